Context: an optimization exercise on an open-source flow, tuned for small area, a short achievable clock period and few clock cycles per item. The choices shown serve that exercise and are no tape-out recipe. Where RTL was checked, it was by simulation tests only, not by an equivalence proof against the original. The runs stand in the order in which they began. Some may have run side by side, so a run need not build on the results above it, and the first need not be the original design. Some runs may be left out. An edit can pass the tests and still lose a function that they never use. For runs 3 to 5, 8 and 9, only the layout was checked, not whether the RTL still works. Power is estimated from default activity; no workload was simulated.

File: design/flow/design.v
`timescale 1ns / 1ps
module fixed2float_32 (
    input aclk,
    input aclken,
    input aresetn,
    input s_axis_a_tvalid,
    input [31:0] s_axis_a_tdata,
    output reg m_axis_result_tvalid,
    output reg [31:0] m_axis_result_tdata
);
reg [31:0] mag;
reg [31:0] norm;
reg [5:0] lz;
reg [23:0] mant;
reg [7:0] expo;
reg rnd;
integer i;
always @(*) begin
    mag = s_axis_a_tdata[31] ? (~s_axis_a_tdata + 32'd1) : s_axis_a_tdata;
    lz = 6'd32;
    for (i = 0; i < 32; i = i + 1)
        if (mag[i]) lz = 6'd31 - i[5:0];
    norm = mag << lz[4:0];
    rnd = norm[7] & ((|norm[6:0]) | norm[8]);
    mant = {1'b0, norm[30:8]} + {23'd0, rnd};
    expo = 8'd158 - {2'b00, lz} + {7'd0, mant[23]};
end
always @(posedge aclk or negedge aresetn) begin
    if (~aresetn) begin
        m_axis_result_tvalid <= 0;
        m_axis_result_tdata <= 0;
    end else if (aclken) begin
        m_axis_result_tvalid <= s_axis_a_tvalid;
        if (mag == 32'd0)
            m_axis_result_tdata <= 32'd0;
        else
            m_axis_result_tdata <= {s_axis_a_tdata[31], expo, mant[22:0]};
    end
end
endmodule
module fixed2float_64 (
    input aclk,
    input aclken,
    input aresetn,
    input s_axis_a_tvalid,
    input [63:0] s_axis_a_tdata,
    output reg m_axis_result_tvalid,
    output reg [31:0] m_axis_result_tdata
);
reg [63:0] mag;
reg [63:0] norm;
reg [6:0] lz;
reg [23:0] mant;
reg [7:0] expo;
reg rnd;
integer i;
always @(*) begin
    mag = s_axis_a_tdata[63] ? (~s_axis_a_tdata + 64'd1) : s_axis_a_tdata;
    lz = 7'd64;
    for (i = 0; i < 64; i = i + 1)
        if (mag[i]) lz = 7'd63 - i[6:0];
    norm = mag << lz[5:0];
    rnd = norm[39] & ((|norm[38:0]) | norm[40]);
    mant = {1'b0, norm[62:40]} + {23'd0, rnd};
    expo = 8'd190 - {1'b0, lz} + {7'd0, mant[23]};
end
always @(posedge aclk or negedge aresetn) begin
    if (~aresetn) begin
        m_axis_result_tvalid <= 0;
        m_axis_result_tdata <= 0;
    end else if (aclken) begin
        m_axis_result_tvalid <= s_axis_a_tvalid;
        if (mag == 64'd0)
            m_axis_result_tdata <= 32'd0;
        else
            m_axis_result_tdata <= {s_axis_a_tdata[63], expo, mant[22:0]};
    end
end
endmodule
module sqrt (
    input aclk,
    input aclken,
    input aresetn,
    input s_axis_a_tvalid,
    input [31:0] s_axis_a_tdata,
    output reg m_axis_result_tvalid,
    output reg [31:0] m_axis_result_tdata
);
localparam NS = 7;
wire sgn = s_axis_a_tdata[31];
wire [7:0] ea = s_axis_a_tdata[30:23];
wire [22:0] fa = s_axis_a_tdata[22:0];
reg [49:0] x_r [0:NS-1];
reg [24:0] r_r [0:NS-1];
reg [27:0] rem_r [0:NS-1];
reg [7:0] e_r [0:NS-1];
reg [1:0] spc_r [0:NS-1];
reg v_r [0:NS-1];
reg [49:0] x;
reg [24:0] r;
reg [27:0] rem;
reg [27:0] trial;
reg [24:0] mant;
reg [7:0] expo;
reg [1:0] spc;
reg [31:0] res;
integer i, j;
always @(posedge aclk or negedge aresetn) begin
    if (~aresetn) begin
        for (j = 0; j < NS; j = j + 1) v_r[j] <= 0;
        m_axis_result_tvalid <= 0;
        m_axis_result_tdata <= 0;
    end else if (aclken) begin
        for (j = 0; j < NS; j = j + 1) begin
            if (j == 0) begin
                if (ea[0]) x = {1'b0, 1'b1, fa, 25'd0};
                else       x = {1'b1, fa, 26'd0};
                r = 25'd0;
                rem = 28'd0;
                expo = {1'b0, ea[7:1]} + 8'd63 + {7'd0, ea[0]};
                if (ea == 8'hff && fa != 0) spc = 2'd1;        
                else if (ea == 8'd0) spc = sgn ? 2'd3 : 2'd2;  
                else if (sgn) spc = 2'd1;                      
                else if (ea == 8'hff) spc = 2'd0;              
                else spc = 2'd0;
                if (ea == 8'hff && fa == 0 && !sgn) expo = 8'hff;
                v_r[0] <= s_axis_a_tvalid;
            end else begin
                x = x_r[j-1];
                r = r_r[j-1];
                rem = rem_r[j-1];
                expo = e_r[j-1];
                spc = spc_r[j-1];
                v_r[j] <= v_r[j-1];
            end
            for (i = 0; i < 4; i = i + 1) begin
                if (j * 4 + i < 25) begin
                    rem = {rem[25:0], x[49:48]};
                    x = {x[47:0], 2'b00};
                    trial = {1'b0, r, 2'b01};
                    if (rem >= trial) begin
                        rem = rem - trial;
                        r = {r[23:0], 1'b1};
                    end else begin
                        r = {r[23:0], 1'b0};
                    end
                end
            end
            x_r[j] <= x;
            r_r[j] <= r;
            rem_r[j] <= rem;
            e_r[j] <= expo;
            spc_r[j] <= spc;
        end
        mant = {1'b0, r_r[NS-1][24:1]} + {24'd0, r_r[NS-1][0] & ((rem_r[NS-1] != 28'd0) | r_r[NS-1][1])};
        if (spc_r[NS-1] == 2'd1)
            res = 32'h7fc00000;
        else if (spc_r[NS-1] == 2'd2)
            res = 32'd0;
        else if (spc_r[NS-1] == 2'd3)
            res = 32'h80000000;
        else if (e_r[NS-1] == 8'hff)
            res = 32'h7f800000;
        else
            res = {1'b0, e_r[NS-1] + {7'd0, mant[24]}, mant[22:0]};
        m_axis_result_tvalid <= v_r[NS-1];
        m_axis_result_tdata <= res;
    end
end
endmodule
module divide_float (
    input aclk,
    input aclken,
    input aresetn,
    input s_axis_a_tvalid,
    input [31:0] s_axis_a_tdata,
    input s_axis_b_tvalid,
    input [31:0] s_axis_b_tdata,
    output reg m_axis_result_tvalid,
    output reg [31:0] m_axis_result_tdata
);
localparam NS = 7;
wire sa = s_axis_a_tdata[31];
wire sb = s_axis_b_tdata[31];
wire [7:0] ea = s_axis_a_tdata[30:23];
wire [7:0] eb = s_axis_b_tdata[30:23];
wire [22:0] fa = s_axis_a_tdata[22:0];
wire [22:0] fb = s_axis_b_tdata[22:0];
wire a_zero = (ea == 8'd0);
wire b_zero = (eb == 8'd0);
wire a_inf = (ea == 8'hff) && (fa == 0);
wire b_inf = (eb == 8'hff) && (fb == 0);
wire a_nan = (ea == 8'hff) && (fa != 0);
wire b_nan = (eb == 8'hff) && (fb != 0);
reg [24:0] rem_r [0:NS-1];
reg [26:0] q_r [0:NS-1];
reg [23:0] mb_r [0:NS-1];
reg [9:0] e_r [0:NS-1];
reg sr_r [0:NS-1];
reg [1:0] spc_r [0:NS-1];
reg v_r [0:NS-1];
reg [24:0] rem;
reg [26:0] q;
reg [23:0] mb;
reg [9:0] e;
reg sr;
reg [1:0] spc;
reg [23:0] m;
reg g, st;
reg [24:0] mant;
reg [31:0] res;
integer i, j;
always @(posedge aclk or negedge aresetn) begin
    if (~aresetn) begin
        for (j = 0; j < NS; j = j + 1) v_r[j] <= 0;
        m_axis_result_tvalid <= 0;
        m_axis_result_tdata <= 0;
    end else if (aclken) begin
        for (j = 0; j < NS; j = j + 1) begin
            if (j == 0) begin
                rem = {2'b01, fa};
                q = 27'd0;
                mb = {1'b1, fb};
                e = {2'b00, ea} - {2'b00, eb} + 10'd127;
                sr = sa ^ sb;
                if (a_nan || b_nan || (a_zero && b_zero) || (a_inf && b_inf))
                    spc = 2'd1;                        
                else if (a_inf || b_zero)
                    spc = 2'd2;                        
                else if (a_zero || b_inf)
                    spc = 2'd3;                        
                else
                    spc = 2'd0;
                v_r[0] <= s_axis_a_tvalid & s_axis_b_tvalid;
            end else begin
                rem = rem_r[j-1];
                q = q_r[j-1];
                mb = mb_r[j-1];
                e = e_r[j-1];
                sr = sr_r[j-1];
                spc = spc_r[j-1];
                v_r[j] <= v_r[j-1];
            end
            for (i = 0; i < 4; i = i + 1) begin
                if (j * 4 + i < 27) begin
                    if (rem >= {1'b0, mb}) begin
                        rem = rem - {1'b0, mb};
                        q = {q[25:0], 1'b1};
                    end else begin
                        q = {q[25:0], 1'b0};
                    end
                    rem = {rem[23:0], 1'b0};
                end
            end
            rem_r[j] <= rem;
            q_r[j] <= q;
            mb_r[j] <= mb;
            e_r[j] <= e;
            sr_r[j] <= sr;
            spc_r[j] <= spc;
        end
        q = q_r[NS-1];
        e = e_r[NS-1];
        if (q[26]) begin
            m = q[26:3];
            g = q[2];
            st = (|q[1:0]) | (rem_r[NS-1] != 25'd0);
        end else begin
            m = q[25:2];
            g = q[1];
            st = q[0] | (rem_r[NS-1] != 25'd0);
            e = e - 10'd1;
        end
        mant = {1'b0, m} + {24'd0, g & (st | m[0])};
        if (mant[24]) e = e + 10'd1;
        sr = sr_r[NS-1];
        if (spc_r[NS-1] == 2'd1)
            res = 32'h7fc00000;
        else if (spc_r[NS-1] == 2'd2)
            res = {sr, 8'hff, 23'd0};
        else if (spc_r[NS-1] == 2'd3)
            res = {sr, 31'd0};
        else if (e[9] || e == 10'd0)
            res = {sr, 31'd0};
        else if (e >= 10'd255)
            res = {sr, 8'hff, 23'd0};
        else
            res = {sr, e[7:0], mant[22:0]};
        m_axis_result_tvalid <= v_r[NS-1];
        m_axis_result_tdata <= res;
    end
end
endmodule
`timescale 1ns / 1ps
module sub #(
    parameter BIT = 32
)
(
    input clk,
    input rst_n,
    input data_in_valid,
    output reg data_out_valid,
    input [BIT-1:0] A_in,
    input [BIT-1:0] B_in,
    output reg [BIT-1:0] C_out
    );
wire  signed [BIT-1:0] A_in_signed;
wire  signed [BIT-1:0] B_in_signed;
assign A_in_signed = A_in;
assign B_in_signed = B_in;
always @(posedge clk or negedge rst_n) begin
    if(~rst_n) begin
        C_out <= 0;
        data_out_valid <= 0;
    end
    else begin
        C_out <= A_in - B_in;
        data_out_valid <= data_in_valid;
    end
end
endmodule
`timescale 1ns / 1ps
module multiplier #(
    parameter BIT = 32
)
(
    input clk,
    input rst_n,
    input data_in_valid,
    output reg data_out_valid,
    input [BIT-1:0] A_in,
    input [BIT-1:0] B_in,
    output reg [2*BIT-1:0] C_out
    );
wire signed [BIT-1:0] A_in_signed = A_in;
wire signed [BIT-1:0] B_in_signed = B_in;
always @(posedge clk or negedge rst_n) begin
    if(~rst_n) begin
        C_out <= 0;
        data_out_valid <= 0;
    end
    else begin
        C_out <= A_in_signed * B_in_signed;
        data_out_valid <= data_in_valid;
    end
end
endmodule
`timescale 1ns / 1ps
module right_shift_N #(
    parameter N = 4,
    parameter BIT = 40
)
(
    input clk,
    input rst_n,
    input data_in_valid,
    input [BIT-1:0] data_in,
    output reg [BIT-1:0] data_out,
    output reg data_out_valid
    );
wire signed [BIT-1:0] data_in_signed;
assign data_in_signed = data_in;
always @(posedge clk or negedge rst_n) begin
    if(~rst_n) begin
        data_out <= 0;
        data_out_valid <= 0;
    end
    else if(data_in_valid) begin
        data_out_valid <= data_in_valid;
        data_out <= data_in_signed >>> N;
    end
    else begin
        data_out <= 0;
        data_out_valid <= 0;
    end
end
endmodule
`timescale 1ns / 1ps
module normalizer #(
    parameter CNT = 64,
    parameter N = 6
)
(
    input clk,
    input rst_n,
    input [31:0] data_in,
    input start_en,
    input data_in_valid,
    output process_end_flag,
    output [31:0] data_out,
    output data_out_valid
);
localparam STATE_IDLE = 6'b000000;
localparam STATE_STORE = 6'b000001;
localparam STATE_CAL_MU = 6'b000010;
localparam STATE_CAL_SIGMA = 6'b000100;
localparam STATE_WAIT_SIGMA = 6'b001000;
localparam STATE_DIVIDE = 6'b010000;
reg [5:0] current_STATE;
reg [6:0] data_cnt;
reg [6:0] rd_cnt;
reg rd_en;
reg rd_last;
reg [31:0] sum;
reg [31:0] mu;
reg [63:0] sq_sum;
reg [31:0] sigma;
(* ram_style="block" *) reg [31:0] MEM [0:CNT-1];
always @(posedge clk) begin
    if(data_in_valid && current_STATE == STATE_STORE) begin
        MEM[data_cnt[5:0]] <= data_in;
    end
end
reg [31:0] read_data;
reg read_valid_sigma;
reg read_valid_divide;
reg read_last;
always @(posedge clk or negedge rst_n) begin
    if(~rst_n) begin
        read_data <= 0;
        read_valid_sigma <= 0;
        read_valid_divide <= 0;
        read_last <= 0;
    end
    else begin
        read_data <= rd_en ? MEM[rd_cnt[5:0]] : 32'd0;
        read_valid_sigma <= rd_en && (current_STATE == STATE_CAL_SIGMA);
        read_valid_divide <= rd_en && (current_STATE == STATE_DIVIDE);
        read_last <= rd_en && rd_last && (current_STATE == STATE_CAL_SIGMA);
    end
end
wire sub_data_out_valid;
wire [31:0] sub_C_out;
sub #(
    .BIT(32)
)
sub_inst_0(
    .clk(clk),
    .rst_n(rst_n),
    .data_in_valid(read_valid_sigma),
    .data_out_valid(sub_data_out_valid),
    .A_in(read_data),
    .B_in(mu),
    .C_out(sub_C_out)
);
wire [63:0] multi_out;
wire multi_out_valid;
multiplier #(
    .BIT(32)
)
multipiler_inst_0(
    .clk(clk),
    .rst_n(rst_n),
    .data_in_valid(sub_data_out_valid),
    .data_out_valid(multi_out_valid),
    .A_in(sub_C_out),
    .B_in(sub_C_out),
    .C_out(multi_out)
);
reg sub_last, multi_last, acc_last;
always @(posedge clk or negedge rst_n) begin
    if(~rst_n) begin
        sub_last <= 0;
        multi_last <= 0;
        acc_last <= 0;
    end
    else begin
        sub_last <= read_last;
        multi_last <= sub_last;
        acc_last <= multi_last;
    end
end
always @(posedge clk or negedge rst_n) begin
    if(~rst_n) begin
        sq_sum <= 0;
    end
    else if (current_STATE == STATE_CAL_MU) begin
        sq_sum <= 0;
    end
    else if (multi_out_valid) begin
        sq_sum <= sq_sum + multi_out;
    end
end
wire [63:0] sigma2_data_out;
wire sigma2_data_out_valid;
right_shift_N #(
    .N(N),
    .BIT(64)
)
right_shift_N_inst_1(
    .clk(clk),
    .rst_n(rst_n),
    .data_in_valid(acc_last),
    .data_in(sq_sum),
    .data_out(sigma2_data_out),
    .data_out_valid(sigma2_data_out_valid)
);
wire [31:0] fixed2float_data_out;
wire fixed2float_data_out_valid;
fixed2float_64 fixed2float_64_inst (
  .aclk(clk),
  .aclken(1'b1),
  .aresetn(rst_n),
  .s_axis_a_tvalid(sigma2_data_out_valid),
  .s_axis_a_tdata(sigma2_data_out),
  .m_axis_result_tvalid(fixed2float_data_out_valid),
  .m_axis_result_tdata(fixed2float_data_out)
);
wire sqrt_data_out_valid;
wire [31:0] sqrt_data_out;
sqrt sqrt_inst (
  .aclk(clk),
  .aclken(1'b1),
  .aresetn(rst_n),
  .s_axis_a_tvalid(fixed2float_data_out_valid),
  .s_axis_a_tdata(fixed2float_data_out),
  .m_axis_result_tvalid(sqrt_data_out_valid),
  .m_axis_result_tdata(sqrt_data_out)
);
always @(posedge clk or negedge rst_n) begin
    if(~rst_n) begin
        sigma <= 0;
    end
    else if (sqrt_data_out_valid) begin
        sigma <= sqrt_data_out;
    end
end
wire [31:0] sub_C_out1;
wire sub1_data_out_valid;
sub #(
    .BIT(32)
)
sub_inst_1(
    .clk(clk),
    .rst_n(rst_n),
    .data_in_valid(read_valid_divide),
    .data_out_valid(sub1_data_out_valid),
    .A_in(read_data),
    .B_in(mu),
    .C_out(sub_C_out1)
);
wire [31:0] fixed2float_32_1_data_out;
wire fixed2float_32_1_data_out_valid;
fixed2float_32 fixed2float_32_inst_1 (
  .aclk(clk),
  .aclken(1'b1),
  .aresetn(rst_n),
  .s_axis_a_tvalid(sub1_data_out_valid),
  .s_axis_a_tdata(sub_C_out1),
  .m_axis_result_tvalid(fixed2float_32_1_data_out_valid),
  .m_axis_result_tdata(fixed2float_32_1_data_out)
);
wire [31:0] norm_data_out_float;
wire norm_data_out_float_valid;
divide_float divide_float_inst(
  .aclk(clk),
  .aclken(1'b1),
  .aresetn(rst_n),
  .s_axis_a_tvalid(fixed2float_32_1_data_out_valid),
  .s_axis_a_tdata(fixed2float_32_1_data_out),
  .s_axis_b_tvalid(1'b1),
  .s_axis_b_tdata(sigma),
  .m_axis_result_tvalid(norm_data_out_float_valid),
  .m_axis_result_tdata(norm_data_out_float)
);
assign data_out = norm_data_out_float;
assign data_out_valid = norm_data_out_float_valid;
reg data_out_valid_reg;
always @(posedge clk or negedge rst_n) begin
    if(~rst_n) begin
        data_out_valid_reg <= 0;
    end
    else begin
        data_out_valid_reg  <= data_out_valid;
    end
end
assign process_end_flag = data_out_valid_reg && ~data_out_valid;
always @(posedge clk or negedge rst_n) begin
    if(~rst_n) begin
        current_STATE <= STATE_IDLE;
        data_cnt <= 0;
        rd_cnt <= 0;
        rd_en <= 0;
        rd_last <= 0;
        sum <= 0;
        mu <= 0;
    end
    else begin
        case(current_STATE)
            STATE_IDLE: begin
                rd_en <= 0;
                if(start_en) begin
                    current_STATE <= STATE_STORE;
                    data_cnt <= 0;
                    sum <= 0;
                end
            end
            STATE_STORE: begin
                if(data_in_valid) begin
                    sum <= sum + data_in;
                    data_cnt <= data_cnt + 1;
                    if(data_cnt == CNT - 1) begin
                        current_STATE <= STATE_CAL_MU;
                    end
                end
            end
            STATE_CAL_MU: begin
                mu <= $signed(sum) >>> N;
                rd_cnt <= 0;
                rd_en <= 1;
                rd_last <= 0;
                current_STATE <= STATE_CAL_SIGMA;
            end
            STATE_CAL_SIGMA: begin
                if(rd_en) begin
                    rd_cnt <= rd_cnt + 1;
                    rd_last <= (rd_cnt == CNT - 2);
                    if(rd_last) begin
                        rd_en <= 0;
                        current_STATE <= STATE_WAIT_SIGMA;
                    end
                end
            end
            STATE_WAIT_SIGMA: begin
                if(sqrt_data_out_valid) begin
                    rd_cnt <= 0;
                    rd_en <= 1;
                    rd_last <= 0;
                    current_STATE <= STATE_DIVIDE;
                end
            end
            STATE_DIVIDE: begin
                if(rd_en) begin
                    rd_cnt <= rd_cnt + 1;
                    rd_last <= (rd_cnt == CNT - 2);
                    if(rd_last) begin
                        rd_en <= 0;
                    end
                end
                else if(process_end_flag) begin
                    if(start_en) begin
                        current_STATE <= STATE_STORE;
                        data_cnt <= 0;
                        sum <= 0;
                    end
                    else begin
                        current_STATE <= STATE_IDLE;
                    end
                end
            end
            default: current_STATE <= STATE_IDLE;
        endcase
    end
end
endmodule
File: design/flow/run.sh
#!/bin/bash
# synth_recipe.tcl (not shown) runs the flow's synth.tcl, then flattens the netlist and writes it again
# the make line also repeats each setting of config.mk as NAME=value (left out here)
make -C /OpenROAD-flow-scripts/flow DESIGN_CONFIG=/design/flow/config.mk WORK_HOME=/design/flow/orfs CLKGATE_MAP_FILE= SYNTH_SCRIPT=/design/flow/synth_recipe.tcl finish
File: design/flow/config.mk
export PLATFORM = sky130hd
export DESIGN_NAME = normalizer
export DESIGN_NICKNAME = normalizer
export VERILOG_FILES = /design/flow/design.v
export SDC_FILE = /design/flow/constraint.sdc
export NUM_CORES = 4
export LEC_CHECK = 0
export CAP_MARGIN = 20
export CORE_MARGIN = 2
export CORE_UTILIZATION = 40
export SLEW_MARGIN = 20
File: design/flow/constraint.sdc
create_clock -name core_clock -period 20.0 [get_ports {clk}]
set_input_delay 4.0000 -clock core_clock [delete_from_list [all_inputs] [get_ports {clk}]]
set_output_delay 4.0000 -clock core_clock [all_outputs]
set_load 0.01 [all_outputs]
==> flow_summary.yaml, run 1 <==
sta:
  drv_slew: 0
  fin_skew_ns: 0.1732
  fmax_mhz: 55.99
  hold_viol: 0
  relSlewSlack: 0.2289
  worst_pin_slew_ns: 1.157
  hold_ws_ns: 0.3370
  rsz0062_at_grt: "no"
  min_period_ns: 17.86
  fin_tns_setup_ns: 0
  finalCritPeriodShare: 0.8931
  setup_viol: 0
setup_path:
  r2r_end: "divide_float_inst.rem_r[5][3]"
  crit_fanout: 31
  worstPathRequired_ns: 20.70
  rr_startpoint: "divide_float_inst.mb_r[4][1]"
  critPathMostFrequentCell: "o21ai_0"
  crit_type: "reg -> reg"
  reg2reg_setup_slack_ns: 2.14
  crit_arrival_ns: 18.56
  start_kind: "flop"
  cpPeakStageDelay_ns: 0.75
  cpMaxStageDelayCell: "a2111oi_0"
  end_kind: "flop"
  rr_worst_depth: 73
die:
  die-area_um2: 583500
  ioPinCount: 70
  die_x_um: 763.9
  core-area_um2: 576300
  die_y_um: 763.9
  start_util: 0.4008
  rows: 279
yosys:
  synth_top_area_frac: 0.3825
  ys.flop_type: "edfxtp_1"
  synthTopCellsByArea: "edfxtp_1 (38%), fa_1 (8.9%), ha_1 (6.9%)"
  synth_area_um2: 231000
  seq_area_frac_synth: 0.4385
  synth.ff_latch_count: 3459
  synth-edff-count: 2942
  synth_cell_type_count: 142
  synth_top_area_cell: "edfxtp_1"
  ys.warnings.count: 21
  async_flop_share: 0.1495
  syn_inst: 19880
  syn-mean-instance-area_um2: 11.62
grt:
  gr-total-overflow: 0
  grt_usage: 0.2147
  grt_max_degree: 179
  antenna_found_initial: 28
  grt_pass1_vias: 153700
  grt_pass1_wl_um: 965900
cts:
  postCtsHoldBufs: 0
  numCtsBuffers: 357
  h-tree-depth: 5
  clock_sinks: 3459
  clk_path_buf_depth: 4
  clkLatencyLatePin_ns: 1.08
  cts.root.buffer_cell: "clkbuf_16"
  cts_tree: "built"
  cts.clk_slew.worst_paths_ns: 0.07
min_path:
  holdPathEnd: "divide_float_inst.v_r[0]"
  hp-class: "reg -> reg"
  min_from: "fixed2float_32_inst_1.m_axis_result_tvalid"
  whs_path_depth: 0
cells_and_area:
  layout-area-overhead-vs-synth_pct: 9.482
  fillers: 53070
  drive_above_1_share: 0.1138
  finish.instance_area_um2: 252900
  largest_reg_flops: 2048
  finalNetCount: 22210
  fin_cells: 27920
placement:
  postPlaceCellArea_um2: 241200
  io_buffers: 69
  routabilityCongestion: 0.9254
  dp_hpwl_um: 444800
  dpl.cell_count: 27250
route:
  drtIter0Drc: 14190
  wl_um: 639200
  ant_nets: 0
  viasPerCell: 5.615
  wire_per_inst_um: 22.89
  dr.pass1.iters: 8
  drc: 0
  vias: 156800
pwr:
  power.density_nw_per_um2: 163.4
  p_leak_nw: 101.5
  ir_drop_v: 0.0003591
status:
  status: "no timing/DRC/antenna violations"
run:
  drv_cap: 0
==> logic make-up (layout without fill, tap and decap cells) <==
logic type                 count (synthesis)  count (layout)  share of synthesized area
xor gates and xnor gates                1210            1210                    0.04598
buffers and inverters                   2427            2732                    0.04051
and+or+nand+nor                         5160            5160                     0.1078
DFF                                     3459            3459                     0.4385
muxes                                   1442            1442                     0.1004
other                                      2              16                 0.00003251
AOI/OAI and AO/OA                       3880            3880                     0.1093
adders and majority gates               2295            2295                     0.1575
==> power breakdown <==
part	internal, W	switching [W]	total [W]
sequential	0.00921	0.000321	0.00953
clock	0.00374	0.00291	0.00664
combinational	0.0109	0.0142	0.0252
==> worst max-delay path: cells and delay by family (launching register included) <==
| kind | cells | cell delay (ns) |
|---|---|---|
| compound gates | 52 | 12.18 |
| fa+ha+maj | 4 | 1.25 |
| buf+inv | 6 | 1.70 |
| flops | 1 | 0.48 |
| mux | 1 | 0.39 |
| simple gates | 10 | 1.55 |
==> cell usage after synthesis, types with 31 or more instances <==
cell	instances
a21boi_0	104
inv_1	1702
o21a_1	198
o21bai_1	133
a211oi_1	131
fa_1	1022
nand4_1	187
or2_2	94
nor2_1	1478
and2_1	315
mux2_2	471
and3_1	142
nand2b_1	185
o22ai_1	40
o31a_1	42
a211o_1	50
nand2_1	1449
nand3b_1	33
clkbuf_1	463
a31oi_1	106
a21oi_1	1066
o211a_1	51
and4_1	31
xnor2_1	817
nor3_1	318
edfxtp_1	2942
buf_1	149
xor2_1	390
mux2i_1	315
buf_2	59
ha_1	1273
nand3_1	319
a41oi_1	36
o41ai_1	48
a21o_1	361
mux4_2	648
dfrtp_1	517
or3_1	125
o31ai_1	143
or4_1	43
nor4_1	128
o211ai_1	105
nor2b_1	179
o21ai_0	873
==> worst max path at each step <==
stage               slack [ns]                         start                        endpoint
floorplan                 4.26  divide_float_inst.mb_r[4][1]  divide_float_inst.rem_r[5][11]
global placement          2.56  divide_float_inst.mb_r[4][1]   divide_float_inst.rem_r[5][5]
detailed placement        2.32  divide_float_inst.mb_r[4][1]  divide_float_inst.rem_r[5][20]
CTS                       2.15  divide_float_inst.mb_r[4][1]   divide_float_inst.rem_r[5][3]
global route              0.11  divide_float_inst.mb_r[4][1]   divide_float_inst.rem_r[5][3]
finish                    2.14  divide_float_inst.mb_r[4][1]   divide_float_inst.rem_r[5][3]
==> layout by cell type (no fill, tap or decap), types with 141 or more instances in the layout <==
| cell | n |
|---|---|
| dfrtp_1 | 505 |
| clkbuf_16 | 358 |
| mux2_2 | 471 |
| xor2_1 | 390 |
| mux4_2 | 648 |
| a21o_1 | 361 |
| nor3_1 | 317 |
| nand4_1 | 187 |
| nand2b_1 | 185 |
| and3_1 | 141 |
| mux2i_1 | 315 |
| nor2_1 | 1412 |
| xnor2_1 | 817 |
| o21a_1 | 198 |
| ha_1 | 1273 |
| nor2b_1 | 179 |
| inv_1 | 1702 |
| and2_1 | 315 |
| a21oi_1 | 1065 |
| edfxtp_1 | 2942 |
| buf_4 | 268 |
| o21ai_0 | 868 |
| fa_1 | 1021 |
| nand2_1 | 1447 |
| o31ai_1 | 142 |
| nand3_1 | 319 |
==> layer usage <==
metal / share of wire / vias up / global-route usage / wire (um)
met5: 0.00018 / - / 0 / 115
met4: 0.029 / 18 / 0.05794 / 18700
met3: 0.062 / 871 / 0.02729 / 39900
met2: 0.48 / 4728 / 0.3584 / 306200
met1: 0.43 / 78710 / 0.2956 / 274200
li1: - / 72460 / - / -
==> final cells by class <==
type | count | area, um2 | share of cell area
well taps | 7727 | 9668 | 0.03823
multi-input cells | 13990 | 121000 | 0.4784
clock inverters | 184 | 1997 | 0.007897
repair buffers | 346 | 2731 | 0.01080
inverters | 1725 | 6481 | 0.02563
clock buffers | 477 | 9673 | 0.03825
diodes | 10 | 25.02 | 0.00009896
flip-flops and latches | 3459 | 101300 | 0.4006
==> timing repair <==
item | 4_1_cts | 5_1_grt
setup buffers | 0 | 0
setup endpoints to repair | 0 | 14
endpoints found under the hold margin | 0 | 0
resized for setup | 0 | 2
==> metrics by stage <==
step	power (W)	setup WS (ns)	util
5_1_grt	0.04441	0.1109	0.4387
2_1_floorplan	0.02864	4.256	-
4_1_cts	0.04124	2.146	0.4387
3_5_place_dp	0.03434	2.323	0.4184
6_report	0.04133	2.139	0.4388
3_3_place_gp	0.03430	2.564	0.4184
Testbench counts, summed over its fixed seeds: cycles 28,040, batches 128.
==> run 2: changes to the inputs <==
==> design/flow/design.v (replaced) <==
`timescale 1ns / 1ps
module normalizer #(
    parameter CNT = 64,
    parameter N = 6
)
(
    input clk,
    input rst_n,
    input [31:0] data_in,
    input start_en,
    input data_in_valid,
    output process_end_flag,
    output [31:0] data_out,
    output data_out_valid
);
localparam SK = 4;                  
localparam NI = (25 + SK - 1) / SK;  
localparam RW = NI * SK;            
localparam DK = 4;                  
localparam ND = (25 + DK - 1) / DK;  
localparam ST_IDLE  = 3'd0;
localparam ST_STORE = 3'd1;
localparam ST_FIN   = 3'd2;
localparam ST_DEC   = 3'd3;
localparam ST_WAIT  = 3'd4;    
localparam ST_SQRT  = 3'd5;
localparam ST_OUT   = 3'd6;
reg [2:0] st;
reg [6:0] cnt;           
reg rot;                 
reg sh;                  
reg v1;                  
reg fb;                  
reg [31:0] S;
reg big;
reg [31:0] SR [0:CNT-1];
wire take = (st == ST_STORE) && data_in_valid;
integer k;
always @(posedge clk) begin
    if (take) SR[0] <= data_in;
    else if (rot) SR[0] <= SR[CNT-1];
    if (sh) begin
        for (k = 1; k < CNT; k = k + 1) SR[k] <= SR[k-1];
    end
end
wire [31:0] x_out = SR[CNT-1];
wire [31:0] mu = {{N{S[31]}}, S[31:N]};
wire sel_s = (st == ST_DEC) && !big;
wire [31:0] pa = v1 ? SR[0] : (sel_s ? S : x_out);
wire [31:0] pb = rot ? mu : 32'd0;
wire [31:0] dab = pa - pb;
wire [31:0] dba = pb - pa;
reg [31:0] mag_r;
reg mag_sgn;
reg m_add, m_first, m_fin, m_corr, m_dv;
reg first_pend;
always @(posedge clk) begin
    mag_r <= dab[31] ? dba : dab;
    mag_sgn <= dab[31];
end
always @(posedge clk or negedge rst_n) begin
    if (~rst_n) begin
        m_add <= 0; m_first <= 0; m_fin <= 0; m_corr <= 0; m_dv <= 0;
    end else begin
        m_add <= v1 || (rot && fb);
        m_first <= (v1 && (cnt == 1)) || (rot && fb && (cnt == 0));
        m_fin <= (rot && fb && (cnt == CNT-1)) || sel_s;
        m_corr <= sel_s;
        m_dv <= rot && !fb;
    end
end
reg [63:0] sq_r;
reg s_add, s_first, s_fin, s_corr;
wire [31:0] a = mag_r;
reg [63:0] sqv;
integer i;
always @(*) begin
    sqv = 64'd0;
    for (i = 0; i < 32; i = i + 1)
        sqv = sqv + (a[i] ? ((({32'd0, a} >> (i + 1)) << (2 * i + 2)) | (64'd1 << (2 * i))) : 64'd0);
end
always @(posedge clk) sq_r <= sqv;
always @(posedge clk or negedge rst_n) begin
    if (~rst_n) begin
        s_add <= 0; s_first <= 0; s_fin <= 0; s_corr <= 0;
    end else begin
        s_add <= m_add; s_first <= m_first; s_fin <= m_fin | m_corr; s_corr <= m_corr;
    end
end
reg [63:0] Q;
reg qdone;
wire [5:0] r = S[5:0];
wire [11:0] rr = r * r;
wire [63:0] addA = s_corr ? ~{6'd0, sq_r[63:6]} : sq_r;
wire [63:0] addB = s_corr ? {58'd0, rr[11:6]} : 64'd0;
always @(posedge clk) begin
    if (s_add || s_corr)
        Q <= (s_first ? 64'd0 : Q) + addA + addB + {63'd0, s_corr};
end
always @(posedge clk or negedge rst_n) begin
    if (~rst_n) qdone <= 0;
    else qdone <= s_fin;
end
wire nvar = qdone;
wire [57:0] nin = nvar ? Q[63:6] : {mag_r, 26'd0};
reg [5:0] lz;
integer j;
always @(*) begin
    lz = 6'd0;
    for (j = 0; j < 58; j = j + 1)
        if (nin[j]) lz = 6'd57 - j[5:0];
end
wire [57:0] nn = nin << lz;
wire nsticky = |nn[32:0];
wire nrnd = nn[33] & (nsticky | nn[34]);
wire [24:0] nm = {1'b0, nn[57:34]} + {24'd0, nrnd};
wire [5:0] np = 6'd57 - lz + {5'd0, nm[24]};
reg [23:0] n_m;       
reg [5:0] n_p;        
reg n_zero, n_sgn;
always @(posedge clk) begin
    n_m <= nm[24] ? 24'h800000 : nm[23:0];
    n_p <= np;
    n_zero <= (nin == 58'd0);
    n_sgn <= nvar ? Q[63] : mag_sgn;
end
reg n_dv, n_var;
always @(posedge clk or negedge rst_n) begin
    if (~rst_n) begin
        n_dv <= 0; n_var <= 0;
    end else begin
        n_dv <= m_dv;
        n_var <= nvar;
    end
end
reg [25:0] qx;       
reg [RW-1:0] qr;     
reg [RW+2:0] qrem;   
reg [3:0] qi;        
reg [7:0] q_e;       
reg q_nan, q_zero;
reg [25:0] tx;
reg [RW-1:0] tr;
reg [RW+2:0] trem;
reg [RW+2:0] ttr;
integer s;
always @(*) begin
    tx = qx; tr = qr; trem = qrem;
    for (s = 0; s < SK; s = s + 1) begin
        trem = {trem[RW:0], tx[25:24]};
        tx = {tx[23:0], 2'b00};
        ttr = {1'b0, tr, 2'b01};
        if (trem >= ttr) begin
            trem = trem - ttr;
            tr = {tr[RW-2:0], 1'b1};
        end else begin
            tr = {tr[RW-2:0], 1'b0};
        end
    end
end
always @(posedge clk) begin
    if (n_var) begin
        qx <= n_p[0] ? {n_m, 2'b00} : {1'b0, n_m, 1'b0};
        qr <= 0;
        qrem <= 0;
        q_e <= 8'd127 + {3'd0, n_p[5:1]};
        q_nan <= n_sgn;
        q_zero <= n_zero;
    end else begin
        qx <= tx;
        qr <= tr;
        qrem <= trem;
    end
end
reg [23:0] sB;
reg [7:0] sE;
reg s_nan, s_zero;
wire [RW-1:0] q_lowmask = (({{(RW-1){1'b0}}, 1'b1}) << (RW - 25)) - 1;
wire q_sticky = (qrem != 0) | ((qr & q_lowmask) != 0);
wire [24:0] sm = {1'b0, qr[RW-1:RW-24]} + {24'd0, qr[RW-25] & (q_sticky | qr[RW-24])};
always @(posedge clk) begin
    if (st == ST_SQRT && qi == NI + 1) begin
        sB <= sm[24] ? 24'h800000 : sm[23:0];
        sE <= q_e + {7'd0, sm[24]};
        s_nan <= q_nan;
        s_zero <= q_zero;
    end
end
reg [24:0] d_rem [0:ND-1];
reg [24:0] d_q [0:ND-1];
reg [7:0] d_e [0:ND-1];
reg d_sgn [0:ND-1];
reg d_zero [0:ND-1];
reg d_v [0:ND-1];
reg [24:0] vrem;
reg [24:0] vq;
reg [25:0] tdiff;
reg [7:0] ve;
reg vs, vz;
reg [25:0] t1, t2;
integer st_i, stp;
always @(posedge clk) begin
    for (st_i = 0; st_i < ND; st_i = st_i + 1) begin
        if (st_i == 0) begin
            t1 = {2'b00, n_m} - {2'b00, sB};
            t2 = {1'b0, n_m, 1'b0} - {2'b00, sB};
            vrem = t1[25] ? t2[24:0] : t1[24:0];
            vrem = {vrem[23:0], 1'b0};
            vq = 25'd1;
            ve = {2'b00, n_p} + 8'd228 - sE - {7'd0, t1[25]};
            vs = n_sgn;
            vz = n_zero;
        end else begin
            vrem = d_rem[st_i-1];
            vq = d_q[st_i-1];
            ve = d_e[st_i-1];
            vs = d_sgn[st_i-1];
            vz = d_zero[st_i-1];
        end
        for (stp = 0; stp < DK; stp = stp + 1) begin
            if (st_i * DK + stp >= 1 && st_i * DK + stp < 25) begin
                tdiff = {1'b0, vrem} - {2'b00, sB};
                if (!tdiff[25]) begin
                    vrem = {tdiff[23:0], 1'b0};
                    vq = {vq[23:0], 1'b1};
                end else begin
                    vrem = {vrem[23:0], 1'b0};
                    vq = {vq[23:0], 1'b0};
                end
            end
        end
        d_rem[st_i] <= vrem;
        d_q[st_i] <= vq;
        d_e[st_i] <= ve;
        d_sgn[st_i] <= vs;
        d_zero[st_i] <= vz;
    end
end
integer vi;
always @(posedge clk or negedge rst_n) begin
    if (~rst_n) begin
        for (vi = 0; vi < ND; vi = vi + 1) d_v[vi] <= 0;
    end else begin
        d_v[0] <= n_dv;
        for (vi = 1; vi < ND; vi = vi + 1) d_v[vi] <= d_v[vi-1];
    end
end
wire [24:0] fq = d_q[ND-1];
wire fst = (d_rem[ND-1] != 25'd0);
wire [23:0] fm = {1'b0, fq[23:1]} + {23'd0, fq[0] & (fst | fq[1])};
wire [7:0] fe = d_e[ND-1] + {7'd0, fm[23]};
wire fs = d_sgn[ND-1];
wire fz = d_zero[ND-1];
reg [31:0] out_r;
reg out_v, pef_r;
always @(posedge clk) begin
    if (s_nan || (fz && s_zero))
        out_r <= 32'h7fc00000;
    else if (s_zero)
        out_r <= {fs, 8'hff, 23'd0};
    else if (fz)
        out_r <= 32'd0;
    else
        out_r <= {fs, fe, fm[22:0]};
end
wire pef_d = out_v && !d_v[ND-1];
always @(posedge clk or negedge rst_n) begin
    if (~rst_n) begin
        out_v <= 0;
        pef_r <= 0;
    end else begin
        out_v <= d_v[ND-1];
        pef_r <= pef_d;
    end
end
assign data_out = out_r;
assign data_out_valid = out_v;
assign process_end_flag = pef_r;
always @(posedge clk or negedge rst_n) begin
    if (~rst_n) begin
        st <= ST_IDLE;
        cnt <= 0;
        rot <= 0;
        sh <= 0;
        v1 <= 0;
        fb <= 0;
        S <= 0;
        big <= 0;
        qi <= 0;
    end else begin
        v1 <= take;
        sh <= take && (cnt != CNT-1);
        if (v1) begin
            S <= S + SR[0];
            big <= big | ~((SR[0][31:25] == 7'h00) | (SR[0][31:25] == 7'h7f));
        end
        if (rot) begin
            cnt <= cnt + 1;
            if (cnt == CNT-1) rot <= 0;
            else sh <= 1;
        end
        case (st)
            ST_IDLE: begin
                if (start_en) begin
                    st <= ST_STORE;
                    cnt <= 0;
                    S <= 0;
                    big <= 0;
                end
            end
            ST_STORE: begin
                if (data_in_valid) begin
                    cnt <= cnt + 1;
                    if (cnt == CNT-1) st <= ST_FIN;
                end
            end
            ST_FIN: st <= ST_DEC;
            ST_DEC: begin
                st <= ST_WAIT;
                if (big) begin
                    fb <= 1;
                    rot <= 1;
                    sh <= 1;
                    cnt <= 0;
                end
            end
            ST_WAIT: begin
                if (qdone) begin
                    st <= ST_SQRT;
                    fb <= 0;
                    qi <= 0;
                end
            end
            ST_SQRT: begin
                qi <= qi + 1;
                if (qi == NI - 1) begin
                    rot <= 1;
                    sh <= 1;
                    cnt <= 0;
                end
                if (qi == NI + 1) st <= ST_OUT;
            end
            ST_OUT: begin
                if (pef_d) begin
                    st <= ST_IDLE;
                    if (start_en) begin
                    end
                end
            end
            default: st <= ST_IDLE;
        endcase
    end
end
endmodule
==> run 2 against run 1 <==
Compared with the run above:
- synthesized cell count fell by 32%
- setup slack improved by 1.5 ns
- synthesized area shrank 33%
==> flow_summary.yaml, run 2 <==
setup_path:
  critPathMostFrequentCell: "a21oi_1"
  crit_arrival_ns: 17.20
  cpMaxStageDelayCell: "o41ai_1"
  start_kind: "flop"
  end_kind: "flop"
  reg2reg_setup_slack_ns: 3.59
  crit_fanout: 31
  cp_top_family: "compound AO/OA/AOI/OAI gates"
  cpPeakStageDelay_ns: 0.57
  worstPathRequired_ns: 20.80
  cp.buffers_inverters: 8
  crit_type: "reg -> reg"
cells_and_area:
  drive_above_1_share: 0.07917
  fin_util: 0.4459
  layout-area-overhead-vs-synth_pct: 10.87
  multiInputGateArea_um2: 72200
  fillers: 35540
  largest_reg_flops: 2048
  seqCellArea_um2: 78260
  final_cell_mix: "edfxtp_1 (2,156), ha_1 (1,178), nand2_1 (1,083)"
  final_common_cell: "edfxtp_1"
  finalNetCount: 15250
die:
  ioPinCount: 70
  rows: 228
  die_y_um: 627.0
  core-area_um2: 386000
  die_x_um: 627.0
  start_util: 0.4022
  die-area_um2: 393100
min_path:
  hp-class: "reg -> reg"
grt:
  antenna_found_initial: 7
  grt_max_degree: 196
  grt_usage: 0.1752
  gr-total-overflow: 0
  grt_pass1_wl_um: 549800
  grt_pass1_vias: 97050
sta:
  setup_ws_ns: 3.595
  drv_slew: 0
  hold_viol: 0
  worst_pin_slew_ns: 1.256
  fmax_mhz: 60.96
  relSlewSlack: 0.1630
  fin_skew_ns: 0.04646
  rsz0062_at_grt: "no"
  min_period_ns: 16.41
  fin_tns_setup_ns: 0
  setup_viol: 0
  finalCritPeriodShare: 0.8203
placement:
  dp_hpwl_um: 243800
  place_ws_ns: 3.410
  routabilityCongestion: 0.8929
  io_buffers: 69
route:
  vias: 100200
  viasPerCell: 5.264
  wl_um: 349200
  ant_nets: 0
  drc: 0
  dr.pass1.iters: 6
  drtIter0Drc: 7411
  wire_per_inst_um: 18.34
yosys:
  synth_area_um2: 155200
  synth_top_area_cell: "edfxtp_1"
  synth.ff_latch_count: 2812
  ys_top_cells_by_count: "edfxtp_1 (2,156), ha_1 (1,178), nand2_1 (1,083)"
  synth-edff-count: 2156
  ys.flop_type: "edfxtp_1"
  seq_area_frac_synth: 0.5040
  synth_cell_type_count: 115
  ys.warnings.count: 8
  syn-mean-instance-area_um2: 11.50
  async_flop_share: 0.02560
  synthTopCellsByArea: "edfxtp_1 (42%), ha_1 (9.5%), dfxtp_1 (7.5%)"
  syn_inst: 13500
  yosysMostFrequentCell: "edfxtp_1"
  synth_top_area_frac: 0.4171
cts:
  postCtsHoldBufs: 0
  cts_setup_buffers: 0
  cts_tree: "built"
  numCtsBuffers: 306
  cts.root.buffer_cell: "clkbuf_16"
  h-tree-depth: 5
  cts.clk_slew.worst_paths_ns: 0.06
  cts_resized: 0
  clkLatencyLatePin_ns: 0.93
  clock_sinks: 2812
  clk_path_buf_depth: 4
status:
  status: "no timing/DRC/antenna violations"
run:
  drv_cap: 0
==> run 2: cell types whose count changed after synthesis, sizes merged, moves of 257 or more <==
| cell | previous run | this run |
|---|---|---|
| dfrtp | 517 | 72 |
| dfxtp | 0 | 584 |
| edfxtp | 2942 | 2156 |
| fa | 1022 | 432 |
| inv | 1709 | 833 |
| mux4 | 648 | 8 |
| nand2 | 1449 | 1084 |
| nor2 | 1480 | 982 |
| o21ai | 904 | 585 |
| xnor2 | 819 | 562 |
==> run 2: per-layer routing <==
metal | global-route usage | up-vias | routed length (um)
li1 | - | 49030 | -
met1 | 0.2633 | 48610 | 174800
met2 | 0.2665 | 2062 | 150000
met3 | 0.01911 | 517 | 15380
met4 | 0.04860 | 0 | 9089
met5 | 0 | - | 0
==> run 2: cells by family (layout without fill, tap and decap cells) <==
| group | after synthesis | count (layout) | share of synthesized area |
|---|---|---|---|
| and+or+nand+nor | 3541 | 3541 | 0.1068 |
| AOI/OAI and AO/OA | 2894 | 2894 | 0.1207 |
| DFF | 2812 | 2812 | 0.5040 |
| adders and majority gates | 1610 | 1610 | 0.1507 |
| buffers and inverters | 1257 | 1612 | 0.03176 |
| xor gates and xnor gates | 837 | 837 | 0.04727 |
| muxes | 550 | 550 | 0.03885 |
| other | 0 | 8 | 0 |
==> run 2: final timing paths <==
path,endpoint,start,cells past startpoint
setup / recovery,d_rem[0][4],sB[1],70
hold reg to reg,d_e[1][2],d_e[0][2],0
min in group asynchronous,S[20],rst_n,1
max in group asynchronous,qdone,rst_n,2
setup reg to reg,d_rem[0][4],sB[1],70
hold / removal,d_e[1][2],d_e[0][2],0
==> run 2: worst reg2reg max path, delay by kind of cell, from the launching register on <==
kind	cells	cell delay, ns
adder cells (fa/ha/maj)	4	1.38
multiplexers	4	1.29
flip-flops	1	0.32
buffers and inverters	8	1.99
AND/OR/NAND/NOR	11	2.04
AO/OA/AOI/OAI	43	9.29
==> run 2: final cells by class <==
class | count | share of cell area
sequential | 2812 | 0.4547
antenna | 8 | 0.0001163
tap | 5175 | 0.03762
clock buffer | 379 | 0.04715
timing repair buffer | 221 | 0.01176
clock inverter | 177 | 0.01096
multi-input combinational | 9432 | 0.4195
inverter | 835 | 0.01823
==> run 2: metrics by stage <==
step | cells | area [um2] | hold slack [ns]
after global placement | 18470 | 162000 | 0.3096
after floorplan | 13500 | 155200 | 0.3096
final | 19040 | 172100 | 0.3087
after CTS | 19030 | 172000 | 0.3083
after detailed placement | 18470 | 162000 | 0.3121
after global routing | 19030 | 172100 | 0.3213
Testbench counts for the RTL of run 2, summed over its fixed seeds: cycles 19,336, batches 128.
Power of run 2 is not shown: default switching activity piles up to over one toggle a cycle in this logic, so the estimate is an artifact.
==> run 3: changes to the inputs <==
--- a/design/flow/design.v
+++ b/design/flow/design.v
@@ -1,2 +1,1007 @@
 `timescale 1ns / 1ps
+module squarer_cs (
+    input [31:0] a,
+    output [63:0] s,
+    output [63:0] c
+);
+wire t1 = (a[0] & a[25]) ^ (a[1] & a[24]);
+wire t2 = (a[0] & a[25]) & (a[1] & a[24]);
+wire t3 = (a[0] & a[26]) ^ (a[1] & a[25]);
+wire t4 = (a[0] & a[26]) & (a[1] & a[25]);
+wire t5 = (a[0] & a[27]) ^ (a[1] & a[26]) ^ (a[2] & a[25]);
+wire t6 = ((a[0] & a[27]) & (a[1] & a[26])) | ((a[0] & a[27]) & (a[2] & a[25])) | ((a[1] & a[26]) & (a[2] & a[25]));
+wire t7 = (a[3] & a[24]) ^ (a[4] & a[23]);
+wire t8 = (a[3] & a[24]) & (a[4] & a[23]);
+wire t9 = (a[0] & a[28]) ^ (a[1] & a[27]) ^ (a[2] & a[26]);
+wire t10 = ((a[0] & a[28]) & (a[1] & a[27])) | ((a[0] & a[28]) & (a[2] & a[26])) | ((a[1] & a[27]) & (a[2] & a[26]));
+wire t11 = (a[3] & a[25]) ^ (a[4] & a[24]);
+wire t12 = (a[3] & a[25]) & (a[4] & a[24]);
+wire t13 = (a[0] & a[29]) ^ (a[1] & a[28]) ^ (a[2] & a[27]);
+wire t14 = ((a[0] & a[29]) & (a[1] & a[28])) | ((a[0] & a[29]) & (a[2] & a[27])) | ((a[1] & a[28]) & (a[2] & a[27]));
+wire t15 = (a[3] & a[26]) ^ (a[4] & a[25]) ^ (a[5] & a[24]);
+wire t16 = ((a[3] & a[26]) & (a[4] & a[25])) | ((a[3] & a[26]) & (a[5] & a[24])) | ((a[4] & a[25]) & (a[5] & a[24]));
+wire t17 = (a[6] & a[23]) ^ (a[7] & a[22]);
+wire t18 = (a[6] & a[23]) & (a[7] & a[22]);
+wire t19 = (a[0] & a[30]) ^ (a[1] & a[29]) ^ (a[2] & a[28]);
+wire t20 = ((a[0] & a[30]) & (a[1] & a[29])) | ((a[0] & a[30]) & (a[2] & a[28])) | ((a[1] & a[29]) & (a[2] & a[28]));
+wire t21 = (a[3] & a[27]) ^ (a[4] & a[26]) ^ (a[5] & a[25]);
+wire t22 = ((a[3] & a[27]) & (a[4] & a[26])) | ((a[3] & a[27]) & (a[5] & a[25])) | ((a[4] & a[26]) & (a[5] & a[25]));
+wire t23 = (a[6] & a[24]) ^ (a[7] & a[23]);
+wire t24 = (a[6] & a[24]) & (a[7] & a[23]);
+wire t25 = (a[0] & a[31]) ^ (a[1] & a[30]) ^ (a[2] & a[29]);
+wire t26 = ((a[0] & a[31]) & (a[1] & a[30])) | ((a[0] & a[31]) & (a[2] & a[29])) | ((a[1] & a[30]) & (a[2] & a[29]));
+wire t27 = (a[3] & a[28]) ^ (a[4] & a[27]) ^ (a[5] & a[26]);
+wire t28 = ((a[3] & a[28]) & (a[4] & a[27])) | ((a[3] & a[28]) & (a[5] & a[26])) | ((a[4] & a[27]) & (a[5] & a[26]));
+wire t29 = (a[6] & a[25]) ^ (a[7] & a[24]) ^ (a[8] & a[23]);
+wire t30 = ((a[6] & a[25]) & (a[7] & a[24])) | ((a[6] & a[25]) & (a[8] & a[23])) | ((a[7] & a[24]) & (a[8] & a[23]));
+wire t31 = (a[9] & a[22]) ^ (a[10] & a[21]);
+wire t32 = (a[9] & a[22]) & (a[10] & a[21]);
+wire t33 = (a[1] & a[31]) ^ (a[2] & a[30]) ^ (a[3] & a[29]);
+wire t34 = ((a[1] & a[31]) & (a[2] & a[30])) | ((a[1] & a[31]) & (a[3] & a[29])) | ((a[2] & a[30]) & (a[3] & a[29]));
+wire t35 = (a[4] & a[28]) ^ (a[5] & a[27]) ^ (a[6] & a[26]);
+wire t36 = ((a[4] & a[28]) & (a[5] & a[27])) | ((a[4] & a[28]) & (a[6] & a[26])) | ((a[5] & a[27]) & (a[6] & a[26]));
+wire t37 = (a[7] & a[25]) ^ (a[8] & a[24]) ^ (a[9] & a[23]);
+wire t38 = ((a[7] & a[25]) & (a[8] & a[24])) | ((a[7] & a[25]) & (a[9] & a[23])) | ((a[8] & a[24]) & (a[9] & a[23]));
+wire t39 = (a[2] & a[31]) ^ (a[3] & a[30]) ^ (a[4] & a[29]);
+wire t40 = ((a[2] & a[31]) & (a[3] & a[30])) | ((a[2] & a[31]) & (a[4] & a[29])) | ((a[3] & a[30]) & (a[4] & a[29]));
+wire t41 = (a[5] & a[28]) ^ (a[6] & a[27]) ^ (a[7] & a[26]);
+wire t42 = ((a[5] & a[28]) & (a[6] & a[27])) | ((a[5] & a[28]) & (a[7] & a[26])) | ((a[6] & a[27]) & (a[7] & a[26]));
+wire t43 = (a[8] & a[25]) ^ (a[9] & a[24]) ^ (a[10] & a[23]);
+wire t44 = ((a[8] & a[25]) & (a[9] & a[24])) | ((a[8] & a[25]) & (a[10] & a[23])) | ((a[9] & a[24]) & (a[10] & a[23]));
+wire t45 = (a[3] & a[31]) ^ (a[4] & a[30]) ^ (a[5] & a[29]);
+wire t46 = ((a[3] & a[31]) & (a[4] & a[30])) | ((a[3] & a[31]) & (a[5] & a[29])) | ((a[4] & a[30]) & (a[5] & a[29]));
+wire t47 = (a[6] & a[28]) ^ (a[7] & a[27]) ^ (a[8] & a[26]);
+wire t48 = ((a[6] & a[28]) & (a[7] & a[27])) | ((a[6] & a[28]) & (a[8] & a[26])) | ((a[7] & a[27]) & (a[8] & a[26]));
+wire t49 = (a[4] & a[31]) ^ (a[5] & a[30]) ^ (a[6] & a[29]);
+wire t50 = ((a[4] & a[31]) & (a[5] & a[30])) | ((a[4] & a[31]) & (a[6] & a[29])) | ((a[5] & a[30]) & (a[6] & a[29]));
+wire t51 = (a[7] & a[28]) ^ (a[8] & a[27]) ^ (a[9] & a[26]);
+wire t52 = ((a[7] & a[28]) & (a[8] & a[27])) | ((a[7] & a[28]) & (a[9] & a[26])) | ((a[8] & a[27]) & (a[9] & a[26]));
+wire t53 = (a[5] & a[31]) ^ (a[6] & a[30]) ^ (a[7] & a[29]);
+wire t54 = ((a[5] & a[31]) & (a[6] & a[30])) | ((a[5] & a[31]) & (a[7] & a[29])) | ((a[6] & a[30]) & (a[7] & a[29]));
+wire t55 = (a[6] & a[31]) ^ (a[7] & a[30]) ^ (a[8] & a[29]);
+wire t56 = ((a[6] & a[31]) & (a[7] & a[30])) | ((a[6] & a[31]) & (a[8] & a[29])) | ((a[7] & a[30]) & (a[8] & a[29]));
+wire t57 = (a[0] & a[17]) ^ (a[1] & a[16]);
+wire t58 = (a[0] & a[17]) & (a[1] & a[16]);
+wire t59 = (a[0] & a[18]) ^ (a[1] & a[17]);
+wire t60 = (a[0] & a[18]) & (a[1] & a[17]);
+wire t61 = (a[0] & a[19]) ^ (a[1] & a[18]) ^ (a[2] & a[17]);
+wire t62 = ((a[0] & a[19]) & (a[1] & a[18])) | ((a[0] & a[19]) & (a[2] & a[17])) | ((a[1] & a[18]) & (a[2] & a[17]));
+wire t63 = (a[3] & a[16]) ^ (a[4] & a[15]);
+wire t64 = (a[3] & a[16]) & (a[4] & a[15]);
+wire t65 = (a[0] & a[20]) ^ (a[1] & a[19]) ^ (a[2] & a[18]);
+wire t66 = ((a[0] & a[20]) & (a[1] & a[19])) | ((a[0] & a[20]) & (a[2] & a[18])) | ((a[1] & a[19]) & (a[2] & a[18]));
+wire t67 = (a[3] & a[17]) ^ (a[4] & a[16]);
+wire t68 = (a[3] & a[17]) & (a[4] & a[16]);
+wire t69 = (a[0] & a[21]) ^ (a[1] & a[20]) ^ (a[2] & a[19]);
+wire t70 = ((a[0] & a[21]) & (a[1] & a[20])) | ((a[0] & a[21]) & (a[2] & a[19])) | ((a[1] & a[20]) & (a[2] & a[19]));
+wire t71 = (a[3] & a[18]) ^ (a[4] & a[17]) ^ (a[5] & a[16]);
+wire t72 = ((a[3] & a[18]) & (a[4] & a[17])) | ((a[3] & a[18]) & (a[5] & a[16])) | ((a[4] & a[17]) & (a[5] & a[16]));
+wire t73 = (a[6] & a[15]) ^ (a[7] & a[14]);
+wire t74 = (a[6] & a[15]) & (a[7] & a[14]);
+wire t75 = (a[0] & a[22]) ^ (a[1] & a[21]) ^ (a[2] & a[20]);
+wire t76 = ((a[0] & a[22]) & (a[1] & a[21])) | ((a[0] & a[22]) & (a[2] & a[20])) | ((a[1] & a[21]) & (a[2] & a[20]));
+wire t77 = (a[3] & a[19]) ^ (a[4] & a[18]) ^ (a[5] & a[17]);
+wire t78 = ((a[3] & a[19]) & (a[4] & a[18])) | ((a[3] & a[19]) & (a[5] & a[17])) | ((a[4] & a[18]) & (a[5] & a[17]));
+wire t79 = (a[6] & a[16]) ^ (a[7] & a[15]);
+wire t80 = (a[6] & a[16]) & (a[7] & a[15]);
+wire t81 = (a[0] & a[23]) ^ (a[1] & a[22]) ^ (a[2] & a[21]);
+wire t82 = ((a[0] & a[23]) & (a[1] & a[22])) | ((a[0] & a[23]) & (a[2] & a[21])) | ((a[1] & a[22]) & (a[2] & a[21]));
+wire t83 = (a[3] & a[20]) ^ (a[4] & a[19]) ^ (a[5] & a[18]);
+wire t84 = ((a[3] & a[20]) & (a[4] & a[19])) | ((a[3] & a[20]) & (a[5] & a[18])) | ((a[4] & a[19]) & (a[5] & a[18]));
+wire t85 = (a[6] & a[17]) ^ (a[7] & a[16]) ^ (a[8] & a[15]);
+wire t86 = ((a[6] & a[17]) & (a[7] & a[16])) | ((a[6] & a[17]) & (a[8] & a[15])) | ((a[7] & a[16]) & (a[8] & a[15]));
+wire t87 = (a[9] & a[14]) ^ (a[10] & a[13]);
+wire t88 = (a[9] & a[14]) & (a[10] & a[13]);
+wire t89 = (a[0] & a[24]) ^ (a[1] & a[23]) ^ (a[2] & a[22]);
+wire t90 = ((a[0] & a[24]) & (a[1] & a[23])) | ((a[0] & a[24]) & (a[2] & a[22])) | ((a[1] & a[23]) & (a[2] & a[22]));
+wire t91 = (a[3] & a[21]) ^ (a[4] & a[20]) ^ (a[5] & a[19]);
+wire t92 = ((a[3] & a[21]) & (a[4] & a[20])) | ((a[3] & a[21]) & (a[5] & a[19])) | ((a[4] & a[20]) & (a[5] & a[19]));
+wire t93 = (a[6] & a[18]) ^ (a[7] & a[17]) ^ (a[8] & a[16]);
+wire t94 = ((a[6] & a[18]) & (a[7] & a[17])) | ((a[6] & a[18]) & (a[8] & a[16])) | ((a[7] & a[17]) & (a[8] & a[16]));
+wire t95 = (a[9] & a[15]) ^ (a[10] & a[14]);
+wire t96 = (a[9] & a[15]) & (a[10] & a[14]);
+wire t97 = t1 ^ (a[2] & a[23]) ^ (a[3] & a[22]);
+wire t98 = (t1 & (a[2] & a[23])) | (t1 & (a[3] & a[22])) | ((a[2] & a[23]) & (a[3] & a[22]));
+wire t99 = (a[4] & a[21]) ^ (a[5] & a[20]) ^ (a[6] & a[19]);
+wire t100 = ((a[4] & a[21]) & (a[5] & a[20])) | ((a[4] & a[21]) & (a[6] & a[19])) | ((a[5] & a[20]) & (a[6] & a[19]));
+wire t101 = (a[7] & a[18]) ^ (a[8] & a[17]) ^ (a[9] & a[16]);
+wire t102 = ((a[7] & a[18]) & (a[8] & a[17])) | ((a[7] & a[18]) & (a[9] & a[16])) | ((a[8] & a[17]) & (a[9] & a[16]));
+wire t103 = (a[10] & a[15]) ^ (a[11] & a[14]) ^ (a[12] & a[13]);
+wire t104 = ((a[10] & a[15]) & (a[11] & a[14])) | ((a[10] & a[15]) & (a[12] & a[13])) | ((a[11] & a[14]) & (a[12] & a[13]));
+wire t105 = t2 ^ t3 ^ (a[2] & a[24]);
+wire t106 = (t2 & t3) | (t2 & (a[2] & a[24])) | (t3 & (a[2] & a[24]));
+wire t107 = (a[3] & a[23]) ^ (a[4] & a[22]) ^ (a[5] & a[21]);
+wire t108 = ((a[3] & a[23]) & (a[4] & a[22])) | ((a[3] & a[23]) & (a[5] & a[21])) | ((a[4] & a[22]) & (a[5] & a[21]));
+wire t109 = (a[6] & a[20]) ^ (a[7] & a[19]) ^ (a[8] & a[18]);
+wire t110 = ((a[6] & a[20]) & (a[7] & a[19])) | ((a[6] & a[20]) & (a[8] & a[18])) | ((a[7] & a[19]) & (a[8] & a[18]));
+wire t111 = (a[9] & a[17]) ^ (a[10] & a[16]) ^ (a[11] & a[15]);
+wire t112 = ((a[9] & a[17]) & (a[10] & a[16])) | ((a[9] & a[17]) & (a[11] & a[15])) | ((a[10] & a[16]) & (a[11] & a[15]));
+wire t113 = t4 ^ t5 ^ t7;
+wire t114 = (t4 & t5) | (t4 & t7) | (t5 & t7);
+wire t115 = (a[5] & a[22]) ^ (a[6] & a[21]) ^ (a[7] & a[20]);
+wire t116 = ((a[5] & a[22]) & (a[6] & a[21])) | ((a[5] & a[22]) & (a[7] & a[20])) | ((a[6] & a[21]) & (a[7] & a[20]));
+wire t117 = (a[8] & a[19]) ^ (a[9] & a[18]) ^ (a[10] & a[17]);
+wire t118 = ((a[8] & a[19]) & (a[9] & a[18])) | ((a[8] & a[19]) & (a[10] & a[17])) | ((a[9] & a[18]) & (a[10] & a[17]));
+wire t119 = (a[11] & a[16]) ^ (a[12] & a[15]) ^ (a[13] & a[14]);
+wire t120 = ((a[11] & a[16]) & (a[12] & a[15])) | ((a[11] & a[16]) & (a[13] & a[14])) | ((a[12] & a[15]) & (a[13] & a[14]));
+wire t121 = t6 ^ t8 ^ t9;
+wire t122 = (t6 & t8) | (t6 & t9) | (t8 & t9);
+wire t123 = t11 ^ (a[5] & a[23]) ^ (a[6] & a[22]);
+wire t124 = (t11 & (a[5] & a[23])) | (t11 & (a[6] & a[22])) | ((a[5] & a[23]) & (a[6] & a[22]));
+wire t125 = (a[7] & a[21]) ^ (a[8] & a[20]) ^ (a[9] & a[19]);
+wire t126 = ((a[7] & a[21]) & (a[8] & a[20])) | ((a[7] & a[21]) & (a[9] & a[19])) | ((a[8] & a[20]) & (a[9] & a[19]));
+wire t127 = (a[10] & a[18]) ^ (a[11] & a[17]) ^ (a[12] & a[16]);
+wire t128 = ((a[10] & a[18]) & (a[11] & a[17])) | ((a[10] & a[18]) & (a[12] & a[16])) | ((a[11] & a[17]) & (a[12] & a[16]));
+wire t129 = t10 ^ t12 ^ t13;
+wire t130 = (t10 & t12) | (t10 & t13) | (t12 & t13);
+wire t131 = t15 ^ t17 ^ (a[8] & a[21]);
+wire t132 = (t15 & t17) | (t15 & (a[8] & a[21])) | (t17 & (a[8] & a[21]));
+wire t133 = (a[9] & a[20]) ^ (a[10] & a[19]) ^ (a[11] & a[18]);
+wire t134 = ((a[9] & a[20]) & (a[10] & a[19])) | ((a[9] & a[20]) & (a[11] & a[18])) | ((a[10] & a[19]) & (a[11] & a[18]));
+wire t135 = (a[12] & a[17]) ^ (a[13] & a[16]) ^ (a[14] & a[15]);
+wire t136 = ((a[12] & a[17]) & (a[13] & a[16])) | ((a[12] & a[17]) & (a[14] & a[15])) | ((a[13] & a[16]) & (a[14] & a[15]));
+wire t137 = t14 ^ t16 ^ t18;
+wire t138 = (t14 & t16) | (t14 & t18) | (t16 & t18);
+wire t139 = t19 ^ t21 ^ t23;
+wire t140 = (t19 & t21) | (t19 & t23) | (t21 & t23);
+wire t141 = (a[8] & a[22]) ^ (a[9] & a[21]) ^ (a[10] & a[20]);
+wire t142 = ((a[8] & a[22]) & (a[9] & a[21])) | ((a[8] & a[22]) & (a[10] & a[20])) | ((a[9] & a[21]) & (a[10] & a[20]));
+wire t143 = (a[11] & a[19]) ^ (a[12] & a[18]) ^ (a[13] & a[17]);
+wire t144 = ((a[11] & a[19]) & (a[12] & a[18])) | ((a[11] & a[19]) & (a[13] & a[17])) | ((a[12] & a[18]) & (a[13] & a[17]));
+wire t145 = t20 ^ t22 ^ t24;
+wire t146 = (t20 & t22) | (t20 & t24) | (t22 & t24);
+wire t147 = t25 ^ t27 ^ t29;
+wire t148 = (t25 & t27) | (t25 & t29) | (t27 & t29);
+wire t149 = t31 ^ (a[11] & a[20]) ^ (a[12] & a[19]);
+wire t150 = (t31 & (a[11] & a[20])) | (t31 & (a[12] & a[19])) | ((a[11] & a[20]) & (a[12] & a[19]));
+wire t151 = (a[13] & a[18]) ^ (a[14] & a[17]) ^ (a[15] & a[16]);
+wire t152 = ((a[13] & a[18]) & (a[14] & a[17])) | ((a[13] & a[18]) & (a[15] & a[16])) | ((a[14] & a[17]) & (a[15] & a[16]));
+wire t153 = t26 ^ t28 ^ t30;
+wire t154 = (t26 & t28) | (t26 & t30) | (t28 & t30);
+wire t155 = t32 ^ t33 ^ t35;
+wire t156 = (t32 & t33) | (t32 & t35) | (t33 & t35);
+wire t157 = t37 ^ (a[10] & a[22]) ^ (a[11] & a[21]);
+wire t158 = (t37 & (a[10] & a[22])) | (t37 & (a[11] & a[21])) | ((a[10] & a[22]) & (a[11] & a[21]));
+wire t159 = (a[12] & a[20]) ^ (a[13] & a[19]) ^ (a[14] & a[18]);
+wire t160 = ((a[12] & a[20]) & (a[13] & a[19])) | ((a[12] & a[20]) & (a[14] & a[18])) | ((a[13] & a[19]) & (a[14] & a[18]));
+wire t161 = t34 ^ t36 ^ t38;
+wire t162 = (t34 & t36) | (t34 & t38) | (t36 & t38);
+wire t163 = t39 ^ t41 ^ t43;
+wire t164 = (t39 & t41) | (t39 & t43) | (t41 & t43);
+wire t165 = (a[11] & a[22]) ^ (a[12] & a[21]) ^ (a[13] & a[20]);
+wire t166 = ((a[11] & a[22]) & (a[12] & a[21])) | ((a[11] & a[22]) & (a[13] & a[20])) | ((a[12] & a[21]) & (a[13] & a[20]));
+wire t167 = (a[14] & a[19]) ^ (a[15] & a[18]) ^ (a[16] & a[17]);
+wire t168 = ((a[14] & a[19]) & (a[15] & a[18])) | ((a[14] & a[19]) & (a[16] & a[17])) | ((a[15] & a[18]) & (a[16] & a[17]));
+wire t169 = t40 ^ t42 ^ t44;
+wire t170 = (t40 & t42) | (t40 & t44) | (t42 & t44);
+wire t171 = t45 ^ t47 ^ (a[9] & a[25]);
+wire t172 = (t45 & t47) | (t45 & (a[9] & a[25])) | (t47 & (a[9] & a[25]));
+wire t173 = (a[10] & a[24]) ^ (a[11] & a[23]) ^ (a[12] & a[22]);
+wire t174 = ((a[10] & a[24]) & (a[11] & a[23])) | ((a[10] & a[24]) & (a[12] & a[22])) | ((a[11] & a[23]) & (a[12] & a[22]));
+wire t175 = (a[13] & a[21]) ^ (a[14] & a[20]) ^ (a[15] & a[19]);
+wire t176 = ((a[13] & a[21]) & (a[14] & a[20])) | ((a[13] & a[21]) & (a[15] & a[19])) | ((a[14] & a[20]) & (a[15] & a[19]));
+wire t177 = t46 ^ t48 ^ t49;
+wire t178 = (t46 & t48) | (t46 & t49) | (t48 & t49);
+wire t179 = t51 ^ (a[10] & a[25]) ^ (a[11] & a[24]);
+wire t180 = (t51 & (a[10] & a[25])) | (t51 & (a[11] & a[24])) | ((a[10] & a[25]) & (a[11] & a[24]));
+wire t181 = (a[12] & a[23]) ^ (a[13] & a[22]) ^ (a[14] & a[21]);
+wire t182 = ((a[12] & a[23]) & (a[13] & a[22])) | ((a[12] & a[23]) & (a[14] & a[21])) | ((a[13] & a[22]) & (a[14] & a[21]));
+wire t183 = (a[15] & a[20]) ^ (a[16] & a[19]) ^ (a[17] & a[18]);
+wire t184 = ((a[15] & a[20]) & (a[16] & a[19])) | ((a[15] & a[20]) & (a[17] & a[18])) | ((a[16] & a[19]) & (a[17] & a[18]));
+wire t185 = t50 ^ t52 ^ t53;
+wire t186 = (t50 & t52) | (t50 & t53) | (t52 & t53);
+wire t187 = (a[8] & a[28]) ^ (a[9] & a[27]) ^ (a[10] & a[26]);
+wire t188 = ((a[8] & a[28]) & (a[9] & a[27])) | ((a[8] & a[28]) & (a[10] & a[26])) | ((a[9] & a[27]) & (a[10] & a[26]));
+wire t189 = (a[11] & a[25]) ^ (a[12] & a[24]) ^ (a[13] & a[23]);
+wire t190 = ((a[11] & a[25]) & (a[12] & a[24])) | ((a[11] & a[25]) & (a[13] & a[23])) | ((a[12] & a[24]) & (a[13] & a[23]));
+wire t191 = (a[14] & a[22]) ^ (a[15] & a[21]) ^ (a[16] & a[20]);
+wire t192 = ((a[14] & a[22]) & (a[15] & a[21])) | ((a[14] & a[22]) & (a[16] & a[20])) | ((a[15] & a[21]) & (a[16] & a[20]));
+wire t193 = t54 ^ t55 ^ (a[9] & a[28]);
+wire t194 = (t54 & t55) | (t54 & (a[9] & a[28])) | (t55 & (a[9] & a[28]));
+wire t195 = (a[10] & a[27]) ^ (a[11] & a[26]) ^ (a[12] & a[25]);
+wire t196 = ((a[10] & a[27]) & (a[11] & a[26])) | ((a[10] & a[27]) & (a[12] & a[25])) | ((a[11] & a[26]) & (a[12] & a[25]));
+wire t197 = (a[13] & a[24]) ^ (a[14] & a[23]) ^ (a[15] & a[22]);
+wire t198 = ((a[13] & a[24]) & (a[14] & a[23])) | ((a[13] & a[24]) & (a[15] & a[22])) | ((a[14] & a[23]) & (a[15] & a[22]));
+wire t199 = (a[16] & a[21]) ^ (a[17] & a[20]) ^ (a[18] & a[19]);
+wire t200 = ((a[16] & a[21]) & (a[17] & a[20])) | ((a[16] & a[21]) & (a[18] & a[19])) | ((a[17] & a[20]) & (a[18] & a[19]));
+wire t201 = t56 ^ (a[7] & a[31]) ^ (a[8] & a[30]);
+wire t202 = (t56 & (a[7] & a[31])) | (t56 & (a[8] & a[30])) | ((a[7] & a[31]) & (a[8] & a[30]));
+wire t203 = (a[9] & a[29]) ^ (a[10] & a[28]) ^ (a[11] & a[27]);
+wire t204 = ((a[9] & a[29]) & (a[10] & a[28])) | ((a[9] & a[29]) & (a[11] & a[27])) | ((a[10] & a[28]) & (a[11] & a[27]));
+wire t205 = (a[12] & a[26]) ^ (a[13] & a[25]) ^ (a[14] & a[24]);
+wire t206 = ((a[12] & a[26]) & (a[13] & a[25])) | ((a[12] & a[26]) & (a[14] & a[24])) | ((a[13] & a[25]) & (a[14] & a[24]));
+wire t207 = (a[15] & a[23]) ^ (a[16] & a[22]) ^ (a[17] & a[21]);
+wire t208 = ((a[15] & a[23]) & (a[16] & a[22])) | ((a[15] & a[23]) & (a[17] & a[21])) | ((a[16] & a[22]) & (a[17] & a[21]));
+wire t209 = (a[8] & a[31]) ^ (a[9] & a[30]) ^ (a[10] & a[29]);
+wire t210 = ((a[8] & a[31]) & (a[9] & a[30])) | ((a[8] & a[31]) & (a[10] & a[29])) | ((a[9] & a[30]) & (a[10] & a[29]));
+wire t211 = (a[11] & a[28]) ^ (a[12] & a[27]) ^ (a[13] & a[26]);
+wire t212 = ((a[11] & a[28]) & (a[12] & a[27])) | ((a[11] & a[28]) & (a[13] & a[26])) | ((a[12] & a[27]) & (a[13] & a[26]));
+wire t213 = (a[14] & a[25]) ^ (a[15] & a[24]) ^ (a[16] & a[23]);
+wire t214 = ((a[14] & a[25]) & (a[15] & a[24])) | ((a[14] & a[25]) & (a[16] & a[23])) | ((a[15] & a[24]) & (a[16] & a[23]));
+wire t215 = (a[17] & a[22]) ^ (a[18] & a[21]) ^ (a[19] & a[20]);
+wire t216 = ((a[17] & a[22]) & (a[18] & a[21])) | ((a[17] & a[22]) & (a[19] & a[20])) | ((a[18] & a[21]) & (a[19] & a[20]));
+wire t217 = (a[9] & a[31]) ^ (a[10] & a[30]) ^ (a[11] & a[29]);
+wire t218 = ((a[9] & a[31]) & (a[10] & a[30])) | ((a[9] & a[31]) & (a[11] & a[29])) | ((a[10] & a[30]) & (a[11] & a[29]));
+wire t219 = (a[12] & a[28]) ^ (a[13] & a[27]) ^ (a[14] & a[26]);
+wire t220 = ((a[12] & a[28]) & (a[13] & a[27])) | ((a[12] & a[28]) & (a[14] & a[26])) | ((a[13] & a[27]) & (a[14] & a[26]));
+wire t221 = (a[15] & a[25]) ^ (a[16] & a[24]) ^ (a[17] & a[23]);
+wire t222 = ((a[15] & a[25]) & (a[16] & a[24])) | ((a[15] & a[25]) & (a[17] & a[23])) | ((a[16] & a[24]) & (a[17] & a[23]));
+wire t223 = (a[10] & a[31]) ^ (a[11] & a[30]) ^ (a[12] & a[29]);
+wire t224 = ((a[10] & a[31]) & (a[11] & a[30])) | ((a[10] & a[31]) & (a[12] & a[29])) | ((a[11] & a[30]) & (a[12] & a[29]));
+wire t225 = (a[13] & a[28]) ^ (a[14] & a[27]) ^ (a[15] & a[26]);
+wire t226 = ((a[13] & a[28]) & (a[14] & a[27])) | ((a[13] & a[28]) & (a[15] & a[26])) | ((a[14] & a[27]) & (a[15] & a[26]));
+wire t227 = (a[16] & a[25]) ^ (a[17] & a[24]) ^ (a[18] & a[23]);
+wire t228 = ((a[16] & a[25]) & (a[17] & a[24])) | ((a[16] & a[25]) & (a[18] & a[23])) | ((a[17] & a[24]) & (a[18] & a[23]));
+wire t229 = (a[11] & a[31]) ^ (a[12] & a[30]) ^ (a[13] & a[29]);
+wire t230 = ((a[11] & a[31]) & (a[12] & a[30])) | ((a[11] & a[31]) & (a[13] & a[29])) | ((a[12] & a[30]) & (a[13] & a[29]));
+wire t231 = (a[14] & a[28]) ^ (a[15] & a[27]) ^ (a[16] & a[26]);
+wire t232 = ((a[14] & a[28]) & (a[15] & a[27])) | ((a[14] & a[28]) & (a[16] & a[26])) | ((a[15] & a[27]) & (a[16] & a[26]));
+wire t233 = (a[12] & a[31]) ^ (a[13] & a[30]) ^ (a[14] & a[29]);
+wire t234 = ((a[12] & a[31]) & (a[13] & a[30])) | ((a[12] & a[31]) & (a[14] & a[29])) | ((a[13] & a[30]) & (a[14] & a[29]));
+wire t235 = (a[15] & a[28]) ^ (a[16] & a[27]) ^ (a[17] & a[26]);
+wire t236 = ((a[15] & a[28]) & (a[16] & a[27])) | ((a[15] & a[28]) & (a[17] & a[26])) | ((a[16] & a[27]) & (a[17] & a[26]));
+wire t237 = (a[13] & a[31]) ^ (a[14] & a[30]) ^ (a[15] & a[29]);
+wire t238 = ((a[13] & a[31]) & (a[14] & a[30])) | ((a[13] & a[31]) & (a[15] & a[29])) | ((a[14] & a[30]) & (a[15] & a[29]));
+wire t239 = (a[14] & a[31]) ^ (a[15] & a[30]) ^ (a[16] & a[29]);
+wire t240 = ((a[14] & a[31]) & (a[15] & a[30])) | ((a[14] & a[31]) & (a[16] & a[29])) | ((a[15] & a[30]) & (a[16] & a[29]));
+wire t241 = (a[0] & a[11]) ^ (a[1] & a[10]);
+wire t242 = (a[0] & a[11]) & (a[1] & a[10]);
+wire t243 = (a[0] & a[12]) ^ (a[1] & a[11]);
+wire t244 = (a[0] & a[12]) & (a[1] & a[11]);
+wire t245 = (a[0] & a[13]) ^ (a[1] & a[12]) ^ (a[2] & a[11]);
+wire t246 = ((a[0] & a[13]) & (a[1] & a[12])) | ((a[0] & a[13]) & (a[2] & a[11])) | ((a[1] & a[12]) & (a[2] & a[11]));
+wire t247 = (a[3] & a[10]) ^ (a[4] & a[9]);
+wire t248 = (a[3] & a[10]) & (a[4] & a[9]);
+wire t249 = (a[0] & a[14]) ^ (a[1] & a[13]) ^ (a[2] & a[12]);
+wire t250 = ((a[0] & a[14]) & (a[1] & a[13])) | ((a[0] & a[14]) & (a[2] & a[12])) | ((a[1] & a[13]) & (a[2] & a[12]));
+wire t251 = (a[3] & a[11]) ^ (a[4] & a[10]);
+wire t252 = (a[3] & a[11]) & (a[4] & a[10]);
+wire t253 = (a[0] & a[15]) ^ (a[1] & a[14]) ^ (a[2] & a[13]);
+wire t254 = ((a[0] & a[15]) & (a[1] & a[14])) | ((a[0] & a[15]) & (a[2] & a[13])) | ((a[1] & a[14]) & (a[2] & a[13]));
+wire t255 = (a[3] & a[12]) ^ (a[4] & a[11]) ^ (a[5] & a[10]);
+wire t256 = ((a[3] & a[12]) & (a[4] & a[11])) | ((a[3] & a[12]) & (a[5] & a[10])) | ((a[4] & a[11]) & (a[5] & a[10]));
+wire t257 = (a[6] & a[9]) ^ (a[7] & a[8]);
+wire t258 = (a[6] & a[9]) & (a[7] & a[8]);
+wire t259 = (a[0] & a[16]) ^ (a[1] & a[15]) ^ (a[2] & a[14]);
+wire t260 = ((a[0] & a[16]) & (a[1] & a[15])) | ((a[0] & a[16]) & (a[2] & a[14])) | ((a[1] & a[15]) & (a[2] & a[14]));
+wire t261 = (a[3] & a[13]) ^ (a[4] & a[12]) ^ (a[5] & a[11]);
+wire t262 = ((a[3] & a[13]) & (a[4] & a[12])) | ((a[3] & a[13]) & (a[5] & a[11])) | ((a[4] & a[12]) & (a[5] & a[11]));
+wire t263 = (a[6] & a[10]) ^ (a[7] & a[9]);
+wire t264 = (a[6] & a[10]) & (a[7] & a[9]);
+wire t265 = t57 ^ (a[2] & a[15]) ^ (a[3] & a[14]);
+wire t266 = (t57 & (a[2] & a[15])) | (t57 & (a[3] & a[14])) | ((a[2] & a[15]) & (a[3] & a[14]));
+wire t267 = (a[4] & a[13]) ^ (a[5] & a[12]) ^ (a[6] & a[11]);
+wire t268 = ((a[4] & a[13]) & (a[5] & a[12])) | ((a[4] & a[13]) & (a[6] & a[11])) | ((a[5] & a[12]) & (a[6] & a[11]));
+wire t269 = (a[7] & a[10]) ^ (a[8] & a[9]) ^ a[9];
+wire t270 = ((a[7] & a[10]) & (a[8] & a[9])) | ((a[7] & a[10]) & a[9]) | ((a[8] & a[9]) & a[9]);
+wire t271 = t58 ^ t59 ^ (a[2] & a[16]);
+wire t272 = (t58 & t59) | (t58 & (a[2] & a[16])) | (t59 & (a[2] & a[16]));
+wire t273 = (a[3] & a[15]) ^ (a[4] & a[14]) ^ (a[5] & a[13]);
+wire t274 = ((a[3] & a[15]) & (a[4] & a[14])) | ((a[3] & a[15]) & (a[5] & a[13])) | ((a[4] & a[14]) & (a[5] & a[13]));
+wire t275 = (a[6] & a[12]) ^ (a[7] & a[11]) ^ (a[8] & a[10]);
+wire t276 = ((a[6] & a[12]) & (a[7] & a[11])) | ((a[6] & a[12]) & (a[8] & a[10])) | ((a[7] & a[11]) & (a[8] & a[10]));
+wire t277 = t60 ^ t61 ^ t63;
+wire t278 = (t60 & t61) | (t60 & t63) | (t61 & t63);
+wire t279 = (a[5] & a[14]) ^ (a[6] & a[13]) ^ (a[7] & a[12]);
+wire t280 = ((a[5] & a[14]) & (a[6] & a[13])) | ((a[5] & a[14]) & (a[7] & a[12])) | ((a[6] & a[13]) & (a[7] & a[12]));
+wire t281 = (a[8] & a[11]) ^ (a[9] & a[10]) ^ a[10];
+wire t282 = ((a[8] & a[11]) & (a[9] & a[10])) | ((a[8] & a[11]) & a[10]) | ((a[9] & a[10]) & a[10]);
+wire t283 = t62 ^ t64 ^ t65;
+wire t284 = (t62 & t64) | (t62 & t65) | (t64 & t65);
+wire t285 = t67 ^ (a[5] & a[15]) ^ (a[6] & a[14]);
+wire t286 = (t67 & (a[5] & a[15])) | (t67 & (a[6] & a[14])) | ((a[5] & a[15]) & (a[6] & a[14]));
+wire t287 = (a[7] & a[13]) ^ (a[8] & a[12]) ^ (a[9] & a[11]);
+wire t288 = ((a[7] & a[13]) & (a[8] & a[12])) | ((a[7] & a[13]) & (a[9] & a[11])) | ((a[8] & a[12]) & (a[9] & a[11]));
+wire t289 = t66 ^ t68 ^ t69;
+wire t290 = (t66 & t68) | (t66 & t69) | (t68 & t69);
+wire t291 = t71 ^ t73 ^ (a[8] & a[13]);
+wire t292 = (t71 & t73) | (t71 & (a[8] & a[13])) | (t73 & (a[8] & a[13]));
+wire t293 = (a[9] & a[12]) ^ (a[10] & a[11]) ^ a[11];
+wire t294 = ((a[9] & a[12]) & (a[10] & a[11])) | ((a[9] & a[12]) & a[11]) | ((a[10] & a[11]) & a[11]);
+wire t295 = t70 ^ t72 ^ t74;
+wire t296 = (t70 & t72) | (t70 & t74) | (t72 & t74);
+wire t297 = t75 ^ t77 ^ t79;
+wire t298 = (t75 & t77) | (t75 & t79) | (t77 & t79);
+wire t299 = (a[8] & a[14]) ^ (a[9] & a[13]) ^ (a[10] & a[12]);
+wire t300 = ((a[8] & a[14]) & (a[9] & a[13])) | ((a[8] & a[14]) & (a[10] & a[12])) | ((a[9] & a[13]) & (a[10] & a[12]));
+wire t301 = t76 ^ t78 ^ t80;
+wire t302 = (t76 & t78) | (t76 & t80) | (t78 & t80);
+wire t303 = t81 ^ t83 ^ t85;
+wire t304 = (t81 & t83) | (t81 & t85) | (t83 & t85);
+wire t305 = t87 ^ (a[11] & a[12]) ^ a[12];
+wire t306 = (t87 & (a[11] & a[12])) | (t87 & a[12]) | ((a[11] & a[12]) & a[12]);
+wire t307 = t82 ^ t84 ^ t86;
+wire t308 = (t82 & t84) | (t82 & t86) | (t84 & t86);
+wire t309 = t88 ^ t89 ^ t91;
+wire t310 = (t88 & t89) | (t88 & t91) | (t89 & t91);
+wire t311 = t93 ^ t95 ^ (a[11] & a[13]);
+wire t312 = (t93 & t95) | (t93 & (a[11] & a[13])) | (t95 & (a[11] & a[13]));
+wire t313 = t90 ^ t92 ^ t94;
+wire t314 = (t90 & t92) | (t90 & t94) | (t92 & t94);
+wire t315 = t96 ^ t97 ^ t99;
+wire t316 = (t96 & t97) | (t96 & t99) | (t97 & t99);
+wire t317 = t101 ^ t103 ^ a[13];
+wire t318 = (t101 & t103) | (t101 & a[13]) | (t103 & a[13]);
+wire t319 = t98 ^ t100 ^ t102;
+wire t320 = (t98 & t100) | (t98 & t102) | (t100 & t102);
+wire t321 = t104 ^ t105 ^ t107;
+wire t322 = (t104 & t105) | (t104 & t107) | (t105 & t107);
+wire t323 = t109 ^ t111 ^ (a[12] & a[14]);
+wire t324 = (t109 & t111) | (t109 & (a[12] & a[14])) | (t111 & (a[12] & a[14]));
+wire t325 = t106 ^ t108 ^ t110;
+wire t326 = (t106 & t108) | (t106 & t110) | (t108 & t110);
+wire t327 = t112 ^ t113 ^ t115;
+wire t328 = (t112 & t113) | (t112 & t115) | (t113 & t115);
+wire t329 = t117 ^ t119 ^ a[14];
+wire t330 = (t117 & t119) | (t117 & a[14]) | (t119 & a[14]);
+wire t331 = t114 ^ t116 ^ t118;
+wire t332 = (t114 & t116) | (t114 & t118) | (t116 & t118);
+wire t333 = t120 ^ t121 ^ t123;
+wire t334 = (t120 & t121) | (t120 & t123) | (t121 & t123);
+wire t335 = t125 ^ t127 ^ (a[13] & a[15]);
+wire t336 = (t125 & t127) | (t125 & (a[13] & a[15])) | (t127 & (a[13] & a[15]));
+wire t337 = t122 ^ t124 ^ t126;
+wire t338 = (t122 & t124) | (t122 & t126) | (t124 & t126);
+wire t339 = t128 ^ t129 ^ t131;
+wire t340 = (t128 & t129) | (t128 & t131) | (t129 & t131);
+wire t341 = t133 ^ t135 ^ a[15];
+wire t342 = (t133 & t135) | (t133 & a[15]) | (t135 & a[15]);
+wire t343 = t130 ^ t132 ^ t134;
+wire t344 = (t130 & t132) | (t130 & t134) | (t132 & t134);
+wire t345 = t136 ^ t137 ^ t139;
+wire t346 = (t136 & t137) | (t136 & t139) | (t137 & t139);
+wire t347 = t141 ^ t143 ^ (a[14] & a[16]);
+wire t348 = (t141 & t143) | (t141 & (a[14] & a[16])) | (t143 & (a[14] & a[16]));
+wire t349 = t138 ^ t140 ^ t142;
+wire t350 = (t138 & t140) | (t138 & t142) | (t140 & t142);
+wire t351 = t144 ^ t145 ^ t147;
+wire t352 = (t144 & t145) | (t144 & t147) | (t145 & t147);
+wire t353 = t149 ^ t151 ^ a[16];
+wire t354 = (t149 & t151) | (t149 & a[16]) | (t151 & a[16]);
+wire t355 = t146 ^ t148 ^ t150;
+wire t356 = (t146 & t148) | (t146 & t150) | (t148 & t150);
+wire t357 = t152 ^ t153 ^ t155;
+wire t358 = (t152 & t153) | (t152 & t155) | (t153 & t155);
+wire t359 = t157 ^ t159 ^ (a[15] & a[17]);
+wire t360 = (t157 & t159) | (t157 & (a[15] & a[17])) | (t159 & (a[15] & a[17]));
+wire t361 = t154 ^ t156 ^ t158;
+wire t362 = (t154 & t156) | (t154 & t158) | (t156 & t158);
+wire t363 = t160 ^ t161 ^ t163;
+wire t364 = (t160 & t161) | (t160 & t163) | (t161 & t163);
+wire t365 = t165 ^ t167 ^ a[17];
+wire t366 = (t165 & t167) | (t165 & a[17]) | (t167 & a[17]);
+wire t367 = t162 ^ t164 ^ t166;
+wire t368 = (t162 & t164) | (t162 & t166) | (t164 & t166);
+wire t369 = t168 ^ t169 ^ t171;
+wire t370 = (t168 & t169) | (t168 & t171) | (t169 & t171);
+wire t371 = t173 ^ t175 ^ (a[16] & a[18]);
+wire t372 = (t173 & t175) | (t173 & (a[16] & a[18])) | (t175 & (a[16] & a[18]));
+wire t373 = t170 ^ t172 ^ t174;
+wire t374 = (t170 & t172) | (t170 & t174) | (t172 & t174);
+wire t375 = t176 ^ t177 ^ t179;
+wire t376 = (t176 & t177) | (t176 & t179) | (t177 & t179);
+wire t377 = t181 ^ t183 ^ a[18];
+wire t378 = (t181 & t183) | (t181 & a[18]) | (t183 & a[18]);
+wire t379 = t178 ^ t180 ^ t182;
+wire t380 = (t178 & t180) | (t178 & t182) | (t180 & t182);
+wire t381 = t184 ^ t185 ^ t187;
+wire t382 = (t184 & t185) | (t184 & t187) | (t185 & t187);
+wire t383 = t189 ^ t191 ^ (a[17] & a[19]);
+wire t384 = (t189 & t191) | (t189 & (a[17] & a[19])) | (t191 & (a[17] & a[19]));
+wire t385 = t186 ^ t188 ^ t190;
+wire t386 = (t186 & t188) | (t186 & t190) | (t188 & t190);
+wire t387 = t192 ^ t193 ^ t195;
+wire t388 = (t192 & t193) | (t192 & t195) | (t193 & t195);
+wire t389 = t197 ^ t199 ^ a[19];
+wire t390 = (t197 & t199) | (t197 & a[19]) | (t199 & a[19]);
+wire t391 = t194 ^ t196 ^ t198;
+wire t392 = (t194 & t196) | (t194 & t198) | (t196 & t198);
+wire t393 = t200 ^ t201 ^ t203;
+wire t394 = (t200 & t201) | (t200 & t203) | (t201 & t203);
+wire t395 = t205 ^ t207 ^ (a[18] & a[20]);
+wire t396 = (t205 & t207) | (t205 & (a[18] & a[20])) | (t207 & (a[18] & a[20]));
+wire t397 = t202 ^ t204 ^ t206;
+wire t398 = (t202 & t204) | (t202 & t206) | (t204 & t206);
+wire t399 = t208 ^ t209 ^ t211;
+wire t400 = (t208 & t209) | (t208 & t211) | (t209 & t211);
+wire t401 = t213 ^ t215 ^ a[20];
+wire t402 = (t213 & t215) | (t213 & a[20]) | (t215 & a[20]);
+wire t403 = t210 ^ t212 ^ t214;
+wire t404 = (t210 & t212) | (t210 & t214) | (t212 & t214);
+wire t405 = t216 ^ t217 ^ t219;
+wire t406 = (t216 & t217) | (t216 & t219) | (t217 & t219);
+wire t407 = t221 ^ (a[18] & a[22]) ^ (a[19] & a[21]);
+wire t408 = (t221 & (a[18] & a[22])) | (t221 & (a[19] & a[21])) | ((a[18] & a[22]) & (a[19] & a[21]));
+wire t409 = t218 ^ t220 ^ t222;
+wire t410 = (t218 & t220) | (t218 & t222) | (t220 & t222);
+wire t411 = t223 ^ t225 ^ t227;
+wire t412 = (t223 & t225) | (t223 & t227) | (t225 & t227);
+wire t413 = (a[19] & a[22]) ^ (a[20] & a[21]) ^ a[21];
+wire t414 = ((a[19] & a[22]) & (a[20] & a[21])) | ((a[19] & a[22]) & a[21]) | ((a[20] & a[21]) & a[21]);
+wire t415 = t224 ^ t226 ^ t228;
+wire t416 = (t224 & t226) | (t224 & t228) | (t226 & t228);
+wire t417 = t229 ^ t231 ^ (a[17] & a[25]);
+wire t418 = (t229 & t231) | (t229 & (a[17] & a[25])) | (t231 & (a[17] & a[25]));
+wire t419 = (a[18] & a[24]) ^ (a[19] & a[23]) ^ (a[20] & a[22]);
+wire t420 = ((a[18] & a[24]) & (a[19] & a[23])) | ((a[18] & a[24]) & (a[20] & a[22])) | ((a[19] & a[23]) & (a[20] & a[22]));
+wire t421 = t230 ^ t232 ^ t233;
+wire t422 = (t230 & t232) | (t230 & t233) | (t232 & t233);
+wire t423 = t235 ^ (a[18] & a[25]) ^ (a[19] & a[24]);
+wire t424 = (t235 & (a[18] & a[25])) | (t235 & (a[19] & a[24])) | ((a[18] & a[25]) & (a[19] & a[24]));
+wire t425 = (a[20] & a[23]) ^ (a[21] & a[22]) ^ a[22];
+wire t426 = ((a[20] & a[23]) & (a[21] & a[22])) | ((a[20] & a[23]) & a[22]) | ((a[21] & a[22]) & a[22]);
+wire t427 = t234 ^ t236 ^ t237;
+wire t428 = (t234 & t236) | (t234 & t237) | (t236 & t237);
+wire t429 = (a[16] & a[28]) ^ (a[17] & a[27]) ^ (a[18] & a[26]);
+wire t430 = ((a[16] & a[28]) & (a[17] & a[27])) | ((a[16] & a[28]) & (a[18] & a[26])) | ((a[17] & a[27]) & (a[18] & a[26]));
+wire t431 = (a[19] & a[25]) ^ (a[20] & a[24]) ^ (a[21] & a[23]);
+wire t432 = ((a[19] & a[25]) & (a[20] & a[24])) | ((a[19] & a[25]) & (a[21] & a[23])) | ((a[20] & a[24]) & (a[21] & a[23]));
+wire t433 = t238 ^ t239 ^ (a[17] & a[28]);
+wire t434 = (t238 & t239) | (t238 & (a[17] & a[28])) | (t239 & (a[17] & a[28]));
+wire t435 = (a[18] & a[27]) ^ (a[19] & a[26]) ^ (a[20] & a[25]);
+wire t436 = ((a[18] & a[27]) & (a[19] & a[26])) | ((a[18] & a[27]) & (a[20] & a[25])) | ((a[19] & a[26]) & (a[20] & a[25]));
+wire t437 = (a[21] & a[24]) ^ (a[22] & a[23]) ^ a[23];
+wire t438 = ((a[21] & a[24]) & (a[22] & a[23])) | ((a[21] & a[24]) & a[23]) | ((a[22] & a[23]) & a[23]);
+wire t439 = t240 ^ (a[15] & a[31]) ^ (a[16] & a[30]);
+wire t440 = (t240 & (a[15] & a[31])) | (t240 & (a[16] & a[30])) | ((a[15] & a[31]) & (a[16] & a[30]));
+wire t441 = (a[17] & a[29]) ^ (a[18] & a[28]) ^ (a[19] & a[27]);
+wire t442 = ((a[17] & a[29]) & (a[18] & a[28])) | ((a[17] & a[29]) & (a[19] & a[27])) | ((a[18] & a[28]) & (a[19] & a[27]));
+wire t443 = (a[20] & a[26]) ^ (a[21] & a[25]) ^ (a[22] & a[24]);
+wire t444 = ((a[20] & a[26]) & (a[21] & a[25])) | ((a[20] & a[26]) & (a[22] & a[24])) | ((a[21] & a[25]) & (a[22] & a[24]));
+wire t445 = (a[16] & a[31]) ^ (a[17] & a[30]) ^ (a[18] & a[29]);
+wire t446 = ((a[16] & a[31]) & (a[17] & a[30])) | ((a[16] & a[31]) & (a[18] & a[29])) | ((a[17] & a[30]) & (a[18] & a[29]));
+wire t447 = (a[19] & a[28]) ^ (a[20] & a[27]) ^ (a[21] & a[26]);
+wire t448 = ((a[19] & a[28]) & (a[20] & a[27])) | ((a[19] & a[28]) & (a[21] & a[26])) | ((a[20] & a[27]) & (a[21] & a[26]));
+wire t449 = (a[22] & a[25]) ^ (a[23] & a[24]) ^ a[24];
+wire t450 = ((a[22] & a[25]) & (a[23] & a[24])) | ((a[22] & a[25]) & a[24]) | ((a[23] & a[24]) & a[24]);
+wire t451 = (a[17] & a[31]) ^ (a[18] & a[30]) ^ (a[19] & a[29]);
+wire t452 = ((a[17] & a[31]) & (a[18] & a[30])) | ((a[17] & a[31]) & (a[19] & a[29])) | ((a[18] & a[30]) & (a[19] & a[29]));
+wire t453 = (a[20] & a[28]) ^ (a[21] & a[27]) ^ (a[22] & a[26]);
+wire t454 = ((a[20] & a[28]) & (a[21] & a[27])) | ((a[20] & a[28]) & (a[22] & a[26])) | ((a[21] & a[27]) & (a[22] & a[26]));
+wire t455 = (a[18] & a[31]) ^ (a[19] & a[30]) ^ (a[20] & a[29]);
+wire t456 = ((a[18] & a[31]) & (a[19] & a[30])) | ((a[18] & a[31]) & (a[20] & a[29])) | ((a[19] & a[30]) & (a[20] & a[29]));
+wire t457 = (a[21] & a[28]) ^ (a[22] & a[27]) ^ (a[23] & a[26]);
+wire t458 = ((a[21] & a[28]) & (a[22] & a[27])) | ((a[21] & a[28]) & (a[23] & a[26])) | ((a[22] & a[27]) & (a[23] & a[26]));
+wire t459 = (a[19] & a[31]) ^ (a[20] & a[30]) ^ (a[21] & a[29]);
+wire t460 = ((a[19] & a[31]) & (a[20] & a[30])) | ((a[19] & a[31]) & (a[21] & a[29])) | ((a[20] & a[30]) & (a[21] & a[29]));
+wire t461 = (a[20] & a[31]) ^ (a[21] & a[30]) ^ (a[22] & a[29]);
+wire t462 = ((a[20] & a[31]) & (a[21] & a[30])) | ((a[20] & a[31]) & (a[22] & a[29])) | ((a[21] & a[30]) & (a[22] & a[29]));
+wire t463 = (a[0] & a[7]) ^ (a[1] & a[6]);
+wire t464 = (a[0] & a[7]) & (a[1] & a[6]);
+wire t465 = (a[0] & a[8]) ^ (a[1] & a[7]);
+wire t466 = (a[0] & a[8]) & (a[1] & a[7]);
+wire t467 = (a[0] & a[9]) ^ (a[1] & a[8]) ^ (a[2] & a[7]);
+wire t468 = ((a[0] & a[9]) & (a[1] & a[8])) | ((a[0] & a[9]) & (a[2] & a[7])) | ((a[1] & a[8]) & (a[2] & a[7]));
+wire t469 = (a[3] & a[6]) ^ (a[4] & a[5]);
+wire t470 = (a[3] & a[6]) & (a[4] & a[5]);
+wire t471 = (a[0] & a[10]) ^ (a[1] & a[9]) ^ (a[2] & a[8]);
+wire t472 = ((a[0] & a[10]) & (a[1] & a[9])) | ((a[0] & a[10]) & (a[2] & a[8])) | ((a[1] & a[9]) & (a[2] & a[8]));
+wire t473 = (a[3] & a[7]) ^ (a[4] & a[6]);
+wire t474 = (a[3] & a[7]) & (a[4] & a[6]);
+wire t475 = t241 ^ (a[2] & a[9]) ^ (a[3] & a[8]);
+wire t476 = (t241 & (a[2] & a[9])) | (t241 & (a[3] & a[8])) | ((a[2] & a[9]) & (a[3] & a[8]));
+wire t477 = (a[4] & a[7]) ^ (a[5] & a[6]) ^ a[6];
+wire t478 = ((a[4] & a[7]) & (a[5] & a[6])) | ((a[4] & a[7]) & a[6]) | ((a[5] & a[6]) & a[6]);
+wire t479 = t242 ^ t243 ^ (a[2] & a[10]);
+wire t480 = (t242 & t243) | (t242 & (a[2] & a[10])) | (t243 & (a[2] & a[10]));
+wire t481 = (a[3] & a[9]) ^ (a[4] & a[8]) ^ (a[5] & a[7]);
+wire t482 = ((a[3] & a[9]) & (a[4] & a[8])) | ((a[3] & a[9]) & (a[5] & a[7])) | ((a[4] & a[8]) & (a[5] & a[7]));
+wire t483 = t244 ^ t245 ^ t247;
+wire t484 = (t244 & t245) | (t244 & t247) | (t245 & t247);
+wire t485 = (a[5] & a[8]) ^ (a[6] & a[7]) ^ a[7];
+wire t486 = ((a[5] & a[8]) & (a[6] & a[7])) | ((a[5] & a[8]) & a[7]) | ((a[6] & a[7]) & a[7]);
+wire t487 = t246 ^ t248 ^ t249;
+wire t488 = (t246 & t248) | (t246 & t249) | (t248 & t249);
+wire t489 = t251 ^ (a[5] & a[9]) ^ (a[6] & a[8]);
+wire t490 = (t251 & (a[5] & a[9])) | (t251 & (a[6] & a[8])) | ((a[5] & a[9]) & (a[6] & a[8]));
+wire t491 = t250 ^ t252 ^ t253;
+wire t492 = (t250 & t252) | (t250 & t253) | (t252 & t253);
+wire t493 = t255 ^ t257 ^ a[8];
+wire t494 = (t255 & t257) | (t255 & a[8]) | (t257 & a[8]);
+wire t495 = t254 ^ t256 ^ t258;
+wire t496 = (t254 & t256) | (t254 & t258) | (t256 & t258);
+wire t497 = t259 ^ t261 ^ t263;
+wire t498 = (t259 & t261) | (t259 & t263) | (t261 & t263);
+wire t499 = t260 ^ t262 ^ t264;
+wire t500 = (t260 & t262) | (t260 & t264) | (t262 & t264);
+wire t501 = t265 ^ t267 ^ t269;
+wire t502 = (t265 & t267) | (t265 & t269) | (t267 & t269);
+wire t503 = t266 ^ t268 ^ t270;
+wire t504 = (t266 & t268) | (t266 & t270) | (t268 & t270);
+wire t505 = t271 ^ t273 ^ t275;
+wire t506 = (t271 & t273) | (t271 & t275) | (t273 & t275);
+wire t507 = t272 ^ t274 ^ t276;
+wire t508 = (t272 & t274) | (t272 & t276) | (t274 & t276);
+wire t509 = t277 ^ t279 ^ t281;
+wire t510 = (t277 & t279) | (t277 & t281) | (t279 & t281);
+wire t511 = t278 ^ t280 ^ t282;
+wire t512 = (t278 & t280) | (t278 & t282) | (t280 & t282);
+wire t513 = t283 ^ t285 ^ t287;
+wire t514 = (t283 & t285) | (t283 & t287) | (t285 & t287);
+wire t515 = t284 ^ t286 ^ t288;
+wire t516 = (t284 & t286) | (t284 & t288) | (t286 & t288);
+wire t517 = t289 ^ t291 ^ t293;
+wire t518 = (t289 & t291) | (t289 & t293) | (t291 & t293);
+wire t519 = t290 ^ t292 ^ t294;
+wire t520 = (t290 & t292) | (t290 & t294) | (t292 & t294);
+wire t521 = t295 ^ t297 ^ t299;
+wire t522 = (t295 & t297) | (t295 & t299) | (t297 & t299);
+wire t523 = t296 ^ t298 ^ t300;
+wire t524 = (t296 & t298) | (t296 & t300) | (t298 & t300);
+wire t525 = t301 ^ t303 ^ t305;
+wire t526 = (t301 & t303) | (t301 & t305) | (t303 & t305);
+wire t527 = t302 ^ t304 ^ t306;
+wire t528 = (t302 & t304) | (t302 & t306) | (t304 & t306);
+wire t529 = t307 ^ t309 ^ t311;
+wire t530 = (t307 & t309) | (t307 & t311) | (t309 & t311);
+wire t531 = t308 ^ t310 ^ t312;
+wire t532 = (t308 & t310) | (t308 & t312) | (t310 & t312);
+wire t533 = t313 ^ t315 ^ t317;
+wire t534 = (t313 & t315) | (t313 & t317) | (t315 & t317);
+wire t535 = t314 ^ t316 ^ t318;
+wire t536 = (t314 & t316) | (t314 & t318) | (t316 & t318);
+wire t537 = t319 ^ t321 ^ t323;
+wire t538 = (t319 & t321) | (t319 & t323) | (t321 & t323);
+wire t539 = t320 ^ t322 ^ t324;
+wire t540 = (t320 & t322) | (t320 & t324) | (t322 & t324);
+wire t541 = t325 ^ t327 ^ t329;
+wire t542 = (t325 & t327) | (t325 & t329) | (t327 & t329);
+wire t543 = t326 ^ t328 ^ t330;
+wire t544 = (t326 & t328) | (t326 & t330) | (t328 & t330);
+wire t545 = t331 ^ t333 ^ t335;
+wire t546 = (t331 & t333) | (t331 & t335) | (t333 & t335);
+wire t547 = t332 ^ t334 ^ t336;
+wire t548 = (t332 & t334) | (t332 & t336) | (t334 & t336);
+wire t549 = t337 ^ t339 ^ t341;
+wire t550 = (t337 & t339) | (t337 & t341) | (t339 & t341);
+wire t551 = t338 ^ t340 ^ t342;
+wire t552 = (t338 & t340) | (t338 & t342) | (t340 & t342);
+wire t553 = t343 ^ t345 ^ t347;
+wire t554 = (t343 & t345) | (t343 & t347) | (t345 & t347);
+wire t555 = t344 ^ t346 ^ t348;
+wire t556 = (t344 & t346) | (t344 & t348) | (t346 & t348);
+wire t557 = t349 ^ t351 ^ t353;
+wire t558 = (t349 & t351) | (t349 & t353) | (t351 & t353);
+wire t559 = t350 ^ t352 ^ t354;
+wire t560 = (t350 & t352) | (t350 & t354) | (t352 & t354);
+wire t561 = t355 ^ t357 ^ t359;
+wire t562 = (t355 & t357) | (t355 & t359) | (t357 & t359);
+wire t563 = t356 ^ t358 ^ t360;
+wire t564 = (t356 & t358) | (t356 & t360) | (t358 & t360);
+wire t565 = t361 ^ t363 ^ t365;
+wire t566 = (t361 & t363) | (t361 & t365) | (t363 & t365);
+wire t567 = t362 ^ t364 ^ t366;
+wire t568 = (t362 & t364) | (t362 & t366) | (t364 & t366);
+wire t569 = t367 ^ t369 ^ t371;
+wire t570 = (t367 & t369) | (t367 & t371) | (t369 & t371);
+wire t571 = t368 ^ t370 ^ t372;
+wire t572 = (t368 & t370) | (t368 & t372) | (t370 & t372);
+wire t573 = t373 ^ t375 ^ t377;
+wire t574 = (t373 & t375) | (t373 & t377) | (t375 & t377);
+wire t575 = t374 ^ t376 ^ t378;
+wire t576 = (t374 & t376) | (t374 & t378) | (t376 & t378);
+wire t577 = t379 ^ t381 ^ t383;
+wire t578 = (t379 & t381) | (t379 & t383) | (t381 & t383);
+wire t579 = t380 ^ t382 ^ t384;
+wire t580 = (t380 & t382) | (t380 & t384) | (t382 & t384);
+wire t581 = t385 ^ t387 ^ t389;
+wire t582 = (t385 & t387) | (t385 & t389) | (t387 & t389);
+wire t583 = t386 ^ t388 ^ t390;
+wire t584 = (t386 & t388) | (t386 & t390) | (t388 & t390);
+wire t585 = t391 ^ t393 ^ t395;
+wire t586 = (t391 & t393) | (t391 & t395) | (t393 & t395);
+wire t587 = t392 ^ t394 ^ t396;
+wire t588 = (t392 & t394) | (t392 & t396) | (t394 & t396);
+wire t589 = t397 ^ t399 ^ t401;
+wire t590 = (t397 & t399) | (t397 & t401) | (t399 & t401);
+wire t591 = t398 ^ t400 ^ t402;
+wire t592 = (t398 & t400) | (t398 & t402) | (t400 & t402);
+wire t593 = t403 ^ t405 ^ t407;
+wire t594 = (t403 & t405) | (t403 & t407) | (t405 & t407);
+wire t595 = t404 ^ t406 ^ t408;
+wire t596 = (t404 & t406) | (t404 & t408) | (t406 & t408);
+wire t597 = t409 ^ t411 ^ t413;
+wire t598 = (t409 & t411) | (t409 & t413) | (t411 & t413);
+wire t599 = t410 ^ t412 ^ t414;
+wire t600 = (t410 & t412) | (t410 & t414) | (t412 & t414);
+wire t601 = t415 ^ t417 ^ t419;
+wire t602 = (t415 & t417) | (t415 & t419) | (t417 & t419);
+wire t603 = t416 ^ t418 ^ t420;
+wire t604 = (t416 & t418) | (t416 & t420) | (t418 & t420);
+wire t605 = t421 ^ t423 ^ t425;
+wire t606 = (t421 & t423) | (t421 & t425) | (t423 & t425);
+wire t607 = t422 ^ t424 ^ t426;
+wire t608 = (t422 & t424) | (t422 & t426) | (t424 & t426);
+wire t609 = t427 ^ t429 ^ t431;
+wire t610 = (t427 & t429) | (t427 & t431) | (t429 & t431);
+wire t611 = t428 ^ t430 ^ t432;
+wire t612 = (t428 & t430) | (t428 & t432) | (t430 & t432);
+wire t613 = t433 ^ t435 ^ t437;
+wire t614 = (t433 & t435) | (t433 & t437) | (t435 & t437);
+wire t615 = t434 ^ t436 ^ t438;
+wire t616 = (t434 & t436) | (t434 & t438) | (t436 & t438);
+wire t617 = t439 ^ t441 ^ t443;
+wire t618 = (t439 & t441) | (t439 & t443) | (t441 & t443);
+wire t619 = t440 ^ t442 ^ t444;
+wire t620 = (t440 & t442) | (t440 & t444) | (t442 & t444);
+wire t621 = t445 ^ t447 ^ t449;
+wire t622 = (t445 & t447) | (t445 & t449) | (t447 & t449);
+wire t623 = t446 ^ t448 ^ t450;
+wire t624 = (t446 & t448) | (t446 & t450) | (t448 & t450);
+wire t625 = t451 ^ t453 ^ (a[23] & a[25]);
+wire t626 = (t451 & t453) | (t451 & (a[23] & a[25])) | (t453 & (a[23] & a[25]));
+wire t627 = t452 ^ t454 ^ t455;
+wire t628 = (t452 & t454) | (t452 & t455) | (t454 & t455);
+wire t629 = t457 ^ (a[24] & a[25]) ^ a[25];
+wire t630 = (t457 & (a[24] & a[25])) | (t457 & a[25]) | ((a[24] & a[25]) & a[25]);
+wire t631 = t456 ^ t458 ^ t459;
+wire t632 = (t456 & t458) | (t456 & t459) | (t458 & t459);
+wire t633 = (a[22] & a[28]) ^ (a[23] & a[27]) ^ (a[24] & a[26]);
+wire t634 = ((a[22] & a[28]) & (a[23] & a[27])) | ((a[22] & a[28]) & (a[24] & a[26])) | ((a[23] & a[27]) & (a[24] & a[26]));
+wire t635 = t460 ^ t461 ^ (a[23] & a[28]);
+wire t636 = (t460 & t461) | (t460 & (a[23] & a[28])) | (t461 & (a[23] & a[28]));
+wire t637 = (a[24] & a[27]) ^ (a[25] & a[26]) ^ a[26];
+wire t638 = ((a[24] & a[27]) & (a[25] & a[26])) | ((a[24] & a[27]) & a[26]) | ((a[25] & a[26]) & a[26]);
+wire t639 = t462 ^ (a[21] & a[31]) ^ (a[22] & a[30]);
+wire t640 = (t462 & (a[21] & a[31])) | (t462 & (a[22] & a[30])) | ((a[21] & a[31]) & (a[22] & a[30]));
+wire t641 = (a[23] & a[29]) ^ (a[24] & a[28]) ^ (a[25] & a[27]);
+wire t642 = ((a[23] & a[29]) & (a[24] & a[28])) | ((a[23] & a[29]) & (a[25] & a[27])) | ((a[24] & a[28]) & (a[25] & a[27]));
+wire t643 = (a[22] & a[31]) ^ (a[23] & a[30]) ^ (a[24] & a[29]);
+wire t644 = ((a[22] & a[31]) & (a[23] & a[30])) | ((a[22] & a[31]) & (a[24] & a[29])) | ((a[23] & a[30]) & (a[24] & a[29]));
+wire t645 = (a[25] & a[28]) ^ (a[26] & a[27]) ^ a[27];
+wire t646 = ((a[25] & a[28]) & (a[26] & a[27])) | ((a[25] & a[28]) & a[27]) | ((a[26] & a[27]) & a[27]);
+wire t647 = (a[23] & a[31]) ^ (a[24] & a[30]) ^ (a[25] & a[29]);
+wire t648 = ((a[23] & a[31]) & (a[24] & a[30])) | ((a[23] & a[31]) & (a[25] & a[29])) | ((a[24] & a[30]) & (a[25] & a[29]));
+wire t649 = (a[24] & a[31]) ^ (a[25] & a[30]) ^ (a[26] & a[29]);
+wire t650 = ((a[24] & a[31]) & (a[25] & a[30])) | ((a[24] & a[31]) & (a[26] & a[29])) | ((a[25] & a[30]) & (a[26] & a[29]));
+wire t651 = (a[0] & a[5]) ^ (a[1] & a[4]);
+wire t652 = (a[0] & a[5]) & (a[1] & a[4]);
+wire t653 = (a[0] & a[6]) ^ (a[1] & a[5]);
+wire t654 = (a[0] & a[6]) & (a[1] & a[5]);
+wire t655 = t463 ^ (a[2] & a[5]) ^ (a[3] & a[4]);
+wire t656 = (t463 & (a[2] & a[5])) | (t463 & (a[3] & a[4])) | ((a[2] & a[5]) & (a[3] & a[4]));
+wire t657 = t464 ^ t465 ^ (a[2] & a[6]);
+wire t658 = (t464 & t465) | (t464 & (a[2] & a[6])) | (t465 & (a[2] & a[6]));
+wire t659 = t466 ^ t467 ^ t469;
+wire t660 = (t466 & t467) | (t466 & t469) | (t467 & t469);
+wire t661 = t468 ^ t470 ^ t471;
+wire t662 = (t468 & t470) | (t468 & t471) | (t470 & t471);
+wire t663 = t472 ^ t474 ^ t475;
+wire t664 = (t472 & t474) | (t472 & t475) | (t474 & t475);
+wire t665 = t476 ^ t478 ^ t479;
+wire t666 = (t476 & t478) | (t476 & t479) | (t478 & t479);
+wire t667 = t480 ^ t482 ^ t483;
+wire t668 = (t480 & t482) | (t480 & t483) | (t482 & t483);
+wire t669 = t484 ^ t486 ^ t487;
+wire t670 = (t484 & t486) | (t484 & t487) | (t486 & t487);
+wire t671 = t488 ^ t490 ^ t491;
+wire t672 = (t488 & t490) | (t488 & t491) | (t490 & t491);
+wire t673 = t492 ^ t494 ^ t495;
+wire t674 = (t492 & t494) | (t492 & t495) | (t494 & t495);
+wire t675 = t496 ^ t498 ^ t499;
+wire t676 = (t496 & t498) | (t496 & t499) | (t498 & t499);
+wire t677 = t500 ^ t502 ^ t503;
+wire t678 = (t500 & t502) | (t500 & t503) | (t502 & t503);
+wire t679 = t504 ^ t506 ^ t507;
+wire t680 = (t504 & t506) | (t504 & t507) | (t506 & t507);
+wire t681 = t508 ^ t510 ^ t511;
+wire t682 = (t508 & t510) | (t508 & t511) | (t510 & t511);
+wire t683 = t512 ^ t514 ^ t515;
+wire t684 = (t512 & t514) | (t512 & t515) | (t514 & t515);
+wire t685 = t516 ^ t518 ^ t519;
+wire t686 = (t516 & t518) | (t516 & t519) | (t518 & t519);
+wire t687 = t520 ^ t522 ^ t523;
+wire t688 = (t520 & t522) | (t520 & t523) | (t522 & t523);
+wire t689 = t524 ^ t526 ^ t527;
+wire t690 = (t524 & t526) | (t524 & t527) | (t526 & t527);
+wire t691 = t528 ^ t530 ^ t531;
+wire t692 = (t528 & t530) | (t528 & t531) | (t530 & t531);
+wire t693 = t532 ^ t534 ^ t535;
+wire t694 = (t532 & t534) | (t532 & t535) | (t534 & t535);
+wire t695 = t536 ^ t538 ^ t539;
+wire t696 = (t536 & t538) | (t536 & t539) | (t538 & t539);
+wire t697 = t540 ^ t542 ^ t543;
+wire t698 = (t540 & t542) | (t540 & t543) | (t542 & t543);
+wire t699 = t544 ^ t546 ^ t547;
+wire t700 = (t544 & t546) | (t544 & t547) | (t546 & t547);
+wire t701 = t548 ^ t550 ^ t551;
+wire t702 = (t548 & t550) | (t548 & t551) | (t550 & t551);
+wire t703 = t552 ^ t554 ^ t555;
+wire t704 = (t552 & t554) | (t552 & t555) | (t554 & t555);
+wire t705 = t556 ^ t558 ^ t559;
+wire t706 = (t556 & t558) | (t556 & t559) | (t558 & t559);
+wire t707 = t560 ^ t562 ^ t563;
+wire t708 = (t560 & t562) | (t560 & t563) | (t562 & t563);
+wire t709 = t564 ^ t566 ^ t567;
+wire t710 = (t564 & t566) | (t564 & t567) | (t566 & t567);
+wire t711 = t568 ^ t570 ^ t571;
+wire t712 = (t568 & t570) | (t568 & t571) | (t570 & t571);
+wire t713 = t572 ^ t574 ^ t575;
+wire t714 = (t572 & t574) | (t572 & t575) | (t574 & t575);
+wire t715 = t576 ^ t578 ^ t579;
+wire t716 = (t576 & t578) | (t576 & t579) | (t578 & t579);
+wire t717 = t580 ^ t582 ^ t583;
+wire t718 = (t580 & t582) | (t580 & t583) | (t582 & t583);
+wire t719 = t584 ^ t586 ^ t587;
+wire t720 = (t584 & t586) | (t584 & t587) | (t586 & t587);
+wire t721 = t588 ^ t590 ^ t591;
+wire t722 = (t588 & t590) | (t588 & t591) | (t590 & t591);
+wire t723 = t592 ^ t594 ^ t595;
+wire t724 = (t592 & t594) | (t592 & t595) | (t594 & t595);
+wire t725 = t596 ^ t598 ^ t599;
+wire t726 = (t596 & t598) | (t596 & t599) | (t598 & t599);
+wire t727 = t600 ^ t602 ^ t603;
+wire t728 = (t600 & t602) | (t600 & t603) | (t602 & t603);
+wire t729 = t604 ^ t606 ^ t607;
+wire t730 = (t604 & t606) | (t604 & t607) | (t606 & t607);
+wire t731 = t608 ^ t610 ^ t611;
+wire t732 = (t608 & t610) | (t608 & t611) | (t610 & t611);
+wire t733 = t612 ^ t614 ^ t615;
+wire t734 = (t612 & t614) | (t612 & t615) | (t614 & t615);
+wire t735 = t616 ^ t618 ^ t619;
+wire t736 = (t616 & t618) | (t616 & t619) | (t618 & t619);
+wire t737 = t620 ^ t622 ^ t623;
+wire t738 = (t620 & t622) | (t620 & t623) | (t622 & t623);
+wire t739 = t624 ^ t626 ^ t627;
+wire t740 = (t624 & t626) | (t624 & t627) | (t626 & t627);
+wire t741 = t628 ^ t630 ^ t631;
+wire t742 = (t628 & t630) | (t628 & t631) | (t630 & t631);
+wire t743 = t632 ^ t634 ^ t635;
+wire t744 = (t632 & t634) | (t632 & t635) | (t634 & t635);
+wire t745 = t636 ^ t638 ^ t639;
+wire t746 = (t636 & t638) | (t636 & t639) | (t638 & t639);
+wire t747 = t640 ^ t642 ^ t643;
+wire t748 = (t640 & t642) | (t640 & t643) | (t642 & t643);
+wire t749 = t644 ^ t646 ^ t647;
+wire t750 = (t644 & t646) | (t644 & t647) | (t646 & t647);
+wire t751 = t648 ^ t649 ^ (a[27] & a[28]);
+wire t752 = (t648 & t649) | (t648 & (a[27] & a[28])) | (t649 & (a[27] & a[28]));
+wire t753 = t650 ^ (a[25] & a[31]) ^ (a[26] & a[30]);
+wire t754 = (t650 & (a[25] & a[31])) | (t650 & (a[26] & a[30])) | ((a[25] & a[31]) & (a[26] & a[30]));
+wire t755 = (a[26] & a[31]) ^ (a[27] & a[30]) ^ (a[28] & a[29]);
+wire t756 = ((a[26] & a[31]) & (a[27] & a[30])) | ((a[26] & a[31]) & (a[28] & a[29])) | ((a[27] & a[30]) & (a[28] & a[29]));
+wire t757 = (a[0] & a[3]) ^ (a[1] & a[2]);
+wire t758 = (a[0] & a[3]) & (a[1] & a[2]);
+wire t759 = (a[0] & a[4]) ^ (a[1] & a[3]);
+wire t760 = (a[0] & a[4]) & (a[1] & a[3]);
+wire t761 = t651 ^ (a[2] & a[3]) ^ a[3];
+wire t762 = (t651 & (a[2] & a[3])) | (t651 & a[3]) | ((a[2] & a[3]) & a[3]);
+wire t763 = t652 ^ t653 ^ (a[2] & a[4]);
+wire t764 = (t652 & t653) | (t652 & (a[2] & a[4])) | (t653 & (a[2] & a[4]));
+wire t765 = t654 ^ t655 ^ a[4];
+wire t766 = (t654 & t655) | (t654 & a[4]) | (t655 & a[4]);
+wire t767 = t656 ^ t657 ^ (a[3] & a[5]);
+wire t768 = (t656 & t657) | (t656 & (a[3] & a[5])) | (t657 & (a[3] & a[5]));
+wire t769 = t658 ^ t659 ^ a[5];
+wire t770 = (t658 & t659) | (t658 & a[5]) | (t659 & a[5]);
+wire t771 = t660 ^ t661 ^ t473;
+wire t772 = (t660 & t661) | (t660 & t473) | (t661 & t473);
+wire t773 = t662 ^ t663 ^ t477;
+wire t774 = (t662 & t663) | (t662 & t477) | (t663 & t477);
+wire t775 = t664 ^ t665 ^ t481;
+wire t776 = (t664 & t665) | (t664 & t481) | (t665 & t481);
+wire t777 = t666 ^ t667 ^ t485;
+wire t778 = (t666 & t667) | (t666 & t485) | (t667 & t485);
+wire t779 = t668 ^ t669 ^ t489;
+wire t780 = (t668 & t669) | (t668 & t489) | (t669 & t489);
+wire t781 = t670 ^ t671 ^ t493;
+wire t782 = (t670 & t671) | (t670 & t493) | (t671 & t493);
+wire t783 = t672 ^ t673 ^ t497;
+wire t784 = (t672 & t673) | (t672 & t497) | (t673 & t497);
+wire t785 = t674 ^ t675 ^ t501;
+wire t786 = (t674 & t675) | (t674 & t501) | (t675 & t501);
+wire t787 = t676 ^ t677 ^ t505;
+wire t788 = (t676 & t677) | (t676 & t505) | (t677 & t505);
+wire t789 = t678 ^ t679 ^ t509;
+wire t790 = (t678 & t679) | (t678 & t509) | (t679 & t509);
+wire t791 = t680 ^ t681 ^ t513;
+wire t792 = (t680 & t681) | (t680 & t513) | (t681 & t513);
+wire t793 = t682 ^ t683 ^ t517;
+wire t794 = (t682 & t683) | (t682 & t517) | (t683 & t517);
+wire t795 = t684 ^ t685 ^ t521;
+wire t796 = (t684 & t685) | (t684 & t521) | (t685 & t521);
+wire t797 = t686 ^ t687 ^ t525;
+wire t798 = (t686 & t687) | (t686 & t525) | (t687 & t525);
+wire t799 = t688 ^ t689 ^ t529;
+wire t800 = (t688 & t689) | (t688 & t529) | (t689 & t529);
+wire t801 = t690 ^ t691 ^ t533;
+wire t802 = (t690 & t691) | (t690 & t533) | (t691 & t533);
+wire t803 = t692 ^ t693 ^ t537;
+wire t804 = (t692 & t693) | (t692 & t537) | (t693 & t537);
+wire t805 = t694 ^ t695 ^ t541;
+wire t806 = (t694 & t695) | (t694 & t541) | (t695 & t541);
+wire t807 = t696 ^ t697 ^ t545;
+wire t808 = (t696 & t697) | (t696 & t545) | (t697 & t545);
+wire t809 = t698 ^ t699 ^ t549;
+wire t810 = (t698 & t699) | (t698 & t549) | (t699 & t549);
+wire t811 = t700 ^ t701 ^ t553;
+wire t812 = (t700 & t701) | (t700 & t553) | (t701 & t553);
+wire t813 = t702 ^ t703 ^ t557;
+wire t814 = (t702 & t703) | (t702 & t557) | (t703 & t557);
+wire t815 = t704 ^ t705 ^ t561;
+wire t816 = (t704 & t705) | (t704 & t561) | (t705 & t561);
+wire t817 = t706 ^ t707 ^ t565;
+wire t818 = (t706 & t707) | (t706 & t565) | (t707 & t565);
+wire t819 = t708 ^ t709 ^ t569;
+wire t820 = (t708 & t709) | (t708 & t569) | (t709 & t569);
+wire t821 = t710 ^ t711 ^ t573;
+wire t822 = (t710 & t711) | (t710 & t573) | (t711 & t573);
+wire t823 = t712 ^ t713 ^ t577;
+wire t824 = (t712 & t713) | (t712 & t577) | (t713 & t577);
+wire t825 = t714 ^ t715 ^ t581;
+wire t826 = (t714 & t715) | (t714 & t581) | (t715 & t581);
+wire t827 = t716 ^ t717 ^ t585;
+wire t828 = (t716 & t717) | (t716 & t585) | (t717 & t585);
+wire t829 = t718 ^ t719 ^ t589;
+wire t830 = (t718 & t719) | (t718 & t589) | (t719 & t589);
+wire t831 = t720 ^ t721 ^ t593;
+wire t832 = (t720 & t721) | (t720 & t593) | (t721 & t593);
+wire t833 = t722 ^ t723 ^ t597;
+wire t834 = (t722 & t723) | (t722 & t597) | (t723 & t597);
+wire t835 = t724 ^ t725 ^ t601;
+wire t836 = (t724 & t725) | (t724 & t601) | (t725 & t601);
+wire t837 = t726 ^ t727 ^ t605;
+wire t838 = (t726 & t727) | (t726 & t605) | (t727 & t605);
+wire t839 = t728 ^ t729 ^ t609;
+wire t840 = (t728 & t729) | (t728 & t609) | (t729 & t609);
+wire t841 = t730 ^ t731 ^ t613;
+wire t842 = (t730 & t731) | (t730 & t613) | (t731 & t613);
+wire t843 = t732 ^ t733 ^ t617;
+wire t844 = (t732 & t733) | (t732 & t617) | (t733 & t617);
+wire t845 = t734 ^ t735 ^ t621;
+wire t846 = (t734 & t735) | (t734 & t621) | (t735 & t621);
+wire t847 = t736 ^ t737 ^ t625;
+wire t848 = (t736 & t737) | (t736 & t625) | (t737 & t625);
+wire t849 = t738 ^ t739 ^ t629;
+wire t850 = (t738 & t739) | (t738 & t629) | (t739 & t629);
+wire t851 = t740 ^ t741 ^ t633;
+wire t852 = (t740 & t741) | (t740 & t633) | (t741 & t633);
+wire t853 = t742 ^ t743 ^ t637;
+wire t854 = (t742 & t743) | (t742 & t637) | (t743 & t637);
+wire t855 = t744 ^ t745 ^ t641;
+wire t856 = (t744 & t745) | (t744 & t641) | (t745 & t641);
+wire t857 = t746 ^ t747 ^ t645;
+wire t858 = (t746 & t747) | (t746 & t645) | (t747 & t645);
+wire t859 = t748 ^ t749 ^ (a[26] & a[28]);
+wire t860 = (t748 & t749) | (t748 & (a[26] & a[28])) | (t749 & (a[26] & a[28]));
+wire t861 = t750 ^ t751 ^ a[28];
+wire t862 = (t750 & t751) | (t750 & a[28]) | (t751 & a[28]);
+wire t863 = t752 ^ t753 ^ (a[27] & a[29]);
+wire t864 = (t752 & t753) | (t752 & (a[27] & a[29])) | (t753 & (a[27] & a[29]));
+wire t865 = t754 ^ t755 ^ a[29];
+wire t866 = (t754 & t755) | (t754 & a[29]) | (t755 & a[29]);
+wire t867 = t756 ^ (a[27] & a[31]) ^ (a[28] & a[30]);
+wire t868 = (t756 & (a[27] & a[31])) | (t756 & (a[28] & a[30])) | ((a[27] & a[31]) & (a[28] & a[30]));
+wire t869 = (a[28] & a[31]) ^ (a[29] & a[30]) ^ a[30];
+wire t870 = ((a[28] & a[31]) & (a[29] & a[30])) | ((a[28] & a[31]) & a[30]) | ((a[29] & a[30]) & a[30]);
+assign s[0] = a[0];
+assign c[0] = 1'b0;
+assign s[1] = 1'b0;
+assign c[1] = 1'b0;
+assign s[2] = (a[0] & a[1]);
+assign c[2] = a[1];
+assign s[3] = (a[0] & a[2]);
+assign c[3] = 1'b0;
+assign s[4] = t757;
+assign c[4] = a[2];
+assign s[5] = t758;
+assign c[5] = t759;
+assign s[6] = t760;
+assign c[6] = t761;
+assign s[7] = t762;
+assign c[7] = t763;
+assign s[8] = t764;
+assign c[8] = t765;
+assign s[9] = t766;
+assign c[9] = t767;
+assign s[10] = t768;
+assign c[10] = t769;
+assign s[11] = t770;
+assign c[11] = t771;
+assign s[12] = t772;
+assign c[12] = t773;
+assign s[13] = t774;
+assign c[13] = t775;
+assign s[14] = t776;
+assign c[14] = t777;
+assign s[15] = t778;
+assign c[15] = t779;
+assign s[16] = t780;
+assign c[16] = t781;
+assign s[17] = t782;
+assign c[17] = t783;
+assign s[18] = t784;
+assign c[18] = t785;
+assign s[19] = t786;
+assign c[19] = t787;
+assign s[20] = t788;
+assign c[20] = t789;
+assign s[21] = t790;
+assign c[21] = t791;
+assign s[22] = t792;
+assign c[22] = t793;
+assign s[23] = t794;
+assign c[23] = t795;
+assign s[24] = t796;
+assign c[24] = t797;
+assign s[25] = t798;
+assign c[25] = t799;
+assign s[26] = t800;
+assign c[26] = t801;
+assign s[27] = t802;
+assign c[27] = t803;
+assign s[28] = t804;
+assign c[28] = t805;
+assign s[29] = t806;
+assign c[29] = t807;
+assign s[30] = t808;
+assign c[30] = t809;
+assign s[31] = t810;
+assign c[31] = t811;
+assign s[32] = t812;
+assign c[32] = t813;
+assign s[33] = t814;
+assign c[33] = t815;
+assign s[34] = t816;
+assign c[34] = t817;
+assign s[35] = t818;
+assign c[35] = t819;
+assign s[36] = t820;
+assign c[36] = t821;
+assign s[37] = t822;
+assign c[37] = t823;
+assign s[38] = t824;
+assign c[38] = t825;
+assign s[39] = t826;
+assign c[39] = t827;
+assign s[40] = t828;
+assign c[40] = t829;
+assign s[41] = t830;
+assign c[41] = t831;
+assign s[42] = t832;
+assign c[42] = t833;
+assign s[43] = t834;
+assign c[43] = t835;
+assign s[44] = t836;
+assign c[44] = t837;
+assign s[45] = t838;
+assign c[45] = t839;
+assign s[46] = t840;
+assign c[46] = t841;
+assign s[47] = t842;
+assign c[47] = t843;
+assign s[48] = t844;
+assign c[48] = t845;
+assign s[49] = t846;
+assign c[49] = t847;
+assign s[50] = t848;
+assign c[50] = t849;
+assign s[51] = t850;
+assign c[51] = t851;
+assign s[52] = t852;
+assign c[52] = t853;
+assign s[53] = t854;
+assign c[53] = t855;
+assign s[54] = t856;
+assign c[54] = t857;
+assign s[55] = t858;
+assign c[55] = t859;
+assign s[56] = t860;
+assign c[56] = t861;
+assign s[57] = t862;
+assign c[57] = t863;
+assign s[58] = t864;
+assign c[58] = t865;
+assign s[59] = t866;
+assign c[59] = t867;
+assign s[60] = t868;
+assign c[60] = t869;
+assign s[61] = t870;
+assign c[61] = (a[29] & a[31]);
+assign s[62] = (a[30] & a[31]);
+assign c[62] = a[31];
+assign s[63] = 1'b0;
+assign c[63] = 1'b0;
+endmodule
+`timescale 1ns / 1ps
 module normalizer #(
@@ -15,7 +1020,27 @@
 );
-localparam SK = 4;                  
+localparam SK = 2;                  
 localparam NI = (25 + SK - 1) / SK;  
 localparam RW = NI * SK;            
-localparam DK = 4;                  
+localparam DK = 2;                  
 localparam ND = (25 + DK - 1) / DK;  
+function automatic ge32(input [31:0] a, input [31:0] b);
+    reg [31:0] g, p, g2, p2;
+    integer k, l;
+    begin
+        g = a & ~b;
+        p = a | ~b;
+        for (l = 1; l < 32; l = l * 2) begin
+            g2 = g;
+            p2 = p;
+            for (k = 0; k < 32; k = k + 1)
+                if (k >= l) begin
+                    g2[k] = g[k] | (p[k] & g[k-l]);
+                    p2[k] = p[k] & p[k-l];
+                end
+            g = g2;
+            p = p2;
+        end
+        ge32 = g[31] | p[31];
+    end
+endfunction
 localparam ST_IDLE  = 3'd0;
@@ -47,7 +1072,17 @@
 wire [31:0] mu = {{N{S[31]}}, S[31:N]};
+reg [31:0] dreg;
+reg m1_add, m1_first, m1_fin, m1_dv;
+always @(posedge clk) dreg <= x_out - mu;
+always @(posedge clk or negedge rst_n) begin
+    if (~rst_n) begin
+        m1_add <= 0; m1_first <= 0; m1_fin <= 0; m1_dv <= 0;
+    end else begin
+        m1_add <= rot && fb;
+        m1_first <= rot && fb && (cnt == 0);
+        m1_fin <= rot && fb && (cnt == CNT-1);
+        m1_dv <= rot && !fb;
+    end
+end
 wire sel_s = (st == ST_DEC) && !big;
-wire [31:0] pa = v1 ? SR[0] : (sel_s ? S : x_out);
-wire [31:0] pb = rot ? mu : 32'd0;
-wire [31:0] dab = pa - pb;
-wire [31:0] dba = pb - pa;
+wire [31:0] op = v1 ? SR[0] : (sel_s ? S : dreg);
 reg [31:0] mag_r;
@@ -55,6 +1090,5 @@
 reg m_add, m_first, m_fin, m_corr, m_dv;
-reg first_pend;
 always @(posedge clk) begin
-    mag_r <= dab[31] ? dba : dab;
-    mag_sgn <= dab[31];
+    mag_r <= op[31] ? (~op + 32'd1) : op;
+    mag_sgn <= op[31];
 end
@@ -64,20 +1098,17 @@
     end else begin
-        m_add <= v1 || (rot && fb);
-        m_first <= (v1 && (cnt == 1)) || (rot && fb && (cnt == 0));
-        m_fin <= (rot && fb && (cnt == CNT-1)) || sel_s;
+        m_add <= v1 || m1_add;
+        m_first <= (v1 && (cnt == 1)) || m1_first;
+        m_fin <= m1_fin || sel_s;
         m_corr <= sel_s;
-        m_dv <= rot && !fb;
+        m_dv <= m1_dv;
     end
 end
-reg [63:0] sq_r;
-reg s_add, s_first, s_fin, s_corr;
-wire [31:0] a = mag_r;
-reg [63:0] sqv;
-integer i;
-always @(*) begin
-    sqv = 64'd0;
-    for (i = 0; i < 32; i = i + 1)
-        sqv = sqv + (a[i] ? ((({32'd0, a} >> (i + 1)) << (2 * i + 2)) | (64'd1 << (2 * i))) : 64'd0);
+wire [63:0] sq_s, sq_c;
+squarer_cs sq_inst (.a(mag_r), .s(sq_s), .c(sq_c));
+reg [63:0] s_r, c_r;
+always @(posedge clk) begin
+    s_r <= sq_s;
+    c_r <= sq_c;
 end
-always @(posedge clk) sq_r <= sqv;
+reg s_add, s_first, s_fin, s_corr;
 always @(posedge clk or negedge rst_n) begin
@@ -86,3 +1117,3 @@
     end else begin
-        s_add <= m_add; s_first <= m_first; s_fin <= m_fin | m_corr; s_corr <= m_corr;
+        s_add <= m_add; s_first <= m_first; s_fin <= m_fin; s_corr <= m_corr;
     end
@@ -91,9 +1122,12 @@
 reg qdone;
-wire [5:0] r = S[5:0];
-wire [11:0] rr = r * r;
-wire [63:0] addA = s_corr ? ~{6'd0, sq_r[63:6]} : sq_r;
-wire [63:0] addB = s_corr ? {58'd0, rr[11:6]} : 64'd0;
+reg [5:0] rr6;
+wire [11:0] rr = S[5:0] * S[5:0];
+always @(posedge clk) rr6 <= rr[11:6];
+wire [6:0] lo6 = {1'b0, s_r[5:0]} + {1'b0, c_r[5:0]};
+wire [63:0] T1 = s_corr ? ~{6'd0, s_r[63:6]} : s_r;
+wire [63:0] T2 = s_corr ? ~{6'd0, c_r[63:6]} : c_r;
+wire [63:0] T3 = s_corr ? {57'd0, {1'b0, rr6} + 7'd2 - {6'd0, lo6[6]}} : 64'd0;
 always @(posedge clk) begin
     if (s_add || s_corr)
-        Q <= (s_first ? 64'd0 : Q) + addA + addB + {63'd0, s_corr};
+        Q <= (s_first ? 64'd0 : Q) + T1 + T2 + T3;
 end
@@ -113,24 +1147,40 @@
 wire [57:0] nn = nin << lz;
-wire nsticky = |nn[32:0];
-wire nrnd = nn[33] & (nsticky | nn[34]);
-wire [24:0] nm = {1'b0, nn[57:34]} + {24'd0, nrnd};
-wire [5:0] np = 6'd57 - lz + {5'd0, nm[24]};
-reg [23:0] n_m;       
-reg [5:0] n_p;        
-reg n_zero, n_sgn;
+reg [24:0] n1_top;
+reg n1_st;
+reg [5:0] n1_p;
+reg n1_zero, n1_sgn;
 always @(posedge clk) begin
-    n_m <= nm[24] ? 24'h800000 : nm[23:0];
-    n_p <= np;
-    n_zero <= (nin == 58'd0);
-    n_sgn <= nvar ? Q[63] : mag_sgn;
+    n1_top <= nn[57:33];
+    n1_st <= |nn[32:0];
+    n1_p <= 6'd57 - lz;
+    n1_zero <= (nin == 58'd0);
+    n1_sgn <= nvar ? Q[63] : mag_sgn;
 end
-reg n_dv, n_var;
+reg n1_dv, n1_var;
 always @(posedge clk or negedge rst_n) begin
     if (~rst_n) begin
-        n_dv <= 0; n_var <= 0;
+        n1_dv <= 0; n1_var <= 0;
     end else begin
-        n_dv <= m_dv;
-        n_var <= nvar;
+        n1_dv <= m_dv;
+        n1_var <= nvar;
     end
 end
+wire nrnd = n1_top[0] & (n1_st | n1_top[1]);
+wire [24:0] nm = {1'b0, n1_top[24:1]} + {24'd0, nrnd};
+wire [23:0] nmv = nm[24] ? 24'h800000 : nm[23:0];
+wire [5:0] npv = n1_p + {5'd0, nm[24]};
+reg [23:0] n_m;       
+reg [5:0] n_p;        
+reg n_zero, n_sgn;
+always @(posedge clk) begin
+    n_m <= nmv;
+    n_p <= npv;
+    n_zero <= n1_zero;
+    n_sgn <= n1_sgn;
+end
+reg n_dv;
+always @(posedge clk or negedge rst_n) begin
+    if (~rst_n) n_dv <= 0;
+    else n_dv <= n1_dv;
+end
 reg [25:0] qx;       
@@ -152,3 +1202,3 @@
         ttr = {1'b0, tr, 2'b01};
-        if (trem >= ttr) begin
+        if (ge32({{(31-RW-2){1'b0}}, trem}, {{(31-RW-2){1'b0}}, ttr})) begin
             trem = trem - ttr;
@@ -161,9 +1211,9 @@
 always @(posedge clk) begin
-    if (n_var) begin
-        qx <= n_p[0] ? {n_m, 2'b00} : {1'b0, n_m, 1'b0};
+    if (n1_var) begin
+        qx <= npv[0] ? {nmv, 2'b00} : {1'b0, nmv, 1'b0};
         qr <= 0;
         qrem <= 0;
-        q_e <= 8'd127 + {3'd0, n_p[5:1]};
-        q_nan <= n_sgn;
-        q_zero <= n_zero;
+        q_e <= 8'd127 + {3'd0, npv[5:1]};
+        q_nan <= n1_sgn;
+        q_zero <= n1_zero;
     end else begin
@@ -198,3 +1248,3 @@
 reg [7:0] ve;
-reg vs, vz;
+reg vs, vz, cge;
 reg [25:0] t1, t2;
@@ -204,8 +1254,9 @@
         if (st_i == 0) begin
+            cge = ge32({8'd0, n_m}, {8'd0, sB});
             t1 = {2'b00, n_m} - {2'b00, sB};
             t2 = {1'b0, n_m, 1'b0} - {2'b00, sB};
-            vrem = t1[25] ? t2[24:0] : t1[24:0];
+            vrem = cge ? t1[24:0] : t2[24:0];
             vrem = {vrem[23:0], 1'b0};
             vq = 25'd1;
-            ve = {2'b00, n_p} + 8'd228 - sE - {7'd0, t1[25]};
+            ve = {2'b00, n_p} + 8'd228 - sE - {7'd0, ~cge};
             vs = n_sgn;
@@ -222,3 +1273,3 @@
                 tdiff = {1'b0, vrem} - {2'b00, sB};
-                if (!tdiff[25]) begin
+                if (ge32({7'd0, vrem}, {8'd0, sB})) begin
                     vrem = {tdiff[23:0], 1'b0};
@@ -335,3 +1386,3 @@
                 qi <= qi + 1;
-                if (qi == NI - 1) begin
+                if (qi == NI - 3) begin
                     rot <= 1;
--- a/design/flow/config.mk
+++ b/design/flow/config.mk
@@ -7,2 +7,3 @@
 export LEC_CHECK = 0
+export ABC_AREA = 1
 export CAP_MARGIN = 20
==> run 3 against run 2 <==
Compared with the run above:
- die area increased by 7.1%
- count of clock-buffer cells in the layout increased by 67
- setup slack improved by 8.3 ns
- synthesized cell count increased by 20%
- sequential share of layout area increased by 1.2 points
- register-to-register slack improved by 8.3 ns
- final cell count increased by 16%
- critical endpoint is now Q[61]
==> flow_summary.yaml, run 3 <==
placement:
  io_buffers: 69
  routabilityCongestion: 0.9029
  dpl.cell_count: 21530
  dp_hpwl_um: 269100
  postPlaceCellArea_um2: 173900
  place_ws_ns: 11.86
grt:
  gr-total-overflow: 0
  antenna_found_initial: 16
  grt_pass1_wl_um: 598000
  grt_usage: 0.1780
  grt_max_degree: 202
  grt_pass1_vias: 105700
cts:
  numCtsBuffers: 341
  cts.clk_slew.worst_paths_ns: 0.06
  clk_path_buf_depth: 4
  cts_resized: 0
  clock_sinks: 3220
  clkLatencyLatePin_ns: 0.96
  cts_tree: "built"
  postCtsHoldBufs: 0
  h-tree-depth: 5
  cts.root.buffer_cell: "clkbuf_16"
  cts_setup_buffers: 0
sta:
  setup_ws_ns: 11.88
  hold_viol: 0
  drv_slew: 0
  setup_viol: 0
  rsz0062_at_grt: "no"
  relSlewSlack: 0.2716
  min_period_ns: 8.117
  fin_tns_setup_ns: 0
  fmax_mhz: 123.2
  fin_skew_ns: 0.08395
  worst_pin_slew_ns: 1.089
  finalCritPeriodShare: 0.4059
yosys:
  ys_top_cells_by_count: "inv_1 (2,669), nand2_1 (2,454), edfxtp_1 (2,156)"
  ys.warnings.count: 8
  synth_top_area_frac: 0.3892
  seq_area_frac_synth: 0.5198
  synth-edff-count: 2156
  synth_area_um2: 166300
  synth_top_area_cell: "edfxtp_1"
  syn_inst: 16190
  syn-mean-instance-area_um2: 10.27
  ys.flop_type: "edfxtp_1"
  synth_cell_type_count: 68
  async_flop_share: 0.02578
  synth.ff_latch_count: 3220
  synthTopCellsByArea: "edfxtp_1 (39%), dfxtp_1 (12%), ha_1 (11%)"
  yosysMostFrequentCell: "inv_1"
min_path:
  holdPathEnd: "d_q[5][7]"
  hp-class: "reg -> reg"
  min_from: "d_q[4][5]"
  whs_path_depth: 0
setup_path:
  crit_arrival_ns: 8.78
  critPathMostFrequentCell: "nand2_1"
  crit_fanout: 3
  rr_startpoint: "s_r[5]"
  cpPeakStageDelay_ns: 0.53
  cpMaxStageDelayCell: "fa_1"
  end_kind: "flop"
  rr_worst_depth: 54
  crit_type: "reg -> reg"
  worstPathRequired_ns: 20.66
  r2r_end: "Q[61]"
  reg2reg_setup_slack_ns: 11.88
  start_kind: "flop"
route:
  vias: 108400
  wire_per_inst_um: 17.18
  drc: 0
  ant_nets: 0
  wl_um: 380800
  viasPerCell: 4.887
  dr.pass1.iters: 6
  drtIter0Drc: 8135
cells_and_area:
  final_common_cell: "inv_1"
  largest_reg_flops: 2048
  layout-area-overhead-vs-synth_pct: 11.48
  finalNetCount: 18420
  finish.instance_area_um2: 185400
  drive_above_1_share: 0.05776
  fillers: 38560
  final_cell_mix: "inv_1 (2,665), nand2_1 (2,454), edfxtp_1 (2,156)"
  fin_cells: 22170
die:
  die_x_um: 648.9
  rows: 236
  core-area_um2: 413700
  die_y_um: 648.9
  die-area_um2: 421000
  ioPinCount: 70
  start_util: 0.4021
pwr:
  power.density_nw_per_um2: 158.7
  ir_drop_v: 0.0001455
  p_leak_nw: 80.70
run:
  drv_cap: 0
status:
  status: "no timing/DRC/antenna violations"
==> run 3: worst max-delay path: cells and delay by family, from the launching register on <==
kind | cells | cell delay, ns
AOI/OAI and AO/OA | 18 | 2.73
adders and majority gates | 7 | 2.33
and+or+nand+nor | 23 | 2.16
DFF | 1 | 0.31
buffers and inverters | 5 | 0.26
xor gates and xnor gates | 1 | 0.10
==> run 3: cells by family after synthesis <==
family,count (synthesis),share of synthesized area
mux,4,0.0002407
fa+ha+maj,1980,0.1710
xor+xnor,644,0.03391
compound gates,2715,0.09004
flops,3220,0.5198
buf+inv,3072,0.06995
simple gates,4559,0.1152
==> run 3: worst max-delay path by stage <==
stage                       from   endpoint  slack [ns]  depth (start not counted)
after floorplan               sh  SR[10][0]        5.69                          0
after global placement    s_r[5]      Q[61]       11.83                         54
after detailed placement  s_r[5]      Q[61]       11.86                         54
after CTS                 s_r[5]      Q[62]       11.87                         52
after global routing      s_r[5]      Q[61]       11.07                         54
final                     s_r[5]      Q[61]       11.88                         54
==> run 3: power by group <==
group | total (W) | internal, W | leakage, nW | switching [W]
Combinational | 0.0143 | 0.00552 | 48.1 | 0.00883
Clock | 0.00641 | 0.00371 | 5.53 | 0.00270
Sequential | 0.00868 | 0.00814 | 27.1 | 0.000542
Total | 0.0294 | 0.0174 | 80.7 | 0.0121
==> run 3: layout make-up <==
class                      instances  area [um2]  share of cell area
sequential                      3220       86470              0.4663
multi-input combinational       9902       68350              0.3686
inverter                        2676       10050             0.05418
clock buffer                     446        9388             0.05062
tap                             5474        6849             0.03693
timing repair buffer             264        2262             0.01220
clock inverter                   182        2054             0.01108
antenna                            8       20.02           0.0001080
==> run 3: stage by stage <==
step | hold WS [ns] | util | total power (W)
after floorplan | 0.3096 | - | 0.01963
after global placement | 0.3095 | 0.4204 | 0.02290
after detailed placement | 0.3121 | 0.4204 | 0.02312
after CTS | 0.2909 | 0.4481 | 0.02970
after global routing | 0.2917 | 0.4482 | 0.03229
final | 0.3005 | 0.4483 | 0.02943
==> run 3: routing by layer <==
metal,global-route usage,vias up,part of all wire
li1,-,54120,-
met5,0,-,0
met4,0.05034,0,0.029
met3,0.02144,592,0.045
met1,0.2522,51540,0.47
met2,0.2872,2110,0.45
==> run 4: changes to the inputs <==
--- a/design/flow/design.v
+++ b/design/flow/design.v
@@ -1025,12 +1025,13 @@
 localparam ND = (25 + DK - 1) / DK;  
-function automatic ge32(input [31:0] a, input [31:0] b);
-    reg [31:0] g, p, g2, p2;
+function automatic [63:0] padd64(input [63:0] a, input [63:0] b, input cin);
+    reg [63:0] g, p, g2, p2, c;
     integer k, l;
     begin
-        g = a & ~b;
-        p = a | ~b;
-        for (l = 1; l < 32; l = l * 2) begin
+        g = a & b;
+        p = a | b;
+        g[0] = g[0] | (p[0] & cin);
+        for (l = 1; l < 64; l = l * 2) begin
             g2 = g;
             p2 = p;
-            for (k = 0; k < 32; k = k + 1)
+            for (k = 0; k < 64; k = k + 1)
                 if (k >= l) begin
@@ -1042,3 +1043,4 @@
         end
-        ge32 = g[31] | p[31];
+        c = {g[62:0], cin};
+        padd64 = (a ^ c) ^ b;
     end
@@ -1062,2 +1064,4 @@
 wire take = (st == ST_STORE) && data_in_valid;
+wire [63:0] sum_w = padd64({32'd0, S}, {32'd0, SR[0]}, 1'b0);
+wire [31:0] sum_next = sum_w[31:0];
 integer k;
@@ -1074,3 +1078,4 @@
 reg m1_add, m1_first, m1_fin, m1_dv;
-always @(posedge clk) dreg <= x_out - mu;
+wire [63:0] dreg_w = padd64({32'd0, x_out}, {32'd0, ~mu}, 1'b1);
+always @(posedge clk) dreg <= dreg_w[31:0];
 always @(posedge clk or negedge rst_n) begin
@@ -1087,2 +1092,3 @@
 wire [31:0] op = v1 ? SR[0] : (sel_s ? S : dreg);
+wire [63:0] neg_op = padd64({32'd0, ~op}, 64'd0, 1'b1);
 reg [31:0] mag_r;
@@ -1091,3 +1097,3 @@
 always @(posedge clk) begin
-    mag_r <= op[31] ? (~op + 32'd1) : op;
+    mag_r <= op[31] ? neg_op[31:0] : op;
     mag_sgn <= op[31];
@@ -1129,5 +1135,11 @@
 wire [63:0] T3 = s_corr ? {57'd0, {1'b0, rr6} + 7'd2 - {6'd0, lo6[6]}} : 64'd0;
+wire [63:0] T0 = s_first ? 64'd0 : Q;
+wire [63:0] u1 = T0 ^ T1 ^ T2;
+wire [63:0] v1c = {(T0[62:0] & T1[62:0]) | (T0[62:0] & T2[62:0]) | (T1[62:0] & T2[62:0]), 1'b0};
+wire [63:0] u2 = u1 ^ v1c ^ T3;
+wire [63:0] v2c = {(u1[62:0] & v1c[62:0]) | (u1[62:0] & T3[62:0]) | (v1c[62:0] & T3[62:0]), 1'b0};
+wire [63:0] q_next = padd64(u2, v2c, 1'b0);
 always @(posedge clk) begin
     if (s_add || s_corr)
-        Q <= (s_first ? 64'd0 : Q) + T1 + T2 + T3;
+        Q <= q_next;
 end
@@ -1168,3 +1180,4 @@
 wire nrnd = n1_top[0] & (n1_st | n1_top[1]);
-wire [24:0] nm = {1'b0, n1_top[24:1]} + {24'd0, nrnd};
+wire [63:0] nm_w = padd64({40'd0, n1_top[24:1]}, 64'd0, nrnd);
+wire [24:0] nm = nm_w[24:0];
 wire [23:0] nmv = nm[24] ? 24'h800000 : nm[23:0];
@@ -1195,2 +1208,3 @@
 reg [RW+2:0] ttr;
+reg [63:0] tsub;
 integer s;
@@ -1202,4 +1216,5 @@
         ttr = {1'b0, tr, 2'b01};
-        if (ge32({{(31-RW-2){1'b0}}, trem}, {{(31-RW-2){1'b0}}, ttr})) begin
-            trem = trem - ttr;
+        tsub = padd64({{(63-RW-2){1'b0}}, trem}, ~{{(63-RW-2){1'b0}}, ttr}, 1'b1);
+        if (!tsub[63]) begin
+            trem = tsub[RW+2:0];
             tr = {tr[RW-2:0], 1'b1};
@@ -1229,3 +1244,4 @@
 wire q_sticky = (qrem != 0) | ((qr & q_lowmask) != 0);
-wire [24:0] sm = {1'b0, qr[RW-1:RW-24]} + {24'd0, qr[RW-25] & (q_sticky | qr[RW-24])};
+wire [63:0] sm_w = padd64({40'd0, qr[RW-1:RW-24]}, 64'd0, qr[RW-25] & (q_sticky | qr[RW-24]));
+wire [24:0] sm = sm_w[24:0];
 always @(posedge clk) begin
@@ -1249,2 +1265,3 @@
 reg vs, vz, cge;
+reg [63:0] t1w, t2w, tdw;
 reg [25:0] t1, t2;
@@ -1254,6 +1271,6 @@
         if (st_i == 0) begin
-            cge = ge32({8'd0, n_m}, {8'd0, sB});
-            t1 = {2'b00, n_m} - {2'b00, sB};
-            t2 = {1'b0, n_m, 1'b0} - {2'b00, sB};
-            vrem = cge ? t1[24:0] : t2[24:0];
+            t1w = padd64({40'd0, n_m}, ~{40'd0, sB}, 1'b1);
+            t2w = padd64({39'd0, n_m, 1'b0}, ~{40'd0, sB}, 1'b1);
+            cge = !t1w[63];
+            vrem = cge ? t1w[24:0] : t2w[24:0];
             vrem = {vrem[23:0], 1'b0};
@@ -1272,5 +1289,5 @@
             if (st_i * DK + stp >= 1 && st_i * DK + stp < 25) begin
-                tdiff = {1'b0, vrem} - {2'b00, sB};
-                if (ge32({7'd0, vrem}, {8'd0, sB})) begin
-                    vrem = {tdiff[23:0], 1'b0};
+                tdw = padd64({39'd0, vrem}, ~{40'd0, sB}, 1'b1);
+                if (!tdw[63]) begin
+                    vrem = {tdw[23:0], 1'b0};
                     vq = {vq[23:0], 1'b1};
@@ -1300,3 +1317,4 @@
 wire fst = (d_rem[ND-1] != 25'd0);
-wire [23:0] fm = {1'b0, fq[23:1]} + {23'd0, fq[0] & (fst | fq[1])};
+wire [63:0] fm_w = padd64({41'd0, fq[23:1]}, 64'd0, fq[0] & (fst | fq[1]));
+wire [23:0] fm = fm_w[23:0];
 wire [7:0] fe = d_e[ND-1] + {7'd0, fm[23]};
@@ -1344,3 +1362,3 @@
         if (v1) begin
-            S <= S + SR[0];
+            S <= sum_next;
             big <= big | ~((SR[0][31:25] == 7'h00) | (SR[0][31:25] == 7'h7f));
==> run 4 against run 3 <==
Compared with the run above:
- sequential share of layout area rose by 3.1 points
- clock skew rose by 0.0077 ns
- final cell count fell by 0.74%
- first-iteration DRC count fell by 7.0%
- wire length fell by 9.0%
- setup slack improved by 0.49 ns
- synthesized area fell by 5.8%
- critical endpoint is now Q[63]
- sequential power fell by 3.0%
- register-to-register slack improved by 0.49 ns
- still clean on timing, DRC and antenna
- total power fell by 28%
==> flow_summary.yaml, run 4 <==
setup_path:
  start_kind: "flop"
  critPathMostFrequentCell: "inv_2"
  worstPathRequired_ns: 20.62
  crit_arrival_ns: 8.25
  end_kind: "flop"
  crit_type: "reg -> reg"
  cpPeakStageDelay_ns: 0.41
  crit_fanout: 61
  cpMaxStageDelayCell: "fa_1"
sta:
  rsz0062_at_grt: "no"
  fin_skew_ns: 0.09165
  worst_pin_slew_ns: 1.028
  finalCritPeriodShare: 0.3813
  relSlewSlack: 0.3144
  fin_tns_setup_ns: 0
  hold_viol: 0
  fmax_mhz: 131.1
  drv_slew: 0
  setup_viol: 0
  min_period_ns: 7.625
grt:
  gr-total-overflow: 0
  grt_max_degree: 214
  grt_pass1_vias: 99520
  grt_usage: 0.1717
  antenna_found_initial: 14
  grt_pass1_wl_um: 545900
route:
  drtIter0Drc: 7566
  wl_um: 346500
  ant_nets: 0
  vias: 105800
  viasPerCell: 4.806
  drc: 0
  wire_per_inst_um: 15.74
  dr.pass1.iters: 8
pwr:
  total_power_w: 0.02132
  power.density_nw_per_um2: 122.5
  p_leak_nw: 74.11
  ir_drop_v: 0.00008217
placement:
  dpl.cell_count: 21390
  routabilityCongestion: 0.8893
  dp_hpwl_um: 236100
  postPlaceCellArea_um2: 162700
  io_buffers: 69
yosys:
  syn-mean-instance-area_um2: 9.504
  seq_area_frac_synth: 0.5520
  ys_top_cells_by_count: "nand2_1 (3,369), inv_1 (2,820), edfxtp_1 (2,156)"
  synth_top_area_cell: "edfxtp_1"
  synth_area_um2: 156600
  synth.ff_latch_count: 3220
  syn_inst: 16480
  async_flop_share: 0.02578
  synth_top_area_frac: 0.4134
  synth-edff-count: 2156
  ys.flop_type: "edfxtp_1"
  synthTopCellsByArea: "edfxtp_1 (41%), dfxtp_1 (13%), nand2_1 (8.1%)"
  ys.warnings.count: 8
  yosysMostFrequentCell: "nand2_1"
  synth_cell_type_count: 91
die:
  start_util: 0.4022
  rows: 229
  die-area_um2: 396600
  ioPinCount: 70
  die_x_um: 629.7
  die_y_um: 629.7
  core-area_um2: 389400
cts:
  clock_sinks: 3220
  h-tree-depth: 5
  cts.root.buffer_cell: "clkbuf_16"
  cts_resized: 0
  postCtsHoldBufs: 0
  cts_tree: "built"
  clkLatencyLatePin_ns: 0.93
  numCtsBuffers: 337
  cts_setup_buffers: 0
  cts.clk_slew.worst_paths_ns: 0.06
  clk_path_buf_depth: 4
min_path:
  hp-class: "reg -> reg"
cells_and_area:
  fin_util: 0.4467
  drive_above_1_share: 0.06308
  fin_cells: 22010
  layout-area-overhead-vs-synth_pct: 11.06
  final_cell_mix: "nand2_1 (3,369), inv_1 (2,814), edfxtp_1 (2,156)"
  finish.instance_area_um2: 173900
  final_common_cell: "nand2_1"
  largest_reg_flops: 2048
  finalNetCount: 17210
status:
  status: "no timing/DRC/antenna violations"
run:
  drv_cap: 0
## run 4: report_power, final
group | total [W] | internal (W) | leakage, nW | switching [W]
logic | 0.00659 | 0.00230 | 41.6 | 0.00429
registers | 0.00842 | 0.00792 | 27.1 | 0.000498
clock network | 0.00631 | 0.00366 | 5.45 | 0.00265
## run 4: routing by layer
| layer | routed length [um] | GRT usage | vias to the layer above |
|---|---|---|---|
| met5 | 13 | 0 | - |
| met4 | 12510 | 0.06052 | 2 |
| met3 | 16520 | 0.02100 | 638 |
| met2 | 154300 | 0.2728 | 2243 |
| met1 | 163100 | 0.2420 | 49770 |
| li1 | - | - | 53130 |
## run 4: kinds of logic after synthesis
group | Yosys count | share of synthesized area
muxes | 20 | 0.001278
adders and majority gates | 647 | 0.07516
DFF | 3220 | 0.5520
AOI/OAI and AO/OA | 2385 | 0.08895
buffers and inverters | 3371 | 0.08346
and+or+nand+nor | 6114 | 0.1587
xor gates and xnor gates | 722 | 0.04038
## run 4: cell type report
| class | instances | area, um2 |
|---|---|---|
| timing repair buffer | 212 | 1827 |
| inverter | 2869 | 10780 |
| antenna | 6 | 15.01 |
| sequential | 3220 | 86470 |
| fill | 36690 | 215400 |
| clock buffer | 427 | 9115 |
| tap | 5197 | 6502 |
| multi-input combinational | 9888 | 57120 |
| clock inverter | 189 | 2111 |
## run 4: metrics by stage
step,hold WS [ns],setup WS (ns)
global placement,0.3096,12.23
CTS,0.3085,12.31
finish,0.3007,12.38
global route,0.3180,11.70
detailed placement,0.3121,12.39
floorplan,0.3096,5.691
## run 4: worst paths after layout
check	start	endpoint	slack, ns	cells past startpoint
max reg2reg	s_corr	Q[63]	12.38	45
max in group asynchronous	rst_n	sh	15.64	2
min reg2reg	d_q[5][10]	d_q[6][12]	0.30	0
min in group asynchronous	rst_n	S[5]	3.06	1
max	s_corr	Q[63]	12.38	45
min	d_q[5][10]	d_q[6][12]	0.30	0
## run 4: worst max-delay path: cells and delay by family, from the launching register on
kind | cells | cell delay, ns
DFF | 1 | 0.32
AOI/OAI and AO/OA | 20 | 3.37
xor gates and xnor gates | 1 | 0.13
adders and majority gates | 4 | 1.18
buffers and inverters | 13 | 1.38
and+or+nand+nor | 7 | 0.92
==> run 5: changes to the inputs <==
--- a/design/flow/design.v
+++ b/design/flow/design.v
@@ -1020,5 +1020,6 @@
 );
+localparam SI = 3;                  
 localparam SK = 2;                  
-localparam NI = (25 + SK - 1) / SK;  
-localparam RW = NI * SK;            
+localparam NI = (25 - SI + SK - 1) / SK;  
+localparam RW = SI + NI * SK;       
 localparam DK = 2;                  
@@ -1126,4 +1127,4 @@
 end
-reg [63:0] Q;
-reg qdone;
+reg [63:0] Q_s, Q_c, Qv;
+reg qfin, qdone;
 reg [5:0] rr6;
@@ -1135,18 +1136,29 @@
 wire [63:0] T3 = s_corr ? {57'd0, {1'b0, rr6} + 7'd2 - {6'd0, lo6[6]}} : 64'd0;
-wire [63:0] T0 = s_first ? 64'd0 : Q;
-wire [63:0] u1 = T0 ^ T1 ^ T2;
-wire [63:0] v1c = {(T0[62:0] & T1[62:0]) | (T0[62:0] & T2[62:0]) | (T1[62:0] & T2[62:0]), 1'b0};
-wire [63:0] u2 = u1 ^ v1c ^ T3;
-wire [63:0] v2c = {(u1[62:0] & v1c[62:0]) | (u1[62:0] & T3[62:0]) | (v1c[62:0] & T3[62:0]), 1'b0};
-wire [63:0] q_next = padd64(u2, v2c, 1'b0);
+wire [63:0] A0 = s_first ? 64'd0 : Q_s;
+wire [63:0] B0 = s_first ? 64'd0 : Q_c;
+wire [63:0] u1 = A0 ^ B0 ^ T1;
+wire [63:0] v1c = {(A0[62:0] & B0[62:0]) | (A0[62:0] & T1[62:0]) | (B0[62:0] & T1[62:0]), 1'b0};
+wire [63:0] u2 = u1 ^ v1c ^ T2;
+wire [63:0] v2c = {(u1[62:0] & v1c[62:0]) | (u1[62:0] & T2[62:0]) | (v1c[62:0] & T2[62:0]), 1'b0};
+wire [63:0] u3 = u2 ^ v2c ^ T3;
+wire [63:0] v3c = {(u2[62:0] & v2c[62:0]) | (u2[62:0] & T3[62:0]) | (v2c[62:0] & T3[62:0]), 1'b0};
 always @(posedge clk) begin
-    if (s_add || s_corr)
-        Q <= q_next;
+    if (s_add || s_corr) begin
+        Q_s <= u3;
+        Q_c <= v3c;
+    end
 end
+wire [63:0] qv_w = padd64(Q_s, Q_c, 1'b0);
+always @(posedge clk) Qv <= qv_w;
 always @(posedge clk or negedge rst_n) begin
-    if (~rst_n) qdone <= 0;
-    else qdone <= s_fin;
+    if (~rst_n) begin
+        qfin <= 0;
+        qdone <= 0;
+    end else begin
+        qfin <= s_fin;
+        qdone <= qfin;
+    end
 end
 wire nvar = qdone;
-wire [57:0] nin = nvar ? Q[63:6] : {mag_r, 26'd0};
+wire [57:0] nin = nvar ? Qv[63:6] : {mag_r, 26'd0};
 reg [5:0] lz;
@@ -1168,3 +1180,3 @@
     n1_zero <= (nin == 58'd0);
-    n1_sgn <= nvar ? Q[63] : mag_sgn;
+    n1_sgn <= nvar ? Qv[63] : mag_sgn;
 end
@@ -1209,4 +1221,22 @@
 reg [63:0] tsub;
+reg [25:0] ix;
+reg [RW-1:0] ir;
+reg [RW+2:0] irem;
 integer s;
 always @(*) begin
+    ix = npv[0] ? {nmv, 2'b00} : {1'b0, nmv, 1'b0};
+    ir = 0;
+    irem = 0;
+    for (s = 0; s < SI; s = s + 1) begin
+        irem = {irem[RW:0], ix[25:24]};
+        ix = {ix[23:0], 2'b00};
+        ttr = {1'b0, ir, 2'b01};
+        tsub = padd64({{(63-RW-2){1'b0}}, irem}, ~{{(63-RW-2){1'b0}}, ttr}, 1'b1);
+        if (!tsub[63]) begin
+            irem = tsub[RW+2:0];
+            ir = {ir[RW-2:0], 1'b1};
+        end else begin
+            ir = {ir[RW-2:0], 1'b0};
+        end
+    end
     tx = qx; tr = qr; trem = qrem;
@@ -1227,5 +1257,5 @@
     if (n1_var) begin
-        qx <= npv[0] ? {nmv, 2'b00} : {1'b0, nmv, 1'b0};
-        qr <= 0;
-        qrem <= 0;
+        qx <= ix;
+        qr <= ir;
+        qrem <= irem;
         q_e <= 8'd127 + {3'd0, npv[5:1]};
@@ -1242,4 +1272,4 @@
 reg s_nan, s_zero;
-wire [RW-1:0] q_lowmask = (({{(RW-1){1'b0}}, 1'b1}) << (RW - 25)) - 1;
-wire q_sticky = (qrem != 0) | ((qr & q_lowmask) != 0);
+wire [RW:0] q_lowmask = (({{RW{1'b0}}, 1'b1}) << (RW - 25)) - 1;
+wire q_sticky = (qrem != 0) | (({1'b0, qr} & q_lowmask) != 0);
 wire [63:0] sm_w = padd64({40'd0, qr[RW-1:RW-24]}, 64'd0, qr[RW-25] & (q_sticky | qr[RW-24]));
@@ -1254,8 +1284,18 @@
 end
-reg [24:0] d_rem [0:ND-1];
-reg [24:0] d_q [0:ND-1];
-reg [7:0] d_e [0:ND-1];
-reg d_sgn [0:ND-1];
-reg d_zero [0:ND-1];
-reg d_v [0:ND-1];
+localparam NR = ND - 1;
+localparam GS = 3;
+localparam NC = (ND + GS - 1) / GS;
+reg [23:0] sBd [1:NC-1];
+integer ci;
+always @(posedge clk) begin
+    sBd[1] <= sB;
+    for (ci = 2; ci < NC; ci = ci + 1) sBd[ci] <= sBd[ci-1];
+end
+reg [23:0] bsel;
+reg [24:0] d_rem [0:NR-1];
+reg [24:0] d_q [0:NR-1];
+reg [7:0] d_e [0:NR-1];
+reg d_sgn [0:NR-1];
+reg d_zero [0:NR-1];
+reg d_v [0:NR-1];
 reg [24:0] vrem;
@@ -1269,3 +1309,3 @@
 always @(posedge clk) begin
-    for (st_i = 0; st_i < ND; st_i = st_i + 1) begin
+    for (st_i = 0; st_i < NR; st_i = st_i + 1) begin
         if (st_i == 0) begin
@@ -1289,3 +1329,4 @@
             if (st_i * DK + stp >= 1 && st_i * DK + stp < 25) begin
-                tdw = padd64({39'd0, vrem}, ~{40'd0, sB}, 1'b1);
+                bsel = (st_i < GS) ? sB : sBd[st_i / GS];
+                tdw = padd64({39'd0, vrem}, ~{40'd0, bsel}, 1'b1);
                 if (!tdw[63]) begin
@@ -1309,15 +1350,34 @@
     if (~rst_n) begin
-        for (vi = 0; vi < ND; vi = vi + 1) d_v[vi] <= 0;
+        for (vi = 0; vi < NR; vi = vi + 1) d_v[vi] <= 0;
     end else begin
         d_v[0] <= n_dv;
-        for (vi = 1; vi < ND; vi = vi + 1) d_v[vi] <= d_v[vi-1];
+        for (vi = 1; vi < NR; vi = vi + 1) d_v[vi] <= d_v[vi-1];
+    end
+end
+reg [24:0] lrem, lq;
+reg [63:0] ldw;
+integer lstp;
+always @(*) begin
+    lrem = d_rem[NR-1];
+    lq = d_q[NR-1];
+    for (lstp = 0; lstp < DK; lstp = lstp + 1) begin
+        if (NR * DK + lstp < 25) begin
+            ldw = padd64({39'd0, lrem}, ~{40'd0, (NR < GS) ? sB : sBd[NR / GS]}, 1'b1);
+            if (!ldw[63]) begin
+                lrem = {ldw[23:0], 1'b0};
+                lq = {lq[23:0], 1'b1};
+            end else begin
+                lrem = {lrem[23:0], 1'b0};
+                lq = {lq[23:0], 1'b0};
+            end
+        end
     end
 end
-wire [24:0] fq = d_q[ND-1];
-wire fst = (d_rem[ND-1] != 25'd0);
+wire [24:0] fq = lq;
+wire fst = (lrem != 25'd0);
 wire [63:0] fm_w = padd64({41'd0, fq[23:1]}, 64'd0, fq[0] & (fst | fq[1]));
 wire [23:0] fm = fm_w[23:0];
-wire [7:0] fe = d_e[ND-1] + {7'd0, fm[23]};
-wire fs = d_sgn[ND-1];
-wire fz = d_zero[ND-1];
+wire [7:0] fe = d_e[NR-1] + {7'd0, fm[23]};
+wire fs = d_sgn[NR-1];
+wire fz = d_zero[NR-1];
 reg [31:0] out_r;
@@ -1334,3 +1394,3 @@
 end
-wire pef_d = out_v && !d_v[ND-1];
+wire pef_d = out_v && !d_v[NR-1];
 always @(posedge clk or negedge rst_n) begin
@@ -1340,3 +1400,3 @@
     end else begin
-        out_v <= d_v[ND-1];
+        out_v <= d_v[NR-1];
         pef_r <= pef_d;
==> run 5 against run 4 <==
Compared with the run above:
- still clean on timing, DRC and antenna
- register-to-register slack improved by 1.0 ns
- synthesized cell count is 2.5% higher
- flip-flop and latch count is 151 higher
- largest power group unchanged
==> flow_summary.yaml, run 5 <==
route:
  dr.pass1.iters: 6
  wire_per_inst_um: 15.13
  vias: 107700
  drtIter0Drc: 7769
  ant_nets: 0
  drc: 0
  viasPerCell: 4.744
  wl_um: 343500
die:
  rows: 233
  ioPinCount: 70
  core-area_um2: 403200
  die-area_um2: 410400
  die_x_um: 640.6
  die_y_um: 640.6
  start_util: 0.4021
setup_path:
  r2r_end: "d_rem[1][19]"
  worstPathRequired_ns: 20.79
  cpPeakStageDelay_ns: 0.73
  rr_worst_depth: 35
  reg2reg_setup_slack_ns: 13.41
  critPathMostFrequentCell: "nand2_1"
  cpMaxStageDelayCell: "nand2_1"
  crit_path_end: "d_rem[1][19]"
  crit_start: "sB[0]"
  crit_fanout: 43
  start_kind: "flop"
  crit_type: "reg -> reg"
  rr_startpoint: "sB[0]"
  end_kind: "flop"
  crit_arrival_ns: 7.39
yosys:
  yosys.area_share.simple: 0.1552
  synth_cell_type_count: 88
  synth_top_area_frac: 0.4110
  synth_area_um2: 162100
  synth-edff-count: 2219
  synth_top_area_cell: "edfxtp_1"
  syn_inst: 16890
  synth.ff_latch_count: 3371
  synthTopCellsByArea: "edfxtp_1 (41%), dfxtp_1 (13%), nand2_1 (8.1%)"
  ys.warnings.count: 9
  seq_area_frac_synth: 0.5558
  syn-mean-instance-area_um2: 9.599
  synth_compound_area_frac: 0.08552
  async_flop_share: 0.02462
  synth.mux.area_fraction: 0.001482
  ys_top_cells_by_count: "nand2_1 (3,493), inv_1 (2,995), edfxtp_1 (2,219)"
  ys.flop_type: "edfxtp_1"
  synth_top_family_by_area: "simple AND/OR/NAND/NOR gates"
  synth_fa_ha_area_frac: 0.08034
  yosysMostFrequentCell: "nand2_1"
  synth_xor_xnor_area_share: 0.03895
cts:
  numCtsBuffers: 359
  cts.root.buffer_cell: "clkbuf_16"
  clkLatencyLatePin_ns: 0.95
  cts_tree: "built"
  cts_setup_buffers: 0
  clk_path_buf_depth: 4
  cts.clk_slew.worst_paths_ns: 0.06
  cts_resized: 0
  postCtsHoldBufs: 0
  clock_sinks: 3371
  h-tree-depth: 5
grt:
  gr-total-overflow: 0
  antenna_found_initial: 16
  grt_max_degree: 197
  grt_pass1_vias: 104400
  grt_usage: 0.1664
  grt_pass1_wl_um: 553000
cells_and_area:
  fin_cells: 22700
  largest_reg_flops: 2048
  fin_util: 0.4483
  final_cell_mix: "nand2_1 (3,493), inv_1 (2,992), edfxtp_1 (2,219)"
  finalNetCount: 17730
  final_common_cell: "nand2_1"
  fillers: 37770
  layout-area-overhead-vs-synth_pct: 11.48
  drive_above_1_share: 0.06132
sta:
  finalCritPeriodShare: 0.3297
  fin_skew_ns: 0.05923
  setup_viol: 0
  rsz0062_at_grt: "no"
  drv_slew: 0
  min_period_ns: 6.593
  fmax_mhz: 151.7
  relSlewSlack: 0.2878
  hold_viol: 0
  fin_tns_setup_ns: 0
  worst_pin_slew_ns: 1.058
placement:
  dp_hpwl_um: 243900
  dpl.cell_count: 22020
  routabilityCongestion: 0.8683
  io_buffers: 69
run:
  drv_cap: 0
min_path:
  hp-class: "reg -> reg"
status:
  status: "no timing/DRC/antenna violations"
pwr:
  ir_drop_v: 0.00007242
  p_leak_nw: 78.22
  power.density_nw_per_um2: 118.0
==> run 5: cell types whose count changed after synthesis, sizes merged, moves of 10 or more <==
| cell | change |
|---|---|
| a21oi | -34 |
| buf | -65 |
| dfxtp | +88 |
| edfxtp | +63 |
| fa | +60 |
| inv | +175 |
| nand2 | +113 |
| nand3 | +25 |
| nand4 | +13 |
| nor2 | -48 |
| nor3 | -11 |
| nor4 | -10 |
| o21ai | -22 |
| o21bai | +11 |
==> run 5: worst min path at each step <==
stage                     cells after the start  slack (ns)         end        from
after floorplan                               0        0.31  d_e[10][0]   d_e[9][0]
after global routing                          0        0.32   d_zero[4]   d_zero[3]
after detailed placement                      0        0.31  d_e[10][0]   d_e[9][0]
after CTS                                     0        0.31   d_zero[4]   d_zero[3]
after global placement                        0        0.31  d_q[11][4]  d_q[10][2]
final                                         0        0.31   d_e[5][4]   d_e[4][4]
==> run 5: critical path: cells and delay by family, from the launching register on <==
kind	cells	cell delay (ns)
DFF	1	0.52
buffers and inverters	1	0.49
AOI/OAI and AO/OA	14	2.21
and+or+nand+nor	20	3.27
==> run 5: logic make-up after synthesis <==
logic type,Yosys count
buffers and inverters,3497
AO/OA/AOI/OAI,2362
adder cells (fa/ha/maj),711
multiplexers,24
XOR/XNOR,721
AND/OR/NAND/NOR,6204
flip-flops,3371
==> run 5: per-stage QoR <==
step,cell area (um2),total power [W],setup slack [ns],hold slack [ns]
2_1_floorplan,162100,0.01331,5.691,0.3096
3_5_place_dp,168500,0.01469,12.76,0.3121
6_report,180700,0.02132,13.41,0.3090
5_1_grt,180700,0.02291,12.50,0.3156
3_3_place_gp,168500,0.01455,12.81,0.3099
4_1_cts,180700,0.02157,13.23,0.3080
==> run 5: area by class of cell <==
class,count,area (um2),share of cell area
Antenna cell,6,15.01,0.00008308
Clock inverter,219,2531,0.01401
Multi-Input combinational cell,10020,58650,0.3245
Inverter,3053,11460,0.06343
Clock buffer,449,9663,0.05347
Sequential cell,3371,90130,0.4987
Timing Repair Buffer,172,1515,0.008384
Tap cell,5405,6763,0.03742
==> run 5: where the power goes <==
part	internal, W	switching, W
Sequential	0.00810	0.000403
Combinational	0.00219	0.00383
Clock	0.00397	0.00282
==> run 5: layer usage <==
| metal | vias to the layer above | track usage | wire (um) |
|---|---|---|---|
| li1 | 54410 | - | - |
| met1 | 50800 | 0.2284 | 159900 |
| met2 | 1987 | 0.2770 | 160000 |
| met3 | 486 | 0.02202 | 15230 |
| met4 | 0 | 0.04406 | 8323 |
| met5 | - | 0 | 0 |
==> run 6: changes to the inputs <==
--- a/design/flow/design.v
+++ b/design/flow/design.v
@@ -1050,3 +1050,2 @@
 localparam ST_STORE = 3'd1;
-localparam ST_FIN   = 3'd2;
 localparam ST_DEC   = 3'd3;
@@ -1058,3 +1057,2 @@
 reg rot;                 
-reg sh;                  
 reg v1;                  
@@ -1063,5 +1061,8 @@
 reg big;
-reg [31:0] SR [0:CNT-1];
-wire take = (st == ST_STORE) && data_in_valid;
-wire [63:0] sum_w = padd64({32'd0, S}, {32'd0, SR[0]}, 1'b0);
+reg [31:0] SR [0:CNT];
+wire first = v1 && (cnt == 0);
+wire last_in = v1 && (cnt == CNT-1);
+wire store_open = (st == ST_STORE) && !last_in;
+reg sh;                  
+wire [63:0] sum_w = padd64({32'd0, first ? 32'd0 : S}, {32'd0, SR[0]}, 1'b0);
 wire [31:0] sum_next = sum_w[31:0];
@@ -1069,9 +1070,9 @@
 always @(posedge clk) begin
-    if (take) SR[0] <= data_in;
-    else if (rot) SR[0] <= SR[CNT-1];
+    SR[0] <= data_in;
     if (sh) begin
-        for (k = 1; k < CNT; k = k + 1) SR[k] <= SR[k-1];
+        SR[1] <= v1 ? SR[0] : SR[CNT];
+        for (k = 2; k <= CNT; k = k + 1) SR[k] <= SR[k-1];
     end
 end
-wire [31:0] x_out = SR[CNT-1];
+wire [31:0] x_out = SR[CNT];
 wire [31:0] mu = {{N{S[31]}}, S[31:N]};
@@ -1106,3 +1107,3 @@
         m_add <= v1 || m1_add;
-        m_first <= (v1 && (cnt == 1)) || m1_first;
+        m_first <= first || m1_first;
         m_fin <= m1_fin || sel_s;
@@ -1407,2 +1408,3 @@
 assign process_end_flag = pef_r;
+wire rot_d = (rot && cnt != CNT-1) || (st == ST_DEC && big) || (st == ST_SQRT && qi == NI - 3);
 always @(posedge clk or negedge rst_n) begin
@@ -1419,29 +1421,18 @@
     end else begin
-        v1 <= take;
-        sh <= take && (cnt != CNT-1);
+        v1 <= data_in_valid && store_open;
+        sh <= (data_in_valid && store_open) || rot_d;
         if (v1) begin
             S <= sum_next;
-            big <= big | ~((SR[0][31:25] == 7'h00) | (SR[0][31:25] == 7'h7f));
-        end
-        if (rot) begin
-            cnt <= cnt + 1;
-            if (cnt == CNT-1) rot <= 0;
-            else sh <= 1;
+            big <= (big && !first) | ~((SR[0][31:25] == 7'h00) | (SR[0][31:25] == 7'h7f));
         end
+        if (rot || v1) cnt <= cnt + 1;
+        rot <= rot_d;
         case (st)
             ST_IDLE: begin
-                if (start_en) begin
-                    st <= ST_STORE;
-                    cnt <= 0;
-                    S <= 0;
-                    big <= 0;
-                end
+                cnt <= 0;
+                if (start_en) st <= ST_STORE;
             end
             ST_STORE: begin
-                if (data_in_valid) begin
-                    cnt <= cnt + 1;
-                    if (cnt == CNT-1) st <= ST_FIN;
-                end
+                if (last_in) st <= ST_DEC;
             end
-            ST_FIN: st <= ST_DEC;
             ST_DEC: begin
@@ -1450,4 +1441,2 @@
                     fb <= 1;
-                    rot <= 1;
-                    sh <= 1;
                     cnt <= 0;
@@ -1464,7 +1453,3 @@
                 qi <= qi + 1;
-                if (qi == NI - 3) begin
-                    rot <= 1;
-                    sh <= 1;
-                    cnt <= 0;
-                end
+                if (qi == NI - 3) cnt <= 0;
                 if (qi == NI + 1) st <= ST_OUT;
==> run 6 against run 5 <==
Compared with the run above:
- still clean on timing, DRC and antenna
- setup slack worse by 0.66 ns
- total power grew 19%
- sequential share of layout area increased by 0.30 points
- global-route usage increased by 0.34 points
- combinational power grew 61%
- register-to-register slack got worse by 0.66 ns
- critical endpoint is now n1_st
- highest routed layer unchanged
==> flow_summary.yaml, run 6 <==
cts:
  clock_sinks: 3403
  postCtsHoldBufs: 0
  cts_tree: "built"
  clk_path_buf_depth: 4
  h-tree-depth: 5
  cts_resized: 0
  cts.clk_slew.worst_paths_ns: 0.06
  cts.root.buffer_cell: "clkbuf_16"
  cts_setup_buffers: 0
  numCtsBuffers: 359
  clkLatencyLatePin_ns: 0.97
setup_path:
  end_kind: "flop"
  cp_top_family: "simple AND/OR/NAND/NOR gates"
  worstPathRequired_ns: 20.78
  crit_arrival_ns: 8.03
  crit_type: "reg -> reg"
  crit_start: "qdone"
  rr_startpoint: "qdone"
  cp_num_cells: 69
  critPathMostFrequentCell: "nand2_1"
  cp.buffers_inverters: 2
  crit_path_end: "n1_st"
  crit_fanout: 85
  start_kind: "flop"
  cpMaxStageDelayCell: "buf_4"
  r2r_end: "n1_st"
  rr_worst_depth: 69
  cpPeakStageDelay_ns: 0.63
  reg2reg_setup_slack_ns: 12.75
cells_and_area:
  final_common_cell: "nand2_1"
  fillers: 38030
  final_cell_mix: "nand2_1 (3,559), inv_1 (2,928), edfxtp_1 (2,219)"
  multiInputGateArea_um2: 58490
  finish.instance_area_um2: 180900
  finalNetCount: 17700
  drive_above_1_share: 0.06399
  layout-area-overhead-vs-synth_pct: 11.33
  largest_reg_flops: 2080
  seqCellArea_um2: 90760
die:
  rows: 234
  die_x_um: 641.4
  die-area_um2: 411400
  die_y_um: 641.4
  start_util: 0.4008
  core-area_um2: 405500
  ioPinCount: 70
yosys:
  ys_top_cells_by_count: "nand2_1 (3,559), inv_1 (2,931), edfxtp_1 (2,219)"
  yosysMostFrequentCell: "nand2_1"
  ys.warnings.count: 9
  seq_area_frac_synth: 0.5584
  syn_inst: 16840
  synth_top_area_cell: "edfxtp_1"
  synth_area_um2: 162500
  syn-mean-instance-area_um2: 9.652
  synth_top_area_frac: 0.4100
  ys.flop_type: "edfxtp_1"
  synth_cell_type_count: 98
  synth-edff-count: 2219
  async_flop_share: 0.02439
  synthTopCellsByArea: "edfxtp_1 (41%), dfxtp_1 (14%), nand2_1 (8.2%)"
  synth.ff_latch_count: 3403
route:
  vias: 107100
  ant_nets: 0
  dr.pass1.iters: 6
  drc: 0
  wl_um: 352500
  wire_per_inst_um: 15.54
  drtIter0Drc: 7340
  viasPerCell: 4.719
grt:
  antenna_found_initial: 9
  grt_max_degree: 193
  grt_pass1_vias: 103400
  grt_pass1_wl_um: 560400
  grt_usage: 0.1698
  gr-total-overflow: 0
sta:
  relSlewSlack: 0.2868
  finalCritPeriodShare: 0.3627
  setup_ws_ns: 12.75
  setup_viol: 0
  drv_slew: 0
  fin_tns_setup_ns: 0
  rsz0062_at_grt: "no"
  fin_skew_ns: 0.08294
  fmax_mhz: 137.9
  min_period_ns: 7.254
  hold_viol: 0
  worst_pin_slew_ns: 1.070
min_path:
  hp-class: "reg -> reg"
status:
  status: "no timing/DRC/antenna violations"
placement:
  place_ws_ns: 12.87
  routabilityCongestion: 0.8889
  io_buffers: 69
  postPlaceCellArea_um2: 168900
  dp_hpwl_um: 248800
pwr:
  p_leak_nw: 78.53
  power.density_nw_per_um2: 139.7
  ir_drop_v: 0.00008941
run:
  drv_cap: 0
-- run 6: changes by cell type after synthesis, sizes merged, moves of 26 or more --
cell / previous run / this run
a21oi: 574 / 535
dfxtp: 1069 / 1101
inv: 3032 / 2994
nand2: 3529 / 3616
nand4: 80 / 53
nor2: 1716 / 1684
o211ai: 106 / 80
xor2: 452 / 481
-- run 6: final cells by class --
cell class	instances	share of cell area
clock inverters	199	0.01235
clock buffers	465	0.05383
repair buffers	179	0.008796
multi-input cells	10000	0.3233
well taps	5428	0.03754
flip-flops and latches	3403	0.5016
inverters	3007	0.06251
diodes	5	0.00006915
-- run 6: worst min-delay path by stage --
stage                            from          end  slack, ns  cells after the start
after CTS                   d_q[2][1]    d_q[3][3]       0.26                      0
after detailed placement   d_e[10][2]   d_e[11][2]       0.31                      0
after floorplan             d_e[9][0]   d_e[10][0]       0.31                      0
after global placement    d_q[10][20]  d_q[11][22]       0.31                      0
after global routing        d_q[2][1]    d_q[3][3]       0.27                      0
final                       d_q[2][1]    d_q[3][3]       0.28                      0
-- run 6: power by group --
group | internal [W] | switching, W | total [W] | leakage (nW)
Combinational | 0.00359 | 0.00610 | 0.00968 | 42.4
Sequential | 0.00840 | 0.000477 | 0.00887 | 30.3
Clock | 0.00389 | 0.00282 | 0.00672 | 5.83
-- run 6: worst register-to-register path: cells and delay by family, from the launching register on --
family / cells / cell delay [ns]
AO/OA/AOI/OAI: 1 / 0.13
buffers and inverters: 2 / 1.13
flip-flops: 1 / 0.33
AND/OR/NAND/NOR: 66 / 5.52
-- run 6: per-stage QoR --
step / total power [W] / hold WS (ns) / utilization / std cells
floorplan: 0.01649 / 0.3096 / - / 16840
global placement: 0.01849 / 0.3098 / 0.4165 / 22020
detailed placement: 0.01873 / 0.3121 / 0.4165 / 22020
CTS: 0.02554 / 0.2624 / 0.4460 / 22680
global route: 0.02746 / 0.2715 / 0.4462 / 22680
finish: 0.02527 / 0.2796 / 0.4462 / 22690
-- run 6: per-layer routing --
| metal | share of wire | routed length (um) | global-route usage | up-vias |
|---|---|---|---|---|
| li1 | - | - | - | 54100 |
| met3 | 0.043 | 15270 | 0.02324 | 586 |
| met4 | 0.032 | 11190 | 0.05349 | 0 |
| met5 | 0 | 0 | 0 | - |
| met2 | 0.45 | 159300 | 0.2740 | 1942 |
| met1 | 0.47 | 166700 | 0.2367 | 50430 |
-- run 6: logic make-up (layout without fill, tap and decap cells) --
kind of cell / after synthesis / count (layout) / synth area share
AND/OR/NAND/NOR: 6233 / 6233 / 0.1553
buffers and inverters: 3433 / 3850 / 0.08193
flip-flops: 3403 / 3403 / 0.5584
AO/OA/AOI/OAI: 2277 / 2277 / 0.08199
XOR/XNOR: 762 / 762 / 0.04107
adder cells (fa/ha/maj): 710 / 710 / 0.08007
multiplexers: 19 / 19 / 0.001178
other: 0 / 5 / 0
Testbench counts for the RTL of run 6, summed over its fixed seeds: cycles 20,616, batches 128.
==> run 7: changes to the inputs <==
--- a/design/flow/config.mk
+++ b/design/flow/config.mk
@@ -11,2 +11,3 @@
 export CORE_UTILIZATION = 40
+export CTS_BUF_LIST = sky130_fd_sc_hd__clkbuf_8
 export SLEW_MARGIN = 20
==> run 7 against run 6 <==
Compared with the run above:
- sequential share of layout area grew 0.21 points
- critical path type unchanged
- sequential power about the same
- count of clock-buffer cells in the layout is 176 higher
- largest power group unchanged
- final area fell by 0.42%
- wire length increased by 0.82%
- still clean on timing, DRC and antenna
- non-clock buffer count unchanged
- via count increased by 1.1%
- fmax is 2.8% higher
==> flow_summary.yaml, run 7 <==
status:
  status: "no timing/DRC/antenna violations"
placement:
  routabilityCongestion: 0.8889
  io_buffers: 69
  dp_hpwl_um: 248800
setup_path:
  rr_startpoint: "qdone"
  rr_worst_depth: 69
  r2r_end: "n1_st"
  crit_arrival_ns: 8.08
  crit_start: "qdone"
  crit_path_end: "n1_st"
  end_kind: "flop"
  critPathMostFrequentCell: "nand2_1"
  start_kind: "flop"
  crit_fanout: 85
  cpPeakStageDelay_ns: 0.61
  reg2reg_setup_slack_ns: 12.95
  cp.buffers_inverters: 2
  worstPathRequired_ns: 21.03
  cp_top_family: "simple AND/OR/NAND/NOR gates"
  crit_type: "reg -> reg"
  cp_num_cells: 69
  cpMaxStageDelayCell: "buf_4"
cts:
  cts_tree: "built"
  clkLatencyLatePin_ns: 1.16
  h-tree-depth: 6
  cts_setup_buffers: 0
  numCtsBuffers: 575
  cts_resized: 0
  postCtsHoldBufs: 0
  clock_sinks: 3403
  clk_path_buf_depth: 4
  cts.root.buffer_cell: "clkbuf_8"
  cts.clk_slew.worst_paths_ns: 0.06
yosys:
  ys.flop_type: "edfxtp_1"
  yosysMostFrequentCell: "nand2_1"
  syn_inst: 16840
  synth_area_um2: 162500
  synth_cell_type_count: 98
  seq_area_frac_synth: 0.5584
  synth_top_area_frac: 0.4100
  ys_top_cells_by_count: "nand2_1 (3,559), inv_1 (2,931), edfxtp_1 (2,219)"
  async_flop_share: 0.02439
  synth_top_area_cell: "edfxtp_1"
  ys.warnings.count: 9
  synthTopCellsByArea: "edfxtp_1 (41%), dfxtp_1 (14%), nand2_1 (8.2%)"
  synth-edff-count: 2219
  synth.ff_latch_count: 3403
  syn-mean-instance-area_um2: 9.652
grt:
  grt_usage: 0.1712
  grt_pass1_wl_um: 565600
  gr-total-overflow: 0
  antenna_found_initial: 8
  grt_pass1_vias: 105300
  grt_max_degree: 193
route:
  vias: 108300
  wire_per_inst_um: 15.40
  ant_nets: 0
  dr.pass1.iters: 6
  wl_um: 355400
  viasPerCell: 4.692
  drtIter0Drc: 7302
  drc: 0
min_path:
  whs_path_depth: 0
  hp-class: "reg -> reg"
  min_from: "d_q[10][17]"
run:
  drv_cap: 0
pwr:
  power.density_nw_per_um2: 136.3
  p_leak_nw: 79.12
  ir_drop_v: 0.00007534
sta:
  setup_viol: 0
  worst_pin_slew_ns: 1.083
  min_period_ns: 7.054
  fin_skew_ns: 0.09440
  fmax_mhz: 141.8
  finalCritPeriodShare: 0.3527
  relSlewSlack: 0.2779
  fin_tns_setup_ns: 0
  hold_viol: 0
  drv_slew: 0
  rsz0062_at_grt: "no"
cells_and_area:
  fin_util: 0.4443
  final_cell_mix: "nand2_1 (3,559), inv_1 (3,111), edfxtp_1 (2,219)"
  final_common_cell: "nand2_1"
  multiInputGateArea_um2: 58490
  seqCellArea_um2: 90760
  layout-area-overhead-vs-synth_pct: 10.86
  fillers: 38290
  finalNetCount: 17910
  largest_reg_flops: 2080
  drive_above_1_share: 0.07633
die:
  ioPinCount: 70
  rows: 234
  die-area_um2: 411400
  die_x_um: 641.4
  die_y_um: 641.4
  core-area_um2: 405500
  start_util: 0.4008
run 7: area by class of cell:
type                            count  share of cell area
Timing Repair Buffer              179            0.008813
Inverter                         3007             0.06277
Antenna cell                        8           0.0001111
Sequential cell                  3403              0.5038
Tap cell                         5428             0.03770
Clock buffer                      641             0.04897
Clock inverter                    402             0.01321
Multi-Input combinational cell  10000              0.3246
run 7: worst min path at each step:
| stage | endpoint | slack [ns] |
|---|---|---|
| floorplan | d_e[10][0] | 0.31 |
| global placement | d_q[11][22] | 0.31 |
| detailed placement | d_e[11][2] | 0.31 |
| CTS | d_e[6][0] | 0.31 |
| global route | d_e[8][5] | 0.32 |
| finish | d_q[11][19] | 0.32 |
run 7: cell families (layout without fill, tap and decap cells):
group                    count (synthesis)  count (layout)  synth area share
other                                    0               8                 0
adder cells (fa/ha/maj)                710             710           0.08007
AND/OR/NAND/NOR                       6233            6233            0.1553
multiplexers                            19              19          0.001178
AO/OA/AOI/OAI                         2277            2277           0.08199
flip-flops                            3403            3403            0.5584
buffers and inverters                 3433            4229           0.08193
XOR/XNOR                               762             762           0.04107
run 7: report_power, final:
part	leakage, nW	internal [W]	switching [W]
combinational	42.4	0.00358	0.00608
clock	6.43	0.00315	0.00288
sequential	30.3	0.00840	0.000475
run 7: metal layers:
layer,track usage,up-vias,share of wire
met4,0.06287,0,0.035
met3,0.02354,652,0.043
met2,0.2741,2131,0.45
met5,0,-,0
met1,0.2370,50820,0.47
li1,-,54650,-
run 7: metrics by stage:
| stage | instances | instance area [um2] | power (W) | setup WS, ns | hold WS [ns] |
|---|---|---|---|---|---|
| 5_1_grt | 23070 | 180200 | 0.02680 | 11.91 | 0.3153 |
| 3_3_place_gp | 22020 | 168900 | 0.01849 | 12.45 | 0.3098 |
| 6_report | 23070 | 180200 | 0.02456 | 12.95 | 0.3176 |
| 2_1_floorplan | 16840 | 162500 | 0.01649 | 5.476 | 0.3096 |
| 4_1_cts | 23060 | 180100 | 0.02487 | 12.90 | 0.3113 |
| 3_5_place_dp | 22020 | 168900 | 0.01873 | 12.87 | 0.3121 |
==> run 8: changes to the inputs <==
--- a/design/flow/design.v
+++ b/design/flow/design.v
@@ -1033,12 +1033,8 @@
         g[0] = g[0] | (p[0] & cin);
-        for (l = 1; l < 64; l = l * 2) begin
-            g2 = g;
-            p2 = p;
+        for (l = 0; l < 6; l = l + 1) begin
             for (k = 0; k < 64; k = k + 1)
-                if (k >= l) begin
-                    g2[k] = g[k] | (p[k] & g[k-l]);
-                    p2[k] = p[k] & p[k-l];
+                if ((k >> l) & 1) begin
+                    g[k] = g[k] | (p[k] & g[((k >> l) << l) - 1]);
+                    p[k] = p[k] & p[((k >> l) << l) - 1];
                 end
-            g = g2;
-            p = p2;
         end
@@ -1048,2 +1044,20 @@
 endfunction
+function automatic [6:0] lzc64(input [63:0] x);
+    reg [447:0] c;
+    reg [63:0] v;
+    integer i, l;
+    begin
+        c = 448'd0;
+        v = x;
+        for (l = 0; l < 6; l = l + 1) begin
+            for (i = 0; i < 32; i = i + 1) begin
+                if (i < (32 >> l)) begin
+                    c[i*7 +: 7] = v[2*i+1] ? c[(2*i+1)*7 +: 7] : (c[(2*i)*7 +: 7] | (7'd1 << l));
+                    v[i] = v[2*i+1] | v[2*i];
+                end
+            end
+        end
+        lzc64 = v[0] ? c[6:0] : 7'd64;
+    end
+endfunction
 localparam ST_IDLE  = 3'd0;
@@ -1164,9 +1178,4 @@
 wire [57:0] nin = nvar ? Qv[63:6] : {mag_r, 26'd0};
-reg [5:0] lz;
-integer j;
-always @(*) begin
-    lz = 6'd0;
-    for (j = 0; j < 58; j = j + 1)
-        if (nin[j]) lz = 6'd57 - j[5:0];
-end
+wire [6:0] lz_w = lzc64({nin, 6'd0});
+wire [5:0] lz = lz_w[5:0];    
 wire [57:0] nn = nin << lz;
@@ -1357,25 +1366,11 @@
 end
-reg [24:0] lrem, lq;
-reg [63:0] ldw;
-integer lstp;
-always @(*) begin
-    lrem = d_rem[NR-1];
-    lq = d_q[NR-1];
-    for (lstp = 0; lstp < DK; lstp = lstp + 1) begin
-        if (NR * DK + lstp < 25) begin
-            ldw = padd64({39'd0, lrem}, ~{40'd0, (NR < GS) ? sB : sBd[NR / GS]}, 1'b1);
-            if (!ldw[63]) begin
-                lrem = {ldw[23:0], 1'b0};
-                lq = {lq[23:0], 1'b1};
-            end else begin
-                lrem = {lrem[23:0], 1'b0};
-                lq = {lq[23:0], 1'b0};
-            end
-        end
-    end
-end
-wire [24:0] fq = lq;
-wire fst = (lrem != 25'd0);
-wire [63:0] fm_w = padd64({41'd0, fq[23:1]}, 64'd0, fq[0] & (fst | fq[1]));
-wire [23:0] fm = fm_w[23:0];
+wire [23:0] lB = (NR < GS) ? sB : sBd[NR / GS];
+wire [24:0] lrem = d_rem[NR-1];
+wire [63:0] ldw = padd64({39'd0, lrem}, ~{40'd0, lB}, 1'b1);
+wire lge = !ldw[63];                           
+wire lst = lge ? (lrem != {1'b0, lB}) : (lrem != 25'd0);    
+wire [22:0] lfrac = d_q[NR-1][22:0];           
+wire lrnd = lge & (lst | lfrac[0]);
+wire [63:0] linc = padd64({41'd0, lfrac}, 64'd0, 1'b1);
+wire [23:0] fm = lrnd ? linc[23:0] : {1'b0, lfrac};
 wire [7:0] fe = d_e[NR-1] + {7'd0, fm[23]};
--- a/design/flow/config.mk
+++ b/design/flow/config.mk
@@ -11,3 +11,2 @@
 export CORE_UTILIZATION = 40
-export CTS_BUF_LIST = sky130_fd_sc_hd__clkbuf_8
 export SLEW_MARGIN = 20
==> run 8 against run 7 <==
Compared with the run above:
- wire length grew 5.4%
- hold slack worse by 0.043 ns
- still clean
- clock skew shrank 0.0044 ns
- count of clock-buffer cells in the layout is 183 lower
- register-to-register slack better by 1.2 ns
==> flow_summary.yaml, run 8 <==
yosys:
  synth_top_area_cell: "edfxtp_1"
  synth-edff-count: 2219
  synth_area_um2: 169000
  async_flop_share: 0.02439
  syn-mean-instance-area_um2: 9.357
  synth_cell_type_count: 78
  yosysMostFrequentCell: "nand2_1"
  ys.warnings.count: 9
  synthTopCellsByArea: "edfxtp_1 (39%), dfxtp_1 (13%), nand2_1 (11%)"
  synth_top_area_frac: 0.3942
  ys_top_cells_by_count: "nand2_1 (5,105), inv_1 (2,808), edfxtp_1 (2,219)"
  ys.flop_type: "edfxtp_1"
  seq_area_frac_synth: 0.5368
  synth.ff_latch_count: 3403
  syn_inst: 18070
route:
  dr.pass1.iters: 6
  drtIter0Drc: 8552
  ant_nets: 0
  viasPerCell: 4.779
  wire_per_inst_um: 15.56
  vias: 115100
  drc: 0
  wl_um: 374700
cells_and_area:
  final_cell_mix: "nand2_1 (5,104), inv_1 (2,806), edfxtp_1 (2,219)"
  drive_above_1_share: 0.06909
  finalNetCount: 19070
  layout-area-overhead-vs-synth_pct: 10.65
  fin_util: 0.4449
  largest_reg_flops: 2080
  fin_cells: 24090
  final_common_cell: "nand2_1"
  fillers: 39800
setup_path:
  crit_arrival_ns: 1.85
  rr_worst_depth: 23
  crit_fanout: 2
  crit_path_end: "data_out_valid"
  reg2reg_setup_slack_ns: 14.17
  end_kind: "output pin"
  crit_type: "reg -> out"
  cp_top_family: "buffers and inverters"
  crit_start: "out_v"
  rr_startpoint: "qdone"
  cp_num_cells: 1
  worstPathRequired_ns: 16.00
  cpPeakStageDelay_ns: 0.54
  start_kind: "flop"
  r2r_end: "n1_st"
  crit_chain: "clkdlybuf4s50_1"
  cp.buffers_inverters: 1
  cpMaxStageDelayCell: "clkdlybuf4s50_1"
cts:
  cts.root.buffer_cell: "clkbuf_16"
  numCtsBuffers: 360
  clkLatencyLatePin_ns: 0.97
  clk_path_buf_depth: 4
  postCtsHoldBufs: 0
  cts_tree: "built"
  cts.clk_slew.worst_paths_ns: 0.06
  cts_setup_buffers: 0
  clock_sinks: 3403
  cts_resized: 0
  h-tree-depth: 5
sta:
  fin_skew_ns: 0.09000
  finalCritPeriodShare: 0.2926
  setup_viol: 0
  worst_pin_slew_ns: 1.059
  fin_tns_setup_ns: 0
  rsz0062_at_grt: "no"
  hold_viol: 0
  fmax_mhz: 170.9
  hold_ws_ns: 0.2747
  min_period_ns: 5.852
  drv_slew: 0
  relSlewSlack: 0.2942
die:
  rows: 238
  die_y_um: 654.1
  die_x_um: 654.1
  core-area_um2: 420500
  ioPinCount: 70
  die-area_um2: 427800
  start_util: 0.4020
status:
  status: "no timing/DRC/antenna violations"
run:
  drv_cap: 0
pwr:
  ir_drop_v: 0.00009135
  p_leak_nw: 85.01
  power.density_nw_per_um2: 145.6
  switchingPower_w: 0.01078
  p_int_w: 0.01646
  p_clk_frac: 0.251
  seq_power_share: 0.325
  swShare: 0.3958
  p_comb_frac: 0.425
min_path:
  hp-class: "reg -> reg"
placement:
  dpl.cell_count: 23420
  routabilityCongestion: 0.8823
  dp_hpwl_um: 266900
  io_buffers: 69
grt:
  gr-total-overflow: 0
  grt_pass1_vias: 111300
  antenna_found_initial: 9
  grt_usage: 0.1738
  grt_max_degree: 191
  grt_pass1_wl_um: 598600
[run 8: kinds of logic after synthesis]
kind of cell / share of synthesized area
flip-flops: 0.5368
multiplexers: 0.0004737
AO/OA/AOI/OAI: 0.05203
AND/OR/NAND/NOR: 0.2125
XOR/XNOR: 0.02072
buffers and inverters: 0.08208
adder cells (fa/ha/maj): 0.09538
[run 8: stage by stage]
stage	worst slack [ns]	area (um2)	power [W]
final	14.15	187100	0.02724
after global placement	14.39	174900	0.02035
after CTS	14.05	187000	0.02752
after detailed placement	14.36	174900	0.02058
after floorplan	5.476	169100	0.01814
after global routing	13.68	187000	0.02972
[run 8: worst min path at each step]
stage,start,end,slack (ns),cells after the start
after floorplan,d_e[9][0],d_e[10][0],0.31,0
after global placement,d_e[10][1],d_e[11][1],0.31,0
after detailed placement,d_e[3][3],d_e[4][3],0.31,0
after CTS,d_q[4][4],d_q[5][6],0.28,0
after global routing,d_q[6][9],d_q[7][11],0.28,0
final,d_q[6][9],d_q[7][11],0.27,0
[run 8: layout make-up]
type,instances,area [um2],share of cell area
Tap cell,5640,7057,0.03773
Clock buffer,458,9782,0.05229
Inverter,2973,11190,0.05985
Multi-Input combinational cell,11250,64460,0.3446
Timing Repair Buffer,161,1408,0.007525
Clock inverter,199,2362,0.01263
Sequential cell,3403,90770,0.4852
Antenna cell,8,20.02,0.0001070
[run 8: power groups by stage]
stage | clock network, W | registers, W | logic, W
after global placement | 0 | 0.00899 | 0.0114
after global routing | 0.00730 | 0.00891 | 0.0135
after CTS | 0.00704 | 0.00885 | 0.0116
after floorplan | 0 | 0.00878 | 0.00937
after detailed placement | 0 | 0.00899 | 0.0116
final | 0.00683 | 0.00885 | 0.0116
[run 8: per-layer routing]
layer / track usage / wire length (um) / up-vias
met5: 0 / 0 / -
met4: 0.05889 / 13130 / 0
met3: 0.02251 / 17150 / 670
met2: 0.2869 / 172600 / 2360
met1: 0.2361 / 171800 / 54390
li1: - / - / 57690
==> run 9: changes to the inputs <==
--- a/design/flow/design.v
+++ b/design/flow/design.v
@@ -1021,3 +1021,3 @@
 localparam SI = 3;                  
-localparam SK = 2;                  
+localparam SK = 3;                  
 localparam NI = (25 - SI + SK - 1) / SK;  
==> run 9 against run 8 <==
Compared with the run above:
- utilization rose by 0.23 points
- setup slack worse by 2.4 ns
- sequential share of layout area is 1.5 points higher
- first-iteration DRC count down 5.9%
- count of clock-buffer cells in the layout up 5
- clock skew increased by 0.0089 ns
- hold slack improved by 0.024 ns
- die area shrank 3.4%
- fmax down 29%
- synthesized area down 3.4%
- final cell count is 5.0% lower
==> flow_summary.yaml, run 9 <==
status:
  status: "no timing/DRC/antenna violations"
setup_path:
  crit_type: "reg -> reg"
  worstPathRequired_ns: 20.80
  critPathMostFrequentCell: "nand2_1"
  cpMaxStageDelayCell: "a21oi_4"
  rr_startpoint: "qr[16]"
  cp.buffers_inverters: 5
  crit_fanout: 41
  end_kind: "flop"
  reg2reg_setup_slack_ns: 11.74
  crit_start: "qr[16]"
  start_kind: "flop"
  cpPeakStageDelay_ns: 0.72
  rr_worst_depth: 34
  r2r_end: "qrem[13]"
  cp_top_family: "simple AND/OR/NAND/NOR gates"
  crit_arrival_ns: 9.06
yosys:
  async_flop_share: 0.02436
  yosysMostFrequentCell: "nand2_1"
  synthTopCellsByArea: "edfxtp_1 (41%), dfxtp_1 (14%), nand2_1 (10%)"
  synth.ff_latch_count: 3407
  synth_top_area_frac: 0.4080
  synth_area_um2: 163300
  ys_top_cells_by_count: "nand2_1 (4,382), inv_1 (2,711), edfxtp_1 (2,219)"
  synth-edff-count: 2219
  ys.flop_type: "edfxtp_1"
  synth_cell_type_count: 71
  syn_inst: 17050
  ys.warnings.count: 9
  seq_area_frac_synth: 0.5562
  syn-mean-instance-area_um2: 9.578
  synth_top_area_cell: "edfxtp_1"
die:
  die-area_um2: 413400
  start_util: 0.4019
  rows: 234
  die_x_um: 643.0
  ioPinCount: 70
  die_y_um: 643.0
  core-area_um2: 406400
cts:
  postCtsHoldBufs: 0
  h-tree-depth: 5
  clk_path_buf_depth: 4
  clkLatencyLatePin_ns: 0.94
  cts.clk_slew.worst_paths_ns: 0.06
  cts_tree: "built"
  numCtsBuffers: 360
  cts.root.buffer_cell: "clkbuf_16"
  cts_resized: 0
  cts_setup_buffers: 0
  clock_sinks: 3407
sta:
  worst_pin_slew_ns: 1.122
  fin_skew_ns: 0.09888
  fmax_mhz: 121.0
  min_period_ns: 8.263
  finalCritPeriodShare: 0.4131
  relSlewSlack: 0.2520
  drv_slew: 0
  rsz0062_at_grt: "no"
  hold_viol: 0
  setup_viol: 0
  fin_tns_setup_ns: 0
route:
  dr_wl_met3_um: 16720
  ant_nets: 0
  wl_um: 347700
  wl_met1_um: 168200
  drc: 0
  wl_met2_um: 153200
  vias: 108900
  topRoutingLayerUsed: "met5"
  dr.pass1.iters: 6
  wire_per_inst_um: 15.19
  viasPerCell: 4.756
  drtIter0Drc: 8048
min_path:
  whs_path_depth: 0
  hp-class: "reg -> reg"
  min_from: "d_q[6][4]"
  holdPathEnd: "d_q[7][6]"
cells_and_area:
  fillers: 38240
  drive_above_1_share: 0.05369
  layout-area-overhead-vs-synth_pct: 11.27
  finalNetCount: 18070
  fin_util: 0.4472
  largest_reg_flops: 2080
  final_common_cell: "nand2_1"
  final_cell_mix: "nand2_1 (4,379), inv_1 (2,708), edfxtp_1 (2,219)"
run:
  drv_cap: 0
grt:
  antenna_found_initial: 7
  grt_pass1_wl_um: 561400
  grt_pass1_vias: 104600
  gr-total-overflow: 0
  grt_usage: 0.1669
  grt_max_degree: 96
placement:
  routabilityCongestion: 0.8742
  io_buffers: 69
  dp_hpwl_um: 244600
## run 9: kinds of logic (layout without fill, tap and decap cells)
group,count (synthesis),after routing,share of synthesized area
AOI/OAI and AO/OA,1982,1982,0.06643
xor gates and xnor gates,483,483,0.02590
adders and majority gates,895,895,0.09933
buffers and inverters,3241,3643,0.07636
DFF,3407,3407,0.5562
muxes,21,21,0.001287
other,0,6,0
and+or+nand+nor,7022,7022,0.1745
## run 9: worst max-delay path by stage
stage | cells past startpoint | slack, ns | endpoint
after global placement | 34 | 11.97 | qrem[13]
final | 34 | 11.74 | qrem[13]
after CTS | 34 | 11.91 | qrem[13]
after floorplan | 0 | 5.48 | SR[10][0]
after global routing | 34 | 11.12 | qrem[13]
after detailed placement | 34 | 11.94 | qrem[13]
## run 9: area by class of cell
cell class / instances / area, um2 / area share
antenna: 6 / 15.01 / 0.00008263
sequential: 3407 / 90840 / 0.4999
multi-input combinational: 10400 / 60060 / 0.3305
inverter: 2777 / 10430 / 0.05738
timing repair buffer: 194 / 1634 / 0.008992
clock buffer: 463 / 9771 / 0.05377
clock inverter: 209 / 2180 / 0.01199
tap: 5428 / 6792 / 0.03737
## run 9: stage by stage
step | std cells | hold WS [ns] | cell area, um2 | worst slack [ns]
2_1_floorplan | 17050 | 0.3096 | 163300 | 5.476
3_3_place_gp | 22210 | 0.3102 | 169700 | 11.97
3_5_place_dp | 22210 | 0.3121 | 169700 | 11.94
4_1_cts | 22880 | 0.2952 | 181700 | 11.91
5_1_grt | 22880 | 0.2993 | 181700 | 11.12
6_report | 22890 | 0.2990 | 181700 | 11.74
## run 9: per-layer routing
| layer | track usage | vias up |
|---|---|---|
| met5 | 0 | - |
| met4 | 0.04757 | 2 |
| met3 | 0.01955 | 553 |
| met2 | 0.2630 | 2236 |
| met1 | 0.2424 | 51320 |
| li1 | - | 54740 |
Power of run 9 is left out: the tool's default activity adds up to more than one toggle a clock period on the data nets, which glitch-free logic cannot reach.
==> run 10: changes to the inputs <==
--- a/design/flow/design.v
+++ b/design/flow/design.v
@@ -1021,3 +1021,3 @@
 localparam SI = 3;                  
-localparam SK = 3;                  
+localparam SK = 2;                  
 localparam NI = (25 - SI + SK - 1) / SK;  
@@ -1080,4 +1080,4 @@
 reg sh;                  
-wire [63:0] sum_w = padd64({32'd0, first ? 32'd0 : S}, {32'd0, SR[0]}, 1'b0);
-wire [31:0] sum_next = sum_w[31:0];
+wire [63:0] sum_w = padd64({32'd0, S}, {32'd0, SR[0]}, 1'b0);
+wire [31:0] sum_next = first ? SR[0] : sum_w[31:0];
 integer k;
@@ -1107,3 +1107,3 @@
 wire sel_s = (st == ST_DEC) && !big;
-wire [31:0] op = v1 ? SR[0] : (sel_s ? S : dreg);
+wire [31:0] op = v1 ? SR[0] : (sel_s ? S : ((m1_add || m1_dv) ? dreg : 32'd0));
 wire [63:0] neg_op = padd64({32'd0, ~op}, 64'd0, 1'b1);
@@ -1166,3 +1166,3 @@
 wire [63:0] qv_w = padd64(Q_s, Q_c, 1'b0);
-always @(posedge clk) Qv <= qv_w;
+always @(posedge clk) Qv <= qfin ? qv_w : 64'd0;
 always @(posedge clk or negedge rst_n) begin
@@ -1177,3 +1177,3 @@
 wire nvar = qdone;
-wire [57:0] nin = nvar ? Qv[63:6] : {mag_r, 26'd0};
+wire [57:0] nin = Qv[63:6] | {mag_r, 26'd0};
 wire [6:0] lz_w = lzc64({nin, 6'd0});
==> run 10 against run 9 <==
Compared with the run above:
- still clean
- flip-flop and latch count is 4 lower
- synthesized cell count grew 5.7%
- non-clock buffer count shrank 27
- synthesized area is 2.5% higher
- register-to-register slack better by 2.3 ns
- largest cell class unchanged
==> flow_summary.yaml, run 10 <==
cells_and_area:
  drive_above_1_share: 0.05749
  fin_util: 0.4460
  final_common_cell: "nand2_1"
  largest_reg_flops: 2080
  final_cell_mix: "nand2_1 (5,151), inv_1 (2,841), edfxtp_1 (2,219)"
  finalNetCount: 19030
  layout-area-overhead-vs-synth_pct: 11.04
  fillers: 38970
grt:
  antenna_found_initial: 10
  grt_pass1_wl_um: 600300
  grt_max_degree: 195
  gr-total-overflow: 0
  grt_pass1_vias: 111100
  grt_usage: 0.1750
setup_path:
  r2r_end: "qrem[6]"
  worstPathRequired_ns: 20.75
  cpMaxStageDelayCell: "nand3b_2"
  crit_type: "reg -> reg"
  rr_worst_depth: 27
  start_kind: "flop"
  critPathMostFrequentCell: "nand2_1"
  reg2reg_setup_slack_ns: 14.02
  cpPeakStageDelay_ns: 0.74
  crit_arrival_ns: 6.73
  crit_fanout: 30
  end_kind: "flop"
  rr_startpoint: "qx[24]"
sta:
  fin_skew_ns: 0.08486
  relSlewSlack: 0.2216
  hold_viol: 0
  finalCritPeriodShare: 0.2989
  drv_slew: 0
  min_period_ns: 5.979
  setup_ws_ns: 14.02
  worst_pin_slew_ns: 1.158
  fin_tns_setup_ns: 0
  setup_viol: 0
  hold_ws_ns: 0.3137
  fmax_mhz: 167.3
  rsz0062_at_grt: "no"
route:
  ant_nets: 0
  dr.pass1.iters: 8
  drtIter0Drc: 8906
  viasPerCell: 4.826
  wire_per_inst_um: 15.65
  vias: 115400
  drc: 0
  wl_um: 374200
yosys:
  async_flop_share: 0.02439
  seq_area_frac_synth: 0.5423
  synth_area_um2: 167300
  syn-mean-instance-area_um2: 9.289
  syn_inst: 18020
  synth_cell_type_count: 72
  synthTopCellsByArea: "edfxtp_1 (40%), dfxtp_1 (13%), nand2_1 (12%)"
  synth_top_area_cell: "edfxtp_1"
  synth-edff-count: 2219
  synth_top_area_frac: 0.3982
  ys.flop_type: "edfxtp_1"
  ys_top_cells_by_count: "nand2_1 (5,152), inv_1 (2,845), edfxtp_1 (2,219)"
  synth.ff_latch_count: 3403
  ys.warnings.count: 9
  yosysMostFrequentCell: "nand2_1"
placement:
  io_buffers: 69
  place_ws_ns: 14.15
  dp_hpwl_um: 264500
  routabilityCongestion: 0.8731
die:
  start_util: 0.4016
  core-area_um2: 416600
  ioPinCount: 70
  die-area_um2: 423500
  die_y_um: 650.8
  die_x_um: 650.8
  rows: 237
min_path:
  hp-class: "reg -> reg"
  holdPathEnd: "d_e[1][1]"
  min_from: "d_e[0][1]"
  whs_path_depth: 0
cts:
  cts.root.buffer_cell: "clkbuf_16"
  h-tree-depth: 5
  postCtsHoldBufs: 0
  clk_path_buf_depth: 4
  cts_setup_buffers: 0
  clkLatencyLatePin_ns: 0.94
  cts_resized: 0
  cts_tree: "built"
  cts.clk_slew.worst_paths_ns: 0.06
  clock_sinks: 3403
  numCtsBuffers: 365
status:
  status: "no timing/DRC/antenna violations"
run:
  drv_cap: 0
run 10: kinds of logic (layout without fill, tap and decap cells):
kind of cell    Yosys count  in the layout  synth area share
simple gates           8396           8396            0.2103
flops                  3403           3403            0.5423
buf+inv                3390           3778           0.08035
compound gates         1592           1592           0.05253
fa+ha+maj               890            890           0.09641
xor+xnor                340            340           0.01780
mux                       4              4         0.0002393
other cells               0              7                 0
run 10: worst max path at each step:
stage | start | end | slack, ns | depth (start not counted)
6_report | qx[24] | qrem[6] | 14.02 | 27
5_1_grt | qr[20] | qrem[23] | 13.46 | 25
4_1_cts | qx[24] | qrem[6] | 14.07 | 27
3_5_place_dp | qx[24] | qrem[25] | 14.15 | 27
3_3_place_gp | qx[24] | qrem[6] | 14.22 | 27
2_1_floorplan | sh | SR[10][0] | 5.48 | 0
run 10: through the flow:
step                instances  area, um2
finish                  23910     185800
global route            23900     185800
CTS                     23900     185800
detailed placement      23230     173300
global placement        23230     173300
floorplan               18020     167300
run 10: area by class of cell:
cell class,count,area [um2],share of cell area
Timing Repair Buffer,167,1461,0.007865
Clock inverter,212,2552,0.01374
Clock buffer,456,9917,0.05337
Inverter,2943,11060,0.05950
Multi-Input combinational cell,11220,63180,0.3400
Sequential cell,3403,90760,0.4884
Antenna cell,7,17.52,0.00009427
Tap cell,5497,6878,0.03701
run 10: worst max-delay path, delay by kind of cell, from the launching register on:
kind | cells | cell delay, ns
simple gates | 22 | 4.16
flops | 1 | 0.40
buf+inv | 4 | 1.04
fa+ha+maj | 1 | 0.19
run 10: per-layer routing:
layer | vias up | share of wire | track usage | wire (um)
met1 | 54530 | 0.47 | 0.2461 | 175300
li1 | 57680 | - | - | -
met3 | 634 | 0.047 | 0.01927 | 17530
met5 | - | 0 | 0 | 0
met2 | 2537 | 0.45 | 0.2825 | 169200
met4 | 0 | 0.033 | 0.05732 | 12200
Testbench counts for the RTL of run 10, summed over its fixed seeds: cycles 20,616, batches 128.
Power of run 10 is left out for the same reason.
==> run 11: changes to the inputs <==
==> design/flow/flow/run.sh (new file) <==
#!/bin/bash
# The standard layout (standard.sh: the standard flow's synthesis, floorplan, placement,
# CTS, routing), with ORFS timing repair asked to keep a setup slack margin,
# so that the layout is sized for a period below the constraint's.
# The constraint (constraint.sdc) is not changed. Gate cloning is left off:
# it left overloaded nets behind in an earlier run.
export SETUP_SLACK_MARGIN=14
export SKIP_GATE_CLONING=1
{
  echo "run.sh: SETUP_SLACK_MARGIN=$SETUP_SLACK_MARGIN SKIP_GATE_CLONING=$SKIP_GATE_CLONING"
} > run_info.log 2>&1
bash standard.sh > standard_flow.log 2>&1
status=$?
echo "standard.sh exit $status" >> run_info.log
exit $status
==> design/flow/standard.sh (new file) <==
#!/bin/bash
# synth_recipe.tcl (not shown) runs the flow's synth.tcl, then flattens the netlist and writes it again
# the make line also repeats each setting of config.mk as NAME=value (left out here)
make -C /OpenROAD-flow-scripts/flow DESIGN_CONFIG=/design/flow/config.mk WORK_HOME=/design/flow/orfs CLKGATE_MAP_FILE= SYNTH_SCRIPT=/design/flow/synth_recipe.tcl "${@:-finish}"
removed: design/flow/run.sh
==> run 11 against run 10 <==
Compared with the run above:
- still clean
- critical endpoint is now data_out_valid
- count of clock-buffer cells in the layout unchanged
- synthesized cell count is the same
- largest cell class unchanged
- wire length is essentially flat
- fmax increased by 2.9%
==> flow_summary.yaml, run 11 <==
grt:
  grt_pass1_vias: 111100
  gr-total-overflow: 0
  grt_max_degree: 195
  grt_usage: 0.1750
  grt_pass1_wl_um: 600300
  antenna_found_initial: 11
yosys:
  async_flop_share: 0.02439
  synthTopCellsByArea: "edfxtp_1 (40%), dfxtp_1 (13%), nand2_1 (12%)"
  synth.ff_latch_count: 3403
  synth_top_area_frac: 0.3982
  synth_area_um2: 167300
  ys.flop_type: "edfxtp_1"
  synth-edff-count: 2219
  syn_inst: 18020
  synth_cell_type_count: 72
  seq_area_frac_synth: 0.5423
  yosysMostFrequentCell: "nand2_1"
  syn-mean-instance-area_um2: 9.289
  synth_top_area_cell: "edfxtp_1"
  ys_top_cells_by_count: "nand2_1 (5,152), inv_1 (2,845), edfxtp_1 (2,219)"
  ys.warnings.count: 9
die:
  rows: 237
  ioPinCount: 70
  start_util: 0.4016
  die-area_um2: 423500
  die_y_um: 650.8
  core-area_um2: 416600
  die_x_um: 650.8
cts:
  clkLatencyLatePin_ns: 0.94
  cts.clk_slew.worst_paths_ns: 0.06
  cts_tree: "built"
  cts.root.buffer_cell: "clkbuf_16"
  h-tree-depth: 5
  numCtsBuffers: 365
  clock_sinks: 3403
  clk_path_buf_depth: 4
cells_and_area:
  drive_above_1_share: 0.05776
  final_cell_mix: "nand2_1 (5,149), inv_1 (2,841), edfxtp_1 (2,219)"
  fillers: 38970
  final_common_cell: "nand2_1"
  finalNetCount: 19030
  layout-area-overhead-vs-synth_pct: 11.07
  largest_reg_flops: 2080
sta:
  fmax_mhz: 172.1
  fin_tns_setup_ns: 0
  hold_viol: 0
  drv_slew: 0
  rsz0062_at_grt: "no"
  min_period_ns: 5.809
  relSlewSlack: 0.2223
  worst_pin_slew_ns: 1.154
  fin_skew_ns: 0.08466
  setup_viol: 0
  finalCritPeriodShare: 0.2905
setup_path:
  cpMaxStageDelayCell: "clkdlybuf4s50_1"
  worstPathRequired_ns: 16.00
  cp_top_family: "buffers and inverters"
  cp.buffers_inverters: 1
  end_kind: "output pin"
  crit_type: "reg -> out"
  crit_arrival_ns: 1.81
  crit_chain: "clkdlybuf4s50_1"
  crit_fanout: 2
  start_kind: "flop"
  cpPeakStageDelay_ns: 0.54
route:
  viasPerCell: 4.826
  wl_um: 374400
  ant_nets: 0
  dr.pass1.iters: 6
  vias: 115400
  drc: 0
  wire_per_inst_um: 15.66
  drtIter0Drc: 9075
placement:
  dp_hpwl_um: 264500
  routabilityCongestion: 0.8731
  io_buffers: 69
min_path:
  hp-class: "reg -> reg"
status:
  status: "no timing/DRC/antenna violations"
run:
  drv_cap: 0
-- run 11: cell counts after synthesis --
Identical to the previous run, type by type.
-- run 11: per-stage QoR --
| stage | hold slack, ns | utilization | cells | cell area, um2 | setup slack, ns |
|---|---|---|---|---|---|
| after floorplan | 0.3096 | - | 18020 | 167300 | 5.476 |
| after detailed placement | 0.3121 | 0.4160 | 23230 | 173300 | 14.15 |
| after global routing | 0.3236 | 0.4461 | 23900 | 185900 | 14.00 |
| after global placement | 0.3100 | 0.4160 | 23230 | 173300 | 14.22 |
| final | 0.3158 | 0.4461 | 23910 | 185900 | 14.19 |
| after CTS | 0.3182 | 0.4460 | 23900 | 185800 | 14.07 |
-- run 11: logic make-up after synthesis --
| kind of cell | after synthesis | synth area share |
|---|---|---|
| muxes | 4 | 0.0002393 |
| DFF | 3403 | 0.5423 |
| AOI/OAI and AO/OA | 1592 | 0.05253 |
| adders and majority gates | 890 | 0.09641 |
| xor gates and xnor gates | 340 | 0.01780 |
| and+or+nand+nor | 8396 | 0.2103 |
| buffers and inverters | 3390 | 0.08035 |
-- run 11: layer usage --
metal	GRT usage	wire length (um)	share of wire
met3	0.01927	17200	0.046
met4	0.05732	12440	0.033
met2	0.2825	169300	0.45
met5	0	0	0
met1	0.2461	175500	0.47
-- run 11: final cells by class --
cell class,count,area [um2],area share
multi-input cells,11220,63210,0.3401
diodes,4,10.01,0.00005386
inverters,2943,11060,0.05948
flip-flops and latches,3403,90760,0.4883
repair buffers,168,1473,0.007923
clock inverters,212,2552,0.01373
clock buffers,456,9917,0.05336
well taps,5497,6878,0.03701
-- run 11: path summary, 6_finish.rpt --
path	from	to	slack, ns	cells after the start
max	out_v	data_out_valid	14.19	1
min reg2reg	d_e[0][1]	d_e[1][1]	0.32	0
max in group asynchronous	rst_n	sh	15.76	2
max reg2reg	qx[24]	qrem[6]	14.54	27
min in group asynchronous	rst_n	pef_r	2.95	1
min	d_e[0][1]	d_e[1][1]	0.32	0
-- run 11: repair_timing --
item                       in CTS  in global routing
buffers inserted                0                  1
setup endpoints to repair       0                 39
resized for setup               0                  7
hold buffers                    0                  0
Power of run 11 is left out for the same reason.
==> run 12: changes to the inputs <==
--- a/design/flow/config.mk
+++ b/design/flow/config.mk
@@ -11,2 +11,4 @@
 export CORE_UTILIZATION = 40
+export CTS_CLUSTER_DIAMETER = 100
+export CTS_CLUSTER_SIZE = 20
 export SLEW_MARGIN = 20
==> run 12 against run 11 <==
Compared with the run above:
- clock skew down 0.022 ns
- via count shrank 1.2%
- critical path depth unchanged
- die area is the same
- final area fell by 3.4%
- register-to-register slack barely moved
- count of clock-buffer cells in the layout shrank 169
- utilization is 1.5 points lower
- flip-flop and latch count did not move
- fmax shrank 0.31%
- critical path type unchanged
- highest routed layer unchanged
==> flow_summary.yaml, run 12 <==
yosys:
  synthTopCellsByArea: "edfxtp_1 (40%), dfxtp_1 (13%), nand2_1 (12%)"
  ys_top_cells_by_count: "nand2_1 (5,152), inv_1 (2,845), edfxtp_1 (2,219)"
  yosysMostFrequentCell: "nand2_1"
  syn_inst: 18020
  seq_area_frac_synth: 0.5423
  synth_cell_type_count: 72
  ys.warnings.count: 9
  synth-edff-count: 2219
  async_flop_share: 0.02439
  syn-mean-instance-area_um2: 9.289
  yosys.area_share.simple: 0.2103
  synth.mux.area_fraction: 0.0002393
  synth_fa_ha_area_frac: 0.09641
  synth_xor_xnor_area_share: 0.01780
  synth_top_family_by_area: "simple AND/OR/NAND/NOR gates"
  synth_top_area_frac: 0.3982
  ys.flop_type: "edfxtp_1"
  synth_compound_area_frac: 0.05253
  synth_top_area_cell: "edfxtp_1"
  synth.ff_latch_count: 3403
  synth_area_um2: 167300
cells_and_area:
  final_cell_mix: "nand2_1 (5,149), inv_1 (2,841), edfxtp_1 (2,219)"
  drive_above_1_share: 0.04151
  finalNetCount: 18870
  layout-area-overhead-vs-synth_pct: 7.279
  fillers: 39590
  fin_util: 0.4309
  largest_reg_flops: 2080
  final_common_cell: "nand2_1"
  multiInputGateArea_um2: 63220
  seqCellArea_um2: 90760
  finish.instance_area_um2: 179500
placement:
  io_buffers: 69
  postPlaceCellArea_um2: 173300
  routabilityCongestion: 0.8731
  dp_hpwl_um: 264500
setup_path:
  cpPeakStageDelay_ns: 0.54
  cpMaxStageDelayCell: "clkdlybuf4s50_1"
  crit_type: "reg -> out"
  cp.buffers_inverters: 1
  crit_chain: "clkdlybuf4s50_1"
  crit_arrival_ns: 1.83
  worstPathRequired_ns: 16.00
  start_kind: "flop"
  crit_fanout: 2
  end_kind: "output pin"
  cp_top_family: "buffers and inverters"
route:
  drc: 0
  viasPerCell: 4.837
  wl_um: 369600
  wire_per_inst_um: 15.68
  ant_nets: 0
  dr.pass1.iters: 9
  drtIter0Drc: 9221
  vias: 114000
status:
  status: "no timing/DRC/antenna violations"
sta:
  hold_viol: 0
  min_period_ns: 5.827
  drv_slew: 0
  finalCritPeriodShare: 0.2914
  setup_viol: 0
  worst_pin_slew_ns: 1.119
  fin_tns_setup_ns: 0
  fin_skew_ns: 0.06284
  relSlewSlack: 0.2459
  rsz0062_at_grt: "no"
  fmax_mhz: 171.6
cts:
  clock_sinks: 3403
  numCtsBuffers: 206
  postCtsHoldBufs: 0
  clk_path_buf_depth: 4
  cts_tree: "built"
  h-tree-depth: 4
  cts.clk_slew.worst_paths_ns: 0.09
  clkLatencyLatePin_ns: 0.94
  cts.root.buffer_cell: "clkbuf_16"
grt:
  gr-total-overflow: 0
  grt_pass1_wl_um: 592100
  grt_usage: 0.1727
  grt_pass1_vias: 109100
  grt_max_degree: 195
  antenna_found_initial: 10
run:
  drv_cap: 0
die:
  die_x_um: 650.8
  ioPinCount: 70
  rows: 237
  die-area_um2: 423500
  core-area_um2: 416600
  die_y_um: 650.8
  start_util: 0.4016
min_path:
  hp-class: "reg -> reg"
run 12: per-stage QoR:
stage	setup slack, ns	hold WS [ns]	cells
finish	14.17	0.3067	23570
CTS	14.06	0.3109	23560
floorplan	5.476	0.3096	18020
global placement	14.22	0.3100	23230
detailed placement	14.15	0.3121	23230
global route	14.07	0.3283	23570
run 12: final timing paths:
path,from,endpoint,slack (ns),cells past startpoint
worst max-delay path,out_v,data_out_valid,14.17,1
worst min-delay path,d_q[4][5],d_q[5][7],0.31,0
worst max register to register,sBd[3][0],d_rem[9][8],14.54,27
worst min register to register,d_q[4][5],d_q[5][7],0.31,0
max in group asynchronous,rst_n,s_corr,15.75,2
min in group asynchronous,rst_n,pef_r,2.94,1
run 12: metal layers:
metal / up-vias / routed length (um) / track usage
met3: 524 / 16410 / 0.01652
li1: 57130 / - / -
met5: - / 0 / 0
met1: 54030 / 174600 / 0.2454
met2: 2312 / 167600 / 0.2802
met4: 0 / 11020 / 0.05171
run 12: area by class of cell:
class,count,share of cell area
well taps,5497,0.03831
multi-input cells,11220,0.3522
flip-flops and latches,3403,0.5056
repair buffers,168,0.008203
clock buffers,287,0.03081
clock inverters,45,0.003262
diodes,4,0.00005576
inverters,2943,0.06159
run 12: cells by family (layout without fill, tap and decap cells):
kind of cell,after synthesis,count (layout)
muxes,4,4
buffers and inverters,3390,3443
other,0,4
xor gates and xnor gates,340,340
and+or+nand+nor,8396,8396
DFF,3403,3403
AOI/OAI and AO/OA,1592,1592
adders and majority gates,890,890
run 12: what timing repair did:
action,CTS,global route
gates resized for setup,0,8
buffers inserted,0,1
endpoints found under the setup margin,0,49
Power of run 12 is left out for the same reason.

==> re-timing with driven ports <==
Ports are ideal in the flow. The routed layouts listed here were re-timed in OpenROAD.
Step 1 (the two cells are an assumption about what drives the block):
set clk [get_ports {clk}]
set_driving_cell -lib_cell sky130_fd_sc_hd__clkbuf_16 $clk
set_driving_cell -lib_cell sky130_fd_sc_hd__buf_2 [delete_from_list [all_inputs] $clk]
Step 2 adds t to the input delays and takes it off the output delays; t is the mean of the earliest and latest rising clock arrival at the registers after step 1. Input paths then give back, and output paths get back, about the clock's delay inside the block.
a / b / c = ideal / step 1 / step 2; a / b = the first two.
| run | shift t [ns] | setup WS [ns] | worst data-port slew with drivers (ns) |
|---|---|---|---|
| run 1 | 1.116 | 2.139 / 2.139 / 2.139 | 0.23 |
| run 2 | 0.994 | 3.595 / 3.595 / 3.595 | 0.06 |
| run 3 | 1.021 | 11.883 / 11.883 / 11.883 | 0.10 |
| run 4 | 0.996 | 12.375 / 12.375 / 12.375 | 0.09 |
| run 5 | 1.026 | 13.407 / 13.407 / 12.691 | 0.05 |
| run 6 | 1.031 | 12.746 / 12.746 / 12.746 | 0.07 |
| run 7 | 1.224 | 12.946 / 12.946 / 12.946 | 0.07 |
| run 8 | 1.034 | 14.148 / 14.037 / 14.173 | 0.04 |
| run 9 | 0.994 | 11.737 / 11.737 / 11.737 | 0.05 |
| run 10 | 1.003 | 14.021 / 14.021 / 14.021 | 0.03 |
| run 11 | 1.002 | 14.191 / 14.090 / 14.540 | 0.03 |
| run 12 | 1.013 | 14.173 / 14.070 / 14.542 | 0.03 |
After both steps every run listed still meets setup and hold. For run 5, which loses most, drivers alone change the setup slack by 0.000 ns; drivers and shift together by -0.716 ns.
